From an optimization exercise on the open Yosys and OpenROAD flow, aimed at small area; shortcuts taken in it are not production practice. RTL that was checked went through simulation tests only; none was proved equivalent to the original. Runs are listed by start time; runs that overlapped did not see each other's results, and the first one shown may already differ from the original design. The series may have gaps, and a smaller design here may also do less where the tests do not look. For runs 6, 15 to 17, 19, 20 and 23 to 26, only the layout was checked, not whether the RTL still works.

### design/flow/run.sh
#!/bin/bash
# synth_recipe.tcl (not shown) runs the flow's synth.tcl, then flattens the netlist and writes it again
# the make line also repeats each setting of config.mk as NAME=value (left out here)
make -C /OpenROAD-flow-scripts/flow DESIGN_CONFIG=/design/flow/config.mk WORK_HOME=/design/flow/orfs CLKGATE_MAP_FILE= SYNTH_SCRIPT=/design/flow/synth_recipe.tcl finish
### design/flow/config.mk
export PLATFORM = sky130hd
export DESIGN_NAME = systolic
export DESIGN_NICKNAME = systolic
export VERILOG_FILES = /design/flow/design.v
export SDC_FILE = /design/flow/constraint.sdc
export NUM_CORES = 4
export LEC_CHECK = 0
export CAP_MARGIN = 20
export CORE_MARGIN = 2
export CORE_UTILIZATION = 40
export SLEW_MARGIN = 20
### design/flow/constraint.sdc
create_clock -name core_clock -period 7.0 [get_ports {clk}]
set_input_delay 1.4000 -clock core_clock [delete_from_list [all_inputs] [get_ports {clk}]]
set_output_delay 1.4000 -clock core_clock [all_outputs]
set_load 0.01 [all_outputs]
### design/flow/design.v
`timescale 1 ps / 1 ps
module counter
#(
  parameter   WIDTH   = 32,
  parameter   HEIGHT  = 32
)
(
  input   wire clk,
  input   wire rst,
  input   wire enable_row_count,
  output  reg  [($clog2(WIDTH)?$clog2(WIDTH):1)-1:0]     pixel_cntr,
  output  reg  [($clog2(HEIGHT)?$clog2(HEIGHT):1)-1:0]    slice_cntr
);
always@(posedge clk)
begin
  if (rst)
  begin
    pixel_cntr <= 0;
    slice_cntr <= 0;
  end
  else if(enable_row_count)
  begin
    if((pixel_cntr + 1) % WIDTH == 0)
    begin
      slice_cntr <= (slice_cntr + 1) % HEIGHT;
      pixel_cntr <= (pixel_cntr + 1) % WIDTH;
    end
    else
    pixel_cntr <= (pixel_cntr + 1) % WIDTH;
  end
  else
  pixel_cntr <= (pixel_cntr + 1) % WIDTH;
end
endmodule
`timescale 1 ps / 1 ps
module control
  #(
    parameter   N   = 3,
    parameter   M   = 6
  )
  (
    input   wire                                        clk,
    input   wire                                        rst,
    input   wire                                        enable_row_count,
    output  wire    [$clog2(M)-1:0]                     pixel_cntr_A,
    output  wire    [($clog2(M/N)?$clog2(M/N):1)-1:0]   slice_cntr_A,
    output  wire    [($clog2(M/N)?$clog2(M/N):1)-1:0]   pixel_cntr_B,
    output  wire    [$clog2(M)-1:0]                     slice_cntr_B,
    output  wire    [$clog2((M*M)/N)-1:0]               rd_addr_A,
    output  wire    [$clog2((M*M)/N)-1:0]               rd_addr_B
  );
assign rd_addr_A = slice_cntr_A*M+pixel_cntr_A;
assign rd_addr_B = pixel_cntr_B*M+slice_cntr_B;
counter#
(
  .WIDTH  (M),
  .HEIGHT (M/N)
)
counter_B
(
  .clk                  (clk),
  .rst                  (rst),
  .enable_row_count     (1'b1),
  .pixel_cntr           (slice_cntr_B),
  .slice_cntr           (pixel_cntr_B)
);
counter#
(
  .WIDTH  (M),
  .HEIGHT (M/N)
)
counter_A
(
  .clk                  (clk),
  .rst                  (rst),
  .enable_row_count     (enable_row_count),
  .pixel_cntr           (pixel_cntr_A),
  .slice_cntr           (slice_cntr_A)
);
endmodule
`timescale 1 ps / 1 ps
module pe
#(
    parameter   D_W_ACC  = 64,  
    parameter   D_W      = 32   
)
(
    input   wire                  clk,
    input   wire                  rst,
    input   wire                  init,
    input   wire    [D_W-1:0]     in_a,
    input   wire    [D_W-1:0]     in_b,
    output  reg     [D_W_ACC-1:0] out_sum,
    output  reg     [D_W-1:0]     out_b,
    output  reg     [D_W-1:0]     out_a,
    output  reg                  valid_D
);
reg     [D_W_ACC-1:0] counter;
always @(posedge clk)
begin
    if (rst == 1)
    begin
      valid_D <= 0;
      out_sum <= 0;
      counter <= 0;
      out_a <= 0;
      out_b <= 0;
    end
    else if (init == 1)
    begin
      valid_D <= 1;
      out_sum <= counter;
      counter <= in_a*in_b;
      out_a <= in_a;
      out_b <= in_b;
    end
    else 
    begin
      valid_D <= 0;
      counter <= counter + in_a*in_b;
      out_a <= in_a;
      out_b <= in_b;
    end
end
endmodule
`timescale 1 ps / 1 ps
module systolic
#
(
    parameter   D_W  = 8,  
    parameter   D_W_ACC = 16,  
    parameter   N   = 8,
    parameter   M   = 16
)
(
    input   wire                                        clk,
    input   wire                                        rst,
    input   wire                                        enable_row_count_A,
    output  wire    [$clog2(M)-1:0]                     pixel_cntr_A,
    output  wire    [($clog2(M/N)?$clog2(M/N):1)-1:0]   slice_cntr_A,
    output  wire    [($clog2(M/N)?$clog2(M/N):1)-1:0]   pixel_cntr_B,
    output  wire    [$clog2(M)-1:0]                     slice_cntr_B,
    output  wire    [$clog2((M*M)/N)-1:0]               rd_addr_A,
    output  wire    [$clog2((M*M)/N)-1:0]               rd_addr_B,
    input   wire    [N*D_W-1:0]                         A,  
    input   wire    [N*D_W-1:0]                         B,  
    output  wire    [N*N*D_W_ACC-1:0]                   D,  
    output  wire    [N*N-1:0]                           valid_D  
);
wire    [D_W-1:0]    out_a   [N-1:0][N-1:0];
wire    [D_W-1:0]    out_b   [N-1:0][N-1:0];
wire    [D_W-1:0]    in_a   [N-1:0][N-1:0];
wire    [D_W-1:0]    in_b   [N-1:0][N-1:0];
reg    [N-1:0] init_pe  [N-1:0];
integer p;
integer q;
control #
(
    .N        (N),
    .M        (M)
  )
  control_inst
  (
    .clk                  (clk),
    .rst                  (rst),
    .enable_row_count     (enable_row_count_A),
    .pixel_cntr_B         (pixel_cntr_B),
    .slice_cntr_B         (slice_cntr_B),
    .pixel_cntr_A         (pixel_cntr_A),
    .slice_cntr_A         (slice_cntr_A),
    .rd_addr_A            (rd_addr_A),
    .rd_addr_B            (rd_addr_B)
  );
genvar i;
genvar j;
genvar k;
generate
  for(k = 0; k < N; k =k+1)
  begin 
    assign in_a[k][0] = A[k*D_W +: D_W];
    assign in_b[0][k] = B[k*D_W +: D_W];
  end
  for(i = 0; i < N; i = i + 1)
  begin
    for(j = 0; j < N; j = j + 1)
    begin
    pe#
    (
      .D_W_ACC   (D_W_ACC),
      .D_W (D_W)
    )
    pe_v
    (
      .clk                  (clk),
      .rst                  (rst),
      .init     (init_pe[i][j]),
      .in_a           (in_a[i][j]),
      .in_b           (in_b[i][j]),
      .out_sum           (D[(i*N+j)*D_W_ACC +: D_W_ACC]),
      .out_a           (out_a[i][j]),
      .out_b           (out_b[i][j]),
      .valid_D           (valid_D[i*N+j])
    );
    if (j+1 <N)
    begin
      assign in_a[i][j+1] = out_a[i][j];
    end
    if (i+1 <N)
    begin
      assign in_b[i+1][j] = out_b[i][j];
    end
    end
  end
endgenerate
reg [$clog2(M)-1:0] tempA;
reg [$clog2(M)-1:0] tempB;
always @(posedge clk)
begin  
  if(pixel_cntr_A == 0 && slice_cntr_B == 0 && tempA == M-1 && tempB == M-1)
  begin
    init_pe[0][0] <= 1;
  end
  else 
  init_pe[0][0] <= 0;
  for(p = 0; p < N; p = p + 1)
  begin
    for(q = 0; q < N; q = q + 1)
    begin
      begin
        if (q+1 < N)
        init_pe[p][q+1] <= init_pe[p][q];
        if (p+1 < N)
        init_pe[p+1][q] <= init_pe[p][q];
      end
    end
  end
  tempA <= pixel_cntr_A;
  tempB <= slice_cntr_B;
end
endmodule
==> run summary, run 1 <==
* Unrepaired setup endpoints after global routing: no
* Hold Startpoint: control_inst.counter_B.pixel_cntr[0]$_SDFF_PP0_
* Post-Route WL at 772000 um
* CP Class: reg2reg
* Fillers at 64.0k
* Dpl ws at -0.414 ns
* Number of CTS-inserted buffers at 377
* Final setup vio count at 0
* Max Clk Rate at 0.155 GHz
* CTS root buffer: clkbuf_16
* WP data arrival at approximately 7.4 ns
* Fin worst setup slack at ~0.57 ns
* First-pass GRT wire length at around 1200000 um
* Placed cell count at 39.4k
* Share of layout cells above drive strength 1 at ~4.5%
* Fin crit period at 6.43 ns
* DR pass1 iterations at 6
* Row count at 299
* Synthesized instance count at 29.4k
* Port Buffers at about 1.2k
* Element type at the critical path start: register
* Clk sinks at 2992
* Total core area at about 0.66 mm^2
* Layout Cells excl Fill at about 40k
* Post-synth top cells: and2_1, inv_1, ha_1, dfxtp_1, nor2_1
* Crit path max fanout at 9
* # H-tree levels at 5
* Synth unique cells at between 80 and 90
* Area Overhead vs Synth at 14.7%
* Hold Fails Final Rpt at 0
* Final Max Slew Viols at 0
* Top-count cell post-synth: and2_1
* Die H at between 800 and 900 um
* Die X at 821 um
* # DRC at 0
* CP startpoint: genblk2[2].genblk1[5].pe_v.out_b[2]$_SDFF_PP0_
* Total grt overflow at 0
* Post-cts hold buffer count at 0
* Latest clock arrival within the worst-skew pair at 1.06 ns
* Reg clk slew, reported paths at 0.06 ns
* Post-cts gate resize count at 0
* Post-Syn Area at ~0.27 mm^2
* Worst slew pin tran at 1.11 ns
* # IOs at 1239
* GP Congestion at 0.900
* Initial Utilization at 40.2%
* Critical Path RT at roughly 8.0 ns
* Largest net degree at the start of global routing at approximately 170
* Antenna violation net count after detailed routing at 0
* CTS tree: done
* Asr flop ratio synth at 0%
* Vias in the first global route at 206k
* Post-DR vias/cell at ~5.1
* Multi-input gate area at 0.191 mm^2
* Synth warn at 5
* Clock buffer depth at 4
* Wire per inst at 19.2 um
* DRT iter0 DRCs at 9968
* Initial antenna violation count at between 50 and 60
* Register area share after synthesis at 22.5%
* Final net count at 36.8k
* Worst R2R Start: genblk2[2].genblk1[5].pe_v.out_b[2]$_SDFF_PP0_
* Die area at 0.673 mm^2
* Vias at 203k
* Max_slew headroom at 25.8%
* Synth area leader: dfxtp_1
* Synth top area cells: dfxtp_1, fa_1, ha_1, and2_1, mux2i_1
* FF+latch area at 0.0599 mm^2
* Synth top area share at 22.5%
* Clk_skew at between 0.09 and 0.1 ns
* Tcrit/Tclk final at 91.9%
* Buffer count from post-CTS setup fixing at 0
* Yosys reg bits at 2992
* Total GRT Usage at 22.6%
* Most used DFF post-synth: dfxtp_1
* Max Cap Viol at 0
* HPWL after DPL at 621000 um
* Hold Crit Class: reg2reg
* Crit end category: register
* Avg Inst Size Synth at 9.07 um^2
* Post-synth EDFFs at 0
* Status: finished clean
layer usage:
metal  routed length (um)  GRT usage [%]  part of all wire [%]
met1               339000           29.2                    44
met2               359000           38.0                    47
met3                39600           3.67                   5.1
met4                33800           8.50                   4.4
met5                  189              0                 0.024
placed cells by master (no fill, tap or decap), types with 52 or more instances in the layout:
master	instances
nor4_1	52
xnor2_1	1028
a21oi_1	1490
and2_1	3568
dfxtp_1	2977
mux2i_1	1286
nor2_1	2940
clkbuf_16	379
o21ai_0	463
xor2_1	521
o21a_1	168
nand2_1	1234
inv_1	3398
clkbuf_8	65
clkdlybuf4s50_1	1237
a21o_1	462
nand2b_1	99
nor3_1	440
ha_1	3334
fa_1	2368
clkinv_2	57
o31ai_1	68
a211oi_1	118
o211ai_1	64
a22o_1	77
nor2b_1	1029
and3_1	147
o41ai_1	88
buf_4	576
o21bai_1	206
or2_2	68
nand3_1	219
a31oi_1	107
or3_1	121
layout make-up:
| cell class | instances | share of cell area [%] |
|---|---|---|
| multi-input cells | 22300 | 62.5 |
| flip-flops and latches | 2992 | 19.6 |
| repair buffers | 1837 | 5.62 |
| inverters | 3403 | 4.18 |
| well taps | 8879 | 3.63 |
| clock buffers | 491 | 3.45 |
| clock inverters | 207 | 0.981 |
| diodes | 32 | 0.0262 |
worst paths after layout:
path                            depth (start not counted)                                           endpoint  slack (ns)
worst min register to register                          0                                   tempB[0]$_DFF_P_        0.45
worst min-delay path                                    0                                   tempB[0]$_DFF_P_        0.45
worst max-delay path                                   21  genblk2[3].genblk1[5].pe_v.counter[15]$_SDFF_PP0_        0.57
worst max register to register                         21  genblk2[3].genblk1[5].pe_v.counter[15]$_SDFF_PP0_        0.57
stage by stage:
step	TNS (ns)	area [um^2]	hold WS [ns]	utilization, %
after floorplan	0	267000	0.329	-
after global placement	-3.65	292000	0.451	44.0
after detailed placement	-5.56	292000	0.459	44.0
after CTS	0	306000	0.436	46.1
after global routing	0	306000	0.471	46.1
final	0	306000	0.450	46.1
flip-flops by register name, summed over array words and instances (netlist names):
signal	count
genblk2.genblk1.pe_v.valid_D	15
control_inst.counter_A.pixel_cntr	4
genblk2.genblk1.pe_v.counter	1024
init_pe	15
control_inst.counter_B.pixel_cntr	4
genblk2.genblk1.pe_v.out_a	448
control_inst.counter_B.slice_cntr	1
tempB	4
genblk2.genblk1.pe_v.out_sum	1024
control_inst.counter_A.slice_cntr	1
genblk2.genblk1.pe_v.out_b	448
tempA	4
critical path: stages (launching register included):
cell	delay [ns]
dfxtp_1	0.59
nand2_1	0.14
fa_1	0.52
fa_1	0.54
inv_1	0.05
fa_1	0.47
inv_1	0.05
fa_1	0.47
inv_1	0.04
ha_1	0.32
a2111oi_0	0.91
o31ai_1	0.18
a21oi_1	0.25
xnor2_1	0.16
ha_1	0.38
nand2_1	0.12
nor2_1	0.11
o31ai_1	0.10
a311oi_1	0.33
xnor2_1	0.13
or3_1	0.35
a21oi_1	0.14
cells by family after synthesis:
family / Yosys count / synth area share (%)
compound gates: 3702 / 8.86
xor+xnor: 1549 / 5.09
fa+ha+maj: 5702 / 33.4
buf+inv: 4105 / 5.88
flops: 2992 / 22.5
mux: 1287 / 4.83
simple gates: 10100 / 19.5
Power of run 1 is not shown: the default activity estimate is doubtful for this run.
==> inputs of run 2 (changes only) <==
==> design/flow/design.v (replaced) <==
`timescale 1 ps / 1 ps
module counter
(
  input   wire       clk,
  input   wire       rst,
  output  reg  [3:0] cnt
);
always @(posedge clk)
  if (rst) cnt <= 4'd0;
  else     cnt <= cnt + 4'd1;
endmodule
`timescale 1 ps / 1 ps
module control
(
  input   wire       clk,
  input   wire       rst,
  input   wire       enable_row_count,
  output  wire [3:0] pixel_cntr_A,
  output  reg        slice_cntr_A,
  output  reg        pixel_cntr_B,
  output  wire [3:0] slice_cntr_B,
  output  wire [4:0] rd_addr_A,
  output  wire [4:0] rd_addr_B,
  output  wire       wrap         
);
wire [3:0] cnt;
counter cnt_inst (.clk(clk), .rst(rst), .cnt(cnt));
assign wrap = &cnt;
always @(posedge clk)
  if (rst) begin
    slice_cntr_A <= 1'b0;
    pixel_cntr_B <= 1'b0;
  end else begin
    if (wrap & enable_row_count) slice_cntr_A <= ~slice_cntr_A;
    if (wrap)                    pixel_cntr_B <= ~pixel_cntr_B;
  end
assign pixel_cntr_A = cnt;
assign slice_cntr_B = cnt;
assign rd_addr_A    = {slice_cntr_A, cnt};
assign rd_addr_B    = {pixel_cntr_B, cnt};
endmodule
`timescale 1 ps / 1 ps
module pe
(
    input   wire          clk,
    input   wire          clr,
    input   wire  [7:0]   in_a,
    input   wire  [7:0]   in_b,
    output  reg   [7:0]   out_a,
    output  reg   [7:0]   out_b,
    output  reg   [15:0]  acc
);
always @(posedge clk) begin
    out_a <= in_a;
    out_b <= in_b;
    acc   <= (clr ? 16'd0 : acc) + out_a * out_b;
end
endmodule
`timescale 1 ps / 1 ps
module systolic
#
(
    parameter   D_W  = 8,  
    parameter   D_W_ACC = 16,  
    parameter   N   = 8,
    parameter   M   = 16
)
(
    input   wire                                        clk,
    input   wire                                        rst,
    input   wire                                        enable_row_count_A,
    output  wire    [$clog2(M)-1:0]                     pixel_cntr_A,
    output  wire    [($clog2(M/N)?$clog2(M/N):1)-1:0]   slice_cntr_A,
    output  wire    [($clog2(M/N)?$clog2(M/N):1)-1:0]   pixel_cntr_B,
    output  wire    [$clog2(M)-1:0]                     slice_cntr_B,
    output  wire    [$clog2((M*M)/N)-1:0]               rd_addr_A,
    output  wire    [$clog2((M*M)/N)-1:0]               rd_addr_B,
    input   wire    [N*D_W-1:0]                         A,  
    input   wire    [N*D_W-1:0]                         B,  
    output  wire    [N*N*D_W_ACC-1:0]                   D,  
    output  wire    [N*N-1:0]                           valid_D  
);
wire wrap;
control control_inst
  (
    .clk                  (clk),
    .rst                  (rst),
    .enable_row_count     (enable_row_count_A),
    .pixel_cntr_A         (pixel_cntr_A),
    .slice_cntr_A         (slice_cntr_A),
    .pixel_cntr_B         (pixel_cntr_B),
    .slice_cntr_B         (slice_cntr_B),
    .rd_addr_A            (rd_addr_A),
    .rd_addr_B            (rd_addr_B),
    .wrap                 (wrap)
  );
reg        was15;
reg [15:0] chain;    
always @(posedge clk) begin
  was15    <= wrap;
  chain[0] <= (pixel_cntr_A == 4'd0) && was15;
  chain[15:1] <= rst ? 15'd0 : chain[14:0];
end
reg [8:0] rd;
always @(posedge clk)
  rd <= {rd[7:0], rst};
wire [7:0] rstart;
genvar i, j;
generate
  for (i = 0; i < N; i = i + 1) begin : g_rs
    assign rstart[i] = rd[i+1] & ~rd[i];
  end
endgenerate
wire [D_W-1:0] fa [N-1:0][N:0];
wire [D_W-1:0] fb [N:0][N-1:0];
generate
  for (i = 0; i < N; i = i + 1) begin : g_in
    assign fa[i][0] = A[i*D_W +: D_W];
    assign fb[0][i] = B[i*D_W +: D_W];
  end
  for (i = 0; i < N; i = i + 1) begin : g_row
    for (j = 0; j < N; j = j + 1) begin : g_col
      localparam K = (i > j) ? i : j;
      assign valid_D[i*N+j] = chain[i+j+1];
      pe pe_v
      (
        .clk    (clk),
        .clr    (chain[i+j+1] | rstart[K]),
        .in_a   (fa[i][j]),
        .in_b   (fb[i][j]),
        .out_a  (fa[i][j+1]),
        .out_b  (fb[i+1][j]),
        .acc    (D[(i*N+j)*D_W_ACC +: D_W_ACC])
      );
    end
  end
endgenerate
endmodule
==> run 2 against run 1 <==
Against the previous run: utilization grew 0.057 points; via count shrank 30%; routed wire length shrank 23%; final cell count shrank 26%; critical path depth shrank 4; synthesized cell count shrank 27%; die area shrank 24%; non-clock buffer count shrank 547; sequential share of layout area shrank 1.7 points; hold slack lost 0.099 ns; sequential cell count shrank 912.
==> run summary, run 2 <==
* Status: finished clean
* Post-Syn Area at 0.203 mm^2 (-24%)
* Unrepaired setup endpoints after global routing: no
* Wire per inst at 20.1 um (+4.5%)
* CTS tree: done
* Vias in the first global route at 153k (-26%)
* Largest net degree at the start of global routing at 33 (-81%)
* Hold Fails Final Rpt at 0 (unchanged)
* Worst slew pin tran at 1.13 ns (+0.0151 ns)
* Port Buffers at 1238 (unchanged)
* Post-cts gate resize count at 0 (unchanged)
* Synthesized instance count at 21.4k (-27%)
* Commonest non-fill, non-tap cell in the layout: inv_1
* Post-DR vias/cell at 4.77 (-5.6%)
* Simple logic cell fraction of the synthesized area at 15.0% (-4.4 points)
* Clk_skew at 0.0820 ns (-0.0113 ns)
* Die X at 716 um (-13%)
* DR pass1 iterations at 6 (unchanged)
* Crit end category: register
* Critical path cell sequence: nor2b_2 > nor2_2 > nand2_1 > fa_1 > inv_1 > fa_1 > fa_1 > inv_1 > fa_1 > inv_1 > ha_1 > o21ai_0 > nor2_1 > a211oi_1 > o21bai_1 > a21oi_1 > xnor2_1
* Max reg flops at 1024
* Total grt overflow at 0 (unchanged)
* Synth area leader: fa_1
* Yosys reg bits at 2080 (-30%)
* Initial Utilization at 40.1% (-0.077 points)
* WP buf/inv at 3 (unchanged)
* Max Clk Rate at 0.173 GHz (+11%)
* WHS Endpoint: rd[1]$_DFF_P_
* Element type at the critical path start: register
* Share of layout cells above drive strength 1 at 2.84% (-1.7 points)
* First-pass GRT wire length at 925000 um (-23%)
* Fin crit period at 5.79 ns (-0.645 ns)
* Tcrit/Tclk final at 82.7% (-9.2 points)
* Synth top area share at 31.6% (+9.2 points)
* Post-synth top cells: inv_1, fa_1, and2_1, nand2_1, ha_1
* Fillers at 48.4k (-24%)
* Hold Crit Class: reg2reg
* Total core area at 0.505 mm^2 (-24%)
* Final net count at 28.4k (-23%)
* Reg-to-reg slack, setup at 1.21 ns (+0.64 ns)
* Final setup vio count at 0 (unchanged)
* Row count at 261 (-13%)
* Die H at 716 um (-13%)
* Synth warn at 4 (-1)
* Top delay family on crit path: adder cells
* DRT iter0 DRCs at 6324 (-37%)
* Vias at 142k (-30%)
* Slowest CP cell: nor2_2
* CP Class: reg2reg
* Clock buffer depth at 4 (unchanged)
* Max Cap Viol at 0 (unchanged)
* Most frequent cells in the layout: inv_1, fa_1, and2_1, nand2_1, ha_1
* Post-synth EDFFs at 0 (unchanged)
* Mux cell area share after synthesis at 0.0204% (-4.8 points)
* Critical Path RT at 7.87 ns (-0.11 ns)
* # IOs at 1239 (unchanged)
* Register area share after synthesis at 20.6% (-1.9 points)
* Area Overhead vs Synth at 15.0%
* Total GRT Usage at 23.7% (+1.1 points)
* Number of CTS-inserted buffers at 284 (-25%)
* XOR/XNOR Fraction of Synth Area at 3.70% (-1.4 points)
* HPWL after DPL at 498000 um (-20%)
* FF+latch area at 0.0416 mm^2 (-31%)
* RR Endpoint: g_row[4].g_col[3].pe_v.acc[13]$_DFF_P_
* Latest clock arrival within the worst-skew pair at 0.99 ns (-0.07 ns)
* Post-cts hold buffer count at 0 (unchanged)
* Synth unique cells at 72 (-11%)
* Worst R2R Path Depth at 17 (-19%)
* Reg clk slew, reported paths at 0.06 ns (about the same)
* Initial antenna violation count at 48 (-14%)
* GP Congestion at 0.909 (+0.94%)
* Main combinational cell family by area after synthesis: adder cells
* Asr flop ratio synth at 0% (unchanged)
* Setup TNS Final at 0 ns (unchanged)
* Antenna violation net count after detailed routing at 0 (unchanged)
* Multi-input gate area at 0.140 mm^2 (-27%)
* Compound-Gate Fraction of Synth Area at 4.90% (-4.0 points)
* Most used cell, CP: fa_1
* Die area at 0.512 mm^2 (-24%)
* # H-tree levels at 5 (unchanged)
* Hold Startpoint: rd[0]$_DFF_P_
* Synth top area cells: fa_1, dfxtp_1, ha_1, inv_1, and2_1
* WHS Path Cells at 0 (unchanged)
* Final Max Slew Viols at 0 (unchanged)
* Synth Area in Adders at 45.5% (+12 points)
* Worst R2R Start: rd[4]$_DFF_P_
* Reg with most FFs: g_row.g_col.pe_v.acc
* Biggest regs: g_row.g_col.pe_v.acc (1024), g_row.g_col.pe_v.out_a (512), g_row.g_col.pe_v.out_b (512)
* Crit-path max cell delay at 0.85 ns (-0.06 ns)
* Avg Inst Size Synth at 9.46 um^2 (+4.3%)
* # DRC at 0 (unchanged)
* WP data arrival at 6.66 ns (-0.75 ns)
* Post-Route WL at 598000 um (-23%)
* CTS root buffer: clkbuf_16
* Crit path max fanout at 9 (unchanged)
* Top-count cell post-synth: inv_1
* Max_slew headroom at 24.6% (-1.2 points)
* Clk sinks at 2080 (-30%)
* Most used DFF post-synth: dfxtp_1
* Buffer count from post-CTS setup fixing at 0 (unchanged)
## run 2: how the worst max path moves through the flow
stage / from / endpoint / slack, ns / cells after the start
after detailed placement: rd[4]$_DFF_P_ / g_row[3].g_col[4].pe_v.acc[15]$_DFF_P_ / 1.27 / 18
after floorplan: rd[7]$_DFF_P_ / g_row[3].g_col[6].pe_v.acc[15]$_DFF_P_ / 2.21 / 19
after CTS: rd[4]$_DFF_P_ / g_row[4].g_col[3].pe_v.acc[13]$_DFF_P_ / 1.25 / 17
after global placement: rd[4]$_DFF_P_ / g_row[3].g_col[4].pe_v.acc[15]$_DFF_P_ / 1.31 / 18
final: rd[4]$_DFF_P_ / g_row[4].g_col[3].pe_v.acc[13]$_DFF_P_ / 1.21 / 17
after global routing: rd[4]$_DFF_P_ / g_row[4].g_col[3].pe_v.acc[15]$_DFF_P_ / 0.95 / 17
## run 2: kinds of logic (layout without fill, tap and decap cells)
kind of cell / after synthesis / in the layout
AOI/OAI and AO/OA: 1554 / 1554
adders and majority gates: 5442 / 5442
xor gates and xnor gates: 856 / 856
buffers and inverters: 5479 / 7091
DFF: 2080 / 2080
and+or+nand+nor: 5992 / 5992
muxes: 4 / 4
other: 0 / 40
## run 2: stage by stage
stage | utilization [%] | area (um^2) | std cells | setup slack (ns) | hold WS, ns
5_1_grt | 46.1 | 233000 | 29800 | 0.952 | 0.372
6_report | 46.1 | 233000 | 29800 | 1.21 | 0.351
2_1_floorplan | - | 203000 | 21400 | 2.21 | 0.329
3_5_place_dp | 44.1 | 223000 | 29200 | 1.27 | 0.342
4_1_cts | 46.1 | 233000 | 29700 | 1.25 | 0.354
3_3_place_gp | 44.1 | 223000 | 29200 | 1.31 | 0.341
## run 2: area by class of cell
class	instances	area share (%)
clock inverters	154	0.946
flip-flops and latches	2080	17.9
clock buffers	363	3.35
repair buffers	1290	5.49
well taps	6706	3.60
diodes	40	0.0430
inverters	5284	8.51
multi-input cells	13800	60.2
## run 2: metal layers
metal	GRT usage, %	vias to the layer above	wire (um)
li1	-	66700	-
met1	27.9	71600	236000
met2	41.0	2743	291000
met3	4.96	942	35500
met4	11.6	36	35100
met5	0	-	220
Power of run 2 is not shown: the default activity estimate is doubtful for this run.
==> inputs of run 3 (changes only) <==
--- a/design/flow/design.v
+++ b/design/flow/design.v
@@ -46,13 +46,246 @@
     input   wire          clr,
-    input   wire  [7:0]   in_a,
-    input   wire  [7:0]   in_b,
-    output  reg   [7:0]   out_a,
-    output  reg   [7:0]   out_b,
+    input   wire  [7:0]   in_a_n,
+    input   wire  [7:0]   in_b_n,
+    output  reg   [7:0]   a_n,
+    output  reg   [7:0]   b_n,
     output  reg   [15:0]  acc
 );
+wire [15:0] accg = acc & {16{~clr}};
+wire pp0_0 = ~(a_n[0] | b_n[0]);
+wire pp0_1 = ~(a_n[0] | b_n[1]);
+wire pp0_2 = ~(a_n[0] | b_n[2]);
+wire pp0_3 = ~(a_n[0] | b_n[3]);
+wire pp0_4 = ~(a_n[0] | b_n[4]);
+wire pp0_5 = ~(a_n[0] | b_n[5]);
+wire pp0_6 = ~(a_n[0] | b_n[6]);
+wire pp0_7 = ~(a_n[0] | b_n[7]);
+wire pp1_0 = ~(a_n[1] | b_n[0]);
+wire pp1_1 = ~(a_n[1] | b_n[1]);
+wire pp1_2 = ~(a_n[1] | b_n[2]);
+wire pp1_3 = ~(a_n[1] | b_n[3]);
+wire pp1_4 = ~(a_n[1] | b_n[4]);
+wire pp1_5 = ~(a_n[1] | b_n[5]);
+wire pp1_6 = ~(a_n[1] | b_n[6]);
+wire pp1_7 = ~(a_n[1] | b_n[7]);
+wire pp2_0 = ~(a_n[2] | b_n[0]);
+wire pp2_1 = ~(a_n[2] | b_n[1]);
+wire pp2_2 = ~(a_n[2] | b_n[2]);
+wire pp2_3 = ~(a_n[2] | b_n[3]);
+wire pp2_4 = ~(a_n[2] | b_n[4]);
+wire pp2_5 = ~(a_n[2] | b_n[5]);
+wire pp2_6 = ~(a_n[2] | b_n[6]);
+wire pp2_7 = ~(a_n[2] | b_n[7]);
+wire pp3_0 = ~(a_n[3] | b_n[0]);
+wire pp3_1 = ~(a_n[3] | b_n[1]);
+wire pp3_2 = ~(a_n[3] | b_n[2]);
+wire pp3_3 = ~(a_n[3] | b_n[3]);
+wire pp3_4 = ~(a_n[3] | b_n[4]);
+wire pp3_5 = ~(a_n[3] | b_n[5]);
+wire pp3_6 = ~(a_n[3] | b_n[6]);
+wire pp3_7 = ~(a_n[3] | b_n[7]);
+wire pp4_0 = ~(a_n[4] | b_n[0]);
+wire pp4_1 = ~(a_n[4] | b_n[1]);
+wire pp4_2 = ~(a_n[4] | b_n[2]);
+wire pp4_3 = ~(a_n[4] | b_n[3]);
+wire pp4_4 = ~(a_n[4] | b_n[4]);
+wire pp4_5 = ~(a_n[4] | b_n[5]);
+wire pp4_6 = ~(a_n[4] | b_n[6]);
+wire pp4_7 = ~(a_n[4] | b_n[7]);
+wire pp5_0 = ~(a_n[5] | b_n[0]);
+wire pp5_1 = ~(a_n[5] | b_n[1]);
+wire pp5_2 = ~(a_n[5] | b_n[2]);
+wire pp5_3 = ~(a_n[5] | b_n[3]);
+wire pp5_4 = ~(a_n[5] | b_n[4]);
+wire pp5_5 = ~(a_n[5] | b_n[5]);
+wire pp5_6 = ~(a_n[5] | b_n[6]);
+wire pp5_7 = ~(a_n[5] | b_n[7]);
+wire pp6_0 = ~(a_n[6] | b_n[0]);
+wire pp6_1 = ~(a_n[6] | b_n[1]);
+wire pp6_2 = ~(a_n[6] | b_n[2]);
+wire pp6_3 = ~(a_n[6] | b_n[3]);
+wire pp6_4 = ~(a_n[6] | b_n[4]);
+wire pp6_5 = ~(a_n[6] | b_n[5]);
+wire pp6_6 = ~(a_n[6] | b_n[6]);
+wire pp6_7 = ~(a_n[6] | b_n[7]);
+wire pp7_0 = ~(a_n[7] | b_n[0]);
+wire pp7_1 = ~(a_n[7] | b_n[1]);
+wire pp7_2 = ~(a_n[7] | b_n[2]);
+wire pp7_3 = ~(a_n[7] | b_n[3]);
+wire pp7_4 = ~(a_n[7] | b_n[4]);
+wire pp7_5 = ~(a_n[7] | b_n[5]);
+wire pp7_6 = ~(a_n[7] | b_n[6]);
+wire pp7_7 = ~(a_n[7] | b_n[7]);
+wire s0, c0;
+ha us0 (.a(pp0_0), .b(accg[0]), .s(s0), .co(c0));
+wire s1, c1;
+fa us1 (.a(pp0_1), .b(pp1_0), .c(accg[1]), .s(s1), .co(c1));
+wire s2, c2;
+ha us2 (.a(c0), .b(s1), .s(s2), .co(c2));
+wire s3, c3;
+fa us3 (.a(pp0_2), .b(pp1_1), .c(pp2_0), .s(s3), .co(c3));
+wire s4, c4;
+fa us4 (.a(s3), .b(accg[2]), .c(c1), .s(s4), .co(c4));
+wire s5, c5;
+ha us5 (.a(c2), .b(s4), .s(s5), .co(c5));
+wire s6, c6;
+fa us6 (.a(pp0_3), .b(pp1_2), .c(pp2_1), .s(s6), .co(c6));
+wire s7, c7;
+fa us7 (.a(pp3_0), .b(c3), .c(s6), .s(s7), .co(c7));
+wire s8, c8;
+fa us8 (.a(accg[3]), .b(s7), .c(c4), .s(s8), .co(c8));
+wire s9, c9;
+ha us9 (.a(c5), .b(s8), .s(s9), .co(c9));
+wire s10, c10;
+fa us10 (.a(pp0_4), .b(pp1_3), .c(pp2_2), .s(s10), .co(c10));
+wire s11, c11;
+fa us11 (.a(pp3_1), .b(pp4_0), .c(c6), .s(s11), .co(c11));
+wire s12, c12;
+fa us12 (.a(s10), .b(accg[4]), .c(s11), .s(s12), .co(c12));
+wire s13, c13;
+fa us13 (.a(c7), .b(s12), .c(c8), .s(s13), .co(c13));
+wire s14, c14;
+ha us14 (.a(c9), .b(s13), .s(s14), .co(c14));
+wire s15, c15;
+fa us15 (.a(pp0_5), .b(pp1_4), .c(pp2_3), .s(s15), .co(c15));
+wire s16, c16;
+fa us16 (.a(pp3_2), .b(pp4_1), .c(pp5_0), .s(s16), .co(c16));
+wire s17, c17;
+fa us17 (.a(c10), .b(s15), .c(s16), .s(s17), .co(c17));
+wire s18, c18;
+fa us18 (.a(accg[5]), .b(c11), .c(s17), .s(s18), .co(c18));
+wire s19, c19;
+fa us19 (.a(c12), .b(s18), .c(c13), .s(s19), .co(c19));
+wire s20, c20;
+ha us20 (.a(c14), .b(s19), .s(s20), .co(c20));
+wire s21, c21;
+fa us21 (.a(pp0_6), .b(pp1_5), .c(pp2_4), .s(s21), .co(c21));
+wire s22, c22;
+fa us22 (.a(pp3_3), .b(pp4_2), .c(pp5_1), .s(s22), .co(c22));
+wire s23, c23;
+fa us23 (.a(pp6_0), .b(c15), .c(c16), .s(s23), .co(c23));
+wire s24, c24;
+fa us24 (.a(s21), .b(s22), .c(accg[6]), .s(s24), .co(c24));
+wire s25, c25;
+fa us25 (.a(s23), .b(c17), .c(s24), .s(s25), .co(c25));
+wire s26, c26;
+fa us26 (.a(c18), .b(s25), .c(c19), .s(s26), .co(c26));
+wire s27, c27;
+ha us27 (.a(c20), .b(s26), .s(s27), .co(c27));
+wire s28, c28;
+fa us28 (.a(pp0_7), .b(pp1_6), .c(pp2_5), .s(s28), .co(c28));
+wire s29, c29;
+fa us29 (.a(pp3_4), .b(pp4_3), .c(pp5_2), .s(s29), .co(c29));
+wire s30, c30;
+fa us30 (.a(pp6_1), .b(pp7_0), .c(c21), .s(s30), .co(c30));
+wire s31, c31;
+fa us31 (.a(c22), .b(s28), .c(s29), .s(s31), .co(c31));
+wire s32, c32;
+fa us32 (.a(accg[7]), .b(c23), .c(s30), .s(s32), .co(c32));
+wire s33, c33;
+fa us33 (.a(s31), .b(c24), .c(s32), .s(s33), .co(c33));
+wire s34, c34;
+fa us34 (.a(c25), .b(s33), .c(c26), .s(s34), .co(c34));
+wire s35, c35;
+ha us35 (.a(c27), .b(s34), .s(s35), .co(c35));
+wire s36, c36;
+fa us36 (.a(pp1_7), .b(pp2_6), .c(pp3_5), .s(s36), .co(c36));
+wire s37, c37;
+fa us37 (.a(pp4_4), .b(pp5_3), .c(pp6_2), .s(s37), .co(c37));
+wire s38, c38;
+fa us38 (.a(pp7_1), .b(c28), .c(c29), .s(s38), .co(c38));
+wire s39, c39;
+fa us39 (.a(s36), .b(s37), .c(accg[8]), .s(s39), .co(c39));
+wire s40, c40;
+fa us40 (.a(c30), .b(s38), .c(c31), .s(s40), .co(c40));
+wire s41, c41;
+fa us41 (.a(s39), .b(c32), .c(s40), .s(s41), .co(c41));
+wire s42, c42;
+fa us42 (.a(c33), .b(s41), .c(c34), .s(s42), .co(c42));
+wire s43, c43;
+ha us43 (.a(c35), .b(s42), .s(s43), .co(c43));
+wire s44, c44;
+fa us44 (.a(pp2_7), .b(pp3_6), .c(pp4_5), .s(s44), .co(c44));
+wire s45, c45;
+fa us45 (.a(pp5_4), .b(pp6_3), .c(pp7_2), .s(s45), .co(c45));
+wire s46, c46;
+fa us46 (.a(c36), .b(c37), .c(s44), .s(s46), .co(c46));
+wire s47, c47;
+fa us47 (.a(s45), .b(accg[9]), .c(c38), .s(s47), .co(c47));
+wire s48, c48;
+fa us48 (.a(s46), .b(c39), .c(s47), .s(s48), .co(c48));
+wire s49, c49;
+fa us49 (.a(c40), .b(s48), .c(c41), .s(s49), .co(c49));
+wire s50, c50;
+fa us50 (.a(s49), .b(c42), .c(c43), .s(s50), .co(c50));
+wire s51, c51;
+fa us51 (.a(pp3_7), .b(pp4_6), .c(pp5_5), .s(s51), .co(c51));
+wire s52, c52;
+fa us52 (.a(pp6_4), .b(pp7_3), .c(c44), .s(s52), .co(c52));
+wire s53, c53;
+fa us53 (.a(c45), .b(s51), .c(accg[10]), .s(s53), .co(c53));
+wire s54, c54;
+fa us54 (.a(s52), .b(c46), .c(s53), .s(s54), .co(c54));
+wire s55, c55;
+fa us55 (.a(c47), .b(s54), .c(c48), .s(s55), .co(c55));
+wire s56, c56;
+ha us56 (.a(c49), .b(s55), .s(s56), .co(c56));
+wire s57, c57;
+fa us57 (.a(pp4_7), .b(pp5_6), .c(pp6_5), .s(s57), .co(c57));
+wire s58, c58;
+fa us58 (.a(pp7_4), .b(c51), .c(s57), .s(s58), .co(c58));
+wire s59, c59;
+fa us59 (.a(accg[11]), .b(c52), .c(s58), .s(s59), .co(c59));
+wire s60, c60;
+fa us60 (.a(c53), .b(s59), .c(c54), .s(s60), .co(c60));
+wire s61, c61;
+fa us61 (.a(s60), .b(c55), .c(c56), .s(s61), .co(c61));
+wire s62, c62;
+fa us62 (.a(pp5_7), .b(pp6_6), .c(pp7_5), .s(s62), .co(c62));
+wire s63, c63;
+fa us63 (.a(c57), .b(s62), .c(accg[12]), .s(s63), .co(c63));
+wire s64, c64;
+fa us64 (.a(c58), .b(s63), .c(c59), .s(s64), .co(c64));
+wire s65, c65;
+fa us65 (.a(s64), .b(c60), .c(c61), .s(s65), .co(c65));
+wire s66, c66;
+fa us66 (.a(pp6_7), .b(pp7_6), .c(c62), .s(s66), .co(c66));
+wire s67, c67;
+fa us67 (.a(accg[13]), .b(s66), .c(c63), .s(s67), .co(c67));
+wire s68, c68;
+fa us68 (.a(s67), .b(c64), .c(c65), .s(s68), .co(c68));
+wire s69, c69;
+fa us69 (.a(pp7_7), .b(accg[14]), .c(c66), .s(s69), .co(c69));
+wire s70, c70;
+fa us70 (.a(s69), .b(c67), .c(c68), .s(s70), .co(c70));
+wire x71 = accg[15] ^ c69 ^ c70;
+wire q10 = s56 ^ c50;
+wire g11 = s56 & c50;
+wire q11 = s61 ^ g11;
+wire pr11 = s56 & s61;
+wire g12 = pr11 & c50;
+wire q12 = s65 ^ g12;
+wire pr12 = pr11 & s65;
+wire g13 = pr12 & c50;
+wire q13 = s68 ^ g13;
+wire pr13 = pr12 & s68;
+wire g14 = pr13 & c50;
+wire q14 = s70 ^ g14;
+wire pr14 = pr13 & s70;
+wire g15 = pr14 & c50;
+wire q15 = x71 ^ g15;
+wire pr15 = pr14 & x71;
+wire [15:0] nxt = {q15, q14, q13, q12, q11, q10, s50, s43, s35, s27, s20, s14, s9, s5, s2, s0};
 always @(posedge clk) begin
-    out_a <= in_a;
-    out_b <= in_b;
-    acc   <= (clr ? 16'd0 : acc) + out_a * out_b;
+    a_n <= in_a_n;
+    b_n <= in_b_n;
+    acc <= nxt;
 end
+endmodule
+module fa (input wire a, input wire b, input wire c, output wire s, output wire co);
+assign s  = a ^ b ^ c;
+assign co = (a & b) | (a & c) | (b & c);
+endmodule
+module ha (input wire a, input wire b, output wire s, output wire co);
+assign s  = a ^ b;
+assign co = a & b;
 endmodule
@@ -98,23 +331,16 @@
 reg [15:0] chain;    
+reg [14:0] clr;
 always @(posedge clk) begin
-  was15    <= wrap;
-  chain[0] <= (pixel_cntr_A == 4'd0) && was15;
+  was15       <= wrap;
+  chain[0]    <= (pixel_cntr_A == 4'd0) && was15;
   chain[15:1] <= rst ? 15'd0 : chain[14:0];
+  clr         <= rst ? 15'h7fff : chain[14:0];
 end
-reg [8:0] rd;
-always @(posedge clk)
-  rd <= {rd[7:0], rst};
-wire [7:0] rstart;
+wire [D_W-1:0] fa [N-1:0][N:0];
+wire [D_W-1:0] fb [N:0][N-1:0];
 genvar i, j;
 generate
-  for (i = 0; i < N; i = i + 1) begin : g_rs
-    assign rstart[i] = rd[i+1] & ~rd[i];
-  end
-endgenerate
-wire [D_W-1:0] fa [N-1:0][N:0];
-wire [D_W-1:0] fb [N:0][N-1:0];
-generate
   for (i = 0; i < N; i = i + 1) begin : g_in
-    assign fa[i][0] = A[i*D_W +: D_W];
-    assign fb[0][i] = B[i*D_W +: D_W];
+    assign fa[i][0] = rst ? {D_W{1'b1}} : ~A[i*D_W +: D_W];
+    assign fb[0][i] = rst ? {D_W{1'b1}} : ~B[i*D_W +: D_W];
   end
@@ -122,3 +348,2 @@
     for (j = 0; j < N; j = j + 1) begin : g_col
-      localparam K = (i > j) ? i : j;
       assign valid_D[i*N+j] = chain[i+j+1];
@@ -127,7 +352,7 @@
         .clk    (clk),
-        .clr    (chain[i+j+1] | rstart[K]),
-        .in_a   (fa[i][j]),
-        .in_b   (fb[i][j]),
-        .out_a  (fa[i][j+1]),
-        .out_b  (fb[i+1][j]),
+        .clr    (clr[i+j]),
+        .in_a_n (fa[i][j]),
+        .in_b_n (fb[i][j]),
+        .a_n    (fa[i][j+1]),
+        .b_n    (fb[i+1][j]),
         .acc    (D[(i*N+j)*D_W_ACC +: D_W_ACC])
--- a/design/flow/config.mk
+++ b/design/flow/config.mk
@@ -11 +11,3 @@
 export SLEW_MARGIN = 20
+export SYNTH_HIERARCHICAL = 1
+export SYNTH_MINIMUM_KEEP_SIZE = 0
==> run 3 against run 2 <==
Against the previous run: final area fell by 20%; utilization fell by 0.17 points; synthesized cell count decreased by 35%; sequential share of layout area increased by 4.5 points; worst setup slack better by 0.24 ns; non-clock buffer count increased by 8; register-to-register slack improved by 0.24 ns; routed wire length fell by 21%; hold slack better by 0.093 ns; clock skew fell by 0.025 ns; critical path type unchanged; largest cell class unchanged.
==> run summary, run 3 <==
* Number of CTS-inserted buffers at 265 (-6.7%)
* Register area share after synthesis at 25.7% (+5.1 points)
* Post-cts gate resize count at 0 (unchanged)
* Element type at the critical path start: register
* Clk_skew at 0.0573 ns (-0.0246 ns)
* CTS root buffer: clkbuf_16
* Latest clock arrival within the worst-skew pair at 0.93 ns (-0.06 ns)
* Total grt overflow at 0 (unchanged)
* Status: finished clean
* Final Max Slew Viols at 0 (unchanged)
* Setup TNS Final at 0 ns (unchanged)
* Synth top area share at 48.1% (+16 points)
* Synthesized instance count at 13.9k (-35%)
* Fillers at 36.9k (-24%)
* Crit end category: register
* Worst slew pin tran at 0.907 ns (-0.221 ns)
* Port Buffers at 1238 (unchanged)
* Hold Crit Class: reg2reg
* CTS tree: done
* Vias in the first global route at 114k (-26%)
* Tcrit/Tclk final at 79.3% (-3.4 points)
* Die H at 641 um (-10%)
* Initial antenna violation count at 10 (-79%)
* Final setup vio count at 0 (unchanged)
* Largest net degree at the start of global routing at 88 (+170%)
* Post-Syn Area at 0.163 mm^2 (-20%)
* # IOs at 1239 (unchanged)
* Yosys reg bits at 2086 (+0.29%)
* Die area at 0.412 mm^2 (-20%)
* Post-DR vias/cell at 5.03 (+5.4%)
* Final net count at 19.0k (-33%)
* Synth warn at 10 (+6)
* Initial Utilization at 40.1% (about the same)
* Avg Inst Size Synth at 11.7 um^2 (+24%)
* Clock buffer depth at 4 (unchanged)
* Reg with most FFs: g_row.g_col.pe_v.acc
* Post-synth top cells: nor2_1, fa_1, dfxtp_1, clkbuf_1, nor2b_1
* Crit path max fanout at 9 (unchanged)
* Buffer count from post-CTS setup fixing at 0 (unchanged)
* Synth area leader: fa_1
* Post-cts hold buffer count at 0 (unchanged)
* Multi-input gate area at 0.116 mm^2 (-17%)
* WP data arrival at 6.37 ns (-0.29 ns)
* Total GRT Usage at 23.4% (-0.28 points)
* Total core area at 0.406 mm^2 (-20%)
* Fin crit period at 5.55 ns (-0.241 ns)
* Area Overhead vs Synth at 14.7%
* Synth top area cells: fa_1, dfxtp_1, nor2_1, ha_1, nor2b_1
* Hold Fails Final Rpt at 0 (unchanged)
* Max_slew headroom at 39.5% (+15 points)
* Row count at 234 (-10%)
* CP Class: reg2reg
* Unrepaired setup endpoints after global routing: no
* Commonest non-fill, non-tap cell in the layout: nor2_1
* Asr flop ratio synth at 0% (unchanged)
* Antenna violation net count after detailed routing at 0 (unchanged)
* First-pass GRT wire length at 723000 um (-22%)
* GP Congestion at 0.890 (-2.1%)
* Post-Route WL at 471000 um (-21%)
* Max Cap Viol at 0 (unchanged)
* Max reg flops at 1024 (unchanged)
* Critical Path RT at 7.83 ns (-0.04 ns)
* HPWL after DPL at 388000 um (-22%)
* Clk sinks at 2086 (+0.29%)
* Most used DFF post-synth: dfxtp_1
* DR pass1 iterations at 7 (+1)
* Wire per inst at 23.6 um (+18%)
* Reg clk slew, reported paths at 0.05 ns (about the same)
* # H-tree levels at 5 (unchanged)
* Max Clk Rate at 0.180 GHz (+4.3%)
* Die X at 641 um (-10%)
* Most frequent cells in the layout: nor2_1, fa_1, dfxtp_1, clkdlybuf4s50_1, nor2b_1
* Synth unique cells at 25 (-65%)
* DRT iter0 DRCs at 5699 (-9.9%)
* Share of layout cells above drive strength 1 at 4.41% (+1.6 points)
* Post-synth EDFFs at 0 (unchanged)
* FF+latch area at 0.0418 mm^2 (+0.36%)
* Vias at 100k (-30%)
* Top-count cell post-synth: nor2_1
* # DRC at 0 (unchanged)
* Biggest regs: g_row.g_col.pe_v.acc (1024), g_row.g_col.pe_v.a_n (512), g_row.g_col.pe_v.b_n (512)
run 3: changes by cell type after synthesis, sizes merged, moves of 797 or more:
cell	previous run	this run
nor2	290	4101
nor2b	52	849
ha	2242	705
and2	2853	1
nand2	2475	64
clkbuf	117	1026
inv	5284	0
run 3: stage by stage:
stage	setup slack (ns)	utilization [%]	instances	instance area, um^2	hold slack, ns
2_1_floorplan	1.57	-	13900	163000	0.329
4_1_cts	1.37	46.0	19900	186000	0.445
6_report	1.45	46.0	19900	186000	0.444
3_3_place_gp	1.40	43.7	19400	177000	0.440
3_5_place_dp	1.37	43.7	19400	177000	0.427
5_1_grt	1.19	46.0	19900	186000	0.452
run 3: kinds of logic after synthesis:
kind of cell / count (synthesis) / share of synthesized area (%)
AND/OR/NAND/NOR: 5546 / 15.4
XOR/XNOR: 450 / 2.42
multiplexers: 1 / 0.00923
AO/OA/AOI/OAI: 2 / 0.0108
flip-flops: 2086 / 25.7
adder cells (fa/ha/maj): 4609 / 53.5
buffers and inverters: 1184 / 2.98
run 3: per-layer routing:
metal  track usage, %  up-vias  routed length [um]
met5                0        -                 161
met4             12.5       18               30200
met2             38.7     3208              228000
met1             28.5    53400              180000
li1                 -    42600                   -
met3             5.38      818               32300
run 3: final cells by class:
| cell class | instances | area share, % |
|---|---|---|
| Clock buffer | 355 | 4.03 |
| Multi-Input combinational cell | 10600 | 62.2 |
| Timing Repair Buffer | 1298 | 6.90 |
| Sequential cell | 2086 | 22.4 |
| Antenna cell | 7 | 0.00940 |
| Clock inverter | 122 | 0.799 |
| Tap cell | 5428 | 3.64 |
run 3: critical path: stages (launching register included):
cell	delay (ns)
dfxtp_1	0.73
nor2_1	0.14
fa_1	0.46
fa_1	0.53
fa_1	0.46
fa_1	0.43
fa_1	0.39
fa_1	0.42
fa_1	0.41
fa_1	0.44
ha_1	0.20
fa_1	0.43
and4_4	0.24
nand2_1	0.08
xnor2_1	0.12
run 3: per-module statistics from Yosys, one instance, submodules excluded:
module / cells / flip-flops and latches
ha: 1 / 0
fa: 1 / 0
systolic: 273 / 32
pe: 141 / 32
control: 24 / 2
counter: 13 / 4
run 3: worst paths after layout:
| check | start | end | slack [ns] | cells after the start |
|---|---|---|---|---|
| max | g_row[3].g_col[5].pe_v.a_n[0]$_DFF_P_ | g_row[3].g_col[5].pe_v.acc[14]$_DFF_P_ | 1.45 | 14 |
| min reg2reg | was15$_DFF_P_ | chain[0]$_DFF_P_ | 0.44 | 1 |
| max reg2reg | g_row[3].g_col[5].pe_v.a_n[0]$_DFF_P_ | g_row[3].g_col[5].pe_v.acc[14]$_DFF_P_ | 1.45 | 14 |
| min | was15$_DFF_P_ | chain[0]$_DFF_P_ | 0.44 | 1 |
Power of run 3 is not shown: the default activity estimate is doubtful for this run.
==> inputs of run 4 (changes only) <==
--- a/design/flow/design.v
+++ b/design/flow/design.v
@@ -230,3 +230,3 @@
 wire s56, c56;
-ha us56 (.a(c49), .b(s55), .s(s56), .co(c56));
+fa us56 (.a(c49), .b(s55), .c(c50), .s(s56), .co(c56));
 wire s57, c57;
@@ -248,3 +248,3 @@
 wire s65, c65;
-fa us65 (.a(s64), .b(c60), .c(c61), .s(s65), .co(c65));
+ha us65 (.a(s64), .b(c60), .s(s65), .co(c65));
 wire s66, c66;
@@ -260,19 +260,13 @@
 wire x71 = accg[15] ^ c69 ^ c70;
-wire q10 = s56 ^ c50;
-wire g11 = s56 & c50;
-wire q11 = s61 ^ g11;
-wire pr11 = s56 & s61;
-wire g12 = pr11 & c50;
-wire q12 = s65 ^ g12;
-wire pr12 = pr11 & s65;
-wire g13 = pr12 & c50;
+wire q12 = s65 ^ c61;
+wire g13 = s65 & c61;
 wire q13 = s68 ^ g13;
-wire pr13 = pr12 & s68;
-wire g14 = pr13 & c50;
+wire pr13 = s65 & s68;
+wire g14 = pr13 & c61;
 wire q14 = s70 ^ g14;
 wire pr14 = pr13 & s70;
-wire g15 = pr14 & c50;
+wire g15 = pr14 & c61;
 wire q15 = x71 ^ g15;
 wire pr15 = pr14 & x71;
-wire [15:0] nxt = {q15, q14, q13, q12, q11, q10, s50, s43, s35, s27, s20, s14, s9, s5, s2, s0};
+wire [15:0] nxt = {q15, q14, q13, q12, s61, s56, s50, s43, s35, s27, s20, s14, s9, s5, s2, s0};
 always @(posedge clk) begin
==> run 4 against run 3 <==
Against the previous run: still clean; sequential share of layout area is 0.051 points higher; global-route usage rose by 1.3 points; worst setup slack got worse by 0.80 ns; area after synthesis down 1.4%; hold slack got worse by 0.043 ns; maximum frequency shrank 13%; final cell count is 0.85% lower; non-clock buffer count grew 239; critical path depth grew 1; first-iteration DRC count rose by 0.91%; via count fell by 0.56%; highest routed layer unchanged.
==> run summary, run 4 <==
* Status: finished clean
* Yosys reg bits at 2086 (unchanged)
* Max reg flops at 1024 (unchanged)
* Total core area at 0.399 mm^2 (-1.6%)
* HPWL after DPL at 412000 um (+6.2%)
* Fin crit period at 6.35 ns (+0.799 ns)
* Most used DFF post-synth: dfxtp_1
* Die H at 637 um (-0.71%)
* Biggest regs: g_row.g_col.pe_v.acc (1024), g_row.g_col.pe_v.a_n (512), g_row.g_col.pe_v.b_n (512)
* Hold Crit Class: reg2reg
* # DRC at 0 (unchanged)
* Layout Cells excl Fill at 19.7k (-0.85%)
* Asr flop ratio synth at 0% (unchanged)
* WP buf/inv at 0 (unchanged)
* Die area at 0.406 mm^2 (-1.4%)
* Register area share after synthesis at 26.1% (+0.37 points)
* Top delay family on crit path: adder cells
* Post-DR vias/cell at 5.05 (+0.30%)
* Placed cell count at 19.2k (-0.93%)
* Synth top area cells: fa_1, dfxtp_1, nor2_1, ha_1, nor2b_1
* Total grt overflow at 0 (unchanged)
* Vias at 99.6k (-0.56%)
* Share of layout cells above drive strength 1 at 5.22% (+0.81 points)
* Crit path max fanout at 9 (unchanged)
* # IOs at 1239 (unchanged)
* Port Buffers at 1238 (unchanged)
* Post-synth top cells: nor2_1, fa_1, dfxtp_1, clkbuf_1, nor2b_1
* Hold Fails Final Rpt at 0 (unchanged)
* First-pass GRT wire length at 743000 um (+2.7%)
* Final net count at 19.0k (-0.089%)
* Synth unique cells at 23 (-8.0%)
* Post-Route WL at 491000 um (+4.4%)
* Synthesized instance count at 13.6k (-1.8%)
* Post-cts hold buffer count at 0 (unchanged)
* Synth warn at 10 (unchanged)
* Reg clk slew, reported paths at 0.06 ns (about the same)
* Post-cts gate resize count at 0 (unchanged)
* Reg with most FFs: g_row.g_col.pe_v.acc
* Max_slew headroom at 35.3% (-4.3 points)
* Fin worst setup slack at 0.651 ns (-0.799 ns)
* Post-Syn Area at 0.160 mm^2 (-1.4%)
* CP Class: reg2reg
* Synth top area share at 48.8% (+0.70 points)
* Total GRT Usage at 24.8% (+1.3 points)
* Max Clk Rate at 0.158 GHz (-13%)
* Dpl ws at 0.497 ns (-0.875 ns)
* Worst slew pin tran at 0.968 ns (+0.0608 ns)
* DRT iter0 DRCs at 5751 (+0.91%)
* Setup TNS Final at 0 ns (unchanged)
* Buffer count from post-CTS setup fixing at 0 (unchanged)
* Largest net degree at the start of global routing at 67 (-24%)
* Row count at 232 (-0.85%)
* CTS tree: done
* Unrepaired setup endpoints after global routing: no
* Most frequent cells in the layout: nor2_1, fa_1, dfxtp_1, clkdlybuf4s50_1, nor2b_1
* Placed inst area at 0.177 mm^2 (-0.41%)
* Final Max Slew Viols at 0 (unchanged)
* Crit-path max cell delay at 0.84 ns (+0.11 ns)
* Area Overhead vs Synth at 16.1%
* Wire per inst at 24.9 um (+5.3%)
* Avg Inst Size Synth at 11.8 um^2 (+0.42%)
* Antenna violation net count after detailed routing at 0 (unchanged)
* Commonest non-fill, non-tap cell in the layout: nor2_1
* Max Cap Viol at 0 (unchanged)
* Slowest CP cell: dfxtp_1
* Crit end category: register
* CTS root buffer: clkbuf_16
* Element type at the critical path start: register
* Latest clock arrival within the worst-skew pair at 0.93 ns (about the same)
* Clock buffer depth at 4 (unchanged)
* # H-tree levels at 5 (unchanged)
* Die X at 637 um (-0.71%)
* Initial Utilization at 40.1% (+0.058 points)
* Clk sinks at 2086 (unchanged)
* Tcrit/Tclk final at 90.7% (+11 points)
* Critical Path RT at 7.79 ns (-0.04 ns)
* WP data arrival at 7.14 ns (+0.77 ns)
* Clk_skew at 0.0449 ns (-0.0124 ns)
* Design area at 0.186 mm^2 (-0.23%)
* Initial antenna violation count at 25 (+15)
* GP Congestion at 0.920 (+3.5%)
* Final setup vio count at 0 (unchanged)
* Post-synth EDFFs at 0 (unchanged)
* Synth area leader: fa_1
* Top-count cell post-synth: nor2_1
* Vias in the first global route at 113k (-0.58%)
* DR pass1 iterations at 6 (-1)
* Most used cell, CP: fa_1
* Number of CTS-inserted buffers at 265 (unchanged)
* Critical path cell sequence: nor2_1 > fa_1 > fa_1 > fa_1 > fa_1 > fa_1 > fa_1 > fa_1 > fa_1 > ha_1 > fa_1 > fa_1 > fa_1 > ha_1 > xor2_1
-- run 4: logic make-up (layout without fill, tap and decap cells) --
group	after synthesis	in the layout	share of synthesized area [%]
AOI/OAI and AO/OA	2	2	0.0109
xor gates and xnor gates	322	322	1.76
adders and majority gates	4609	4609	54.3
buffers and inverters	1184	2011	3.03
DFF	2086	2086	26.1
muxes	1	1	0.00937
other	0	20	0
and+or+nand+nor	5418	5418	14.8
-- run 4: modules after synthesis (local to each module, per instance) --
module	flip-flops and latches	area, um^2
fa	0	20.0
pe	32	1120
ha	0	12.5
counter	4	145
control	2	205
systolic	32	2210
-- run 4: per-stage QoR --
step	utilization (%)	hold WS [ns]
after floorplan	-	0.329
after global placement	44.3	0.391
after detailed placement	44.3	0.391
after CTS	46.6	0.401
after global routing	46.6	0.418
final	46.6	0.401
-- run 4: area by class of cell --
class                      instances  area, um^2
clock buffer                     346        7440
multi-input combinational      10400      114000
clock inverter                   128        1830
fill                           35900      213000
tap                             5265        6590
timing repair buffer            1537       14700
sequential                      2086       41800
antenna                           20        50.0
-- run 4: path summary, 6_finish.rpt --
kind / endpoint / depth (start not counted) / slack, ns / start
worst max-delay path: g_row[2].g_col[5].pe_v.acc[13]$_DFF_P_ / 15 / 0.65 / g_row[2].g_col[5].pe_v.a_n[1]$_DFF_P_
worst max register to register: g_row[2].g_col[5].pe_v.acc[13]$_DFF_P_ / 15 / 0.65 / g_row[2].g_col[5].pe_v.a_n[1]$_DFF_P_
worst min-delay path: g_row[2].g_col[7].pe_v.a_n[2]$_DFF_P_ / 0 / 0.40 / g_row[2].g_col[6].pe_v.a_n[2]$_DFF_P_
worst min register to register: g_row[2].g_col[7].pe_v.a_n[2]$_DFF_P_ / 0 / 0.40 / g_row[2].g_col[6].pe_v.a_n[2]$_DFF_P_
-- run 4: routing by layer --
metal  wire length (um)  GRT usage [%]  up-vias
met5                118              0        -
met4              38800           15.8       20
met3              34000           5.53      854
met2             245000           42.1     3589
met1             174000           28.2    52800
li1                   -              -    42300
Power of run 4 is not shown: the default activity estimate is doubtful for this run.
==> inputs of run 5 (changes only) <==
==> design/flow/flow/run.sh (new file) <==
#!/bin/bash
# Standard layout, with the port buffers made from the smallest buffer cell
# instead of the flow's default choice.
set -e
cp standard.sh standard_sh_copy.log
cp synth_recipe.tcl synth_recipe_copy.log
cp config.mk config_mk_copy.log
export BUFFER_PORTS_ARGS="-buffer_cell sky130_fd_sc_hd__buf_1"
bash standard.sh > standard.log 2>&1
==> design/flow/standard.sh (new file) <==
#!/bin/bash
# synth_recipe.tcl (not shown) runs the flow's synth.tcl, then flattens the netlist and writes it again
# the make line also repeats each setting of config.mk as NAME=value (left out here)
make -C /OpenROAD-flow-scripts/flow DESIGN_CONFIG=/design/flow/config.mk WORK_HOME=/design/flow/orfs CLKGATE_MAP_FILE= SYNTH_SCRIPT=/design/flow/synth_recipe.tcl "${@:-finish}"
removed: design/flow/run.sh
==> run 5 against run 4 <==
Against the previous run: utilization shrank 1.9 points; routed wire length shrank 0.36%; area after synthesis is the same; critical path depth is the same; final area shrank 4.0%; sequential share of layout area grew 0.94 points; still clean on timing, DRC and antenna; global-route usage shrank 0.14 points.
==> run summary, run 5 <==
* Vias in the first global route at 112k (-0.53%)
* Reg clk slew, reported paths at 0.06 ns (about the same)
* CP Class: reg2reg
* Share of layout cells above drive strength 1 at 5.35% (+0.14 points)
* Hold Crit Class: reg2reg
* Final net count at 19.0k (+0.095%)
* Buffer count from post-CTS setup fixing at 0 (unchanged)
* Final Max Slew Viols at 0 (unchanged)
* DR pass1 iterations at 5 (-1)
* Post-synth top cells: nor2_1, fa_1, dfxtp_1, clkbuf_1, nor2b_1
* Post-Syn Area at 0.160 mm^2 (unchanged)
* Crit path max fanout at 9 (unchanged)
* Synth unique cells at 23 (unchanged)
* Wire per inst at 24.8 um (-0.42%)
* Die area at 0.406 mm^2 (unchanged)
* DRT iter0 DRCs at 5689 (-1.1%)
* Total core area at 0.399 mm^2 (unchanged)
* CTS tree: done
* Port Buffers at 1238 (unchanged)
* Max_slew headroom at 36.0% (+0.71 points)
* Biggest regs: g_row.g_col.pe_v.acc (1024), g_row.g_col.pe_v.a_n (512), g_row.g_col.pe_v.b_n (512)
* Crit end category: register
* Status: finished clean
* GP Congestion at 0.918 (-0.24%)
* Element type at the critical path start: register
* First-pass GRT wire length at 738000 um (-0.58%)
* Most frequent cells in the layout: nor2_1, fa_1, dfxtp_1, buf_1, nor2b_1
* Placed cell count at 19.3k (+0.068%)
* Setup TNS Final at 0 ns (unchanged)
* Post-Route WL at 490000 um (-0.36%)
* CTS root buffer: clkbuf_16
* Vias at 100k (+0.57%)
* Tcrit/Tclk final at 91.8% (+1.1 points)
* Synth top area share at 48.8% (unchanged)
* Die X at 637 um (unchanged)
* Max reg flops at 1024 (unchanged)
* Most used DFF post-synth: dfxtp_1
* Number of CTS-inserted buffers at 270 (+1.9%)
* Post-cts hold buffer count at 0 (unchanged)
* Layout Cells excl Fill at 19.7k (+0.066%)
* Asr flop ratio synth at 0% (unchanged)
* Most used cell, CP: fa_1
* Avg Inst Size Synth at 11.8 um^2 (unchanged)
* Clock buffer depth at 4 (unchanged)
* Clk_skew at 0.0533 ns (+0.00837 ns)
* Final setup vio count at 0 (unchanged)
* WP data arrival at 7.23 ns (+0.09 ns)
* Synth area leader: fa_1
* Max Clk Rate at 0.156 GHz (-1.2%)
* Unrepaired setup endpoints after global routing: no
* Largest net degree at the start of global routing at 91 (+36%)
* Initial antenna violation count at 20 (-20%)
* Synthesized instance count at 13.6k (unchanged)
* Max Cap Viol at 0 (unchanged)
* Area Overhead vs Synth at 11.4%
* Slowest CP cell: dfxtp_1
* Design area at 0.179 mm^2 (-4.0%)
* Latest clock arrival within the worst-skew pair at 0.92 ns (about the same)
* Synth top area cells: fa_1, dfxtp_1, nor2_1, ha_1, nor2b_1
* Top-count cell post-synth: nor2_1
* Reg with most FFs: g_row.g_col.pe_v.acc
* Antenna violation net count after detailed routing at 0 (unchanged)
* Fin crit period at 6.43 ns (+0.0775 ns)
* Die H at 637 um (unchanged)
* Placed inst area at 0.169 mm^2 (-4.3%)
* Critical path cell sequence: nor2_1 > fa_1 > fa_1 > fa_1 > fa_1 > fa_1 > fa_1 > fa_1 > fa_1 > ha_1 > fa_1 > fa_1 > fa_1 > ha_1 > xor2_1
* Post-DR vias/cell at 5.07 (+0.50%)
* # DRC at 0 (unchanged)
* Row count at 232 (unchanged)
* Post-synth EDFFs at 0 (unchanged)
* Critical Path RT at 7.81 ns (+0.02 ns)
* # H-tree levels at 5 (unchanged)
* Synth warn at 10 (unchanged)
* Total GRT Usage at 24.6% (-0.14 points)
* Initial Utilization at 40.1% (unchanged)
* HPWL after DPL at 410000 um (-0.48%)
* Clk sinks at 2086 (unchanged)
* Register area share after synthesis at 26.1% (unchanged)
* Hold Fails Final Rpt at 0 (unchanged)
* Commonest non-fill, non-tap cell in the layout: nor2_1
* Worst slew pin tran at 0.964 ns (-0.00375 ns)
* Yosys reg bits at 2086 (unchanged)
* Total grt overflow at 0 (unchanged)
* # IOs at 1239 (unchanged)
* Crit-path max cell delay at 0.77 ns (-0.07 ns)
* Post-cts gate resize count at 0 (unchanged)
[run 5: cell counts after synthesis]
Identical to the previous run, type by type.
[run 5: worst max-delay path, delay by kind of cell, from the launching register on]
kind	cells	cell delay [ns]
fa+ha+maj	13	5.19
flops	1	0.77
simple gates	1	0.18
xor+xnor	1	0.15
[run 5: layout make-up]
| class | count | area (um^2) |
|---|---|---|
| sequential | 2086 | 41800 |
| clock inverter | 141 | 2080 |
| timing repair buffer | 1550 | 7010 |
| antenna | 8 | 20.0 |
| multi-input combinational | 10400 | 114000 |
| clock buffer | 345 | 7430 |
| tap | 5265 | 6590 |
| fill | 36900 | 221000 |
[run 5: final timing paths]
| path | from | endpoint | slack, ns | cells after the start |
|---|---|---|---|---|
| max | g_row[1].g_col[2].pe_v.b_n[2]$_DFF_P_ | g_row[1].g_col[2].pe_v.acc[13]$_DFF_P_ | 0.57 | 15 |
| min | g_row[5].g_col[1].pe_v.a_n[2]$_DFF_P_ | g_row[5].g_col[2].pe_v.a_n[2]$_DFF_P_ | 0.41 | 0 |
| max reg2reg | g_row[1].g_col[2].pe_v.b_n[2]$_DFF_P_ | g_row[1].g_col[2].pe_v.acc[13]$_DFF_P_ | 0.57 | 15 |
| min reg2reg | g_row[5].g_col[1].pe_v.a_n[2]$_DFF_P_ | g_row[5].g_col[2].pe_v.a_n[2]$_DFF_P_ | 0.41 | 0 |
[run 5: cell families (layout without fill, tap and decap cells)]
logic type	Yosys count	count (layout)	synth area share, %
muxes	1	1	0.00937
DFF	2086	2086	26.1
and+or+nand+nor	5418	5418	14.8
xor gates and xnor gates	322	322	1.76
other	0	8	0
AOI/OAI and AO/OA	2	2	0.0109
buffers and inverters	1184	2036	3.03
adders and majority gates	4609	4609	54.3
[run 5: per-layer routing]
| layer | up-vias | routed length [um] | track usage (%) | part of all wire (%) |
|---|---|---|---|---|
| li1 | 42300 | - | - | - |
| met1 | 53300 | 173000 | 28.0 | 35 |
| met2 | 3514 | 245000 | 42.1 | 50 |
| met3 | 943 | 32800 | 5.32 | 6.7 |
| met4 | 20 | 38600 | 15.5 | 7.9 |
| met5 | - | 129 | 0 | 0.026 |
[run 5: per-stage QoR]
| step | util (%) | hold slack, ns | worst slack, ns |
|---|---|---|---|
| 5_1_grt | 44.7 | 0.423 | 0.336 |
| 3_3_place_gp | 42.3 | 0.386 | 0.542 |
| 3_5_place_dp | 42.3 | 0.396 | 0.526 |
| 6_report | 44.7 | 0.408 | 0.574 |
| 4_1_cts | 44.7 | 0.404 | 0.518 |
| 2_1_floorplan | - | 0.329 | 0.813 |
[run 5: modules after synthesis (local to each module, per instance)]
module,times used,cell area (um^2),cells inside,flip-flops and latches
control,1,205,24,2
counter,1,145,13,4
fa,3904,20.0,1,0
ha,640,12.5,1,0
pe,64,1120,137,32
systolic,1,2210,273,32
Power of run 5 is not shown: the default activity estimate is doubtful for this run.
==> inputs of run 6 (changes only) <==
--- a/design/flow/design.v
+++ b/design/flow/design.v
@@ -248,3 +248,3 @@
 wire s65, c65;
-ha us65 (.a(s64), .b(c60), .s(s65), .co(c65));
+fa us65 (.a(s64), .b(c60), .c(c61), .s(s65), .co(c65));
 wire s66, c66;
@@ -254,3 +254,3 @@
 wire s68, c68;
-fa us68 (.a(s67), .b(c64), .c(c65), .s(s68), .co(c68));
+ha us68 (.a(s67), .b(c64), .s(s68), .co(c68));
 wire s69, c69;
@@ -260,13 +260,10 @@
 wire x71 = accg[15] ^ c69 ^ c70;
-wire q12 = s65 ^ c61;
-wire g13 = s65 & c61;
-wire q13 = s68 ^ g13;
-wire pr13 = s65 & s68;
-wire g14 = pr13 & c61;
+wire q13 = s68 ^ c65;
+wire g14 = s68 & c65;
 wire q14 = s70 ^ g14;
-wire pr14 = pr13 & s70;
-wire g15 = pr14 & c61;
+wire pr14 = s68 & s70;
+wire g15 = pr14 & c65;
 wire q15 = x71 ^ g15;
 wire pr15 = pr14 & x71;
-wire [15:0] nxt = {q15, q14, q13, q12, s61, s56, s50, s43, s35, s27, s20, s14, s9, s5, s2, s0};
+wire [15:0] nxt = {q15, q14, q13, s65, s61, s56, s50, s43, s35, s27, s20, s14, s9, s5, s2, s0};
 always @(posedge clk) begin
==> run 6 against run 5 <==
Against the previous run: area after synthesis is 0.30% higher; critical path depth is 1 higher; worst setup slack worse by 0.26 ns; synthesized cell count is 1.4% lower; non-clock buffer count is 214 higher; critical endpoint is now g_row[3].g_col[6].pe_v.acc[14]$_DFF_P_.
==> run summary, run 6 <==
* Crit path max fanout at 5 (-4)
* CTS root buffer: clkbuf_16
* Clk_skew at 0.0515 ns (-0.00184 ns)
* Final setup vio count at 0 (unchanged)
* CTS tree: done
* XOR/XNOR Fraction of Synth Area at 1.61% (-0.15 points)
* Synth warn at 10 (unchanged)
* Initial Utilization at 40.2% (+0.062 points)
* Multi-input gate area at 0.114 mm^2 (+0.49%)
* Setup TNS Final at 0 ns (unchanged)
* Avg Inst Size Synth at 12.0 um^2 (+1.7%)
* Post-DR vias/cell at 5.03 (-0.82%)
* Worst slew pin tran at 0.921 ns (-0.0438 ns)
* Synth top area cells: fa_1, dfxtp_1, nor2_1, ha_1, clkbuf_1
* Wire per inst at 24.5 um (-1.4%)
* Number of CTS-inserted buffers at 267 (-1.1%)
* Buffer count from post-CTS setup fixing at 0 (unchanged)
* Synthesized instance count at 13.4k (-1.4%)
* Clock buffer depth at 4 (unchanged)
* Fillers at 36.6k (-0.80%)
* Die X at 638 um (+0.15%)
* Asr flop ratio synth at 0% (unchanged)
* Antenna violation net count after detailed routing at 0 (unchanged)
* Register area share after synthesis at 26.0% (-0.078 points)
* Die area at 0.407 mm^2 (+0.30%)
* Most frequent cells in the layout: nor2_1, fa_1, dfxtp_1, buf_1, ha_1
* Synth area leader: fa_1
* Post-Route WL at 484000 um (-1.2%)
* Initial antenna violation count at 21 (+5.0%)
* Top-count cell post-synth: nor2_1
* Simple logic cell fraction of the synthesized area at 15.3% (+0.45 points)
* WP data arrival at 7.46 ns (+0.23 ns)
* Clk sinks at 2086 (unchanged)
* Synth Area in Adders at 54.1% (-0.16 points)
* Critical Path RT at 7.77 ns (-0.04 ns)
* Most used DFF post-synth: dfxtp_1
* Tcrit/Tclk final at 95.6% (+3.8 points)
* Max Clk Rate at 0.149 GHz (-3.9%)
* CP Class: reg2reg
* Main combinational cell family by area after synthesis: adder cells
* Synth unique cells at 25 (+8.7%)
* HPWL after DPL at 410000 um (about the same)
* Post-cts hold buffer count at 0 (unchanged)
* Total grt overflow at 0 (unchanged)
* Largest net degree at the start of global routing at 79 (-13%)
* # IOs at 1239 (unchanged)
* Row count at 232 (unchanged)
* Post-cts gate resize count at 0 (unchanged)
* Reg with most FFs: g_row.g_col.pe_v.acc
* Element type at the critical path start: register
* Synth top area share at 48.6% (-0.15 points)
* # H-tree levels at 5 (unchanged)
* Hold Fails Final Rpt at 0 (unchanged)
* Post-synth top cells: nor2_1, fa_1, dfxtp_1, clkbuf_1, ha_1
* Post-synth EDFFs at 0 (unchanged)
* Latest clock arrival within the worst-skew pair at 0.93 ns (about the same)
* Vias at 99.5k (-0.63%)
* Max_slew headroom at 38.9% (+2.9 points)
* Post-Syn Area at 0.161 mm^2 (+0.30%)
* Max reg flops at 1024 (unchanged)
* Vias in the first global route at 112k (-0.65%)
* Reg clk slew, reported paths at 0.06 ns (about the same)
* Status: finished clean
* Total GRT Usage at 24.3% (-0.31 points)
* Area Overhead vs Synth at 12.5%
* Total core area at 0.400 mm^2 (+0.15%)
* Max Cap Viol at 0 (unchanged)
* Die H at 638 um (+0.15%)
* Crit end category: register
* FF+latch area at 0.0418 mm^2 (about the same)
* Final Max Slew Viols at 0 (unchanged)
* Share of layout cells above drive strength 1 at 9.49% (+4.1 points)
* Unrepaired setup endpoints after global routing: no
* DRT iter0 DRCs at 6900 (+21%)
* Port Buffers at 1238 (unchanged)
* Yosys reg bits at 2086 (unchanged)
* Biggest regs: g_row.g_col.pe_v.acc (1024), g_row.g_col.pe_v.a_n (512), g_row.g_col.pe_v.b_n (512)
* First-pass GRT wire length at 732000 um (-0.89%)
* DR pass1 iterations at 5 (unchanged)
* Fin crit period at 6.69 ns (+0.263 ns)
* # DRC at 0 (unchanged)
* Final net count at 19.0k (+0.10%)
* Hold Crit Class: reg2reg
* GP Congestion at 0.932 (+1.5%)
* Commonest non-fill, non-tap cell in the layout: nor2_1
* Mux cell area share after synthesis at 0.00934% (-0.000028 points)
* Compound-Gate Fraction of Synth Area at 0.0109% (-0.000033 points)
run 6: cell count changes in the layout (fill, tap and decap cells not counted), sizes merged, moves of 19 or more:
cell / change
xnor3: +64
nand2b: +64
nor2b: -576
and2b: +512
buf: +214
diode: +19
xnor2: -192
nand4: -64
run 6: cells by family after synthesis:
logic type	after synthesis
flops	2086
compound gates	2
mux	1
xor+xnor	194
fa+ha+maj	4609
buf+inv	1184
simple gates	5354
run 6: Yosys stat by module (local to each module, per instance):
module / cells / cell area [um^2]
control: 24 / 205
counter: 13 / 145
fa: 1 / 20.0
ha: 1 / 12.5
pe: 134 / 1120
systolic: 273 / 2210
run 6: critical path, stage by stage, from the launching register on:
cell and delay [ns]:
dfxtp_1 0.74, nor2_1 0.14, fa_1 0.59, fa_1 0.45, fa_1 0.42, fa_1 0.39
fa_1 0.39, fa_1 0.40, fa_1 0.39, fa_1 0.46, ha_1 0.21, fa_1 0.38
fa_1 0.39, fa_1 0.39, fa_1 0.41, ha_1 0.22, xor2_1 0.16
run 6: layer usage:
metal / track usage (%) / vias up / part of all wire, %
met4: 14.2 / 16 / 7.2
li1: - / 42200 / -
met5: 0 / - / 0.023
met2: 41.3 / 3761 / 50
met1: 28.2 / 52700 / 36
met3: 5.47 / 886 / 7.2
run 6: per-stage QoR:
stage	cell area, um^2	util (%)	instances	setup slack [ns]	hold slack [ns]
after global routing	181000	45.2	19800	0.0961	0.394
final	181000	45.2	19800	0.311	0.390
after detailed placement	171000	42.8	19300	0.185	0.394
after global placement	171000	42.8	19300	0.243	0.384
after floorplan	161000	-	13400	0.555	0.329
after CTS	181000	45.2	19800	0.189	0.381
run 6: path summary, 6_finish.rpt:
path                                          from                                      to  slack, ns  depth (start not counted)
max          g_row[3].g_col[6].pe_v.a_n[0]$_DFF_P_  g_row[3].g_col[6].pe_v.acc[14]$_DFF_P_       0.31                         16
min          g_row[4].g_col[3].pe_v.b_n[2]$_DFF_P_   g_row[5].g_col[3].pe_v.b_n[2]$_DFF_P_       0.39                          0
max reg2reg  g_row[3].g_col[6].pe_v.a_n[0]$_DFF_P_  g_row[3].g_col[6].pe_v.acc[14]$_DFF_P_       0.31                         16
min reg2reg  g_row[4].g_col[3].pe_v.b_n[2]$_DFF_P_   g_row[5].g_col[3].pe_v.b_n[2]$_DFF_P_       0.39                          0
run 6: layout make-up:
type / instances / area share [%]
Clock inverter: 144 / 1.21
Timing Repair Buffer: 1764 / 4.78
Clock buffer: 339 / 4.07
Antenna cell: 27 / 0.0374
Multi-Input combinational cell: 10200 / 63.1
Tap cell: 5265 / 3.64
Sequential cell: 2086 / 23.1
Power of run 6 is not shown: the default activity estimate is doubtful for this run.
==> inputs of run 7 (changes only) <==
--- a/design/flow/design.v
+++ b/design/flow/design.v
@@ -248,3 +248,3 @@
 wire s65, c65;
-fa us65 (.a(s64), .b(c60), .c(c61), .s(s65), .co(c65));
+ha us65 (.a(s64), .b(c60), .s(s65), .co(c65));
 wire s66, c66;
@@ -254,3 +254,3 @@
 wire s68, c68;
-ha us68 (.a(s67), .b(c64), .s(s68), .co(c68));
+fa us68 (.a(s67), .b(c64), .c(c65), .s(s68), .co(c68));
 wire s69, c69;
@@ -260,10 +260,13 @@
 wire x71 = accg[15] ^ c69 ^ c70;
-wire q13 = s68 ^ c65;
-wire g14 = s68 & c65;
+wire q12 = s65 ^ c61;
+wire g13 = s65 & c61;
+wire q13 = s68 ^ g13;
+wire pr13 = s65 & s68;
+wire g14 = pr13 & c61;
 wire q14 = s70 ^ g14;
-wire pr14 = s68 & s70;
-wire g15 = pr14 & c65;
+wire pr14 = pr13 & s70;
+wire g15 = pr14 & c61;
 wire q15 = x71 ^ g15;
 wire pr15 = pr14 & x71;
-wire [15:0] nxt = {q15, q14, q13, s65, s61, s56, s50, s43, s35, s27, s20, s14, s9, s5, s2, s0};
+wire [15:0] nxt = {q15, q14, q13, q12, s61, s56, s50, s43, s35, s27, s20, s14, s9, s5, s2, s0};
 always @(posedge clk) begin
--- a/design/flow/config.mk
+++ b/design/flow/config.mk
@@ -10,2 +10,5 @@
 export CORE_UTILIZATION = 40
+export CTS_BUF_LIST = sky130_fd_sc_hd__clkbuf_8
+export CTS_CLUSTER_SIZE = 20
+export GPL_TIMING_DRIVEN = 0
 export SLEW_MARGIN = 20
==> run 7 against run 6 <==
Against the previous run: critical path depth did not move; die area fell by 0.30%; hold slack got worse by 0.089 ns; sequential cell count did not move; clock-buffer cell count rose by 125; area after synthesis fell by 0.30%; maximum frequency rose by 0.17%; sequential share of layout area barely moved; utilization barely moved; final cell count rose by 5.4%; critical endpoint is now g_row[2].g_col[1].pe_v.acc[13]$_DFF_P_.
==> run summary, run 7 <==
* # DRC at 0 (unchanged)
* Layout Cells excl Fill at 20.9k (+5.4%)
* Total core area at 0.399 mm^2 (-0.15%)
* Compound-Gate Fraction of Synth Area at 0.0109% (+0.000033 points)
* Post-DR vias/cell at 4.94 (-1.7%)
* Most used cell, CP: fa_1
* Slowest CP cell: fa_1
* Top-count cell post-synth: nor2_1
* Asr flop ratio synth at 0% (unchanged)
* Synth top area share at 48.8% (+0.15 points)
* Max_slew headroom at 37.0% (-1.9 points)
* Post-cts hold buffer count at 0 (unchanged)
* Main combinational cell family by area after synthesis: adder cells
* Tcrit/Tclk final at 95.4% (-0.17 points)
* Buffer count from post-CTS setup fixing at 0 (unchanged)
* Clk_skew at 0.0910 ns (+0.0395 ns)
* Die X at 637 um (-0.15%)
* Post-Syn Area at 0.160 mm^2 (-0.30%)
* CP Class: reg2reg
* Commonest non-fill, non-tap cell in the layout: nor2_1
* Area Overhead vs Synth at 12.8%
* Vias at 103k (+3.6%)
* GP Congestion at 0.946 (+1.5%)
* WHS Path Cells at 0 (unchanged)
* Fin crit period at 6.68 ns (-0.0116 ns)
* Number of CTS-inserted buffers at 383 (+43%)
* Port Buffers at 1238 (unchanged)
* Clock buffer depth at 4 (unchanged)
* Hold Fails Final Rpt at 0 (unchanged)
* Largest net degree at the start of global routing at 40 (-49%)
* Crit. path cell count at 16 (unchanged)
* Wire per inst at 24.0 um (-2.0%)
* Max Clk Rate at 0.150 GHz (+0.17%)
* DR pass1 iterations at 7 (+2)
* Vias in the first global route at 114k (+1.8%)
* Crit end category: register
* Yosys reg bits at 2086 (unchanged)
* Multi-input gate area at 0.114 mm^2 (-0.49%)
* Synth area leader: fa_1
* Fin worst setup slack at 0.323 ns (+0.0116 ns)
* Placed cell count at 20.1k (+4.5%)
* XOR/XNOR Fraction of Synth Area at 1.76% (+0.15 points)
* Row count at 232 (unchanged)
* WP buf/inv at 1 (+1)
* Post-cts gate resize count at 0 (unchanged)
* Antenna violation net count after detailed routing at 0 (unchanged)
* Synth Area in Adders at 54.3% (+0.16 points)
* First-pass GRT wire length at 743000 um (+1.6%)
* Most used DFF post-synth: dfxtp_1
* Crit path max fanout at 8 (+3)
* Max reg flops at 1024 (unchanged)
* Crit-path max cell delay at 0.58 ns (-0.16 ns)
* Synth unique cells at 23 (-8.0%)
* Initial antenna violation count at 48 (+130%)
* Latest clock arrival within the worst-skew pair at 1.15 ns (+0.22 ns)
* DRT iter0 DRCs at 6299 (-8.7%)
* Avg Inst Size Synth at 11.8 um^2 (-1.7%)
* Final Max Slew Viols at 0 (unchanged)
* Initial Utilization at 40.1% (-0.062 points)
* Hold Crit Class: reg2reg
* Met1 global-route usage at 29.4% (+1.3 points)
* Worst slew pin tran at 0.944 ns (+0.0236 ns)
* Met3 Use GR at 5.99% (+0.51 points)
* Synth warn at 10 (unchanged)
* Worst R2R Path Depth at 16 (unchanged)
* Max Cap Viol at 0 (unchanged)
* Reg with most FFs: g_row.g_col.pe_v.acc
* Total GRT Usage at 25.1% (+0.76 points)
* Synth top area cells: fa_1, dfxtp_1, nor2_1, ha_1, nor2b_1
* Biggest regs: g_row.g_col.pe_v.acc (1024), g_row.g_col.pe_v.a_n (512), g_row.g_col.pe_v.b_n (512)
* Unrepaired setup endpoints after global routing: no
* Layer with the highest usage: met2
* CTS tree: done
* Post-Route WL at 500000 um (+3.3%)
* WP data arrival at 7.66 ns (+0.20 ns)
* Status: finished clean
* HPWL after DPL at 429000 um (+4.6%)
* Reg clk slew, reported paths at 0.07 ns (about the same)
* Clk sinks at 2086 (unchanged)
* Register area share after synthesis at 26.1% (+0.078 points)
* Dpl ws at 0.303 ns (+0.118 ns)
* # H-tree levels at 5 (unchanged)
* # IOs at 1239 (unchanged)
* Share of layout cells above drive strength 1 at 5.34% (-4.1 points)
* CTS root buffer: clkbuf_8
* Post-synth EDFFs at 0 (unchanged)
* Total grt overflow at 0 (unchanged)
* Synthesized instance count at 13.6k (+1.4%)
* Most frequent cells in the layout: nor2_1, fa_1, dfxtp_1, buf_1, clkbuf_1
* Met2 GRT Util at 40.9% (-0.42 points)
* Post-synth top cells: nor2_1, fa_1, dfxtp_1, clkbuf_1, nor2b_1
* Final net count at 20.0k (+5.1%)
* Die H at 637 um (-0.15%)
* Mux cell area share after synthesis at 0.00937% (+0.000028 points)
* Critical Path RT at 7.98 ns (+0.21 ns)
* Fillers at 37.3k (+1.8%)
* Element type at the critical path start: register
* Top delay family on crit path: adder cells
* FF+latch area at 0.0418 mm^2 (about the same)
* Die area at 0.406 mm^2 (-0.30%)
* Critical path cell sequence: clkbuf_1 > nor2_1 > fa_1 > fa_1 > fa_1 > fa_1 > fa_1 > fa_1 > fa_1 > fa_1 > ha_1 > fa_1 > fa_1 > fa_1 > ha_1 > xor2_1
* Simple logic cell fraction of the synthesized area at 14.8% (-0.45 points)
* Final setup vio count at 0 (unchanged)
==> run 7: changes by cell type in the layout (fill, tap and decap cells not counted), sizes merged, moves of 33 or more <==
cell | previous run | this run
nand2b | 193 | 129
nor2b | 273 | 849
xnor3 | 64 | 0
nand4 | 0 | 64
clkinv | 58 | 91
buf | 1763 | 1404
clkbuf | 340 | 1490
inv | 17 | 75
xnor2 | 66 | 258
and2b | 704 | 192
==> run 7: final cells by class <==
class,instances,share of cell area [%]
multi-input cells,10400,62.9
plain buffers,1184,2.69
well taps,5265,3.65
flip-flops and latches,2086,23.1
clock buffers,464,3.53
repair buffers,1246,2.69
clock inverters,238,1.39
diodes,24,0.0332
==> run 7: worst paths after layout <==
check             slack, ns                                  start                                endpoint
setup / recovery       0.32  g_row[2].g_col[1].pe_v.b_n[3]$_DFF_P_  g_row[2].g_col[1].pe_v.acc[13]$_DFF_P_
hold / removal         0.30  g_row[7].g_col[3].pe_v.a_n[1]$_DFF_P_   g_row[7].g_col[4].pe_v.a_n[1]$_DFF_P_
setup reg to reg       0.32  g_row[2].g_col[1].pe_v.b_n[3]$_DFF_P_  g_row[2].g_col[1].pe_v.acc[13]$_DFF_P_
hold reg to reg        0.30  g_row[7].g_col[3].pe_v.a_n[1]$_DFF_P_   g_row[7].g_col[4].pe_v.a_n[1]$_DFF_P_
==> run 7: metal layers <==
layer	vias to the layer above	wire length, um
li1	44400	-
met1	53900	181000
met2	3751	240000
met3	988	36300
met4	34	41900
met5	-	223
==> run 7: logic make-up (layout without fill, tap and decap cells) <==
group                      Yosys count  after routing
buffers and inverters             1184           3132
other                                0             24
AOI/OAI and AO/OA                    2              2
and+or+nand+nor                   5418           5418
muxes                                1              1
adders and majority gates         4609           4609
DFF                               2086           2086
xor gates and xnor gates           322            322
==> run 7: worst reg2reg max path, cell delays in order, from the launching register on <==
cell	delay, ns
dfxtp_1	0.52
clkbuf_1	0.39
nor2_1	0.14
fa_1	0.58
fa_1	0.46
fa_1	0.43
fa_1	0.40
fa_1	0.40
fa_1	0.45
fa_1	0.41
fa_1	0.49
ha_1	0.22
fa_1	0.39
fa_1	0.39
fa_1	0.46
ha_1	0.25
xor2_1	0.17
==> run 7: stage by stage <==
step           TNS (ns)  cell area, um^2  utilization [%]  hold WS [ns]
2_1_floorplan         0           160000                -         0.329
3_3_place_gp    -152.29           171000             43.0         0.333
3_5_place_dp          0           172000             43.0         0.335
4_1_cts               0           181000             45.3         0.259
5_1_grt               0           181000             45.3         0.302
6_report              0           181000             45.3         0.301
==> run 7: modules after synthesis, one instance, submodules excluded <==
| module | area (um^2) | cells | copies in the design | flip-flops and latches |
|---|---|---|---|---|
| counter | 145 | 13 | 1 | 4 |
| ha | 12.5 | 1 | 640 | 0 |
| systolic | 2210 | 273 | 1 | 32 |
| pe | 1120 | 137 | 64 | 32 |
| control | 205 | 24 | 1 | 2 |
| fa | 20.0 | 1 | 3904 | 0 |
Power of run 7 is not shown: the default activity estimate is doubtful for this run.
==> inputs of run 8 (changes only) <==
--- a/design/flow/config.mk
+++ b/design/flow/config.mk
@@ -10,5 +10,4 @@
 export CORE_UTILIZATION = 40
-export CTS_BUF_LIST = sky130_fd_sc_hd__clkbuf_8
-export CTS_CLUSTER_SIZE = 20
-export GPL_TIMING_DRIVEN = 0
+export CTS_CLUSTER_DIAMETER = 120
+export CTS_CLUSTER_SIZE = 25
 export SLEW_MARGIN = 20
==> run 8 against run 7 <==
Against the previous run: still clean; utilization fell by 2.0 points; critical path depth down 1; non-clock buffer count is 880 lower; routed wire length fell by 3.3%; worst setup slack improved by 0.21 ns; area after synthesis unchanged; sequential share of layout area increased by 1.1 points; critical endpoint is now g_row[1].g_col[2].pe_v.acc[13]$_DFF_P_; largest cell class unchanged.
==> run summary, run 8 <==
* # IOs at 1239 (unchanged)
* Die area at 0.406 mm^2 (unchanged)
* Vias at 98.4k (-4.6%)
* Biggest regs: g_row.g_col.pe_v.acc (1024), g_row.g_col.pe_v.a_n (512), g_row.g_col.pe_v.b_n (512)
* Crit path max fanout at 9 (+1)
* Post-synth top cells: nor2_1, fa_1, dfxtp_1, clkbuf_1, nor2b_1
* Post-synth EDFFs at 0 (unchanged)
* Status: finished clean
* # DRC at 0 (unchanged)
* Top-count cell post-synth: nor2_1
* Synth area leader: fa_1
* Final setup vio count at 0 (unchanged)
* Max_slew headroom at 27.9% (-9.1 points)
* Largest net degree at the start of global routing at 91 (+130%)
* Unrepaired setup endpoints after global routing: no
* Final net count at 18.8k (-5.7%)
* Synth top area share at 48.8% (unchanged)
* Reg clk slew, reported paths at 0.10 ns (+0.03 ns)
* Synth unique cells at 23 (unchanged)
* Die H at 637 um (unchanged)
* Slowest CP cell: dfxtp_1
* Critical path cell sequence: nor2_1 > fa_1 > fa_1 > fa_1 > fa_1 > fa_1 > fa_1 > fa_1 > fa_1 > ha_1 > fa_1 > fa_1 > fa_1 > ha_1 > xor2_1
* Setup TNS Final at 0 ns (unchanged)
* # H-tree levels at 3 (-2)
* Commonest non-fill, non-tap cell in the layout: nor2_1
* Reg with most FFs: g_row.g_col.pe_v.acc
* Row count at 232 (unchanged)
* Post-Route WL at 483000 um (-3.3%)
* Synth Area in Adders at 54.3% (unchanged)
* Max reg flops at 1024 (unchanged)
* Clk_skew at 0.0741 ns (-0.0169 ns)
* Buffer count from post-CTS setup fixing at 0 (unchanged)
* Wire per inst at 24.9 um (+3.7%)
* Asr flop ratio synth at 0% (unchanged)
* Post-cts hold buffer count at 0 (unchanged)
* Synth warn at 10 (unchanged)
* DRT iter0 DRCs at 5956 (-5.4%)
* Post-DR vias/cell at 5.06 (+2.4%)
* Yosys reg bits at 2086 (unchanged)
* Max Cap Viol at 0 (unchanged)
* Main combinational cell family by area after synthesis: adder cells
* CTS root buffer: clkbuf_16
* Critical Path RT at 7.79 ns (-0.19 ns)
* Vias in the first global route at 111k (-2.7%)
* Clk sinks at 2086 (unchanged)
* Number of CTS-inserted buffers at 115 (-70%)
* Most used cell, CP: fa_1
* Hold Fails Final Rpt at 0 (unchanged)
* CP Class: reg2reg
* Hold Crit Class: reg2reg
* Total core area at 0.399 mm^2 (unchanged)
* Port Buffers at 1238 (unchanged)
* Total grt overflow at 0 (unchanged)
* Share of layout cells above drive strength 1 at 3.50% (-1.8 points)
* HPWL after DPL at 410000 um (-4.4%)
* Initial Utilization at 40.1% (unchanged)
* WP data arrival at 7.26 ns (-0.40 ns)
* Clock buffer depth at 4 (unchanged)
* WP buf/inv at 0 (-1)
* Antenna violation net count after detailed routing at 0 (unchanged)
* Max Clk Rate at 0.155 GHz (+3.3%)
* Synth top area cells: fa_1, dfxtp_1, nor2_1, ha_1, nor2b_1
* GP Congestion at 0.918 (-2.9%)
* First-pass GRT wire length at 729000 um (-1.9%)
* Post-cts gate resize count at 0 (unchanged)
* Final Max Slew Viols at 0 (unchanged)
* Worst slew pin tran at 1.09 ns (+0.142 ns)
* Latest clock arrival within the worst-skew pair at 0.95 ns (-0.20 ns)
* DR pass1 iterations at 6 (-1)
* Crit-path max cell delay at 0.80 ns (+0.22 ns)
* Element type at the critical path start: register
* Register area share after synthesis at 26.1% (unchanged)
* Simple logic cell fraction of the synthesized area at 14.8% (unchanged)
* Compound-Gate Fraction of Synth Area at 0.0109% (unchanged)
* Tcrit/Tclk final at 92.4% (-3.0 points)
* Total GRT Usage at 24.3% (-0.75 points)
* Mux cell area share after synthesis at 0.00937% (unchanged)
* Initial antenna violation count at 19 (-60%)
* Crit end category: register
* CTS tree: done
* Most frequent cells in the layout: nor2_1, fa_1, dfxtp_1, buf_1, nor2b_1
* Top delay family on crit path: adder cells
* Post-Syn Area at 0.160 mm^2 (unchanged)
* Most used DFF post-synth: dfxtp_1
* Die X at 637 um (unchanged)
* Fin crit period at 6.47 ns (-0.211 ns)
* Synthesized instance count at 13.6k (unchanged)
* XOR/XNOR Fraction of Synth Area at 1.76% (unchanged)
* Avg Inst Size Synth at 11.8 um^2 (unchanged)
* Area Overhead vs Synth at 7.82%
-- run 8: cell counts after synthesis --
No cell type changed its count.
-- run 8: worst register-to-register path: stages (launching register included) --
cell	delay (ns)
dfxtp_1	0.80
nor2_1	0.20
fa_1	0.50
fa_1	0.52
fa_1	0.43
fa_1	0.39
fa_1	0.39
fa_1	0.40
fa_1	0.42
fa_1	0.46
ha_1	0.21
fa_1	0.39
fa_1	0.40
fa_1	0.44
ha_1	0.23
xor2_1	0.15
-- run 8: path summary, 6_finish.rpt --
| kind | start | endpoint | slack, ns | depth (start not counted) |
|---|---|---|---|---|
| worst max-delay path | g_row[1].g_col[2].pe_v.b_n[2]$_DFF_P_ | g_row[1].g_col[2].pe_v.acc[13]$_DFF_P_ | 0.53 | 15 |
| worst min-delay path | g_row[0].g_col[2].pe_v.b_n[2]$_DFF_P_ | g_row[1].g_col[2].pe_v.b_n[2]$_DFF_P_ | 0.42 | 0 |
| worst max register to register | g_row[1].g_col[2].pe_v.b_n[2]$_DFF_P_ | g_row[1].g_col[2].pe_v.acc[13]$_DFF_P_ | 0.53 | 15 |
| worst min register to register | g_row[0].g_col[2].pe_v.b_n[2]$_DFF_P_ | g_row[1].g_col[2].pe_v.b_n[2]$_DFF_P_ | 0.42 | 0 |
-- run 8: per-module statistics from Yosys (local to each module, per instance) --
module    cells  cell area, um^2  copies in the design  flops+latches
pe          137             1120                    64             32
systolic    273             2210                     1             32
ha            1             12.5                   640              0
fa            1             20.0                  3904              0
counter      13              145                     1              4
control      24              205                     1              2
-- run 8: kinds of logic after synthesis --
| group | after synthesis |
|---|---|
| simple gates | 5418 |
| xor+xnor | 322 |
| mux | 1 |
| fa+ha+maj | 4609 |
| compound gates | 2 |
| buf+inv | 1184 |
| flops | 2086 |
-- run 8: final cells by class --
| type | instances | area (um^2) |
|---|---|---|
| clock buffers | 123 | 2930 |
| clock inverters | 49 | 801 |
| multi-input cells | 10400 | 114000 |
| flip-flops and latches | 2086 | 41800 |
| repair buffers | 1550 | 7010 |
| well taps | 5265 | 6590 |
| diodes | 11 | 27.5 |
| fillers | 37400 | 226000 |
-- run 8: routing by layer --
metal	wire length, um	part of all wire [%]	GRT usage [%]
met3	29100	6.0	4.65
met5	174	0.036	0
met4	40100	8.3	15.9
met1	174000	36	27.8
met2	240000	50	41.6
-- run 8: stage by stage --
stage	hold WS [ns]	instances	worst slack, ns	utilization, %	cell area, um^2
2_1_floorplan	0.329	13600	0.813	-	160000
3_3_place_gp	0.386	19300	0.542	42.3	169000
3_5_place_dp	0.396	19300	0.526	42.3	169000
4_1_cts	0.416	19400	0.510	43.3	173000
5_1_grt	0.434	19400	0.356	43.3	173000
6_report	0.421	19400	0.533	43.3	173000
Power of run 8 is not shown: the default activity estimate is doubtful for this run.
==> inputs of run 9 (changes only) <==
==> design/flow/flow/run.sh (replaced) <==
#!/bin/bash
# Standard layout, with two changes: the port buffers are made from the
# smallest buffer cell, and the buffers synthesis leaves on the nets between
# processing elements are removed at floorplan (placement here is not
# timing-driven, which is where the standard flow would remove them).
set -e
export BUFFER_PORTS_ARGS="-buffer_cell sky130_fd_sc_hd__buf_1"
export REMOVE_ABC_BUFFERS=1
bash standard.sh > standard.log 2>&1
--- a/design/flow/config.mk
+++ b/design/flow/config.mk
@@ -10,4 +10,3 @@
 export CORE_UTILIZATION = 40
-export CTS_CLUSTER_DIAMETER = 120
-export CTS_CLUSTER_SIZE = 25
+export GPL_TIMING_DRIVEN = 0
 export SLEW_MARGIN = 20
==> run 9 against run 8 <==
Against the previous run: register-to-register slack got worse by 0.17 ns; maximum frequency shrank 2.6%; critical path depth rose by 2; final area increased by 2.3%; sequential share of layout area fell by 0.53 points; final cell count about the same; critical endpoint is now g_row[4].g_col[3].pe_v.acc[13]$_DFF_P_; first-iteration DRC count fell by 9.6%; via count fell by 0.12%; synthesized cell count unchanged.
==> run summary, run 9 <==
* Reg clk slew, reported paths at 0.06 ns (-0.04 ns)
* Post-cts hold buffer count at 0 (unchanged)
* Post-synth top cells: nor2_1, fa_1, dfxtp_1, clkbuf_1, nor2b_1
* Vias at 98.2k (-0.12%)
* Max reg flops at 1024 (unchanged)
* # IOs at 1239 (unchanged)
* Post-DR vias/cell at 5.05 (-0.20%)
* Top-count cell post-synth: nor2_1
* Total core area at 0.399 mm^2 (unchanged)
* Worst R2R Start: clr[7]$_SDFF_PP1_
* Hold Startpoint: chain[0]$_DFF_P_
* DR pass1 iterations at 5 (-1)
* Number of CTS-inserted buffers at 270 (+130%)
* Synth area leader: fa_1
* Reg with most FFs: g_row.g_col.pe_v.acc
* DRT iter0 DRCs at 5385 (-9.6%)
* Synth top area share at 48.8% (unchanged)
* Synth top area cells: fa_1, dfxtp_1, nor2_1, ha_1, nor2b_1
* CP startpoint: clr[7]$_SDFF_PP1_
* Placed cell count at 19.0k (-1.5%)
* Crit end category: register
* # H-tree levels at 5 (+2)
* Fin crit period at 6.64 ns (+0.170 ns)
* Most used DFF post-synth: dfxtp_1
* Final setup vio count at 0 (unchanged)
* Post-cts gate resize count at 0 (unchanged)
* Die X at 637 um (unchanged)
* Commonest non-fill, non-tap cell in the layout: nor2_1
* Synth warn at 10 (unchanged)
* Unrepaired setup endpoints after global routing: no
* Crit path max fanout at 48 (+39)
* WP data arrival at 7.39 ns (+0.13 ns)
* Area Overhead vs Synth at 10.3%
* Max_slew headroom at 34.6% (+6.7 points)
* Die H at 637 um (unchanged)
* Clk_skew at 0.0536 ns (-0.0206 ns)
* Tcrit/Tclk final at 94.8% (+2.4 points)
* Total GRT Usage at 23.3% (-0.96 points)
* Die area at 0.406 mm^2 (unchanged)
* Yosys reg bits at 2086 (unchanged)
* CTS tree: done
* Element type at the critical path start: register
* Vias in the first global route at 111k (+0.41%)
* Total grt overflow at 0 (unchanged)
* Post-Route WL at 465000 um (-3.8%)
* Final Max Slew Viols at 0 (unchanged)
* Register area share after synthesis at 26.1% (unchanged)
* Synth unique cells at 23 (unchanged)
* Wire per inst at 23.9 um (-3.8%)
* Port Buffers at 1238 (unchanged)
* Latest clock arrival within the worst-skew pair at 0.92 ns (-0.03 ns)
* Clock buffer depth at 4 (unchanged)
* Avg Inst Size Synth at 11.8 um^2 (unchanged)
* Post-Syn Area at 0.160 mm^2 (unchanged)
* Post-synth EDFFs at 0 (unchanged)
* Hold Fails Final Rpt at 0 (unchanged)
* First-pass GRT wire length at 709000 um (-2.8%)
* GP Congestion at 0.896 (-2.5%)
* Asr flop ratio synth at 0% (unchanged)
* Hold Crit Class: reg2reg
* Initial Utilization at 40.1% (unchanged)
* Clk sinks at 2086 (unchanged)
* Status: finished clean
* CP Class: reg2reg
* Layout Cells excl Fill at 19.5k (+0.077%)
* Antenna violation net count after detailed routing at 0 (unchanged)
* Initial antenna violation count at 23 (+4)
* Final net count at 18.7k (-0.73%)
* Synthesized instance count at 13.6k (unchanged)
* Fillers at 36.8k (-1.7%)
* Biggest regs: g_row.g_col.pe_v.acc (1024), g_row.g_col.pe_v.a_n (512), g_row.g_col.pe_v.b_n (512)
* Largest net degree at the start of global routing at 59 (-35%)
* Max Clk Rate at 0.151 GHz (-2.6%)
* Max Cap Viol at 0 (unchanged)
* Most frequent cells in the layout: nor2_1, fa_1, dfxtp_1, buf_1, nor2b_1
* HPWL after DPL at 381000 um (-7.0%)
* CTS root buffer: clkbuf_16
* Critical Path RT at 7.76 ns (-0.03 ns)
* Share of layout cells above drive strength 1 at 3.47% (-0.033 points)
* # DRC at 0 (unchanged)
* Row count at 232 (unchanged)
* Worst slew pin tran at 0.980 ns (-0.106 ns)
==> run 9: final timing paths <==
kind / slack (ns) / to / cells past startpoint
max: 0.36 / g_row[4].g_col[3].pe_v.acc[13]$_DFF_P_ / 17
min: 0.42 / clr[0]$_SDFF_PP1_ / 1
max reg2reg: 0.36 / g_row[4].g_col[3].pe_v.acc[13]$_DFF_P_ / 17
min reg2reg: 0.42 / clr[0]$_SDFF_PP1_ / 1
==> run 9: cell type report <==
cell class                 instances  area (um^2)  share of cell area [%]
sequential                      2086        41800                    23.7
multi-input combinational      10400       114000                    64.3
tap                             5265         6590                    3.73
antenna                            6         15.0                 0.00850
clock inverter                   139         2000                    1.13
clock buffer                     346         7540                    4.27
timing repair buffer            1257         5110                    2.89
==> run 9: metrics by stage <==
step                setup TNS (ns)  area [um^2]  setup WS (ns)  hold WS (ns)  util (%)
CTS                              0       177000          0.112         0.421      44.3
detailed placement               0       167000          0.153         0.410      41.9
global placement           -727.40       167000          -3.13         0.412      41.7
global route                     0       177000          0.128         0.429      44.3
finish                           0       177000          0.364         0.421      44.3
floorplan                   -14.71       155000         -0.430         0.406         -
==> run 9: cells by family after synthesis <==
group | count (synthesis) | synth area share, %
XOR/XNOR | 322 | 1.76
AND/OR/NAND/NOR | 5418 | 14.8
flip-flops | 2086 | 26.1
multiplexers | 1 | 0.00937
buffers and inverters | 1184 | 3.03
AO/OA/AOI/OAI | 2 | 0.0109
adder cells (fa/ha/maj) | 4609 | 54.3
==> run 9: repair_timing <==
| action | CTS | global route |
|---|---|---|
| setup endpoints to repair | 0 | 4 |
| setup buffers | 0 | 1 |
| hold endpoints to repair | 0 | 0 |
==> run 9: metal layers <==
| layer | wire length, um | track usage (%) |
|---|---|---|
| met1 | 166000 | 26.3 |
| met2 | 231000 | 40.0 |
| met3 | 32700 | 5.50 |
| met4 | 35200 | 14.4 |
| met5 | 195 | 0 |
==> run 9: worst max-delay path, stage by stage (launching register included) <==
cell     delay, ns
dfxtp_4       0.60
buf_12        0.26
buf_16        0.24
and2b_1       0.24
fa_1          0.39
fa_1          0.39
fa_1          0.39
fa_1          0.41
fa_1          0.41
fa_1          0.40
fa_1          0.39
fa_1          0.44
ha_1          0.21
fa_1          0.38
fa_1          0.39
fa_1          0.44
ha_1          0.23
xor2_1        0.15
==> run 9: Yosys stat by module (local to each module, per instance) <==
| module | cells | flops+latches |
|---|---|---|
| ha | 1 | 0 |
| pe | 137 | 32 |
| fa | 1 | 0 |
| counter | 13 | 4 |
| systolic | 273 | 32 |
| control | 24 | 2 |
Power of run 9 is not shown: the default activity estimate is doubtful for this run.
==> inputs of run 10 (changes only) <==
--- a/design/flow/config.mk
+++ b/design/flow/config.mk
@@ -10,2 +10,4 @@
 export CORE_UTILIZATION = 40
+export CTS_CLUSTER_DIAMETER = 130
+export CTS_CLUSTER_SIZE = 28
 export GPL_TIMING_DRIVEN = 0
==> run 10 against run 9 <==
Against the previous run: highest routed layer unchanged; critical path depth unchanged; die area unchanged; sequential share of layout area increased by 0.88 points; hold slack got worse by 0.013 ns; clock skew increased by 0.017 ns; still clean; sequential cell count unchanged; largest cell class unchanged; first-iteration DRC count decreased by 4.2%; register-to-register slack improved by 0.05 ns; non-clock buffer count unchanged.
==> run summary, run 10 <==
* Status: finished clean
* Avg Inst Size Synth at 11.8 um^2 (unchanged)
* Met2 GRT Util at 39.7% (-0.28 points)
* CTS tree: done
* Max reg flops at 1024 (unchanged)
* Vias in the first global route at 109k (-2.0%)
* Crit end category: register
* Synth top area share at 48.8% (unchanged)
* Post-synth EDFFs at 0 (unchanged)
* Latest clock arrival within the worst-skew pair at 0.91 ns (about the same)
* Post-Route WL at 458000 um (-1.5%)
* Hold Fails Final Rpt at 0 (unchanged)
* Post-cts hold buffer count at 0 (unchanged)
* Max Clk Rate at 0.152 GHz (+0.76%)
* # DRC at 0 (unchanged)
* Critical Path RT at 7.79 ns (+0.03 ns)
* Clk sinks at 2086 (unchanged)
* Fin crit period at 6.59 ns (-0.0502 ns)
* Reg-to-reg slack, setup at 0.41 ns (+0.05 ns)
* Post-DR vias/cell at 5.05 (about the same)
* CTS root buffer: clkbuf_16
* Synth area leader: fa_1
* Most used DFF post-synth: dfxtp_1
* Largest net degree at the start of global routing at 59 (unchanged)
* Antenna violation net count after detailed routing at 0 (unchanged)
* Total grt overflow at 0 (unchanged)
* Final Max Slew Viols at 0 (unchanged)
* Yosys reg bits at 2086 (unchanged)
* Commonest non-fill, non-tap cell in the layout: nor2_1
* Die area at 0.406 mm^2 (unchanged)
* Hold Crit Class: reg2reg
* WP data arrival at 7.38 ns (about the same)
* Row count at 232 (unchanged)
* Asr flop ratio synth at 0% (unchanged)
* Met3 Use GR at 4.63% (-0.88 points)
* Layer with the highest usage: met2
* Total core area at 0.399 mm^2 (unchanged)
* Slowest CP cell: dfxtp_4
* Worst slew pin tran at 0.938 ns (-0.0414 ns)
* Die H at 637 um (unchanged)
* Area Overhead vs Synth at 6.32%
* Register area share after synthesis at 26.1% (unchanged)
* DR pass1 iterations at 6 (+1)
* Vias at 96.5k (-1.7%)
* Crit path max fanout at 56 (+17%)
* Crit-path max cell delay at 0.56 ns (-0.04 ns)
* Placed cell count at 19.0k (unchanged)
* Most used cell, CP: fa_1
* HPWL after DPL at 381000 um (unchanged)
* Synthesized instance count at 13.6k (unchanged)
* GP Congestion at 0.896 (unchanged)
* Reg clk slew, reported paths at 0.11 ns (+0.05 ns)
* Synth top area cells: fa_1, dfxtp_1, nor2_1, ha_1, nor2b_1
* Met1 global-route usage at 26.3% (-0.055 points)
* Post-cts gate resize count at 0 (unchanged)
* DRT iter0 DRCs at 5160 (-4.2%)
* Most frequent cells in the layout: nor2_1, fa_1, dfxtp_1, buf_1, nor2b_1
* First-pass GRT wire length at 699000 um (-1.5%)
* Max Cap Viol at 0 (unchanged)
* WP buf/inv at 2 (unchanged)
* Top delay family on crit path: adder cells
* Die X at 637 um (unchanged)
* Clock buffer depth at 4 (unchanged)
* CP Class: reg2reg
* Port Buffers at 1238 (unchanged)
* Element type at the critical path start: register
* Layout Cells excl Fill at 19.1k (-1.7%)
* Post-synth top cells: nor2_1, fa_1, dfxtp_1, clkbuf_1, nor2b_1
* Synth unique cells at 23 (unchanged)
* Synth warn at 10 (unchanged)
* Max_slew headroom at 37.4% (+2.8 points)
* Number of CTS-inserted buffers at 101 (-63%)
* Biggest regs: g_row.g_col.pe_v.acc (1024), g_row.g_col.pe_v.a_n (512), g_row.g_col.pe_v.b_n (512)
* Reg with most FFs: g_row.g_col.pe_v.acc
* Unrepaired setup endpoints after global routing: no
* Post-Syn Area at 0.160 mm^2 (unchanged)
* Total GRT Usage at 23.0% (-0.35 points)
* Wire per inst at 24.0 um (+0.22%)
* Initial antenna violation count at 23 (unchanged)
* Tcrit/Tclk final at 94.1% (-0.72 points)
* Final setup vio count at 0 (unchanged)
* # H-tree levels at 3 (-2)
* Final net count at 18.5k (-0.90%)
* Buffer count from post-CTS setup fixing at 0 (unchanged)
* Clk_skew at 0.0704 ns (+0.0169 ns)
* # IOs at 1239 (unchanged)
* Share of layout cells above drive strength 1 at 1.33% (-2.1 points)
* Critical path cell sequence: buf_16 > buf_16 > and2b_1 > fa_1 > fa_1 > fa_1 > fa_1 > fa_1 > fa_1 > fa_1 > fa_1 > ha_1 > fa_1 > fa_1 > fa_1 > ha_1 > xor2_1
* Top-count cell post-synth: nor2_1
* Initial Utilization at 40.1% (unchanged)
-- run 10: Yosys stat by module (local to each module, per instance) --
module,cells inside,times used,flip-flops and latches,cell area (um^2)
systolic,273,1,32,2210
pe,137,64,32,1120
control,24,1,2,205
counter,13,1,4,145
fa,1,3904,0,20.0
ha,1,640,0,12.5
-- run 10: per-stage QoR --
| step | utilization, % | TNS (ns) | hold slack, ns | area, um^2 | worst slack (ns) |
|---|---|---|---|---|---|
| floorplan | - | -14.71 | 0.406 | 155000 | -0.430 |
| global placement | 41.7 | -727.40 | 0.412 | 167000 | -3.13 |
| detailed placement | 41.9 | 0 | 0.410 | 167000 | 0.153 |
| CTS | 42.7 | 0 | 0.414 | 170000 | 0.171 |
| global route | 42.7 | 0 | 0.433 | 170000 | 0.157 |
| finish | 42.7 | 0 | 0.408 | 170000 | 0.414 |
-- run 10: cell type report --
class | instances | area (um^2)
clock inverters | 38 | 593
clock buffers | 111 | 2630
multi-input cells | 10400 | 114000
fillers | 37400 | 229000
diodes | 7 | 17.5
well taps | 5265 | 6590
repair buffers | 1257 | 5110
flip-flops and latches | 2086 | 41800
-- run 10: path summary, 6_finish.rpt --
kind | from | endpoint | depth (start not counted)
worst max-delay path | clr[6]$_SDFF_PP1_ | g_row[1].g_col[5].pe_v.acc[13]$_DFF_P_ | 17
worst min-delay path | was15$_DFF_P_ | chain[0]$_DFF_P_ | 1
worst max register to register | clr[6]$_SDFF_PP1_ | g_row[1].g_col[5].pe_v.acc[13]$_DFF_P_ | 17
worst min register to register | was15$_DFF_P_ | chain[0]$_DFF_P_ | 1
-- run 10: per-layer routing --
layer / vias up / wire (um)
li1: 41200 / -
met1: 51700 / 166000
met2: 2899 / 228000
met3: 747 / 28800
met4: 34 / 34800
met5: - / 224
-- run 10: cells by family (layout without fill, tap and decap cells) --
| family | after synthesis | in the layout | share of synthesized area [%] |
|---|---|---|---|
| and+or+nand+nor | 5418 | 5418 | 14.8 |
| adders and majority gates | 4609 | 4609 | 54.3 |
| DFF | 2086 | 2086 | 26.1 |
| buffers and inverters | 1184 | 1406 | 3.03 |
| xor gates and xnor gates | 322 | 322 | 1.76 |
| AOI/OAI and AO/OA | 2 | 2 | 0.0109 |
| muxes | 1 | 1 | 0.00937 |
| other | 0 | 7 | 0 |
Power of run 10 is not shown: the default activity estimate is doubtful for this run.
==> inputs of run 11 (changes only) <==
--- a/design/flow/config.mk
+++ b/design/flow/config.mk
@@ -10,4 +10,4 @@
 export CORE_UTILIZATION = 40
-export CTS_CLUSTER_DIAMETER = 130
-export CTS_CLUSTER_SIZE = 28
+export CTS_CLUSTER_DIAMETER = 120
+export CTS_CLUSTER_SIZE = 25
 export GPL_TIMING_DRIVEN = 0
==> run 11 against run 10 <==
Against the previous run: worst setup slack lost 0.062 ns; utilization grew 0.095 points; clock skew grew 0.0027 ns; final area grew 0.22%; global-route usage grew 0.056 points; sequential share of layout area shrank 0.054 points; first-iteration DRC count grew 2.2%; largest cell class unchanged; via count grew 0.23%; still clean; non-clock buffer count is the same.
==> run summary, run 11 <==
* Status: finished clean
* Row count at 232 (unchanged)
* Placed cell count at 19.0k (unchanged)
* Slowest CP cell: dfxtp_4
* Register area share after synthesis at 26.1% (unchanged)
* Main combinational cell family by area after synthesis: adder cells
* Reg with most FFs: g_row.g_col.pe_v.acc
* # IOs at 1239 (unchanged)
* First-pass GRT wire length at 700000 um (+0.23%)
* XOR/XNOR Fraction of Synth Area at 1.76% (unchanged)
* WP data arrival at 7.43 ns (+0.05 ns)
* DR pass1 iterations at 5 (-1)
* Yosys reg bits at 2086 (unchanged)
* Post-Syn Area at 0.160 mm^2 (unchanged)
* Reg clk slew, reported paths at 0.11 ns (about the same)
* Max Cap Viol at 0 (unchanged)
* Vias in the first global route at 109k (+0.23%)
* Port Buffers at 1238 (unchanged)
* Latest clock arrival within the worst-skew pair at 0.92 ns (about the same)
* Multi-input gate area at 0.114 mm^2 (unchanged)
* Post-synth top cells: nor2_1, fa_1, dfxtp_1, clkbuf_1, nor2b_1
* Initial antenna violation count at 24 (+4.3%)
* Synthesized instance count at 13.6k (unchanged)
* Largest net degree at the start of global routing at 59 (unchanged)
* Share of layout cells above drive strength 1 at 1.48% (+0.15 points)
* Critical path cell sequence: buf_16 > buf_16 > and2b_1 > fa_1 > fa_1 > fa_1 > fa_1 > fa_1 > fa_1 > fa_1 > fa_1 > ha_1 > fa_1 > fa_1 > fa_1 > ha_1 > xor2_1
* Crit path max fanout at 56 (unchanged)
* HPWL after DPL at 381000 um (unchanged)
* Wire per inst at 24.0 um (+0.12%)
* Fin crit period at 6.65 ns (+0.0622 ns)
* Mux cell area share after synthesis at 0.00937% (unchanged)
* Total GRT Usage at 23.1% (+0.056 points)
* Hold Fails Final Rpt at 0 (unchanged)
* Synth warn at 10 (unchanged)
* Synth top area cells: fa_1, dfxtp_1, nor2_1, ha_1, nor2b_1
* Die area at 0.406 mm^2 (unchanged)
* Final setup vio count at 0 (unchanged)
* FF+latch area at 0.0418 mm^2 (unchanged)
* WP buf/inv at 2 (unchanged)
* Worst slew pin tran at 0.966 ns (+0.0276 ns)
* Most used cell, CP: fa_1
* Vias at 96.7k (+0.23%)
* CP Class: reg2reg
* Total grt overflow at 0 (unchanged)
* Compound-Gate Fraction of Synth Area at 0.0109% (unchanged)
* Synth Area in Adders at 54.3% (unchanged)
* Dpl ws at 0.153 ns (unchanged)
* Max_slew headroom at 35.5% (-1.8 points)
* Post-cts gate resize count at 0 (unchanged)
* Most used DFF post-synth: dfxtp_1
* Synth area leader: fa_1
* Asr flop ratio synth at 0% (unchanged)
* Synth top area share at 48.8% (unchanged)
* Fin worst setup slack at 0.352 ns (-0.0622 ns)
* DRT iter0 DRCs at 5271 (+2.2%)
* Antenna violation net count after detailed routing at 0 (unchanged)
* Critical Path RT at 7.78 ns (about the same)
* Tcrit/Tclk final at 95.0% (+0.89 points)
* Top delay family on crit path: adder cells
* Final Max Slew Viols at 0 (unchanged)
* GP Congestion at 0.896 (unchanged)
* Max Clk Rate at 0.150 GHz (-0.94%)
* Reg-to-reg slack, setup at 0.35 ns (-0.06 ns)
* Final core utilization at 42.8% (+0.095 points)
* Clock buffer depth at 4 (unchanged)
* Max reg flops at 1024 (unchanged)
* Crit end category: register
* Simple logic cell fraction of the synthesized area at 14.8% (unchanged)
* # DRC at 0 (unchanged)
* Avg Inst Size Synth at 11.8 um^2 (unchanged)
* Biggest regs: g_row.g_col.pe_v.acc (1024), g_row.g_col.pe_v.a_n (512), g_row.g_col.pe_v.b_n (512)
* CTS root buffer: clkbuf_16
* Total core area at 0.399 mm^2 (unchanged)
* # H-tree levels at 3 (unchanged)
* Post-DR vias/cell at 5.05 (+0.11%)
* Post-Route WL at 459000 um (+0.24%)
* Synth unique cells at 23 (unchanged)
* CTS tree: done
* Initial Utilization at 40.1% (unchanged)
* Clk_skew at 0.0731 ns (+0.00267 ns)
* Die X at 637 um (unchanged)
* Crit-path max cell delay at 0.55 ns (about the same)
* Number of CTS-inserted buffers at 115 (+14%)
* Clk sinks at 2086 (unchanged)
* Fillers at 37.3k (-0.14%)
* Post-synth EDFFs at 0 (unchanged)
* Unrepaired setup endpoints after global routing: no
* Layout Cells excl Fill at 19.1k (+0.12%)
* Area Overhead vs Synth at 6.55%
* Die H at 637 um (unchanged)
* Final net count at 18.6k (+0.076%)
* Top-count cell post-synth: nor2_1
* Most frequent cells in the layout: nor2_1, fa_1, dfxtp_1, buf_1, nor2b_1
* Commonest non-fill, non-tap cell in the layout: nor2_1
* Element type at the critical path start: register
* Hold Crit Class: reg2reg
==> run 11: cell counts after synthesis <==
No cell type changed its count.
==> run 11: metal layers <==
layer	routed length, um	track usage [%]	share of wire (%)	vias up
met2	229000	39.6	50	2943
li1	-	-	-	41200
met5	180	0	0.039	-
met3	29200	4.76	6.4	743
met4	35300	14.3	7.7	28
met1	166000	26.3	36	51800
==> run 11: cell families after synthesis <==
group | after synthesis
AOI/OAI and AO/OA | 2
xor gates and xnor gates | 322
adders and majority gates | 4609
buffers and inverters | 1184
DFF | 2086
muxes | 1
and+or+nand+nor | 5418
==> run 11: layout make-up <==
class / count / area share (%)
sequential: 2086 / 24.5
multi-input combinational: 10400 / 66.5
antenna: 6 / 0.00879
tap: 5265 / 3.86
timing repair buffer: 1257 / 2.99
clock inverter: 47 / 0.383
clock buffer: 125 / 1.73
==> run 11: final timing paths <==
path,depth (start not counted),from,end
worst max-delay path,17,clr[6]$_SDFF_PP1_,g_row[1].g_col[5].pe_v.acc[13]$_DFF_P_
worst min-delay path,1,was15$_DFF_P_,chain[0]$_DFF_P_
worst max register to register,17,clr[6]$_SDFF_PP1_,g_row[1].g_col[5].pe_v.acc[13]$_DFF_P_
worst min register to register,1,was15$_DFF_P_,chain[0]$_DFF_P_
==> run 11: stage by stage <==
| step | cell area (um^2) | hold WS, ns | setup TNS [ns] |
|---|---|---|---|
| 2_1_floorplan | 155000 | 0.406 | -14.71 |
| 3_3_place_gp | 167000 | 0.412 | -727.40 |
| 3_5_place_dp | 167000 | 0.410 | 0 |
| 4_1_cts | 171000 | 0.411 | 0 |
| 5_1_grt | 171000 | 0.432 | 0 |
| 6_report | 171000 | 0.412 | 0 |
==> run 11: per-module statistics from Yosys (local to each module, per instance) <==
module	cells inside	cell area [um^2]	copies in the design	flops+latches
counter	13	145	1	4
systolic	273	2210	1	32
pe	137	1120	64	32
ha	1	12.5	640	0
control	24	205	1	2
fa	1	20.0	3904	0
==> run 11: what timing repair did <==
action | in CTS | in global routing
hold buffers | 0 | 0
setup endpoints to repair | 0 | 4
setup buffers | 0 | 1
Power of run 11 is not shown: the default activity estimate is doubtful for this run.
==> inputs of run 12 (changes only) <==
==> design/flow/flow/run.sh (replaced) <==
#!/bin/bash
# Standard layout (standard.sh) with these changes:
#  - the port buffers are made from the smallest buffer cell;
#  - the buffers synthesis leaves on the nets between processing elements
#    are removed at floorplan (placement here is not timing-driven, which is
#    where the standard flow would remove them);
#  - clock tree: larger sink clusters and no dummy loads.
set -e
export BUFFER_PORTS_ARGS="-buffer_cell sky130_fd_sc_hd__buf_1"
export REMOVE_ABC_BUFFERS=1
export CTS_ARGS="-sink_clustering_enable -repair_clock_nets -sink_clustering_size 25 -sink_clustering_max_diameter 120 -dont_use_dummy_load"
bash standard.sh > standard.log 2>&1
--- a/design/flow/config.mk
+++ b/design/flow/config.mk
@@ -9,3 +9,3 @@
 export CORE_MARGIN = 2
-export CORE_UTILIZATION = 40
+export CORE_UTILIZATION = 55
 export CTS_CLUSTER_DIAMETER = 120
==> run 12 against run 11 <==
Against the previous run: via count increased by 1.0%; register-to-register slack got worse by 0.08 ns; worst setup slack got worse by 0.083 ns; final area decreased by 1.6%; utilization increased by 15 points; maximum frequency decreased by 1.2%; clock skew decreased by 0.0021 ns; non-clock buffer count decreased by 3; first-iteration DRC count increased by 19%.
==> run summary, run 12 <==
* RR Endpoint: g_row[1].g_col[6].pe_v.acc[13]$_DFF_P_
* Total grt overflow at 0 (unchanged)
* # H-tree levels at 3 (unchanged)
* Number of CTS-inserted buffers at 105 (-8.7%)
* Max Clk Rate at 0.149 GHz (-1.2%)
* Simple logic cell fraction of the synthesized area at 14.8% (unchanged)
* Die X at 544 um (-15%)
* DR pass1 iterations at 5 (unchanged)
* Main combinational cell family by area after synthesis: adder cells
* Post-Route WL at 444000 um (-3.4%)
* Buffer count from post-CTS setup fixing at 0 (unchanged)
* Fin crit period at 6.73 ns (+0.0829 ns)
* Max_slew headroom at 23.2% (-12 points)
* Largest net degree at the start of global routing at 65 (+10%)
* Die H at 544 um (-15%)
* Mux cell area share after synthesis at 0.00937% (unchanged)
* Wire per inst at 25.1 um (+4.4%)
* Synth top area share at 48.8% (unchanged)
* Unrepaired setup endpoints after global routing: no
* Asr flop ratio synth at 0% (unchanged)
* Critical Path RT at 7.79 ns (about the same)
* WHS Endpoint: chain[0]$_DFF_P_
* Latest clock arrival within the worst-skew pair at 0.92 ns (about the same)
* Commonest non-fill, non-tap cell in the layout: nor2_1
* Tcrit/Tclk final at 96.2% (+1.2 points)
* GP Congestion at 0.927 (+3.5%)
* Reg clk slew, reported paths at 0.10 ns (about the same)
* Synth unique cells at 23 (unchanged)
* Post-synth EDFFs at 0 (unchanged)
* Avg Inst Size Synth at 11.8 um^2 (unchanged)
* Total core area at 0.290 mm^2 (-27%)
* Clock buffer depth at 4 (unchanged)
* Worst slew pin tran at 1.15 ns (+0.184 ns)
* Crit end category: register
* Final net count at 18.5k (-0.070%)
* CP Class: reg2reg
* Compound-Gate Fraction of Synth Area at 0.0109% (unchanged)
* Synthesized instance count at 13.6k (unchanged)
* Top-count cell post-synth: nor2_1
* Area Overhead vs Synth at 4.85%
* Post-cts hold buffer count at 0 (unchanged)
* Clk_skew at 0.0710 ns (-0.00214 ns)
* Initial antenna violation count at 26 (+8.3%)
* Synth Area in Adders at 54.3% (unchanged)
* Clk sinks at 2086 (unchanged)
* Hold Crit Class: reg2reg
* Max reg flops at 1024 (unchanged)
* Hold Startpoint: was15$_DFF_P_
* CTS root buffer: clkbuf_16
* Die area at 0.296 mm^2 (-27%)
* Reg-to-reg slack, setup at 0.27 ns (-0.08 ns)
* Max Cap Viol at 0 (unchanged)
* # DRC at 0 (unchanged)
* Hold Fails Final Rpt at 0 (unchanged)
* Post-synth top cells: nor2_1, fa_1, dfxtp_1, clkbuf_1, nor2b_1
* Synth warn at 10 (unchanged)
* Most frequent cells in the layout: nor2_1, fa_1, dfxtp_1, buf_1, nor2b_1
* Crit path max fanout at 60 (+7.1%)
* Total GRT Usage at 31.0% (+7.9 points)
* XOR/XNOR Fraction of Synth Area at 1.76% (unchanged)
* Post-DR vias/cell at 5.52 (+9.2%)
* Vias at 97.7k (+1.0%)
* Vias in the first global route at 111k (+1.9%)
* Final core utilization at 57.9% (+15 points)
* Row count at 198 (-15%)
* Worst R2R Start: clr[7]$_SDFF_PP1_
* CTS tree: done
* WHS Path Cells at 1 (unchanged)
* Status: finished clean
* DRT iter0 DRCs at 6259 (+19%)
* Reg with most FFs: g_row.g_col.pe_v.acc
* # IOs at 1239 (unchanged)
* Final Max Slew Viols at 0 (unchanged)
* Biggest regs: g_row.g_col.pe_v.acc (1024), g_row.g_col.pe_v.a_n (512), g_row.g_col.pe_v.b_n (512)
* Share of layout cells above drive strength 1 at 1.03% (-0.45 points)
* Post-Syn Area at 0.160 mm^2 (unchanged)
* First-pass GRT wire length at 685000 um (-2.3%)
* Synth top area cells: fa_1, dfxtp_1, nor2_1, ha_1, nor2b_1
* Port Buffers at 1238 (unchanged)
* Antenna violation net count after detailed routing at 0 (unchanged)
* Post-cts gate resize count at 0 (unchanged)
* Most used DFF post-synth: dfxtp_1
* Worst R2R Path Depth at 17 (unchanged)
* WP data arrival at 7.52 ns (+0.09 ns)
* Element type at the critical path start: register
* HPWL after DPL at 366000 um (-4.0%)
* Synth area leader: fa_1
* Register area share after synthesis at 26.1% (unchanged)
* Initial Utilization at 55.2% (+15 points)
* Final setup vio count at 0 (unchanged)
* Yosys reg bits at 2086 (unchanged)
## run 12: cell types whose count changed in the layout (fill, tap and decap cells not counted), moves of 4 or more
cell | before | now
inv_16 | 5 | 0
diode_2 | 6 | 18
clkbuf_16 | 115 | 105
inv_6 | 8 | 0
clkinv_8 | 9 | 0
clkinv_2 | 4 | 0
inv_12 | 4 | 0
clkbuf_1 | 7 | 0
clkinv_16 | 4 | 0
clkinv_4 | 5 | 0
clkinvlp_4 | 4 | 0
## run 12: cell type report
| cell class | instances | area (um^2) |
|---|---|---|
| fill | 24200 | 122000 |
| multi-input combinational | 10400 | 114000 |
| sequential | 2086 | 41800 |
| timing repair buffer | 1254 | 5040 |
| tap | 3900 | 4880 |
| clock buffer | 105 | 2630 |
| antenna | 18 | 45.0 |
## run 12: how the worst max path moves through the flow
stage | start | cells after the start | endpoint | slack [ns]
floorplan | clr[7]$_SDFF_PP1_ | 15 | g_row[0].g_col[7].pe_v.acc[13]$_DFF_P_ | -0.43
detailed placement | clr[7]$_SDFF_PP1_ | 17 | g_row[1].g_col[6].pe_v.acc[13]$_DFF_P_ | 0.30
global route | clr[7]$_SDFF_PP1_ | 17 | g_row[1].g_col[6].pe_v.acc[13]$_DFF_P_ | 0.04
CTS | clr[7]$_SDFF_PP1_ | 17 | g_row[1].g_col[6].pe_v.acc[13]$_DFF_P_ | 0.27
finish | clr[7]$_SDFF_PP1_ | 17 | g_row[1].g_col[6].pe_v.acc[13]$_DFF_P_ | 0.27
global placement | clr[7]$_SDFF_PP1_ | 15 | g_row[1].g_col[6].pe_v.acc[13]$_DFF_P_ | -2.69
## run 12: critical path, cell delays in order (launching register included)
cell	delay, ns
dfxtp_4	0.63
buf_12	0.28
buf_16	0.26
and2b_1	0.24
fa_1	0.37
fa_1	0.40
fa_1	0.40
fa_1	0.40
fa_1	0.40
fa_1	0.41
fa_1	0.43
fa_1	0.45
ha_1	0.21
fa_1	0.40
fa_1	0.40
fa_1	0.45
ha_1	0.24
xor2_1	0.16
## run 12: cell families after synthesis
| logic type | Yosys count |
|---|---|
| simple gates | 5418 |
| fa+ha+maj | 4609 |
| flops | 2086 |
| buf+inv | 1184 |
| xor+xnor | 322 |
| compound gates | 2 |
| mux | 1 |
## run 12: stage by stage
stage | instances | hold WS [ns] | setup slack (ns) | setup TNS, ns | cell area (um^2)
2_1_floorplan | 12400 | 0.406 | -0.430 | -14.71 | 155000
3_3_place_gp | 17600 | 0.412 | -2.69 | -600.57 | 165000
3_5_place_dp | 17600 | 0.418 | 0.302 | 0 | 165000
4_1_cts | 17700 | 0.443 | 0.269 | 0 | 168000
5_1_grt | 17700 | 0.476 | 0.0410 | 0 | 168000
6_report | 17700 | 0.443 | 0.269 | 0 | 168000
## run 12: Yosys stat by module, one instance, submodules excluded
module | cell area (um^2) | copies in the design | flops+latches
systolic | 2210 | 1 | 32
pe | 1120 | 64 | 32
control | 205 | 1 | 2
ha | 12.5 | 640 | 0
fa | 20.0 | 3904 | 0
counter | 145 | 1 | 4
## run 12: layer usage
| metal | global-route usage, % | wire length, um |
|---|---|---|
| met1 | 37.3 | 163000 |
| met2 | 49.6 | 209000 |
| met3 | 8.80 | 38100 |
| met4 | 18.9 | 33400 |
| met5 | 0 | 63 |
Power of run 12 is not shown: the default activity estimate is doubtful for this run.
==> inputs of run 13 (changes only) <==
--- a/design/flow/config.mk
+++ b/design/flow/config.mk
@@ -9,3 +9,3 @@
 export CORE_MARGIN = 2
-export CORE_UTILIZATION = 55
+export CORE_UTILIZATION = 40
 export CTS_CLUSTER_DIAMETER = 120
==> run 13 against run 12 <==
Against the previous run: sequential share of layout area down 0.29 points; first-iteration DRC count down 19%; die area up 37%; worst setup slack better by 0.065 ns; hold slack worse by 0.055 ns; synthesized cell count unchanged; critical path type unchanged; utilization down 15 points.
==> run summary, run 13 <==
* WHS Endpoint: chain[0]$_DFF_P_
* Register area share after synthesis at 26.1% (unchanged)
* Clk_skew at 0.117 ns (+0.0463 ns)
* Element type at the critical path start: register
* Synth warn at 10 (unchanged)
* Die H at 637 um (+17%)
* Final net count at 18.6k (+0.070%)
* Fillers at 37.4k (+54%)
* Port Buffers at 1238 (unchanged)
* Biggest regs: g_row.g_col.pe_v.acc (1024), g_row.g_col.pe_v.a_n (512), g_row.g_col.pe_v.b_n (512)
* Crit end category: register
* CTS tree: done
* Avg Inst Size Synth at 11.8 um^2 (unchanged)
* Dpl ws at 0.153 ns (-0.149 ns)
* Post-cts gate resize count at 0 (unchanged)
* # IOs at 1239 (unchanged)
* Reg with most FFs: g_row.g_col.pe_v.acc
* Largest net degree at the start of global routing at 59 (-9.2%)
* Latest clock arrival within the worst-skew pair at 0.91 ns (about the same)
* Final Max Slew Viols at 0 (unchanged)
* Total core area at 0.399 mm^2 (+37%)
* DRT iter0 DRCs at 5085 (-19%)
* Worst R2R Path Depth at 17 (unchanged)
* DR pass1 iterations at 5 (unchanged)
* Synth unique cells at 23 (unchanged)
* Buffer count from post-CTS setup fixing at 0 (unchanged)
* Worst R2R Start: clr[6]$_SDFF_PP1_
* Synth top area cells: fa_1, dfxtp_1, nor2_1, ha_1, nor2b_1
* Reg-to-reg slack, setup at 0.33 ns (+0.07 ns)
* Slowest CP cell: dfxtp_4
* Post-synth top cells: nor2_1, fa_1, dfxtp_1, clkbuf_1, nor2b_1
* Final hold slack at 0.388 ns (-0.0546 ns)
* Die X at 637 um (+17%)
* Worst slew pin tran at 0.990 ns (-0.160 ns)
* Asr flop ratio synth at 0% (unchanged)
* HPWL after DPL at 381000 um (+4.2%)
* Final setup vio count at 0 (unchanged)
* Max Cap Viol at 0 (unchanged)
* Post-synth EDFFs at 0 (unchanged)
* Critical Path RT at 7.74 ns (-0.05 ns)
* WHS Path Cells at 1 (unchanged)
* Crit-path max cell delay at 0.54 ns (-0.09 ns)
* Wire per inst at 24.0 um (-4.1%)
* Top-count cell post-synth: nor2_1
* Max Clk Rate at 0.150 GHz (+0.98%)
* # DRC at 0 (unchanged)
* Clock buffer depth at 4 (unchanged)
* Critical path cell sequence: buf_16 > buf_16 > and2b_1 > fa_1 > fa_1 > fa_1 > fa_1 > fa_1 > fa_1 > fa_1 > fa_1 > ha_1 > fa_1 > fa_1 > fa_1 > ha_1 > xor2_1
* Fin worst setup slack at 0.334 ns (+0.0652 ns)
* Hold Crit Class: reg2reg
* Total grt overflow at 0 (unchanged)
* Vias in the first global route at 109k (-2.0%)
* Post-Syn Area at 0.160 mm^2 (unchanged)
* GP Congestion at 0.896 (-3.4%)
* Share of layout cells above drive strength 1 at 1.12% (+0.093 points)
* Commonest non-fill, non-tap cell in the layout: nor2_1
* Most used cell, CP: fa_1
* Reg clk slew, reported paths at 0.11 ns (about the same)
* CP startpoint: clr[6]$_SDFF_PP1_
* WP data arrival at 7.41 ns (-0.11 ns)
* Initial antenna violation count at 23 (-12%)
* Row count at 232 (+17%)
* Vias at 96.6k (-1.2%)
* Antenna violation net count after detailed routing at 0 (unchanged)
* Post-Route WL at 459000 um (+3.3%)
* Post-cts hold buffer count at 0 (unchanged)
* Number of CTS-inserted buffers at 115 (+9.5%)
* CTS root buffer: clkbuf_16
* Hold Fails Final Rpt at 0 (unchanged)
* Total GRT Usage at 23.0% (-7.9 points)
* Synthesized instance count at 13.6k (unchanged)
* Initial Utilization at 40.1% (-15 points)
* Synth area leader: fa_1
* CP Class: reg2reg
* Clk sinks at 2086 (unchanged)
* Area Overhead vs Synth at 6.11%
* RR Endpoint: g_row[1].g_col[5].pe_v.acc[13]$_DFF_P_
* Max_slew headroom at 33.9% (+11 points)
* Most frequent cells in the layout: nor2_1, fa_1, dfxtp_1, buf_1, nor2b_1
* Most used DFF post-synth: dfxtp_1
* Fin crit period at 6.67 ns (-0.0652 ns)
* Synth top area share at 48.8% (unchanged)
* Yosys reg bits at 2086 (unchanged)
* Die area at 0.406 mm^2 (+37%)
* Tcrit/Tclk final at 95.2% (-0.93 points)
* Status: finished clean
* Unrepaired setup endpoints after global routing: no
* Post-DR vias/cell at 5.06 (-8.2%)
* Max reg flops at 1024 (unchanged)
* Hold Startpoint: was15$_DFF_P_
* First-pass GRT wire length at 700000 um (+2.2%)
* # H-tree levels at 3 (unchanged)
* Crit path max fanout at 56 (-6.7%)
[run 13: cell counts after synthesis]
Identical to the previous run, type by type.
[run 13: cell families after synthesis]
logic type	Yosys count	share of synthesized area [%]
buf+inv	1184	3.03
xor+xnor	322	1.76
mux	1	0.00937
fa+ha+maj	4609	54.3
compound gates	2	0.0109
simple gates	5418	14.8
flops	2086	26.1
[run 13: metal layers]
metal | routed length, um | GRT usage, % | vias up | share of wire, %
met4 | 35700 | 14.4 | 26 | 7.8
met1 | 164000 | 26.2 | 51700 | 36
met3 | 29800 | 4.79 | 771 | 6.5
li1 | - | - | 41200 | -
met2 | 229000 | 39.6 | 2995 | 50
met5 | 166 | 0 | - | 0.036
[run 13: area by class of cell]
cell class                 count  area [um^2]  area share, %
sequential                  2086        41800           24.6
multi-input combinational  10400       114000           66.8
timing repair buffer        1257         5110           3.01
antenna                        8         20.0         0.0118
clock buffer                 115         2880           1.69
tap                         5265         6590           3.87
[run 13: Yosys stat by module (local to each module, per instance)]
module | times used | area (um^2)
control | 1 | 205
fa | 3904 | 20.0
pe | 64 | 1120
systolic | 1 | 2210
ha | 640 | 12.5
counter | 1 | 145
[run 13: worst max-delay path: cells and delay by family (launching register included)]
| kind | cells | cell delay (ns) |
|---|---|---|
| buffers and inverters | 2 | 0.54 |
| flip-flops | 1 | 0.54 |
| XOR/XNOR | 1 | 0.15 |
| adder cells (fa/ha/maj) | 13 | 4.92 |
| AND/OR/NAND/NOR | 1 | 0.23 |
[run 13: worst max path at each step]
| stage | end | slack (ns) |
|---|---|---|
| 3_3_place_gp | g_row[3].g_col[4].pe_v.acc[13]$_DFF_P_ | -3.13 |
| 2_1_floorplan | g_row[0].g_col[7].pe_v.acc[13]$_DFF_P_ | -0.43 |
| 6_report | g_row[1].g_col[5].pe_v.acc[13]$_DFF_P_ | 0.33 |
| 4_1_cts | g_row[3].g_col[4].pe_v.acc[13]$_DFF_P_ | 0.14 |
| 3_5_place_dp | g_row[3].g_col[4].pe_v.acc[13]$_DFF_P_ | 0.15 |
| 5_1_grt | g_row[1].g_col[3].pe_v.acc[13]$_DFF_P_ | 0.10 |
[run 13: through the flow]
| stage | util [%] | cell area, um^2 | TNS, ns | cells |
|---|---|---|---|---|
| 2_1_floorplan | - | 155000 | -14.71 | 12400 |
| 3_3_place_gp | 41.7 | 167000 | -727.40 | 18900 |
| 3_5_place_dp | 41.9 | 167000 | 0 | 19000 |
| 4_1_cts | 42.6 | 170000 | 0 | 19100 |
| 5_1_grt | 42.6 | 170000 | 0 | 19100 |
| 6_report | 42.6 | 170000 | 0 | 19100 |
Power of run 13 is not shown: the default activity estimate is doubtful for this run.
==> inputs of run 14 (changes only) <==
--- a/design/flow/flow/run.sh
+++ b/design/flow/flow/run.sh
@@ -10,3 +10,3 @@
 export REMOVE_ABC_BUFFERS=1
-export CTS_ARGS="-sink_clustering_enable -repair_clock_nets -sink_clustering_size 25 -sink_clustering_max_diameter 120 -dont_use_dummy_load"
+export CTS_ARGS="-sink_clustering_enable -repair_clock_nets -sink_clustering_size 28 -sink_clustering_max_diameter 130 -dont_use_dummy_load"
 bash standard.sh > standard.log 2>&1
--- a/design/flow/config.mk
+++ b/design/flow/config.mk
@@ -9,5 +9,3 @@
 export CORE_MARGIN = 2
-export CORE_UTILIZATION = 40
-export CTS_CLUSTER_DIAMETER = 120
-export CTS_CLUSTER_SIZE = 25
+export CORE_UTILIZATION = 55
 export GPL_TIMING_DRIVEN = 0
==> run 14 against run 13 <==
Against the previous run: still clean; final cell count decreased by 7.3%; routed wire length down 3.1%; hold slack improved by 0.054 ns; synthesized cell count did not move; register-to-register slack worse by 0.07 ns; non-clock buffer count decreased by 3; first-iteration DRC count up 32%; via count rose by 1.3%; worst setup slack worse by 0.067 ns; final area shrank 1.4%; critical path type unchanged; largest cell class unchanged.
==> run summary, run 14 <==
* Reg with most FFs: g_row.g_col.pe_v.acc
* Worst R2R Path Depth at 17 (unchanged)
* Clock buffer depth at 4 (unchanged)
* Max_slew headroom at 25.3% (-8.6 points)
* Slowest CP cell: dfxtp_4
* Fillers at 24.3k (-35%)
* Total core area at 0.290 mm^2 (-27%)
* Initial Utilization at 55.2% (+15 points)
* Post-Route WL at 444000 um (-3.1%)
* Area Overhead vs Synth at 4.62%
* Worst R2R Start: clr[7]$_SDFF_PP1_
* Total GRT Usage at 31.0% (+7.9 points)
* WHS Endpoint: chain[0]$_DFF_P_
* Crit path max fanout at 60 (+7.1%)
* Fin crit period at 6.73 ns (+0.0667 ns)
* Synth warn at 10 (unchanged)
* Unrepaired setup endpoints after global routing: no
* Final Max Slew Viols at 0 (unchanged)
* Wire per inst at 25.1 um (+4.4%)
* Synth top area cells: fa_1, dfxtp_1, nor2_1, ha_1, nor2b_1
* Latest clock arrival within the worst-skew pair at 0.88 ns (-0.03 ns)
* HPWL after DPL at 366000 um (-4.0%)
* # IOs at 1239 (unchanged)
* Synth unique cells at 23 (unchanged)
* Design area at 0.168 mm^2 (-1.4%)
* Post-cts hold buffer count at 0 (unchanged)
* Share of layout cells above drive strength 1 at 0.921% (-0.20 points)
* CTS root buffer: clkbuf_16
* Avg Inst Size Synth at 11.8 um^2 (unchanged)
* # H-tree levels at 3 (unchanged)
* Vias at 97.9k (+1.3%)
* Asr flop ratio synth at 0% (unchanged)
* Biggest regs: g_row.g_col.pe_v.acc (1024), g_row.g_col.pe_v.a_n (512), g_row.g_col.pe_v.b_n (512)
* Largest net degree at the start of global routing at 65 (+10%)
* FF+latch area at 0.0418 mm^2 (unchanged)
* Critical Path RT at 7.76 ns (+0.02 ns)
* Top-count cell post-synth: nor2_1
* GP Congestion at 0.927 (+3.5%)
* Hold Crit Class: reg2reg
* Clk sinks at 2086 (unchanged)
* Top delay family on crit path: adder cells
* Number of CTS-inserted buffers at 90 (-22%)
* # DRC at 0 (unchanged)
* Synth top area share at 48.8% (unchanged)
* Synth area leader: fa_1
* Crit-path max cell delay at 0.64 ns (+0.10 ns)
* Post-synth EDFFs at 0 (unchanged)
* Setup TNS Final at 0 ns (unchanged)
* Max Clk Rate at 0.149 GHz (-0.99%)
* Post-Syn Area at 0.160 mm^2 (unchanged)
* Element type at the critical path start: register
* Tcrit/Tclk final at 96.2% (+0.95 points)
* Max reg flops at 1024 (unchanged)
* Max Cap Viol at 0 (unchanged)
* Crit end category: register
* WHS Path Cells at 1 (unchanged)
* Most used cell, CP: fa_1
* Total grt overflow at 0 (unchanged)
* Placed inst area at 0.165 mm^2 (-1.1%)
* CP Class: reg2reg
* Initial antenna violation count at 29 (+26%)
* DRT iter0 DRCs at 6728 (+32%)
* Final setup vio count at 0 (unchanged)
* Critical path cell sequence: buf_12 > buf_16 > and2b_1 > fa_1 > fa_1 > fa_1 > fa_1 > fa_1 > fa_1 > fa_1 > fa_1 > ha_1 > fa_1 > fa_1 > fa_1 > ha_1 > xor2_1
* Vias in the first global route at 111k (+1.7%)
* RR Endpoint: g_row[1].g_col[6].pe_v.acc[13]$_DFF_P_
* Clk_skew at 0.0560 ns (-0.0612 ns)
* Row count at 198 (-15%)
* Most frequent cells in the layout: nor2_1, fa_1, dfxtp_1, buf_1, nor2b_1
* Commonest non-fill, non-tap cell in the layout: nor2_1
* Synthesized instance count at 13.6k (unchanged)
* First-pass GRT wire length at 684000 um (-2.2%)
* Die X at 544 um (-15%)
* Final net count at 18.5k (-0.15%)
* Post-DR vias/cell at 5.53 (+9.2%)
* WP buf/inv at 2 (unchanged)
* Antenna violation net count after detailed routing at 0 (unchanged)
* Most used DFF post-synth: dfxtp_1
* Hold Fails Final Rpt at 0 (unchanged)
* Die H at 544 um (-15%)
* Worst slew pin tran at 1.12 ns (+0.128 ns)
* Register area share after synthesis at 26.1% (unchanged)
* CTS tree: done
* Reg-to-reg slack, setup at 0.27 ns (-0.07 ns)
* Port Buffers at 1238 (unchanged)
* WP data arrival at 7.50 ns (+0.09 ns)
* Buffer count from post-CTS setup fixing at 0 (unchanged)
* Post-cts gate resize count at 0 (unchanged)
* Status: finished clean
* Multi-input gate area at 0.114 mm^2 (unchanged)
* Die area at 0.296 mm^2 (-27%)
* DR pass1 iterations at 5 (unchanged)
* Post-synth top cells: nor2_1, fa_1, dfxtp_1, clkbuf_1, nor2b_1
* Hold Startpoint: was15$_DFF_P_
* Yosys reg bits at 2086 (unchanged)
* Reg clk slew, reported paths at 0.11 ns (about the same)
-- run 14: per-stage QoR --
step | setup slack (ns) | instances | utilization, % | hold WS (ns)
floorplan | -0.430 | 12400 | - | 0.406
global placement | -2.69 | 17600 | 56.8 | 0.412
detailed placement | 0.302 | 17600 | 56.9 | 0.418
CTS | 0.277 | 17700 | 57.7 | 0.445
global route | 0.0398 | 17700 | 57.7 | 0.493
finish | 0.267 | 17700 | 57.7 | 0.442
-- run 14: metal layers --
layer | global-route usage, % | vias to the layer above | wire, um | share of wire [%]
met5 | 0 | - | 92 | 0.021
met4 | 19.1 | 14 | 32800 | 7.4
met3 | 8.07 | 830 | 37300 | 8.4
met2 | 49.7 | 3888 | 211000 | 47
met1 | 37.5 | 52100 | 163000 | 37
li1 | - | 41100 | - | -
-- run 14: cells by family (layout without fill, tap and decap cells) --
family                     Yosys count  count (layout)  share of synthesized area [%]
other                                0              17                              0
buffers and inverters             1184            1344                           3.03
and+or+nand+nor                   5418            5418                           14.8
AOI/OAI and AO/OA                    2               2                         0.0109
xor gates and xnor gates           322             322                           1.76
muxes                                1               1                        0.00937
DFF                               2086            2086                           26.1
adders and majority gates         4609            4609                           54.3
-- run 14: modules after synthesis (local to each module, per instance) --
module | flops+latches | cells inside | cell area (um^2) | copies in the design
fa | 0 | 1 | 20.0 | 3904
control | 2 | 24 | 205 | 1
pe | 32 | 137 | 1120 | 64
ha | 0 | 1 | 12.5 | 640
systolic | 32 | 273 | 2210 | 1
counter | 4 | 13 | 145 | 1
-- run 14: final cells by class --
cell class,instances,area share [%]
Clock buffer,90,1.34
Timing Repair Buffer,1254,3.00
Multi-Input combinational cell,10400,67.8
Sequential cell,2086,24.9
Antenna cell,17,0.0254
Tap cell,3900,2.91
-- run 14: worst max-delay path by stage --
stage	startpoint	endpoint	depth (start not counted)
after floorplan	clr[7]$_SDFF_PP1_	g_row[0].g_col[7].pe_v.acc[13]$_DFF_P_	15
after global placement	clr[7]$_SDFF_PP1_	g_row[1].g_col[6].pe_v.acc[13]$_DFF_P_	15
after detailed placement	clr[7]$_SDFF_PP1_	g_row[1].g_col[6].pe_v.acc[13]$_DFF_P_	17
after CTS	clr[7]$_SDFF_PP1_	g_row[1].g_col[6].pe_v.acc[13]$_DFF_P_	17
after global routing	clr[7]$_SDFF_PP1_	g_row[1].g_col[6].pe_v.acc[13]$_DFF_P_	17
final	clr[7]$_SDFF_PP1_	g_row[1].g_col[6].pe_v.acc[13]$_DFF_P_	17
Power of run 14 is not shown: the default activity estimate is doubtful for this run.
==> inputs of run 15 (changes only) <==
--- a/design/flow/design.v
+++ b/design/flow/design.v
@@ -248,3 +248,3 @@
 wire s65, c65;
-ha us65 (.a(s64), .b(c60), .s(s65), .co(c65));
+fa us65 (.a(s64), .b(c60), .c(c61), .s(s65), .co(c65));
 wire s66, c66;
@@ -254,3 +254,3 @@
 wire s68, c68;
-fa us68 (.a(s67), .b(c64), .c(c65), .s(s68), .co(c68));
+ha us68 (.a(s67), .b(c64), .s(s68), .co(c68));
 wire s69, c69;
@@ -260,13 +260,10 @@
 wire x71 = accg[15] ^ c69 ^ c70;
-wire q12 = s65 ^ c61;
-wire g13 = s65 & c61;
-wire q13 = s68 ^ g13;
-wire pr13 = s65 & s68;
-wire g14 = pr13 & c61;
+wire q13 = s68 ^ c65;
+wire g14 = s68 & c65;
 wire q14 = s70 ^ g14;
-wire pr14 = pr13 & s70;
-wire g15 = pr14 & c61;
+wire pr14 = s68 & s70;
+wire g15 = pr14 & c65;
 wire q15 = x71 ^ g15;
 wire pr15 = pr14 & x71;
-wire [15:0] nxt = {q15, q14, q13, q12, s61, s56, s50, s43, s35, s27, s20, s14, s9, s5, s2, s0};
+wire [15:0] nxt = {q15, q14, q13, s65, s61, s56, s50, s43, s35, s27, s20, s14, s9, s5, s2, s0};
 always @(posedge clk) begin
--- a/design/flow/flow/run.sh
+++ b/design/flow/flow/run.sh
@@ -10,3 +10,3 @@
 export REMOVE_ABC_BUFFERS=1
-export CTS_ARGS="-sink_clustering_enable -repair_clock_nets -sink_clustering_size 28 -sink_clustering_max_diameter 130 -dont_use_dummy_load"
+export CTS_ARGS="-sink_clustering_enable -repair_clock_nets -sink_clustering_size 25 -sink_clustering_max_diameter 120 -dont_use_dummy_load"
 bash standard.sh > standard.log 2>&1
--- a/design/flow/config.mk
+++ b/design/flow/config.mk
@@ -9,3 +9,5 @@
 export CORE_MARGIN = 2
-export CORE_UTILIZATION = 55
+export CORE_UTILIZATION = 40
+export CTS_CLUSTER_DIAMETER = 120
+export CTS_CLUSTER_SIZE = 25
 export GPL_TIMING_DRIVEN = 0
==> run 15 against run 14 <==
Against the previous run: worst setup slack worse by 0.095 ns; still clean on timing, DRC and antenna; critical endpoint is now g_row[6].g_col[3].pe_v.acc[14]$_DFF_P_; clock-buffer cell count is 25 higher; sequential cell count stayed put; critical path depth is 1 lower; final cell count is 6.7% higher; final area is 1.8% higher; die area is 38% higher.
==> run summary, run 15 <==
* Fillers at 37.3k (+54%)
* GP Congestion at 0.923 (-0.46%)
* DR pass1 iterations at 7 (+2)
* Crit end category: register
* Simple logic cell fraction of the synthesized area at 15.3% (+0.45 points)
* Latest clock arrival within the worst-skew pair at 0.94 ns (+0.06 ns)
* Row count at 232 (+17%)
* WP data arrival at 7.63 ns (+0.13 ns)
* # IOs at 1239 (unchanged)
* WHS Endpoint: clr[0]$_SDFF_PP1_
* Total core area at 0.400 mm^2 (+38%)
* DRT iter0 DRCs at 5270 (-22%)
* Post-DR vias/cell at 5.03 (-9.0%)
* Compound-Gate Fraction of Synth Area at 0.0109% (-0.000033 points)
* Hold Startpoint: chain[0]$_DFF_P_
* Clk sinks at 2086 (unchanged)
* CTS tree: done
* Slowest CP cell: dfxtp_1
* Wire per inst at 23.8 um (-5.3%)
* Reg-to-reg slack, setup at 0.17 ns (-0.09 ns)
* Asr flop ratio synth at 0% (unchanged)
* Register area share after synthesis at 26.0% (-0.078 points)
* Worst R2R Start: g_row[6].g_col[3].pe_v.a_n[1]$_DFF_P_
* Post-cts hold buffer count at 0 (unchanged)
* Yosys reg bits at 2086 (unchanged)
* Tcrit/Tclk final at 97.5% (+1.4 points)
* Synth Area in Adders at 54.1% (-0.16 points)
* Clock buffer depth at 4 (unchanged)
* Initial Utilization at 40.2% (-15 points)
* Vias at 95.1k (-2.8%)
* # H-tree levels at 3 (unchanged)
* Fin crit period at 6.83 ns (+0.0950 ns)
* Mux cell area share after synthesis at 0.00934% (-0.000028 points)
* Status: finished clean
* Hold Fails Final Rpt at 0 (unchanged)
* Port Buffers at 1238 (unchanged)
* Reg with most FFs: g_row.g_col.pe_v.acc
* Synthesized instance count at 13.4k (-1.4%)
* XOR/XNOR Fraction of Synth Area at 1.61% (-0.15 points)
* Crit path max fanout at 10 (-83%)
* Critical path cell sequence: nor2_1 > fa_1 > fa_1 > fa_1 > fa_1 > fa_1 > fa_1 > fa_1 > fa_1 > ha_1 > fa_1 > fa_1 > fa_1 > fa_1 > ha_1 > xor2_1
* Max reg flops at 1024 (unchanged)
* Synth warn at 10 (unchanged)
* Synth area leader: fa_1
* Total grt overflow at 0 (unchanged)
* Die area at 0.407 mm^2 (+38%)
* Biggest regs: g_row.g_col.pe_v.acc (1024), g_row.g_col.pe_v.a_n (512), g_row.g_col.pe_v.b_n (512)
* Dpl ws at -0.0623 ns (-0.364 ns)
* Area Overhead vs Synth at 6.18%
* Hold Crit Class: reg2reg
* Clk_skew at 0.0919 ns (+0.0359 ns)
* CP Class: reg2reg
* Design area at 0.171 mm^2 (+1.8%)
* Crit-path max cell delay at 0.85 ns (+0.21 ns)
* Element type at the critical path start: register
* Max Clk Rate at 0.146 GHz (-1.4%)
* Synth top area share at 48.6% (-0.15 points)
* Placed inst area at 0.168 mm^2 (+1.4%)
* Largest net degree at the start of global routing at 65 (unchanged)
* Vias in the first global route at 107k (-3.7%)
* RR Endpoint: g_row[6].g_col[3].pe_v.acc[14]$_DFF_P_
* Share of layout cells above drive strength 1 at 4.02% (+3.1 points)
* WHS Path Cells at 1 (unchanged)
* Post-synth top cells: nor2_1, fa_1, dfxtp_1, clkbuf_1, ha_1
* Total GRT Usage at 22.4% (-8.5 points)
* Die H at 638 um (+17%)
* Fin worst setup slack at 0.172 ns (-0.0950 ns)
* Final Max Slew Viols at 0 (unchanged)
* Worst R2R Path Depth at 16 (-1)
* Max Cap Viol at 0 (unchanged)
* Setup TNS Final at 0 ns (unchanged)
* Reg clk slew, reported paths at 0.10 ns (about the same)
* # DRC at 0 (unchanged)
* Commonest non-fill, non-tap cell in the layout: nor2_1
* Top-count cell post-synth: nor2_1
* Post-synth EDFFs at 0 (unchanged)
* Post-Route WL at 449000 um (+1.0%)
* Avg Inst Size Synth at 12.0 um^2 (+1.7%)
* Synth top area cells: fa_1, dfxtp_1, nor2_1, ha_1, clkbuf_1
* Critical Path RT at 7.80 ns (+0.04 ns)
* Synth unique cells at 25 (+8.7%)
* Final net count at 18.4k (-0.86%)
* Die X at 638 um (+17%)
* Initial antenna violation count at 9 (-69%)
* Most used DFF post-synth: dfxtp_1
* Final setup vio count at 0 (unchanged)
* CTS root buffer: clkbuf_16
* Antenna violation net count after detailed routing at 0 (unchanged)
* HPWL after DPL at 371000 um (+1.5%)
* Max_slew headroom at 36.6% (+11 points)
* Worst slew pin tran at 0.949 ns (-0.169 ns)
* Most frequent cells in the layout: nor2_1, fa_1, dfxtp_1, buf_1, ha_1
* Post-Syn Area at 0.161 mm^2 (+0.30%)
* Most used cell, CP: fa_1
* Final core utilization at 42.7% (-15 points)
* First-pass GRT wire length at 684000 um (about the same)
* Number of CTS-inserted buffers at 115 (+28%)
* Main combinational cell family by area after synthesis: adder cells
run 15: cell count changes after synthesis:
cell / before / now
nand2b_2: 0 / 64
buf_2: 77 / 13
xnor3_1: 0 / 64
and2b_2: 0 / 320
nand4_1: 64 / 0
xnor2_1: 258 / 66
and2b_1: 192 / 384
clkbuf_1: 1026 / 1090
nor2b_1: 849 / 273
run 15: final cells by class:
cell class | count | area [um^2] | area share [%]
timing repair buffer | 1262 | 5180 | 3.03
tap | 5265 | 6590 | 3.86
sequential | 2086 | 41800 | 24.5
clock buffer | 115 | 2880 | 1.69
antenna | 4 | 10.0 | 0.00587
multi-input combinational | 10200 | 114000 | 66.9
run 15: modules after synthesis, one instance, submodules excluded:
| module | cell area, um^2 | times used | cells |
|---|---|---|---|
| pe | 1120 | 64 | 134 |
| ha | 12.5 | 640 | 1 |
| control | 205 | 1 | 24 |
| counter | 145 | 1 | 13 |
| systolic | 2210 | 1 | 273 |
| fa | 20.0 | 3904 | 1 |
run 15: routing by layer:
layer	vias up	GRT usage (%)	part of all wire, %
li1	40500	-	-
met3	736	4.39	6.1
met1	50800	26.2	36
met4	6	16.4	9.3
met5	-	0	0.0069
met2	2985	37.0	48
run 15: cell families (layout without fill, tap and decap cells):
family                   Yosys count  count (layout)
other                              0               4
adder cells (fa/ha/maj)         4609            4609
flip-flops                      2086            2086
AO/OA/AOI/OAI                      2               2
multiplexers                       1               1
AND/OR/NAND/NOR                 5354            5354
buffers and inverters           1184            1377
XOR/XNOR                         194             194
run 15: worst max-delay path: cells and delay by family (launching register included):
kind                       cells  cell delay, ns
DFF                            1            0.85
and+or+nand+nor                1            0.15
xor gates and xnor gates       1            0.16
adders and majority gates     14            5.58
run 15: worst max path at each step:
stage / startpoint / end / slack [ns]
after floorplan: clr[7]$_SDFF_PP1_ / g_row[0].g_col[7].pe_v.acc[14]$_DFF_P_ / -0.39
after global placement: clr[7]$_SDFF_PP1_ / g_row[1].g_col[6].pe_v.acc[14]$_DFF_P_ / -2.97
after detailed placement: clr[7]$_SDFF_PP1_ / g_row[1].g_col[6].pe_v.acc[14]$_DFF_P_ / -0.06
after CTS: clr[8]$_SDFF_PP1_ / g_row[1].g_col[7].pe_v.acc[14]$_DFF_P_ / 0.02
after global routing: clr[6]$_SDFF_PP1_ / g_row[0].g_col[6].pe_v.acc[14]$_DFF_P_ / -0.003
final: g_row[6].g_col[3].pe_v.a_n[1]$_DFF_P_ / g_row[6].g_col[3].pe_v.acc[14]$_DFF_P_ / 0.17
run 15: metrics by stage:
stage	hold slack [ns]	std cells
after floorplan	0.406	12200
final	0.436	18900
after global placement	0.415	18700
after global routing	0.463	18900
after CTS	0.440	18900
after detailed placement	0.417	18800
run 15: timing repair:
action,4_1_cts,5_1_grt
resized for setup,0,3
setup endpoints to repair,6,33
buffers inserted,2,7
Power of run 15 is not shown: the default activity estimate is doubtful for this run.
==> inputs of run 16 (changes only) <==
--- a/design/flow/design.v
+++ b/design/flow/design.v
@@ -254,3 +254,3 @@
 wire s68, c68;
-ha us68 (.a(s67), .b(c64), .s(s68), .co(c68));
+fa us68 (.a(s67), .b(c64), .c(c65), .s(s68), .co(c68));
 wire s69, c69;
@@ -258,12 +258,9 @@
 wire s70, c70;
-fa us70 (.a(s69), .b(c67), .c(c68), .s(s70), .co(c70));
+ha us70 (.a(s69), .b(c67), .s(s70), .co(c70));
 wire x71 = accg[15] ^ c69 ^ c70;
-wire q13 = s68 ^ c65;
-wire g14 = s68 & c65;
-wire q14 = s70 ^ g14;
-wire pr14 = s68 & s70;
-wire g15 = pr14 & c65;
+wire q14 = s70 ^ c68;
+wire g15 = s70 & c68;
 wire q15 = x71 ^ g15;
-wire pr15 = pr14 & x71;
-wire [15:0] nxt = {q15, q14, q13, s65, s61, s56, s50, s43, s35, s27, s20, s14, s9, s5, s2, s0};
+wire pr15 = s70 & x71;
+wire [15:0] nxt = {q15, q14, s68, s65, s61, s56, s50, s43, s35, s27, s20, s14, s9, s5, s2, s0};
 always @(posedge clk) begin
==> run 16 against run 15 <==
Against the previous run: still clean on timing, DRC and antenna; final cell count is 0.52% higher; maximum frequency is 0.43% lower; hold slack worse by 0.082 ns; highest routed layer unchanged.
==> run summary, run 16 <==
* Hold Crit Class: reg2reg
* Top-count cell post-synth: nor2_1
* CTS root buffer: clkbuf_16
* Reg clk slew, reported paths at 0.10 ns (about the same)
* Status: finished clean
* Vias at 95.5k (+0.41%)
* Clock buffer depth at 4 (unchanged)
* HPWL after DPL at 355000 um (-4.4%)
* Latest clock arrival within the worst-skew pair at 0.93 ns (about the same)
* Area Overhead vs Synth at 9.06%
* Max_slew headroom at 31.0% (-5.6 points)
* Synth top area share at 49.1% (+0.51 points)
* Most frequent cells in the layout: nor2_1, fa_1, dfxtp_1, buf_1, ha_1
* Post-Syn Area at 0.159 mm^2 (-1.0%)
* Commonest non-fill, non-tap cell in the layout: nor2_1
* Post-cts hold buffer count at 0 (unchanged)
* Tcrit/Tclk final at 98.0% (+0.42 points)
* Worst R2R Path Depth at 18 (+2)
* Clk sinks at 2086 (unchanged)
* Worst slew pin tran at 1.04 ns (+0.0895 ns)
* GP Congestion at 0.904 (-2.0%)
* First-pass GRT wire length at 683000 um (-0.21%)
* Placed cell count at 18.6k (-0.78%)
* Post-Route WL at 450000 um (+0.20%)
* Avg Inst Size Synth at 12.0 um^2 (about the same)
* # IOs at 1239 (unchanged)
* Initial Utilization at 40.2% (-0.044 points)
* Final Max Slew Viols at 0 (unchanged)
* Max Clk Rate at 0.146 GHz (-0.43%)
* Vias in the first global route at 106k (-0.34%)
* Crit path max fanout at 8 (-2)
* Synthesized instance count at 13.3k (-0.95%)
* Final setup vio count at 0 (unchanged)
* Synth warn at 10 (unchanged)
* Initial antenna violation count at 9 (unchanged)
* Total grt overflow at 0 (unchanged)
* Synth area leader: fa_1
* CP Class: reg2reg
* DR pass1 iterations at 6 (-1)
* Post-synth top cells: nor2_1, fa_1, dfxtp_1, clkbuf_1, ha_1
* Element type at the critical path start: register
* # DRC at 0 (unchanged)
* Post-DR vias/cell at 5.03 (-0.10%)
* Largest net degree at the start of global routing at 44 (-32%)
* Critical Path RT at 7.76 ns (-0.04 ns)
* Last element of the critical path: g_row[5].g_col[7].pe_v.acc[15]$_DFF_P_
* Die area at 0.403 mm^2 (-1.0%)
* Crit end category: register
* Die H at 635 um (-0.52%)
* Reg-to-reg slack, setup at 0.14 ns (-0.03 ns)
* Number of CTS-inserted buffers at 111 (-3.5%)
* Share of layout cells above drive strength 1 at 8.51% (+4.5 points)
* Clk_skew at 0.127 ns (+0.0349 ns)
* Max reg flops at 1024 (unchanged)
* Wire per inst at 23.7 um (-0.32%)
* Synth top area cells: fa_1, dfxtp_1, nor2_1, ha_1, nor2b_1
* Worst R2R Start: g_row[5].g_col[7].pe_v.a_n[0]$_DFF_P_
* Total core area at 0.396 mm^2 (-0.94%)
* RR Endpoint: g_row[5].g_col[7].pe_v.acc[15]$_DFF_P_
* Final net count at 18.5k (+0.65%)
* Post-synth EDFFs at 0 (unchanged)
* DRT iter0 DRCs at 5245 (-0.47%)
* Row count at 231 (-0.43%)
* Asr flop ratio synth at 0% (unchanged)
* Synth unique cells at 23 (-8.0%)
* Layout Cells excl Fill at 19.0k (+0.52%)
* Reg with most FFs: g_row.g_col.pe_v.acc
* Max Cap Viol at 0 (unchanged)
* WP data arrival at 7.62 ns (about the same)
* Yosys reg bits at 2086 (unchanged)
* Biggest regs: g_row.g_col.pe_v.acc (1024), g_row.g_col.pe_v.a_n (512), g_row.g_col.pe_v.b_n (512)
* CTS tree: done
* Hold Fails Final Rpt at 0 (unchanged)
* Most used DFF post-synth: dfxtp_1
* # H-tree levels at 3 (unchanged)
* Die X at 635 um (-0.52%)
* Total GRT Usage at 22.6% (+0.14 points)
* Register area share after synthesis at 26.3% (+0.27 points)
* Fin crit period at 6.86 ns (+0.0295 ns)
* Port Buffers at 1238 (unchanged)
* CP startpoint: g_row[5].g_col[7].pe_v.a_n[0]$_DFF_P_
* Antenna violation net count after detailed routing at 0 (unchanged)
==> run 16: area by class of cell <==
type / count / area, um^2
Multi-Input combinational cell: 10000 / 113000
Antenna cell: 6 / 15.0
Tap cell: 5242 / 6560
Timing Repair Buffer: 1513 / 7920
Clock buffer: 111 / 2780
Fill cell: 36700 / 223000
Sequential cell: 2086 / 43000
==> run 16: cells by family (layout without fill, tap and decap cells) <==
logic type / after synthesis / after routing / share of synthesized area [%]
AOI/OAI and AO/OA: 2 / 2 / 0.0110
adders and majority gates: 4609 / 4609 / 54.7
other: 0 / 6 / 0
DFF: 2086 / 2086 / 26.3
muxes: 1 / 1 / 0.00944
xor gates and xnor gates: 130 / 130 / 1.27
and+or+nand+nor: 5290 / 5290 / 14.7
buffers and inverters: 1184 / 1624 / 3.05
==> run 16: per-layer routing <==
layer  vias to the layer above  global-route usage [%]  part of all wire (%)
met1                     51200                    27.0                    37
met2                      2935                    38.3                    50
li1                      40600                       -                     -
met5                         -                       0                 0.010
met3                       704                    4.60                   6.5
met4                         6                    12.1                   7.0
==> run 16: through the flow <==
stage          cell area (um^2)  hold slack (ns)  setup TNS [ns]  utilization [%]  setup slack (ns)
5_1_grt                  173000            0.370          -0.132             43.8           -0.0317
3_3_place_gp             165000            0.412        -1062.74             41.8             -3.85
4_1_cts                  171000            0.383               0             43.1         0.0000639
6_report                 173000            0.354               0             43.8             0.143
2_1_floorplan            154000            0.406         -106.81                -             -1.37
3_5_place_dp             166000            0.416          -18.30             41.9            -0.680
==> run 16: Yosys stat by module (local to each module, per instance) <==
module    copies in the design  area, um^2
systolic                     1        2210
counter                      1         145
pe                          64        1100
control                      1         205
ha                         640        12.5
fa                        3904        20.0
==> run 16: worst max-delay path, stage by stage, from the launching register on <==
cell and delay, ns:
dfxtp_2 0.43, nor2_1 0.09, fa_1 0.44, fa_1 0.52
fa_1 0.44, fa_1 0.43, fa_1 0.40, fa_1 0.40
fa_1 0.40, fa_1 0.44, ha_1 0.20, fa_1 0.38
fa_1 0.39, fa_1 0.39, fa_1 0.40, fa_1 0.39
ha_1 0.22, xnor2_1 0.15, xnor3_1 0.23
==> run 16: how the worst min path moves through the flow <==
stage / cells after the start / endpoint / slack (ns) / startpoint
after floorplan: 1 / clr[0]$_SDFF_PP1_ / 0.41 / chain[0]$_DFF_P_
after global placement: 1 / chain[0]$_DFF_P_ / 0.41 / was15$_DFF_P_
after detailed placement: 1 / chain[0]$_DFF_P_ / 0.42 / was15$_DFF_P_
after CTS: 0 / g_row[3].g_col[2].pe_v.b_n[3]$_DFF_P_ / 0.38 / g_row[2].g_col[2].pe_v.b_n[3]$_DFF_P_
after global routing: 0 / g_row[6].g_col[4].pe_v.b_n[0]$_DFF_P_ / 0.37 / g_row[5].g_col[4].pe_v.b_n[0]$_DFF_P_
final: 0 / g_row[6].g_col[4].pe_v.b_n[2]$_DFF_P_ / 0.35 / g_row[5].g_col[4].pe_v.b_n[2]$_DFF_P_
==> run 16: repair_timing <==
action	CTS	global route
resized for setup	363	578
setup endpoints to repair	81	64
setup buffers	73	153
cloned	21	8
pin swaps	4	25
Power of run 16 is not shown: the default activity estimate is doubtful for this run.
==> inputs of run 17 (changes only) <==
--- a/design/flow/design.v
+++ b/design/flow/design.v
@@ -254,3 +254,3 @@
 wire s68, c68;
-fa us68 (.a(s67), .b(c64), .c(c65), .s(s68), .co(c68));
+ha us68 (.a(s67), .b(c64), .s(s68), .co(c68));
 wire s69, c69;
@@ -258,9 +258,12 @@
 wire s70, c70;
-ha us70 (.a(s69), .b(c67), .s(s70), .co(c70));
+fa us70 (.a(s69), .b(c67), .c(c68), .s(s70), .co(c70));
 wire x71 = accg[15] ^ c69 ^ c70;
-wire q14 = s70 ^ c68;
-wire g15 = s70 & c68;
+wire q13 = s68 ^ c65;
+wire g14 = s68 & c65;
+wire q14 = s70 ^ g14;
+wire pr14 = s68 & s70;
+wire g15 = pr14 & c65;
 wire q15 = x71 ^ g15;
-wire pr15 = s70 & x71;
-wire [15:0] nxt = {q15, q14, s68, s65, s61, s56, s50, s43, s35, s27, s20, s14, s9, s5, s2, s0};
+wire pr15 = pr14 & x71;
+wire [15:0] nxt = {q15, q14, q13, s65, s61, s56, s50, s43, s35, s27, s20, s14, s9, s5, s2, s0};
 always @(posedge clk) begin
--- a/design/flow/config.mk
+++ b/design/flow/config.mk
@@ -10,5 +10,4 @@
 export CORE_UTILIZATION = 40
-export CTS_CLUSTER_DIAMETER = 120
-export CTS_CLUSTER_SIZE = 25
 export GPL_TIMING_DRIVEN = 0
+export PLACE_DENSITY = 0.8
 export SLEW_MARGIN = 20
==> run 17 against run 16 <==
Against the previous run: still clean on timing, DRC and antenna; clock-buffer cell count is 1 lower; sequential share of layout area shrank 0.26 points; via count grew 4.3%; hold slack improved by 0.064 ns; synthesized cell count is 0.96% higher; global-route usage increased by 0.85 points; non-clock buffer count fell by 254; clock skew up 0.018 ns; sequential cell count stayed put; maximum frequency down 0.42%; routed wire length up 5.0%; highest routed layer unchanged.
==> run summary, run 17 <==
* WP data arrival at 7.67 ns (+0.05 ns)
* Most used DFF post-synth: dfxtp_1
* WHS Path Cells at 0 (unchanged)
* Clk sinks at 2086 (unchanged)
* Total core area at 0.400 mm^2 (+0.95%)
* RR Endpoint: g_row[0].g_col[2].pe_v.acc[14]$_DFF_P_
* Hold Fails Final Rpt at 0 (unchanged)
* Final net count at 18.4k (-0.69%)
* Max reg flops at 1024 (unchanged)
* Vias at 99.6k (+4.3%)
* Post-Syn Area at 0.161 mm^2 (+1.1%)
* Latest clock arrival within the worst-skew pair at 0.94 ns (about the same)
* Post-synth top cells: nor2_1, fa_1, dfxtp_1, clkbuf_1, ha_1
* Die area at 0.407 mm^2 (+1.1%)
* Total grt overflow at 0 (unchanged)
* Die X at 638 um (+0.52%)
* Synth unique cells at 25 (+8.7%)
* Crit end category: register
* Synth area leader: fa_1
* HPWL after DPL at 391000 um (+10%)
* Antenna violation net count after detailed routing at 0 (unchanged)
* Reg-to-reg slack, setup at 0.11 ns (-0.03 ns)
* # IOs at 1239 (unchanged)
* Number of CTS-inserted buffers at 110 (-0.90%)
* Worst R2R Start: g_row[0].g_col[2].pe_v.b_n[3]$_DFF_P_
* Die H at 638 um (+0.52%)
* Yosys reg bits at 2086 (unchanged)
* Reg with most FFs: g_row.g_col.pe_v.acc
* Area Overhead vs Synth at 6.12%
* Synth warn at 10 (unchanged)
* Critical path cell sequence: nor2_1 > fa_1 > fa_1 > fa_1 > fa_1 > fa_1 > fa_1 > fa_1 > fa_1 > ha_1 > fa_1 > fa_1 > fa_1 > fa_1 > ha_1 > xor2_1
* Register area share after synthesis at 26.0% (-0.27 points)
* Max_slew headroom at 28.8% (-2.2 points)
* Final Max Slew Viols at 0 (unchanged)
* Worst slew pin tran at 1.07 ns (+0.0334 ns)
* Initial antenna violation count at 41 (+32)
* Most frequent cells in the layout: nor2_1, fa_1, dfxtp_1, buf_1, ha_1
* # DRC at 0 (unchanged)
* WHS Endpoint: g_row[1].g_col[7].pe_v.b_n[1]$_DFF_P_
* Max Clk Rate at 0.145 GHz (-0.42%)
* Final hold slack at 0.418 ns (+0.0635 ns)
* Unrepaired setup endpoints after global routing: no
* Top delay family on crit path: adder cells
* Row count at 232 (+0.43%)
* Clk_skew at 0.145 ns (+0.0177 ns)
* Synthesized instance count at 13.4k (+0.96%)
* Post-synth EDFFs at 0 (unchanged)
* Hold Crit Class: reg2reg
* Post-DR vias/cell at 5.27 (+4.8%)
* Crit-path max cell delay at 0.84 ns (+0.32 ns)
* First-pass GRT wire length at 711000 um (+4.1%)
* Tcrit/Tclk final at 98.4% (+0.41 points)
* Clock buffer depth at 4 (unchanged)
* Worst R2R Path Depth at 16 (-2)
* Critical Path RT at 7.78 ns (+0.02 ns)
* Crit path max fanout at 9 (+1)
* Final setup vio count at 0 (unchanged)
* Largest net degree at the start of global routing at 65 (+48%)
* WP buf/inv at 0 (unchanged)
* Element type at the critical path start: register
* GP Congestion at 0.941 (+4.0%)
* Port Buffers at 1238 (unchanged)
* Most used cell, CP: fa_1
* Asr flop ratio synth at 0% (unchanged)
* # H-tree levels at 3 (unchanged)
* CP Class: reg2reg
* Biggest regs: g_row.g_col.pe_v.acc (1024), g_row.g_col.pe_v.a_n (512), g_row.g_col.pe_v.b_n (512)
* Vias in the first global route at 112k (+5.6%)
* Slowest CP cell: dfxtp_1
* Share of layout cells above drive strength 1 at 4.02% (-4.5 points)
* Reg clk slew, reported paths at 0.10 ns (about the same)
* Status: finished clean
* Top-count cell post-synth: nor2_1
* Final core utilization at 42.7% (-1.1 points)
* Synth top area share at 48.6% (-0.51 points)
* Synth top area cells: fa_1, dfxtp_1, nor2_1, ha_1, clkbuf_1
* Avg Inst Size Synth at 12.0 um^2 (about the same)
* Crit. path cell count at 16 (-2)
* Post-Route WL at 472000 um (+5.0%)
* CTS root buffer: clkbuf_16
* Initial Utilization at 40.2% (+0.044 points)
* Fin crit period at 6.89 ns (+0.0290 ns)
* DRT iter0 DRCs at 7310 (+39%)
* Max Cap Viol at 0 (unchanged)
* Commonest non-fill, non-tap cell in the layout: nor2_1
* Total GRT Usage at 23.4% (+0.85 points)
* Post-cts hold buffer count at 0 (unchanged)
* Wire per inst at 25.0 um (+5.5%)
* CTS tree: done
* DR pass1 iterations at 8 (+2)
* Hold Startpoint: g_row[0].g_col[7].pe_v.b_n[1]$_DFF_P_
-- run 17: changes by cell type in the layout (fill, tap and decap cells not counted), sizes merged, moves of 21 or more --
| cell | change |
|---|---|
| and2b | +384 |
| buf | -223 |
| bufbuf | -21 |
| nand2b | +64 |
| nand3 | +64 |
| nor2b | -448 |
| xor2 | +64 |
-- run 17: timing repair --
item,4_1_cts,5_1_grt
buffers inserted,2,5
resized for setup,2,11
setup endpoints to repair,10,20
-- run 17: area by class of cell --
| class | instances | area (um^2) |
|---|---|---|
| timing repair buffer | 1259 | 5150 |
| tap | 5265 | 6590 |
| sequential | 2086 | 41800 |
| antenna | 24 | 60.1 |
| fill | 35900 | 229000 |
| clock buffer | 110 | 2750 |
| multi-input combinational | 10200 | 114000 |
-- run 17: logic make-up after synthesis --
family                   count (synthesis)  synth area share (%)
multiplexers                             1               0.00934
buffers and inverters                 1184                  2.97
flip-flops                            2086                  26.0
AO/OA/AOI/OAI                            2                0.0109
XOR/XNOR                               194                  1.61
AND/OR/NAND/NOR                       5354                  15.3
adder cells (fa/ha/maj)               4609                  54.1
-- run 17: worst max-delay path by stage --
stage,startpoint,endpoint
6_report,g_row[0].g_col[2].pe_v.b_n[3]$_DFF_P_,g_row[0].g_col[2].pe_v.acc[14]$_DFF_P_
5_1_grt,g_row[0].g_col[6].pe_v.b_n[3]$_DFF_P_,g_row[0].g_col[6].pe_v.acc[14]$_DFF_P_
4_1_cts,g_row[5].g_col[3].pe_v.a_n[0]$_DFF_P_,g_row[5].g_col[3].pe_v.acc[14]$_DFF_P_
3_5_place_dp,clr[7]$_SDFF_PP1_,g_row[2].g_col[5].pe_v.acc[14]$_DFF_P_
3_3_place_gp,clr[7]$_SDFF_PP1_,g_row[1].g_col[6].pe_v.acc[14]$_DFF_P_
2_1_floorplan,clr[7]$_SDFF_PP1_,g_row[0].g_col[7].pe_v.acc[14]$_DFF_P_
-- run 17: routing by layer --
layer  wire [um]  up-vias  part of all wire [%]  GRT usage [%]
li1            -    40600                     -              -
met4       52900       50                    11           20.7
met5         304        -                 0.064              0
met3       41200     1510                   8.7           6.20
met2      229000     5170                    49           39.1
met1      148000    52300                    31           24.4
-- run 17: modules after synthesis, one instance, submodules excluded --
module    area (um^2)  copies in the design  cells  flip-flops and latches
counter           145                     1     13                       4
pe               1120                    64    134                      32
ha               12.5                   640      1                       0
systolic         2210                     1    273                      32
control           205                     1     24                       2
fa               20.0                  3904      1                       0
-- run 17: per-stage QoR --
step	setup TNS (ns)	setup slack (ns)	instances	instance area (um^2)
finish	0	0.114	18900	171000
global route	0	0.0111	18900	171000
CTS	0	0.00515	18900	170000
detailed placement	-0.624	-0.131	18800	168000
global placement	-641.18	-2.78	18700	167000
floorplan	-15.03	-0.390	12200	156000
-- run 17: worst register-to-register path, cell delays in order, from the launching register on --
cell	delay, ns
dfxtp_1	0.84
nor2_1	0.17
fa_1	0.48
fa_1	0.52
fa_1	0.46
fa_1	0.45
fa_1	0.44
fa_1	0.43
fa_1	0.40
fa_1	0.44
ha_1	0.21
fa_1	0.39
fa_1	0.39
fa_1	0.39
fa_1	0.40
ha_1	0.22
xor2_1	0.16
Power of run 17 is not shown: the default activity estimate is doubtful for this run.
==> inputs of run 18 (changes only) <==
--- a/design/flow/design.v
+++ b/design/flow/design.v
@@ -248,3 +248,3 @@
 wire s65, c65;
-fa us65 (.a(s64), .b(c60), .c(c61), .s(s65), .co(c65));
+ha us65 (.a(s64), .b(c60), .s(s65), .co(c65));
 wire s66, c66;
@@ -254,3 +254,3 @@
 wire s68, c68;
-ha us68 (.a(s67), .b(c64), .s(s68), .co(c68));
+fa us68 (.a(s67), .b(c64), .c(c65), .s(s68), .co(c68));
 wire s69, c69;
@@ -260,10 +260,13 @@
 wire x71 = accg[15] ^ c69 ^ c70;
-wire q13 = s68 ^ c65;
-wire g14 = s68 & c65;
+wire q12 = s65 ^ c61;
+wire g13 = s65 & c61;
+wire q13 = s68 ^ g13;
+wire pr13 = s65 & s68;
+wire g14 = pr13 & c61;
 wire q14 = s70 ^ g14;
-wire pr14 = s68 & s70;
-wire g15 = pr14 & c65;
+wire pr14 = pr13 & s70;
+wire g15 = pr14 & c61;
 wire q15 = x71 ^ g15;
 wire pr15 = pr14 & x71;
-wire [15:0] nxt = {q15, q14, q13, s65, s61, s56, s50, s43, s35, s27, s20, s14, s9, s5, s2, s0};
+wire [15:0] nxt = {q15, q14, q13, q12, s61, s56, s50, s43, s35, s27, s20, s14, s9, s5, s2, s0};
 always @(posedge clk) begin
==> run 18 against run 17 <==
Against the previous run: still clean on timing, DRC and antenna; worst setup slack better by 0.098 ns; final area decreased by 0.35%; first-iteration DRC count increased by 7.6%; critical path depth rose by 1; utilization fell by 0.088 points; global-route usage grew 0.33 points; largest cell class unchanged.
==> run summary, run 18 <==
* Status: finished clean
* Initial Utilization at 40.1% (-0.062 points)
* Max_slew headroom at 30.5% (+1.7 points)
* Synthesized instance count at 13.6k (+1.4%)
* Number of CTS-inserted buffers at 113 (+2.7%)
* # H-tree levels at 3 (unchanged)
* Clk sinks at 2086 (unchanged)
* Post-Syn Area at 0.160 mm^2 (-0.30%)
* CTS root buffer: clkbuf_16
* Yosys reg bits at 2086 (unchanged)
* Post-synth EDFFs at 0 (unchanged)
* Unrepaired setup endpoints after global routing: no
* Fillers at 36.1k (+0.67%)
* Post-Route WL at 477000 um (+0.96%)
* Asr flop ratio synth at 0% (unchanged)
* Met3 wire length at 41200 um (about the same)
* Crit end category: register
* Vias in the first global route at 114k (+1.0%)
* Wire length on met2 at 225000 um (-1.7%)
* Post-DR vias/cell at 5.29 (+0.41%)
* Share of layout cells above drive strength 1 at 1.10% (-2.9 points)
* Initial antenna violation count at 47 (+15%)
* Critical path cell sequence: buf_16 > buf_16 > and2b_1 > fa_1 > fa_1 > fa_1 > fa_1 > fa_1 > fa_1 > fa_1 > fa_1 > ha_1 > fa_1 > fa_1 > fa_1 > ha_1 > xor2_1
* Element type at the critical path start: register
* Synth warn at 10 (unchanged)
* Synth top area cells: fa_1, dfxtp_1, nor2_1, ha_1, nor2b_1
* Worst slew pin tran at 1.05 ns (-0.0251 ns)
* Crit-path max cell delay at 0.58 ns (-0.26 ns)
* Clock buffer depth at 4 (unchanged)
* DRT iter0 DRCs at 7862 (+7.6%)
* Crit path max fanout at 57 (+48)
* # IOs at 1239 (unchanged)
* Post-synth top cells: nor2_1, fa_1, dfxtp_1, clkbuf_1, nor2b_1
* # DRC at 0 (unchanged)
* Port Buffers at 1238 (unchanged)
* Wire per inst at 25.0 um (about the same)
* CTS tree: done
* Commonest non-fill, non-tap cell in the layout: nor2_1
* Hold Fails Final Rpt at 0 (unchanged)
* Biggest regs: g_row.g_col.pe_v.acc (1024), g_row.g_col.pe_v.a_n (512), g_row.g_col.pe_v.b_n (512)
* CP Class: reg2reg
* Hold Crit Class: reg2reg
* Total grt overflow at 0 (unchanged)
* Setup TNS Final at 0 ns (unchanged)
* Critical Path RT at 7.78 ns (about the same)
* Max Clk Rate at 0.147 GHz (+1.4%)
* Max Used Layer: met5
* Final net count at 18.5k (+1.0%)
* Avg Inst Size Synth at 11.8 um^2 (-1.7%)
* Die area at 0.406 mm^2 (-0.30%)
* Post-cts gate resize count at 0 (-2)
* Max Cap Viol at 0 (unchanged)
* Largest net degree at the start of global routing at 62 (-4.6%)
* Synth top area share at 48.8% (+0.15 points)
* Most frequent cells in the layout: nor2_1, fa_1, dfxtp_1, buf_1, nor2b_1
* Final Max Slew Viols at 0 (unchanged)
* First-pass GRT wire length at 718000 um (+1.1%)
* Tcrit/Tclk final at 97.0% (-1.4 points)
* HPWL after DPL at 394000 um (+0.79%)
* Die H at 637 um (-0.15%)
* DR pass1 iterations at 6 (-2)
* Synth area leader: fa_1
* WP data arrival at 7.56 ns (-0.11 ns)
* GP Congestion at 0.943 (+0.22%)
* Reg with most FFs: g_row.g_col.pe_v.acc
* Latest clock arrival within the worst-skew pair at 0.93 ns (about the same)
* Most used cell, CP: fa_1
* Area Overhead vs Synth at 6.06% (about the same)
* Top-count cell post-synth: nor2_1
* Die X at 637 um (-0.15%)
* Register area share after synthesis at 26.1% (+0.078 points)
* Max reg flops at 1024 (unchanged)
* Reg clk slew, reported paths at 0.10 ns (about the same)
* Most used DFF post-synth: dfxtp_1
* Met1 Wirelength at 152000 um (+2.2%)
* Synth unique cells at 23 (-8.0%)
* Total core area at 0.399 mm^2 (-0.15%)
* Row count at 232 (unchanged)
* Vias at 101k (+1.3%)
* Fin crit period at 6.79 ns (-0.0980 ns)
* Buffer count from post-CTS setup fixing at 0 (-2)
* Clk_skew at 0.110 ns (-0.0343 ns)
* Antenna violation net count after detailed routing at 0 (unchanged)
* Total GRT Usage at 23.7% (+0.33 points)
* Slowest CP cell: fa_1
* Post-cts hold buffer count at 0 (unchanged)
* Final setup vio count at 0 (unchanged)
==> run 18: cell count changes after synthesis, moves of 192 or more <==
| cell | change |
|---|---|
| nor2b_1 | +576 |
| and2b_2 | -320 |
| and2b_1 | -192 |
| xnor2_1 | +192 |
==> run 18: area by class of cell <==
class                      count  area [um^2]  share of cell area [%]
multi-input combinational  10400       114000                    66.9
sequential                  2086        41800                    24.6
tap                         5265         6590                    3.88
timing repair buffer        1256         5100                    3.00
clock buffer                 113         2830                    1.66
antenna                        6         15.0                 0.00883
==> run 18: per-layer routing <==
layer,vias up,track usage [%]
met5,-,0
met4,52,22.7
met3,1493,6.11
met2,5380,38.6
met1,52900,25.1
li1,41200,-
==> run 18: worst max-delay path, delay by kind of cell, from the launching register on <==
family	cells	cell delay, ns
buf+inv	2	0.55
xor+xnor	1	0.16
simple gates	1	0.24
flops	1	0.50
fa+ha+maj	13	5.08
==> run 18: modules after synthesis, one instance, submodules excluded <==
module	cell area, um^2	copies in the design	cells inside	flip-flops and latches
pe	1120	64	137	32
control	205	1	24	2
ha	12.5	640	1	0
fa	20.0	3904	1	0
systolic	2210	1	273	32
counter	145	1	13	4
==> run 18: worst paths after layout <==
check / from / to / slack, ns / cells after the start
max: clr[7]$_SDFF_PP1_ / g_row[5].g_col[2].pe_v.acc[13]$_DFF_P_ / 0.21 / 17
max reg2reg: clr[7]$_SDFF_PP1_ / g_row[5].g_col[2].pe_v.acc[13]$_DFF_P_ / 0.21 / 17
min: was15$_DFF_P_ / chain[0]$_DFF_P_ / 0.44 / 1
min reg2reg: was15$_DFF_P_ / chain[0]$_DFF_P_ / 0.44 / 1
==> run 18: cells by family (layout without fill, tap and decap cells) <==
group                    Yosys count  count (layout)  share of synthesized area, %
AND/OR/NAND/NOR                 5418            5418                          14.8
adder cells (fa/ha/maj)         4609            4609                          54.3
multiplexers                       1               1                       0.00937
AO/OA/AOI/OAI                      2               2                        0.0109
buffers and inverters           1184            1369                          3.03
other                              0               6                             0
XOR/XNOR                         322             322                          1.76
flip-flops                      2086            2086                          26.1
==> run 18: per-stage QoR <==
stage               util [%]  setup WS [ns]  std cells  hold WS (ns)  area (um^2)
finish                  42.6          0.212      19100         0.436       170000
detailed placement      41.9          0.210      19000         0.420       167000
CTS                     42.6          0.212      19100         0.434       170000
global placement        41.7          -2.98      18900         0.413       167000
floorplan                  -         -0.430      12400         0.406       155000
global route            42.6         0.0353      19100         0.436       170000
Power of run 18 is not shown: the default activity estimate is doubtful for this run.
==> inputs of run 19 (changes only) <==
--- a/design/flow/design.v
+++ b/design/flow/design.v
@@ -52,3 +52,19 @@
 );
-wire [15:0] accg = acc & {16{~clr}};
+wire [15:0] accg;
+gt ug0 (.a(acc[0]), .c(clr), .y(accg[0]));
+gt ug1 (.a(acc[1]), .c(clr), .y(accg[1]));
+gt ug2 (.a(acc[2]), .c(clr), .y(accg[2]));
+gt ug3 (.a(acc[3]), .c(clr), .y(accg[3]));
+gt ug4 (.a(acc[4]), .c(clr), .y(accg[4]));
+gt ug5 (.a(acc[5]), .c(clr), .y(accg[5]));
+gt ug6 (.a(acc[6]), .c(clr), .y(accg[6]));
+gt ug7 (.a(acc[7]), .c(clr), .y(accg[7]));
+gt ug8 (.a(acc[8]), .c(clr), .y(accg[8]));
+gt ug9 (.a(acc[9]), .c(clr), .y(accg[9]));
+gt ug10 (.a(acc[10]), .c(clr), .y(accg[10]));
+gt ug11 (.a(acc[11]), .c(clr), .y(accg[11]));
+gt ug12 (.a(acc[12]), .c(clr), .y(accg[12]));
+gt ug13 (.a(acc[13]), .c(clr), .y(accg[13]));
+gt ug14 (.a(acc[14]), .c(clr), .y(accg[14]));
+gt ug15 (.a(acc[15]), .c(clr), .y(accg[15]));
 wire pp0_0 = ~(a_n[0] | b_n[0]);
@@ -248,3 +264,3 @@
 wire s65, c65;
-ha us65 (.a(s64), .b(c60), .s(s65), .co(c65));
+fa us65 (.a(s64), .b(c60), .c(c61), .s(s65), .co(c65));
 wire s66, c66;
@@ -254,3 +270,3 @@
 wire s68, c68;
-fa us68 (.a(s67), .b(c64), .c(c65), .s(s68), .co(c68));
+ha us68 (.a(s67), .b(c64), .s(s68), .co(c68));
 wire s69, c69;
@@ -260,13 +276,10 @@
 wire x71 = accg[15] ^ c69 ^ c70;
-wire q12 = s65 ^ c61;
-wire g13 = s65 & c61;
-wire q13 = s68 ^ g13;
-wire pr13 = s65 & s68;
-wire g14 = pr13 & c61;
+wire q13 = s68 ^ c65;
+wire g14 = s68 & c65;
 wire q14 = s70 ^ g14;
-wire pr14 = pr13 & s70;
-wire g15 = pr14 & c61;
+wire pr14 = s68 & s70;
+wire g15 = pr14 & c65;
 wire q15 = x71 ^ g15;
 wire pr15 = pr14 & x71;
-wire [15:0] nxt = {q15, q14, q13, q12, s61, s56, s50, s43, s35, s27, s20, s14, s9, s5, s2, s0};
+wire [15:0] nxt = {q15, q14, q13, s65, s61, s56, s50, s43, s35, s27, s20, s14, s9, s5, s2, s0};
 always @(posedge clk) begin
@@ -285,2 +298,5 @@
 endmodule
+module gt (input wire a, input wire c, output wire y);
+assign y = a & ~c;
+endmodule
 `timescale 1 ps / 1 ps
--- a/design/flow/config.mk
+++ b/design/flow/config.mk
@@ -10,4 +10,5 @@
 export CORE_UTILIZATION = 40
+export CTS_CLUSTER_DIAMETER = 120
+export CTS_CLUSTER_SIZE = 25
 export GPL_TIMING_DRIVEN = 0
-export PLACE_DENSITY = 0.8
 export SLEW_MARGIN = 20
==> run 19 against run 18 <==
Against the previous run: still clean on timing, DRC and antenna; sequential share of layout area decreased by 1.2 points; first-iteration DRC count decreased by 34%; maximum frequency decreased by 1.1%; non-clock buffer count increased by 106; largest cell class unchanged.
==> run summary, run 19 <==
* Max Cap Viol at 0 (unchanged)
* Status: finished clean
* Max Clk Rate at 0.146 GHz (-1.1%)
* Most frequent cells in the layout: nor2_1, fa_1, dfxtp_1, buf_1, nor2b_4
* Element type at the critical path start: register
* Initial Utilization at 40.1% (-0.044 points)
* Top delay family on crit path: adder cells
* Hold Crit Class: reg2reg
* DR pass1 iterations at 5 (-1)
* Worst slew pin tran at 0.974 ns (-0.0728 ns)
* Total grt overflow at 0 (unchanged)
* Fin crit period at 6.86 ns (+0.0754 ns)
* Avg Inst Size Synth at 12.5 um^2 (+6.0%)
* WP data arrival at 7.71 ns (+0.15 ns)
* Synth top area share at 46.9% (-1.9 points)
* Crit end category: register
* Register area share after synthesis at 25.0% (-1.0 points)
* Synth unique cells at 23 (unchanged)
* Reg with most FFs: g_row.g_col.pe_v.acc
* Tcrit/Tclk final at 98.1% (+1.1 points)
* Post-DR vias/cell at 5.01 (-5.4%)
* Post-synth top cells: nor2_1, fa_1, dfxtp_1, clkbuf_1, nor2b_4
* Post-synth EDFFs at 0 (unchanged)
* Total GRT Usage at 22.3% (-1.4 points)
* Clk sinks at 2086 (unchanged)
* Dpl ws at -0.894 ns (-1.10 ns)
* Unrepaired setup endpoints after global routing: no
* Antenna violation net count after detailed routing at 0 (unchanged)
* RR Endpoint: g_row[4].g_col[2].pe_v.acc[14]$_DFF_P_
* DRT iter0 DRCs at 5200 (-34%)
* Total core area at 0.416 mm^2 (+4.2%)
* Reg-to-reg slack, setup at 0.14 ns (-0.08 ns)
* Share of layout cells above drive strength 1 at 9.47% (+8.4 points)
* Fin worst setup slack at 0.136 ns (-0.0754 ns)
* Crit path max fanout at 18 (-68%)
* Biggest regs: g_row.g_col.pe_v.acc (1024), g_row.g_col.pe_v.a_n (512), g_row.g_col.pe_v.b_n (512)
* Crit-path max cell delay at 0.44 ns (-0.14 ns)
* Row count at 237 (+2.2%)
* Number of CTS-inserted buffers at 116 (+2.7%)
* Die area at 0.422 mm^2 (+4.0%)
* GP Congestion at 0.911 (-3.3%)
* Commonest non-fill, non-tap cell in the layout: nor2_1
* Vias at 96.3k (-4.6%)
* Top-count cell post-synth: nor2_1
* WP buf/inv at 5 (+3)
* HPWL after DPL at 387000 um (-1.9%)
* Critical Path RT at 7.84 ns (+0.06 ns)
* Final setup vio count at 0 (unchanged)
* Reg clk slew, reported paths at 0.11 ns (about the same)
* Clock buffer depth at 4 (unchanged)
* Most used cell, CP: fa_1
* Hold Startpoint: chain[0]$_DFF_P_
* Synthesized instance count at 13.4k (-1.9%)
* Worst R2R Start: clr[6]$_SDFF_PP1_
* Final Max Slew Viols at 0 (unchanged)
* Critical path cell sequence: buf_16 > buf_16 > buf_16 > buf_16 > buf_16 > nor2b_4 > fa_1 > fa_1 > fa_1 > fa_1 > fa_1 > fa_1 > fa_1 > fa_1 > ha_1 > fa_1 > fa_1 > fa_1 > fa_1 > ha_1 > xor2_1
* Post-Route WL at 464000 um (-2.7%)
* # DRC at 0 (unchanged)
* Most used DFF post-synth: dfxtp_1
* Hold Fails Final Rpt at 0 (unchanged)
* Latest clock arrival within the worst-skew pair at 0.90 ns (-0.03 ns)
* Die X at 650 um (+2.0%)
* First-pass GRT wire length at 705000 um (-1.9%)
* CP Class: reg2reg
* Slowest CP cell: fa_1
* Worst R2R Path Depth at 21 (+4)
* Synth top area cells: fa_1, dfxtp_1, nor2_1, nor2b_4, ha_1
* Largest net degree at the start of global routing at 45 (-27%)
* Max reg flops at 1024 (unchanged)
* Clk_skew at 0.0879 ns (-0.0223 ns)
* Initial antenna violation count at 36 (-23%)
* Max_slew headroom at 35.0% (+4.6 points)
* Die H at 650 um (+2.0%)
* WHS Endpoint: clr[0]$_SDFF_PP1_
* CTS tree: done
* Area Overhead vs Synth at 7.30%
* Wire per inst at 24.1 um (-3.5%)
* Synth area leader: fa_1
* Synth warn at 10 (unchanged)
* Vias in the first global route at 109k (-3.7%)
* Yosys reg bits at 2086 (unchanged)
* Port Buffers at 1238 (unchanged)
* WHS Path Cells at 1 (unchanged)
* Final net count at 18.5k (-0.45%)
* # IOs at 1239 (unchanged)
* Post-Syn Area at 0.167 mm^2 (+4.0%)
* CTS root buffer: clkbuf_16
* # H-tree levels at 3 (unchanged)
* Asr flop ratio synth at 0% (unchanged)
-- run 19: changes by cell type in the layout (fill, tap and decap cells not counted), moves of 21 or more --
cell     before   now
and2b_1     192     0
buf_16       12    33
nor2b_4       0  1024
xnor3_1       0    64
nor2b_1     849    17
buf_4         0    58
nand4_1      64     0
xnor2_1     258     2
xor2_1       64   128
-- run 19: final cells by class --
class                      instances  area (um^2)
fill                           38500       237000
multi-input combinational      10200       120000
sequential                      2086        41800
tap                             5497         6880
timing repair buffer            1362         6810
clock buffer                     116         2900
antenna                           16         40.0
-- run 19: logic make-up (layout without fill, tap and decap cells) --
kind of cell    count (synthesis)  after routing  share of synthesized area [%]
fa+ha+maj                    4609           4609                           52.2
buf+inv                      1120           1478                           2.72
xor+xnor                      194            194                           1.55
other cells                     0             16                              0
flops                        2086           2086                           25.0
simple gates                 5354           5354                           18.5
mux                             1              1                        0.00900
compound gates                  2              2                         0.0105
-- run 19: how the worst max path moves through the flow --
stage | start | endpoint | cells after the start
6_report | clr[6]$_SDFF_PP1_ | g_row[4].g_col[2].pe_v.acc[14]$_DFF_P_ | 21
5_1_grt | g_row[3].g_col[6].pe_v.a_n[0]$_DFF_P_ | g_row[3].g_col[6].pe_v.acc[14]$_DFF_P_ | 16
4_1_cts | g_row[2].g_col[5].pe_v.b_n[0]$_DFF_P_ | g_row[2].g_col[5].pe_v.acc[14]$_DFF_P_ | 16
3_5_place_dp | clr[6]$_SDFF_PP1_ | g_row[4].g_col[2].pe_v.acc[14]$_DFF_P_ | 21
3_3_place_gp | clr[7]$_SDFF_PP1_ | g_row[2].g_col[5].pe_v.acc[14]$_DFF_P_ | 16
2_1_floorplan | clr[7]$_SDFF_PP1_ | g_row[0].g_col[7].pe_v.acc[14]$_DFF_P_ | 16
-- run 19: layer usage --
layer	GRT usage, %	vias up	part of all wire [%]
met3	4.75	788	6.6
met2	39.4	2989	51
met1	24.5	51800	35
met4	13.6	36	7.6
met5	0	-	0.053
li1	-	40700	-
-- run 19: modules after synthesis (local to each module, per instance) --
module | flops+latches | times used
pe | 32 | 64
ha | 0 | 640
systolic | 32 | 1
gt | 0 | 1024
fa | 0 | 3904
control | 2 | 1
counter | 4 | 1
-- run 19: timing repair --
item / in CTS / in global routing
hold endpoints to repair: 0 / 0
pin swaps: 0 / 1
cloned: 12 / 4
setup endpoints to repair: 83 / 22
setup buffers: 19 / 41
hold buffers: 0 / 0
gates resized for setup: 9 / 12
-- run 19: worst reg2reg max path: cells and delay by family, from the launching register on --
| family | cells | cell delay [ns] |
|---|---|---|
| simple gates | 1 | 0.04 |
| buf+inv | 5 | 0.99 |
| xor+xnor | 1 | 0.15 |
| fa+ha+maj | 14 | 5.25 |
| flops | 1 | 0.38 |
-- run 19: metrics by stage --
| step | std cells | setup TNS, ns | cell area, um^2 | utilization, % | hold WS, ns |
|---|---|---|---|---|---|
| detailed placement | 19000 | -24.62 | 175000 | 42.1 | 0.425 |
| global route | 19200 | 0 | 179000 | 43.0 | 0.469 |
| finish | 19200 | 0 | 179000 | 43.0 | 0.449 |
| global placement | 19000 | -3660.17 | 174000 | 41.8 | 0.430 |
| floorplan | 12200 | -1988.78 | 162000 | - | 0.406 |
| CTS | 19200 | 0 | 178000 | 42.9 | 0.455 |
Power of run 19 is not shown: the default activity estimate is doubtful for this run.
==> inputs of run 20 (changes only) <==
--- a/design/flow/design.v
+++ b/design/flow/design.v
@@ -264,3 +264,3 @@
 wire s65, c65;
-fa us65 (.a(s64), .b(c60), .c(c61), .s(s65), .co(c65));
+ha us65 (.a(s64), .b(c60), .s(s65), .co(c65));
 wire s66, c66;
@@ -270,3 +270,3 @@
 wire s68, c68;
-ha us68 (.a(s67), .b(c64), .s(s68), .co(c68));
+fa us68 (.a(s67), .b(c64), .c(c65), .s(s68), .co(c68));
 wire s69, c69;
@@ -276,10 +276,13 @@
 wire x71 = accg[15] ^ c69 ^ c70;
-wire q13 = s68 ^ c65;
-wire g14 = s68 & c65;
+wire q12 = s65 ^ c61;
+wire g13 = s65 & c61;
+wire q13 = s68 ^ g13;
+wire pr13 = s65 & s68;
+wire g14 = pr13 & c61;
 wire q14 = s70 ^ g14;
-wire pr14 = s68 & s70;
-wire g15 = pr14 & c65;
+wire pr14 = pr13 & s70;
+wire g15 = pr14 & c61;
 wire q15 = x71 ^ g15;
 wire pr15 = pr14 & x71;
-wire [15:0] nxt = {q15, q14, q13, s65, s61, s56, s50, s43, s35, s27, s20, s14, s9, s5, s2, s0};
+wire [15:0] nxt = {q15, q14, q13, q12, s61, s56, s50, s43, s35, s27, s20, s14, s9, s5, s2, s0};
 always @(posedge clk) begin
==> run 20 against run 19 <==
Against the previous run: non-clock buffer count is 56 lower; final area is essentially flat; global-route usage decreased by 0.90 points; highest routed layer unchanged; clock-buffer cell count is 3 lower; still clean on timing, DRC and antenna; final cell count increased by 0.30%; routed wire length decreased by 3.6%.
==> run summary, run 20 <==
* Status: finished clean
* Synth top area share at 46.6% (-0.27 points)
* Synth area leader: fa_1
* Port Buffers at 1238 (unchanged)
* Placed inst area at 0.176 mm^2 (+0.60%)
* Post-synth top cells: nor2_1, fa_1, dfxtp_1, clkbuf_1, nor2b_4
* Register area share after synthesis at 24.9% (-0.14 points)
* Tcrit/Tclk final at 98.2% (+0.11 points)
* Hold Startpoint: was15$_DFF_P_
* Most frequent cells in the layout: nor2_1, fa_1, dfxtp_1, buf_1, nor2b_4
* Unrepaired setup endpoints after global routing: yes
* Share of layout cells above drive strength 1 at 8.96% (-0.51 points)
* Latest clock arrival within the worst-skew pair at 0.94 ns (+0.04 ns)
* Initial Utilization at 40.2% (+0.12 points)
* Crit end category: register
* Die X at 651 um (+0.29%)
* WHS Path Cells at 1 (unchanged)
* WP data arrival at 7.71 ns (about the same)
* Clock buffer depth at 4 (unchanged)
* Most used DFF post-synth: dfxtp_1
* Post-Route WL at 447000 um (-3.6%)
* DR pass1 iterations at 5 (unchanged)
* # DRC at 0 (unchanged)
* Top-count cell post-synth: nor2_1
* Wire per inst at 23.2 um (-3.9%)
* Most used cell, CP: fa_1
* Hold Fails Final Rpt at 0 (unchanged)
* HPWL after DPL at 373000 um (-3.6%)
* Post-cts hold buffer count at 0 (unchanged)
* Worst slew pin tran at 0.851 ns (-0.124 ns)
* Crit-path max cell delay at 0.45 ns (about the same)
* Post-Syn Area at 0.168 mm^2 (+0.58%)
* Crit path max fanout at 20 (+2)
* Synth top area cells: fa_1, dfxtp_1, nor2_1, nor2b_4, ha_1
* Final Max Slew Viols at 0 (unchanged)
* WHS Endpoint: chain[0]$_DFF_P_
* Yosys reg bits at 2086 (unchanged)
* First-pass GRT wire length at 689000 um (-2.2%)
* Initial antenna violation count at 18 (-50%)
* Die H at 651 um (+0.29%)
* Largest net degree at the start of global routing at 50 (+11%)
* Die area at 0.424 mm^2 (+0.57%)
* Synth unique cells at 24 (+4.3%)
* CTS tree: done
* Number of CTS-inserted buffers at 113 (-2.6%)
* Synth warn at 10 (unchanged)
* Vias in the first global route at 109k (-0.40%)
* GP Congestion at 0.886 (-2.8%)
* Final setup vio count at 0 (unchanged)
* Post-DR vias/cell at 5.00 (about the same)
* Commonest non-fill, non-tap cell in the layout: nor2_1
* Fin crit period at 6.87 ns (+0.00802 ns)
* Avg Inst Size Synth at 12.4 um^2 (-0.38%)
* Clk_skew at 0.0958 ns (+0.00788 ns)
* Element type at the critical path start: register
* Max reg flops at 1024 (unchanged)
* Antenna violation net count after detailed routing at 0 (unchanged)
* Row count at 237 (unchanged)
* RR Endpoint: g_row[6].g_col[0].pe_v.acc[13]$_DFF_P_
* Total grt overflow at 0 (unchanged)
* Total GRT Usage at 21.4% (-0.90 points)
* Critical path cell sequence: buf_16 > buf_16 > buf_16 > buf_16 > buf_16 > nor2b_4 > fa_1 > fa_1 > fa_1 > fa_1 > fa_1 > fa_1 > fa_1 > fa_1 > ha_1 > fa_1 > fa_1 > fa_2 > ha_1 > xor2_1
* Reg with most FFs: g_row.g_col.pe_v.acc
* Setup TNS Final at 0 ns (unchanged)
* Area Overhead vs Synth at 6.77%
* Asr flop ratio synth at 0% (unchanged)
* Post-synth EDFFs at 0 (unchanged)
* Reg-to-reg slack, setup at 0.13 ns (about the same)
* Design area at 0.179 mm^2 (about the same)
* Max_slew headroom at 43.5% (+8.5 points)
* DRT iter0 DRCs at 5111 (-1.7%)
* # H-tree levels at 3 (unchanged)
* Max Cap Viol at 0 (unchanged)
* Vias at 96.5k (+0.26%)
* Critical Path RT at 7.84 ns (about the same)
* CTS root buffer: clkbuf_16
* CP Class: reg2reg
* Synthesized instance count at 13.5k (+0.96%)
* Final net count at 18.5k (+0.37%)
* Slowest CP cell: fa_1
* Clk sinks at 2086 (unchanged)
* Total core area at 0.417 mm^2 (+0.29%)
* Hold Crit Class: reg2reg
* Max Clk Rate at 0.146 GHz (-0.12%)
* # IOs at 1239 (unchanged)
* Final hold slack at 0.435 ns (-0.0146 ns)
* Reg clk slew, reported paths at 0.11 ns (about the same)
* Worst R2R Start: clr[6]$_SDFF_PP1_
* Biggest regs: g_row.g_col.pe_v.acc (1024), g_row.g_col.pe_v.a_n (512), g_row.g_col.pe_v.b_n (512)
* Worst R2R Path Depth at 20 (-4.8%)
run 20: per-layer routing:
metal / wire [um] / global-route usage [%] / vias up
met5: 104 / 0 / -
met3: 28400 / 4.55 / 648
met2: 223000 / 36.8 / 2789
met4: 27300 / 10.5 / 18
li1: - / - / 41100
met1: 168000 / 25.5 / 52000
run 20: how the worst max path moves through the flow:
stage	startpoint	to	slack, ns	depth (start not counted)
after floorplan	clr[7]$_SDFF_PP1_	g_row[0].g_col[7].pe_v.acc[13]$_DFF_P_	-5.74	15
after global placement	clr[7]$_SDFF_PP1_	g_row[6].g_col[1].pe_v.acc[13]$_DFF_P_	-8.39	15
after detailed placement	clr[6]$_SDFF_PP1_	g_row[6].g_col[0].pe_v.acc[13]$_DFF_P_	-0.60	20
after CTS	clr[6]$_SDFF_PP1_	g_row[6].g_col[0].pe_v.acc[13]$_DFF_P_	0.03	20
after global routing	clr[6]$_SDFF_PP1_	g_row[6].g_col[0].pe_v.acc[13]$_DFF_P_	-0.04	20
final	clr[6]$_SDFF_PP1_	g_row[6].g_col[0].pe_v.acc[13]$_DFF_P_	0.13	20
run 20: what timing repair did:
item | 4_1_cts | 5_1_grt
setup buffers | 8 | 6
resized for setup | 4 | 0
cloned | 1 | 1
setup endpoints to repair | 19 | 5
endpoints found under the hold margin | 0 | 0
run 20: final cells by class:
type	instances	area [um^2]
clock buffers	113	2830
repair buffers	1306	6110
well taps	5497	6880
diodes	5	12.5
fillers	38700	238000
flip-flops and latches	2086	41800
multi-input cells	10300	121000
run 20: worst max-delay path: cells and delay by family (launching register included):
| kind | cells | cell delay, ns |
|---|---|---|
| xor+xnor | 1 | 0.15 |
| flops | 1 | 0.44 |
| simple gates | 1 | 0.06 |
| buf+inv | 5 | 1.21 |
| fa+ha+maj | 13 | 4.76 |
run 20: logic make-up after synthesis:
kind of cell,Yosys count,synth area share [%]
AOI/OAI and AO/OA,2,0.0104
and+or+nand+nor,5418,18.6
DFF,2086,24.9
xor gates and xnor gates,258,1.87
buffers and inverters,1120,2.70
muxes,1,0.00895
adders and majority gates,4609,51.9
run 20: stage by stage:
stage | utilization (%) | setup WS (ns) | std cells
2_1_floorplan | - | -5.74 | 12400
3_3_place_gp | 41.9 | -8.39 | 19100
3_5_place_dp | 42.2 | -0.600 | 19200
4_1_cts | 42.9 | 0.0316 | 19300
5_1_grt | 42.9 | -0.0397 | 19300
6_report | 42.9 | 0.128 | 19300
run 20: modules after synthesis, one instance, submodules excluded:
module	cells inside	area, um^2	copies in the design
ha	1	12.5	640
systolic	273	2210	1
pe	119	1010	64
control	24	205	1
fa	1	20.0	3904
gt	1	13.8	1024
counter	13	145	1
Power of run 20 is not shown: the default activity estimate is doubtful for this run.
==> inputs of run 21 (changes only) <==
--- a/design/flow/design.v
+++ b/design/flow/design.v
@@ -52,19 +52,3 @@
 );
-wire [15:0] accg;
-gt ug0 (.a(acc[0]), .c(clr), .y(accg[0]));
-gt ug1 (.a(acc[1]), .c(clr), .y(accg[1]));
-gt ug2 (.a(acc[2]), .c(clr), .y(accg[2]));
-gt ug3 (.a(acc[3]), .c(clr), .y(accg[3]));
-gt ug4 (.a(acc[4]), .c(clr), .y(accg[4]));
-gt ug5 (.a(acc[5]), .c(clr), .y(accg[5]));
-gt ug6 (.a(acc[6]), .c(clr), .y(accg[6]));
-gt ug7 (.a(acc[7]), .c(clr), .y(accg[7]));
-gt ug8 (.a(acc[8]), .c(clr), .y(accg[8]));
-gt ug9 (.a(acc[9]), .c(clr), .y(accg[9]));
-gt ug10 (.a(acc[10]), .c(clr), .y(accg[10]));
-gt ug11 (.a(acc[11]), .c(clr), .y(accg[11]));
-gt ug12 (.a(acc[12]), .c(clr), .y(accg[12]));
-gt ug13 (.a(acc[13]), .c(clr), .y(accg[13]));
-gt ug14 (.a(acc[14]), .c(clr), .y(accg[14]));
-gt ug15 (.a(acc[15]), .c(clr), .y(accg[15]));
+wire [15:0] accg = acc & {16{~clr}};
 wire pp0_0 = ~(a_n[0] | b_n[0]);
@@ -301,5 +285,2 @@
 endmodule
-module gt (input wire a, input wire c, output wire y);
-assign y = a & ~c;
-endmodule
 `timescale 1 ps / 1 ps
--- a/design/flow/config.mk
+++ b/design/flow/config.mk
@@ -9,5 +9,3 @@
 export CORE_MARGIN = 2
-export CORE_UTILIZATION = 40
-export CTS_CLUSTER_DIAMETER = 120
-export CTS_CLUSTER_SIZE = 25
+export CORE_UTILIZATION = 55
 export GPL_TIMING_DRIVEN = 0
==> run 21 against run 20 <==
Against the previous run: largest cell class unchanged; final cell count shrank 8.2%; clock skew decreased by 0.025 ns; first-iteration DRC count increased by 22%; die area down 30%; global-route usage grew 9.6 points; final area fell by 6.2%; still clean on timing, DRC and antenna; critical path depth down 3; hold slack better by 0.0084 ns; sequential share of layout area grew 1.5 points; area after synthesis shrank 4.4%; critical path type unchanged; maximum frequency grew 2.1%.
==> run summary, run 21 <==
* Register area share after synthesis at 26.1% (+1.2 points)
* Clk sinks at 2086 (unchanged)
* Tcrit/Tclk final at 96.2% (-2.0 points)
* Post-Syn Area at 0.160 mm^2 (-4.4%)
* Total core area at 0.290 mm^2 (-30%)
* Max_slew headroom at 23.2% (-20 points)
* Final setup vio count at 0 (unchanged)
* Buffer count from post-CTS setup fixing at 0 (-8)
* CP Class: reg2reg
* Vias in the first global route at 111k (+2.2%)
* Commonest non-fill, non-tap cell in the layout: nor2_1
* Largest net degree at the start of global routing at 65 (+30%)
* Top-count cell post-synth: nor2_1
* CTS root buffer: clkbuf_16
* GP Congestion at 0.927 (+4.6%)
* Fin crit period at 6.73 ns (-0.140 ns)
* DR pass1 iterations at 5 (unchanged)
* HPWL after DPL at 366000 um (-1.9%)
* Post-cts hold buffer count at 0 (unchanged)
* Final net count at 18.5k (+0.022%)
* Element type at the critical path start: register
* Layout Cells excl Fill at 17.7k (-8.2%)
* Placed cell count at 17.6k (-8.2%)
* Max Cap Viol at 0 (unchanged)
* Crit end category: register
* Synth unique cells at 23 (-4.2%)
* Most frequent cells in the layout: nor2_1, fa_1, dfxtp_1, buf_1, nor2b_1
* Port Buffers at 1238 (unchanged)
* Avg Inst Size Synth at 11.8 um^2 (-5.3%)
* Max Clk Rate at 0.149 GHz (+2.1%)
* Row count at 198 (-16%)
* Multi-input gate area at 0.114 mm^2 (-6.4%)
* WP data arrival at 7.52 ns (-0.19 ns)
* Die H at 544 um (-17%)
* FF+latch area at 0.0418 mm^2 (about the same)
* Max reg flops at 1024 (unchanged)
* Antenna violation net count after detailed routing at 0 (unchanged)
* Crit path max fanout at 60 (+200%)
* DRT iter0 DRCs at 6259 (+22%)
* Fillers at 24.2k (-37%)
* Vias at 97.7k (+1.2%)
* CTS tree: done
* # H-tree levels at 3 (unchanged)
* Synth top area cells: fa_1, dfxtp_1, nor2_1, ha_1, nor2b_1
* Worst slew pin tran at 1.15 ns (+0.299 ns)
* Reg with most FFs: g_row.g_col.pe_v.acc
* Critical Path RT at 7.79 ns (-0.05 ns)
* Asr flop ratio synth at 0% (unchanged)
* Post-synth top cells: nor2_1, fa_1, dfxtp_1, clkbuf_1, nor2b_1
* First-pass GRT wire length at 685000 um (-0.68%)
* Number of CTS-inserted buffers at 105 (-7.1%)
* Total grt overflow at 0 (unchanged)
* Post-DR vias/cell at 5.52 (+10%)
* Synth area leader: fa_1
* Die area at 0.296 mm^2 (-30%)
* Status: finished clean
* Reg-to-reg slack, setup at 0.27 ns (+0.14 ns)
* Clock buffer depth at 4 (unchanged)
* Reg clk slew, reported paths at 0.10 ns (about the same)
* Hold Fails Final Rpt at 0 (unchanged)
* Wire per inst at 25.1 um (+8.1%)
* Initial antenna violation count at 26 (+8)
* Synth top area share at 48.8% (+2.2 points)
* Hold Crit Class: reg2reg
* Share of layout cells above drive strength 1 at 1.03% (-7.9 points)
* Post-synth EDFFs at 0 (unchanged)
* Die X at 544 um (-17%)
* Clk_skew at 0.0710 ns (-0.0248 ns)
* # DRC at 0 (unchanged)
* Unrepaired setup endpoints after global routing: no
* Latest clock arrival within the worst-skew pair at 0.92 ns (-0.02 ns)
* Yosys reg bits at 2086 (unchanged)
* Biggest regs: g_row.g_col.pe_v.acc (1024), g_row.g_col.pe_v.a_n (512), g_row.g_col.pe_v.b_n (512)
* Post-Route WL at 444000 um (-0.74%)
* Synthesized instance count at 13.6k (+0.95%)
* Post-cts gate resize count at 0 (-4)
* Initial Utilization at 55.2% (+15 points)
* Most used DFF post-synth: dfxtp_1
* Synth warn at 10 (unchanged)
* # IOs at 1239 (unchanged)
* Area Overhead vs Synth at 4.85%
* Final Max Slew Viols at 0 (unchanged)
* Total GRT Usage at 31.0% (+9.6 points)
[run 21: cell families after synthesis]
| kind of cell | count (synthesis) | synth area share, % |
|---|---|---|
| AND/OR/NAND/NOR | 5418 | 14.8 |
| AO/OA/AOI/OAI | 2 | 0.0109 |
| buffers and inverters | 1184 | 3.03 |
| adder cells (fa/ha/maj) | 4609 | 54.3 |
| multiplexers | 1 | 0.00937 |
| XOR/XNOR | 322 | 1.76 |
| flip-flops | 2086 | 26.1 |
[run 21: path summary, 6_finish.rpt]
check / start / endpoint / cells after the start
setup / recovery: clr[7]$_SDFF_PP1_ / g_row[1].g_col[6].pe_v.acc[13]$_DFF_P_ / 17
hold reg to reg: was15$_DFF_P_ / chain[0]$_DFF_P_ / 1
setup reg to reg: clr[7]$_SDFF_PP1_ / g_row[1].g_col[6].pe_v.acc[13]$_DFF_P_ / 17
hold / removal: was15$_DFF_P_ / chain[0]$_DFF_P_ / 1
[run 21: routing by layer]
metal	part of all wire, %	global-route usage (%)	up-vias	wire, um
met1	37	37.3	52000	163000
li1	-	-	41100	-
met2	47	49.6	3730	209000
met3	8.6	8.80	852	38100
met4	7.5	18.9	10	33400
met5	0.014	0	-	63
[run 21: cell type report]
cell class | instances | share of cell area (%)
clock buffer | 105 | 1.56
timing repair buffer | 1254 | 3.00
antenna | 18 | 0.0268
tap | 3900 | 2.90
multi-input combinational | 10400 | 67.6
sequential | 2086 | 24.9
[run 21: critical path, stage by stage (launching register included)]
cell and delay (ns):
dfxtp_4 0.63, buf_12 0.28, buf_16 0.26, and2b_1 0.24, fa_1 0.37, fa_1 0.40, fa_1 0.40, fa_1 0.40
fa_1 0.40, fa_1 0.41, fa_1 0.43, fa_1 0.45, ha_1 0.21, fa_1 0.40, fa_1 0.40, fa_1 0.45
ha_1 0.24, xor2_1 0.16
[run 21: per-stage QoR]
step	setup WS [ns]	area, um^2	hold WS [ns]	util [%]	setup TNS, ns
final	0.269	168000	0.443	57.9	0
after global routing	0.0410	168000	0.476	57.9	0
after CTS	0.269	168000	0.443	57.8	0
after detailed placement	0.302	165000	0.418	56.9	0
after global placement	-2.69	165000	0.412	56.8	-600.57
after floorplan	-0.430	155000	0.406	-	-14.71
[run 21: Yosys stat by module, one instance, submodules excluded]
| module | flip-flops and latches | cells inside | copies in the design |
|---|---|---|---|
| control | 2 | 24 | 1 |
| ha | 0 | 1 | 640 |
| systolic | 32 | 273 | 1 |
| counter | 4 | 13 | 1 |
| fa | 0 | 1 | 3904 |
| pe | 32 | 137 | 64 |
Power of run 21 is not shown: the default activity estimate is doubtful for this run.
==> inputs of run 22 (changes only) <==
--- a/design/flow/config.mk
+++ b/design/flow/config.mk
@@ -10,2 +10,3 @@
 export CORE_UTILIZATION = 55
+export GPL_ROUTABILITY_DRIVEN = 0
 export GPL_TIMING_DRIVEN = 0
==> run 22 against run 21 <==
Against the previous run: still clean; sequential share of layout area hardly changed; global-route usage shrank 0.075 points; sequential cell count did not move; area after synthesis did not move; hold slack got worse by 0.0092 ns; clock-buffer cell count fell by 1; utilization barely moved; clock skew down 0.013 ns; via count increased by 0.48%; critical path depth decreased by 1; final cell count barely moved; largest cell class unchanged; highest routed layer unchanged.
==> run summary, run 22 <==
* Row count at 198 (unchanged)
* Buffer count from post-CTS setup fixing at 0 (unchanged)
* Wire per inst at 25.0 um (-0.32%)
* Placed cell count at 17.6k (unchanged)
* Max Cap Viol at 0 (unchanged)
* FF+latch area at 0.0418 mm^2 (unchanged)
* Top delay family on crit path: adder cells
* Reg clk slew, reported paths at 0.10 ns (about the same)
* Share of layout cells above drive strength 1 at 1.02% (-0.0072 points)
* Synth warn at 10 (unchanged)
* Port Buffers at 1238 (unchanged)
* Final Max Slew Viols at 0 (unchanged)
* Initial Utilization at 55.2% (unchanged)
* Die area at 0.296 mm^2 (unchanged)
* Final net count at 18.5k (-0.0054%)
* Synth top area cells: fa_1, dfxtp_1, nor2_1, ha_1, nor2b_1
* # DRC at 0 (unchanged)
* HPWL after DPL at 363000 um (-0.63%)
* Slowest CP cell: dfxtp_4
* Latest clock arrival within the worst-skew pair at 0.89 ns (-0.03 ns)
* Clk_skew at 0.0582 ns (-0.0127 ns)
* Area Overhead vs Synth at 4.83% (about the same)
* DR pass1 iterations at 5 (unchanged)
* Post-Syn Area at 0.160 mm^2 (unchanged)
* Die X at 544 um (unchanged)
* Max reg flops at 1024 (unchanged)
* Number of CTS-inserted buffers at 104 (-0.95%)
* Fillers at 24.2k (unchanged)
* Tcrit/Tclk final at 95.5% (-0.62 points)
* WP buf/inv at 1 (-1)
* Post-cts gate resize count at 0 (unchanged)
* WHS Path Cells at 1 (unchanged)
* WP data arrival at 7.45 ns (-0.07 ns)
* Hold Fails Final Rpt at 0 (unchanged)
* Initial antenna violation count at 37 (+42%)
* Worst R2R Path Depth at 16 (-1)
* Antenna violation net count after detailed routing at 0 (unchanged)
* Post-DR vias/cell at 5.54 (+0.49%)
* Avg Inst Size Synth at 11.8 um^2 (unchanged)
* Crit end category: register
* Synth area leader: fa_1
* First-pass GRT wire length at 685000 um (about the same)
* Vias at 98.2k (+0.48%)
* # H-tree levels at 3 (unchanged)
* Final core utilization at 57.9% (about the same)
* Crit path max fanout at 60 (unchanged)
* CTS root buffer: clkbuf_16
* Most frequent cells in the layout: nor2_1, fa_1, dfxtp_1, buf_1, nor2b_1
* Top-count cell post-synth: nor2_1
* Layout Cells excl Fill at 17.7k (-0.0056%)
* Reg-to-reg slack, setup at 0.31 ns (+0.04 ns)
* Multi-input gate area at 0.114 mm^2 (unchanged)
* Status: finished clean
* Post-cts hold buffer count at 0 (unchanged)
* DRT iter0 DRCs at 6368 (+1.7%)
* Fin crit period at 6.69 ns (-0.0431 ns)
* Reg with most FFs: g_row.g_col.pe_v.acc
* Critical Path RT at 7.76 ns (-0.03 ns)
* RR Endpoint: g_row[3].g_col[5].pe_v.acc[13]$_DFF_P_
* Post-synth EDFFs at 0 (unchanged)
* Max_slew headroom at 25.8% (+2.6 points)
* Register area share after synthesis at 26.1% (unchanged)
* Total grt overflow at 0 (unchanged)
* Element type at the critical path start: register
* Total GRT Usage at 30.9% (-0.075 points)
* Largest net degree at the start of global routing at 65 (unchanged)
* Clock buffer depth at 4 (unchanged)
* Biggest regs: g_row.g_col.pe_v.acc (1024), g_row.g_col.pe_v.a_n (512), g_row.g_col.pe_v.b_n (512)
* Max Clk Rate at 0.150 GHz (+0.64%)
* WHS Endpoint: chain[0]$_DFF_P_
* Vias in the first global route at 112k (+0.93%)
* Post-synth top cells: nor2_1, fa_1, dfxtp_1, clkbuf_1, nor2b_1
* CP Class: reg2reg
* Final setup vio count at 0 (unchanged)
* Hold Startpoint: was15$_DFF_P_
* Asr flop ratio synth at 0% (unchanged)
* Synth top area share at 48.8% (unchanged)
* # IOs at 1239 (unchanged)
* Synthesized instance count at 13.6k (unchanged)
* Total core area at 0.290 mm^2 (unchanged)
* Worst slew pin tran at 1.11 ns (-0.0392 ns)
* Worst R2R Start: clr[8]$_SDFF_PP1_
* Unrepaired setup endpoints after global routing: no
* CTS tree: done
* Critical path cell sequence: buf_16 > and2b_1 > fa_1 > fa_1 > fa_1 > fa_1 > fa_1 > fa_1 > fa_1 > fa_1 > ha_1 > fa_1 > fa_1 > fa_1 > ha_1 > xor2_1
* Post-Route WL at 442000 um (-0.33%)
* Clk sinks at 2086 (unchanged)
* Most used cell, CP: fa_1
* Commonest non-fill, non-tap cell in the layout: nor2_1
* Die H at 544 um (unchanged)
* Most used DFF post-synth: dfxtp_1
* Synth unique cells at 23 (unchanged)
* Yosys reg bits at 2086 (unchanged)
* Crit-path max cell delay at 0.83 ns (+0.20 ns)
* Hold Crit Class: reg2reg
run 22: cell counts after synthesis:
No cell type changed its count.
run 22: Yosys stat by module (local to each module, per instance):
module | area [um^2] | copies in the design | cells
systolic | 2210 | 1 | 273
pe | 1120 | 64 | 137
control | 205 | 1 | 24
counter | 145 | 1 | 13
fa | 20.0 | 3904 | 1
ha | 12.5 | 640 | 1
run 22: per-stage QoR:
stage               hold slack (ns)  setup TNS [ns]  worst slack (ns)  instance area [um^2]
floorplan                     0.406          -14.71            -0.430                155000
CTS                           0.435               0             0.264                168000
global placement              0.413         -593.78             -2.70                165000
detailed placement            0.413               0             0.316                165000
global route                  0.466               0            0.0605                168000
finish                        0.434               0             0.312                168000
run 22: final cells by class:
type / instances / area share, %
multi-input cells: 10400 / 67.6
diodes: 18 / 0.0268
repair buffers: 1254 / 2.99
well taps: 3900 / 2.90
clock buffers: 104 / 1.55
flip-flops and latches: 2086 / 24.9
run 22: logic make-up (layout without fill, tap and decap cells):
kind of cell	after synthesis	in the layout	synth area share (%)
flip-flops	2086	2086	26.1
AND/OR/NAND/NOR	5418	5418	14.8
AO/OA/AOI/OAI	2	2	0.0109
XOR/XNOR	322	322	1.76
multiplexers	1	1	0.00937
buffers and inverters	1184	1358	3.03
other	0	18	0
adder cells (fa/ha/maj)	4609	4609	54.3
run 22: worst reg2reg max path: stages (launching register included):
cell and delay, ns:
dfxtp_4 0.83, buf_16 0.34, and2b_1 0.34, fa_1 0.38, fa_1 0.41, fa_1 0.43, fa_1 0.40, fa_1 0.39
fa_1 0.39, fa_1 0.39, fa_1 0.45, ha_1 0.20, fa_1 0.38, fa_1 0.39, fa_1 0.45, ha_1 0.24
xor2_1 0.16
run 22: how the worst max path moves through the flow:
stage	end	start	slack, ns	cells after the start
after global routing	g_row[1].g_col[6].pe_v.acc[13]$_DFF_P_	clr[7]$_SDFF_PP1_	0.06	17
after floorplan	g_row[0].g_col[7].pe_v.acc[13]$_DFF_P_	clr[7]$_SDFF_PP1_	-0.43	15
after CTS	g_row[2].g_col[6].pe_v.acc[13]$_DFF_P_	clr[8]$_SDFF_PP1_	0.26	16
after global placement	g_row[1].g_col[6].pe_v.acc[13]$_DFF_P_	clr[7]$_SDFF_PP1_	-2.70	15
final	g_row[3].g_col[5].pe_v.acc[13]$_DFF_P_	clr[8]$_SDFF_PP1_	0.31	16
after detailed placement	g_row[1].g_col[6].pe_v.acc[13]$_DFF_P_	clr[7]$_SDFF_PP1_	0.32	17
run 22: layer usage:
layer	routed length (um)	vias up	part of all wire [%]	GRT usage, %
met2	209000	4121	47	49.6
met1	161000	52000	36	37.3
met3	39300	907	8.9	8.39
met5	118	-	0.027	0
li1	-	41100	-	-
met4	32500	18	7.3	18.7
Power of run 22 is not shown: the default activity estimate is doubtful for this run.
==> inputs of run 23 (changes only) <==
--- a/design/flow/design.v
+++ b/design/flow/design.v
@@ -45,3 +45,3 @@
     input   wire          clk,
-    input   wire          clr,
+    input   wire          clr_d,
     input   wire  [7:0]   in_a_n,
@@ -52,2 +52,3 @@
 );
+reg clr;
 wire [15:0] accg = acc & {16{~clr}};
@@ -126,3 +127,3 @@
 wire s4, c4;
-fa us4 (.a(s3), .b(accg[2]), .c(c1), .s(s4), .co(c4));
+fa us4 (.a(accg[2]), .b(s3), .c(c1), .s(s4), .co(c4));
 wire s5, c5;
@@ -132,5 +133,5 @@
 wire s7, c7;
-fa us7 (.a(pp3_0), .b(c3), .c(s6), .s(s7), .co(c7));
+fa us7 (.a(pp3_0), .b(accg[3]), .c(c3), .s(s7), .co(c7));
 wire s8, c8;
-fa us8 (.a(accg[3]), .b(s7), .c(c4), .s(s8), .co(c8));
+fa us8 (.a(s6), .b(s7), .c(c4), .s(s8), .co(c8));
 wire s9, c9;
@@ -140,5 +141,5 @@
 wire s11, c11;
-fa us11 (.a(pp3_1), .b(pp4_0), .c(c6), .s(s11), .co(c11));
+fa us11 (.a(pp3_1), .b(pp4_0), .c(accg[4]), .s(s11), .co(c11));
 wire s12, c12;
-fa us12 (.a(s10), .b(accg[4]), .c(s11), .s(s12), .co(c12));
+fa us12 (.a(c6), .b(s10), .c(s11), .s(s12), .co(c12));
 wire s13, c13;
@@ -152,5 +153,5 @@
 wire s17, c17;
-fa us17 (.a(c10), .b(s15), .c(s16), .s(s17), .co(c17));
+fa us17 (.a(accg[5]), .b(c10), .c(s15), .s(s17), .co(c17));
 wire s18, c18;
-fa us18 (.a(accg[5]), .b(c11), .c(s17), .s(s18), .co(c18));
+fa us18 (.a(s16), .b(c11), .c(s17), .s(s18), .co(c18));
 wire s19, c19;
@@ -164,5 +165,5 @@
 wire s23, c23;
-fa us23 (.a(pp6_0), .b(c15), .c(c16), .s(s23), .co(c23));
+fa us23 (.a(pp6_0), .b(accg[6]), .c(c15), .s(s23), .co(c23));
 wire s24, c24;
-fa us24 (.a(s21), .b(s22), .c(accg[6]), .s(s24), .co(c24));
+fa us24 (.a(c16), .b(s21), .c(s22), .s(s24), .co(c24));
 wire s25, c25;
@@ -178,9 +179,9 @@
 wire s30, c30;
-fa us30 (.a(pp6_1), .b(pp7_0), .c(c21), .s(s30), .co(c30));
+fa us30 (.a(pp6_1), .b(pp7_0), .c(accg[7]), .s(s30), .co(c30));
 wire s31, c31;
-fa us31 (.a(c22), .b(s28), .c(s29), .s(s31), .co(c31));
+fa us31 (.a(c21), .b(c22), .c(s28), .s(s31), .co(c31));
 wire s32, c32;
-fa us32 (.a(accg[7]), .b(c23), .c(s30), .s(s32), .co(c32));
+fa us32 (.a(s29), .b(s30), .c(c23), .s(s32), .co(c32));
 wire s33, c33;
-fa us33 (.a(s31), .b(c24), .c(s32), .s(s33), .co(c33));
+fa us33 (.a(c24), .b(s31), .c(s32), .s(s33), .co(c33));
 wire s34, c34;
@@ -194,5 +195,5 @@
 wire s38, c38;
-fa us38 (.a(pp7_1), .b(c28), .c(c29), .s(s38), .co(c38));
+fa us38 (.a(pp7_1), .b(accg[8]), .c(c28), .s(s38), .co(c38));
 wire s39, c39;
-fa us39 (.a(s36), .b(s37), .c(accg[8]), .s(s39), .co(c39));
+fa us39 (.a(c29), .b(s36), .c(s37), .s(s39), .co(c39));
 wire s40, c40;
@@ -210,5 +211,5 @@
 wire s46, c46;
-fa us46 (.a(c36), .b(c37), .c(s44), .s(s46), .co(c46));
+fa us46 (.a(accg[9]), .b(c36), .c(c37), .s(s46), .co(c46));
 wire s47, c47;
-fa us47 (.a(s45), .b(accg[9]), .c(c38), .s(s47), .co(c47));
+fa us47 (.a(s44), .b(s45), .c(c38), .s(s47), .co(c47));
 wire s48, c48;
@@ -222,5 +223,5 @@
 wire s52, c52;
-fa us52 (.a(pp6_4), .b(pp7_3), .c(c44), .s(s52), .co(c52));
+fa us52 (.a(pp6_4), .b(pp7_3), .c(accg[10]), .s(s52), .co(c52));
 wire s53, c53;
-fa us53 (.a(c45), .b(s51), .c(accg[10]), .s(s53), .co(c53));
+fa us53 (.a(c44), .b(c45), .c(s51), .s(s53), .co(c53));
 wire s54, c54;
@@ -234,7 +235,7 @@
 wire s58, c58;
-fa us58 (.a(pp7_4), .b(c51), .c(s57), .s(s58), .co(c58));
+fa us58 (.a(pp7_4), .b(accg[11]), .c(c51), .s(s58), .co(c58));
 wire s59, c59;
-fa us59 (.a(accg[11]), .b(c52), .c(s58), .s(s59), .co(c59));
+fa us59 (.a(s57), .b(c52), .c(s58), .s(s59), .co(c59));
 wire s60, c60;
-fa us60 (.a(c53), .b(s59), .c(c54), .s(s60), .co(c60));
+fa us60 (.a(c53), .b(c54), .c(s59), .s(s60), .co(c60));
 wire s61, c61;
@@ -244,3 +245,3 @@
 wire s63, c63;
-fa us63 (.a(c57), .b(s62), .c(accg[12]), .s(s63), .co(c63));
+fa us63 (.a(accg[12]), .b(c57), .c(s62), .s(s63), .co(c63));
 wire s64, c64;
@@ -248,7 +249,7 @@
 wire s65, c65;
-ha us65 (.a(s64), .b(c60), .s(s65), .co(c65));
+ha us65 (.a(c60), .b(s64), .s(s65), .co(c65));
 wire s66, c66;
-fa us66 (.a(pp6_7), .b(pp7_6), .c(c62), .s(s66), .co(c66));
+fa us66 (.a(pp6_7), .b(pp7_6), .c(accg[13]), .s(s66), .co(c66));
 wire s67, c67;
-fa us67 (.a(accg[13]), .b(s66), .c(c63), .s(s67), .co(c67));
+fa us67 (.a(c62), .b(s66), .c(c63), .s(s67), .co(c67));
 wire s68, c68;
@@ -272,2 +273,3 @@
 always @(posedge clk) begin
+    clr <= clr_d;
     a_n <= in_a_n;
@@ -325,3 +327,2 @@
 reg [15:0] chain;    
-reg [14:0] clr;
 always @(posedge clk) begin
@@ -330,4 +331,4 @@
   chain[15:1] <= rst ? 15'd0 : chain[14:0];
-  clr         <= rst ? 15'h7fff : chain[14:0];
 end
+wire [14:0] clr_d = chain[14:0] | {15{rst}};
 wire [D_W-1:0] fa [N-1:0][N:0];
@@ -346,3 +347,3 @@
         .clk    (clk),
-        .clr    (clr[i+j]),
+        .clr_d  (clr_d[i+j]),
         .in_a_n (fa[i][j]),
--- a/design/flow/config.mk
+++ b/design/flow/config.mk
@@ -10,3 +10,2 @@
 export CORE_UTILIZATION = 55
-export GPL_ROUTABILITY_DRIVEN = 0
 export GPL_TIMING_DRIVEN = 0
==> run 23 against run 22 <==
Against the previous run: clock-buffer cell count grew 1; hold slack better by 0.023 ns; register-to-register slack better by 0.38 ns; critical path type unchanged.
==> run summary, run 23 <==
* Max reg flops at 1024 (unchanged)
* Asr flop ratio synth at 0% (unchanged)
* Port Buffers at 1238 (unchanged)
* Status: finished clean
* Post-cts hold buffer count at 0 (unchanged)
* Critical path cell sequence: nor2_1 > fa_1 > fa_1 > fa_1 > fa_1 > fa_1 > fa_1 > fa_1 > fa_1 > ha_1 > fa_1 > fa_1 > fa_1 > ha_1 > xor2_1
* # IOs at 1239 (unchanged)
* Post-synth EDFFs at 0 (unchanged)
* Top-count cell post-synth: nor2_1
* Initial Utilization at 55.3% (+0.15 points)
* Final core utilization at 57.9% (about the same)
* Synth top area share at 48.5% (-0.30 points)
* Clk sinks at 2135 (+2.3%)
* HPWL after DPL at 365000 um (+0.40%)
* Clk_skew at 0.0618 ns (+0.00356 ns)
* Multi-input gate area at 0.114 mm^2 (unchanged)
* DRT iter0 DRCs at 6223 (-2.3%)
* First-pass GRT wire length at 691000 um (+0.84%)
* Fillers at 24.4k (+0.75%)
* Post-Route WL at 439000 um (-0.80%)
* Largest net degree at the start of global routing at 43 (-34%)
* Slowest CP cell: dfxtp_1
* Element type at the critical path start: register
* Biggest regs: g_row.g_col.pe_v.acc (1024), g_row.g_col.pe_v.a_n (512), g_row.g_col.pe_v.b_n (512)
* Critical Path RT at 7.79 ns (+0.03 ns)
* Die H at 545 um (+0.30%)
* Reg with most FFs: g_row.g_col.pe_v.acc
* Top delay family on crit path: adder cells
* Max Clk Rate at 0.159 GHz (+6.1%)
* Register area share after synthesis at 26.5% (+0.45 points)
* Max Cap Viol at 0 (unchanged)
* Dpl ws at 0.715 ns (+0.399 ns)
* Row count at 198 (unchanged)
* FF+latch area at 0.0427 mm^2 (+2.3%)
* Initial antenna violation count at 15 (-59%)
* Hold Startpoint: g_row[4].g_col[2].pe_v.a_n[7]$_DFF_P_
* WHS Path Cells at 0 (-1)
* Final Max Slew Viols at 0 (unchanged)
* # H-tree levels at 3 (unchanged)
* Synth top area cells: fa_1, dfxtp_1, nor2_1, ha_1, nor2b_1
* Post-Syn Area at 0.161 mm^2 (+0.61%)
* Vias at 98.0k (-0.24%)
* Fin worst setup slack at 0.696 ns (+0.385 ns)
* Avg Inst Size Synth at 11.8 um^2 (+0.25%)
* Antenna violation net count after detailed routing at 0 (unchanged)
* Most frequent cells in the layout: nor2_1, fa_1, dfxtp_1, buf_1, nor2b_1
* Max_slew headroom at 36.6% (+11 points)
* Wire per inst at 24.7 um (-0.95%)
* Worst R2R Path Depth at 15 (-1)
* Synth unique cells at 23 (unchanged)
* Area Overhead vs Synth at 4.60%
* Reg-to-reg slack, setup at 0.70 ns (+0.38 ns)
* Total GRT Usage at 30.6% (-0.33 points)
* Vias in the first global route at 113k (+0.85%)
* Clock buffer depth at 4 (unchanged)
* Worst slew pin tran at 0.951 ns (-0.160 ns)
* Share of layout cells above drive strength 1 at 0.853% (-0.17 points)
* Tcrit/Tclk final at 90.1% (-5.5 points)
* Hold Fails Final Rpt at 0 (unchanged)
* Most used cell, CP: fa_1
* Latest clock arrival within the worst-skew pair at 0.90 ns (about the same)
* Post-cts gate resize count at 0 (unchanged)
* Die X at 545 um (+0.30%)
* Post-synth top cells: nor2_1, fa_1, dfxtp_1, clkbuf_1, nor2b_1
* CTS tree: done
* Crit path max fanout at 9 (-85%)
* Hold Crit Class: reg2reg
* WP buf/inv at 0 (-1)
* Final hold slack at 0.457 ns (+0.0231 ns)
* Unrepaired setup endpoints after global routing: no
* Crit-path max cell delay at 0.71 ns (-0.12 ns)
* CTS root buffer: clkbuf_16
* Post-DR vias/cell at 5.52 (-0.39%)
* Crit end category: register
* Final net count at 18.6k (+0.21%)
* Yosys reg bits at 2135 (+2.3%)
* Fin crit period at 6.30 ns (-0.385 ns)
* WP data arrival at 7.09 ns (-0.36 ns)
* Synthesized instance count at 13.7k (+0.36%)
* Die area at 0.297 mm^2 (+0.61%)
* Reg clk slew, reported paths at 0.10 ns (about the same)
* GP Congestion at approximately 0.93
* RR Endpoint: g_row[1].g_col[3].pe_v.acc[13]$_DFF_P_
* WHS Endpoint: g_row[4].g_col[3].pe_v.a_n[7]$_DFF_P_
* Buffer count from post-CTS setup fixing at 0 (unchanged)
* Number of CTS-inserted buffers at 105 (+0.96%)
* Commonest non-fill, non-tap cell in the layout: nor2_1
* Worst R2R Start: g_row[1].g_col[3].pe_v.a_n[0]$_DFF_P_
* Synth warn at 10 (unchanged)
* Synth area leader: fa_1
* Total grt overflow at 0 (unchanged)
* CP Class: reg2reg
* DR pass1 iterations at 6 (+1)
* Most used DFF post-synth: dfxtp_1
* Final setup vio count at 0 (unchanged)
* Total core area at 0.291 mm^2 (+0.34%)
* # DRC at 0 (unchanged)
-- run 23: cells by family (layout without fill, tap and decap cells) --
group                    count (synthesis)  count (layout)  share of synthesized area (%)
AND/OR/NAND/NOR                       5418            5418                           14.8
adder cells (fa/ha/maj)               4609            4609                           53.9
flip-flops                            2135            2135                           26.5
buffers and inverters                 1184            1348                           3.01
XOR/XNOR                               322             322                           1.75
AO/OA/AOI/OAI                            2               2                         0.0109
multiplexers                             1               1                        0.00931
other                                    0               5                              0
-- run 23: through the flow --
stage,TNS [ns],instance area [um^2],std cells
2_1_floorplan,0,156000,12500
3_3_place_gp,-219.70,166000,17600
3_5_place_dp,0,166000,17600
4_1_cts,0,169000,17700
5_1_grt,0,169000,17700
6_report,0,169000,17700
-- run 23: area by class of cell --
type	count	area share (%)
Timing Repair Buffer	1243	2.82
Antenna cell	5	0.00742
Clock buffer	105	1.56
Tap cell	3900	2.89
Multi-Input combinational cell	10400	67.4
Sequential cell	2135	25.3
-- run 23: worst max path at each step --
stage	endpoint	start	depth (start not counted)	slack (ns)
2_1_floorplan	g_row[0].g_col[0].pe_v.acc[13]$_DFF_P_	g_row[0].g_col[0].pe_v.clr$_DFF_P_	15	1.34
3_3_place_gp	g_row[1].g_col[7].pe_v.clr$_DFF_P_	rst	2	-1.78
6_report	g_row[1].g_col[3].pe_v.acc[13]$_DFF_P_	g_row[1].g_col[3].pe_v.a_n[0]$_DFF_P_	15	0.70
4_1_cts	g_row[3].g_col[4].pe_v.acc[13]$_DFF_P_	g_row[3].g_col[4].pe_v.a_n[1]$_DFF_P_	15	0.71
3_5_place_dp	g_row[4].g_col[0].pe_v.acc[13]$_DFF_P_	g_row[4].g_col[0].pe_v.b_n[1]$_DFF_P_	15	0.72
5_1_grt	g_row[1].g_col[4].pe_v.acc[13]$_DFF_P_	g_row[1].g_col[4].pe_v.clr$_DFF_P_	15	0.51
-- run 23: worst register-to-register path, cell delays in order (launching register included) --
cell     delay (ns)
dfxtp_1        0.71
nor2_1         0.14
fa_1           0.47
fa_1           0.49
fa_1           0.44
fa_1           0.43
fa_1           0.44
fa_1           0.42
fa_1           0.41
fa_1           0.45
ha_1           0.20
fa_1           0.38
fa_1           0.39
fa_1           0.44
ha_1           0.23
xor2_1         0.16
-- run 23: modules after synthesis (local to each module, per instance) --
| module | cells | flip-flops and latches |
|---|---|---|
| control | 24 | 2 |
| counter | 13 | 4 |
| fa | 1 | 0 |
| ha | 1 | 0 |
| pe | 138 | 33 |
| systolic | 258 | 17 |
-- run 23: per-layer routing --
metal | global-route usage, % | up-vias | share of wire, %
met2 | 49.5 | 3462 | 48
met5 | 0 | - | 0.0082
met3 | 7.93 | 665 | 8.1
met4 | 15.4 | 6 | 6.2
met1 | 38.1 | 52600 | 38
li1 | - | 41300 | -
Power of run 23 is not shown: the default activity estimate is doubtful for this run.
==> inputs of run 24 (changes only) <==
--- a/design/flow/design.v
+++ b/design/flow/design.v
@@ -249,3 +249,3 @@
 wire s65, c65;
-ha us65 (.a(c60), .b(s64), .s(s65), .co(c65));
+fa us65 (.a(c60), .b(s64), .c(c61), .s(s65), .co(c65));
 wire s66, c66;
@@ -255,3 +255,3 @@
 wire s68, c68;
-fa us68 (.a(s67), .b(c64), .c(c65), .s(s68), .co(c68));
+ha us68 (.a(s67), .b(c64), .s(s68), .co(c68));
 wire s69, c69;
@@ -261,13 +261,10 @@
 wire x71 = accg[15] ^ c69 ^ c70;
-wire q12 = s65 ^ c61;
-wire g13 = s65 & c61;
-wire q13 = s68 ^ g13;
-wire pr13 = s65 & s68;
-wire g14 = pr13 & c61;
+wire q13 = s68 ^ c65;
+wire g14 = s68 & c65;
 wire q14 = s70 ^ g14;
-wire pr14 = pr13 & s70;
-wire g15 = pr14 & c61;
+wire pr14 = s68 & s70;
+wire g15 = pr14 & c65;
 wire q15 = x71 ^ g15;
 wire pr15 = pr14 & x71;
-wire [15:0] nxt = {q15, q14, q13, q12, s61, s56, s50, s43, s35, s27, s20, s14, s9, s5, s2, s0};
+wire [15:0] nxt = {q15, q14, q13, s65, s61, s56, s50, s43, s35, s27, s20, s14, s9, s5, s2, s0};
 always @(posedge clk) begin
==> run 24 against run 23 <==
Against the previous run: still clean; final area rose by 0.37%; hold slack got worse by 0.015 ns; clock skew decreased by 0.0013 ns; final cell count decreased by 0.91%; die area up 0.30%; utilization fell by 0.17 points; clock-buffer cell count grew 1; sequential cell count did not move; largest cell class unchanged.
==> run summary, run 24 <==
* Status: finished clean
* Post-synth EDFFs at 0 (unchanged)
* Element type at the critical path start: register
* Asr flop ratio synth at 0% (unchanged)
* Layout Cells excl Fill at 17.6k (-0.91%)
* Crit end category: register
* CTS root buffer: clkbuf_16
* Dpl ws at 0.330 ns (-0.385 ns)
* Reg-to-reg slack, setup at 0.32 ns (-0.38 ns)
* Max reg flops at 1024 (unchanged)
* # H-tree levels at 3 (unchanged)
* # DRC at 0 (unchanged)
* Most used DFF post-synth: dfxtp_1
* Post-DR vias/cell at 5.52 (about the same)
* CP startpoint: g_row[5].g_col[1].pe_v.clr$_DFF_P_
* Fin crit period at 6.68 ns (+0.378 ns)
* Largest net degree at the start of global routing at 43 (unchanged)
* Reg with most FFs: g_row.g_col.pe_v.acc
* Placed cell count at 17.5k (-0.98%)
* Synth unique cells at 25 (+8.7%)
* Max Cap Viol at 0 (unchanged)
* Final core utilization at 57.7% (-0.17 points)
* Final setup vio count at 0 (unchanged)
* Initial antenna violation count at 18 (+3)
* Post-cts gate resize count at 0 (unchanged)
* WP data arrival at 7.45 ns (+0.36 ns)
* Latest clock arrival within the worst-skew pair at 0.90 ns (about the same)
* Vias in the first global route at 113k (-0.52%)
* CTS tree: done
* Avg Inst Size Synth at 12.0 um^2 (+1.7%)
* Clk_skew at 0.0605 ns (-0.00130 ns)
* Wire per inst at 25.3 um (+2.2%)
* # IOs at 1239 (unchanged)
* Die H at 546 um (+0.15%)
* Unrepaired setup endpoints after global routing: no
* RR Endpoint: g_row[5].g_col[1].pe_v.acc[14]$_DFF_P_
* Fillers at 24.4k (-0.0041%)
* WP buf/inv at 0 (unchanged)
* Share of layout cells above drive strength 1 at 3.69% (+2.8 points)
* Final net count at 18.4k (-1.0%)
* Hold Fails Final Rpt at 0 (unchanged)
* Port Buffers at 1238 (unchanged)
* Buffer count from post-CTS setup fixing at 0 (unchanged)
* CP Class: reg2reg
* Crit-path max cell delay at 0.80 ns (+0.09 ns)
* Max Clk Rate at 0.150 GHz (-5.7%)
* Antenna violation net count after detailed routing at 0 (unchanged)
* Biggest regs: g_row.g_col.pe_v.acc (1024), g_row.g_col.pe_v.a_n (512), g_row.g_col.pe_v.b_n (512)
* Last element of the critical path: g_row[5].g_col[1].pe_v.acc[14]$_DFF_P_
* Post-Route WL at 444000 um (+1.3%)
* Slowest CP cell: dfxtp_1
* Synth top area cells: fa_1, dfxtp_1, nor2_1, ha_1, clkbuf_1
* Clk sinks at 2135 (unchanged)
* Worst R2R Start: g_row[5].g_col[1].pe_v.clr$_DFF_P_
* Post-Syn Area at 0.162 mm^2 (+0.30%)
* WHS Path Cells at 1 (+1)
* Crit path max fanout at 16 (+7)
* Yosys reg bits at 2135 (unchanged)
* Clock buffer depth at 4 (unchanged)
* Max_slew headroom at 35.6% (-0.98 points)
* Tcrit/Tclk final at 95.5% (+5.4 points)
* Initial Utilization at 55.1% (-0.21 points)
* Synthesized instance count at 13.5k (-1.4%)
* Post-synth top cells: nor2_1, fa_1, dfxtp_1, clkbuf_1, ha_1
* Synth warn at 10 (unchanged)
* Critical Path RT at 7.77 ns (-0.02 ns)
* Top-count cell post-synth: nor2_1
* Worst slew pin tran at 0.966 ns (+0.0146 ns)
* Final Max Slew Viols at 0 (unchanged)
* GP Congestion at 0.934 (+0.46%)
* Total GRT Usage at 30.7% (+0.16 points)
* Post-cts hold buffer count at 0 (unchanged)
* Fin worst setup slack at 0.318 ns (-0.378 ns)
* HPWL after DPL at 369000 um (+1.2%)
* Die X at 546 um (+0.15%)
* Critical path cell sequence: and2b_2 > fa_1 > fa_1 > fa_1 > fa_1 > fa_1 > fa_1 > fa_1 > fa_1 > ha_1 > fa_1 > fa_1 > fa_1 > fa_1 > ha_1 > xor2_1
* Setup TNS Final at 0 ns (unchanged)
* Die area at 0.298 mm^2 (+0.30%)
* Synth top area share at 48.3% (-0.14 points)
* Reg clk slew, reported paths at 0.10 ns (about the same)
* Most frequent cells in the layout: nor2_1, fa_1, dfxtp_1, buf_1, ha_1
* Vias at 97.1k (-0.93%)
* Area Overhead vs Synth at 4.68% (about the same)
* Most used cell, CP: fa_1
* Register area share after synthesis at 26.4% (-0.079 points)
* DR pass1 iterations at 5 (-1)
* Synth area leader: fa_1
* Number of CTS-inserted buffers at 106 (+0.95%)
* Worst R2R Path Depth at 16 (+1)
* Hold Crit Class: reg2reg
* Row count at 199 (+0.51%)
* Crit. path cell count at 16 (+1)
* DRT iter0 DRCs at 6031 (-3.1%)
* Total core area at 0.293 mm^2 (+0.68%)
* Total grt overflow at 0 (unchanged)
* Commonest non-fill, non-tap cell in the layout: nor2_1
* Top delay family on crit path: adder cells
* First-pass GRT wire length at 691000 um (about the same)
[run 24: changes by cell type after synthesis]
cell      before   now
and2b_1      192   384
and2b_2        0   320
buf_2         77    13
clkbuf_1    1026  1090
nand2b_2       0    64
nand4_1       64     0
nor2b_1      849   273
xnor2_1      258    66
xnor3_1        0    64
[run 24: cell families after synthesis]
family	share of synthesized area, %
AO/OA/AOI/OAI	0.0108
XOR/XNOR	1.60
adder cells (fa/ha/maj)	53.8
buffers and inverters	2.95
flip-flops	26.4
multiplexers	0.00928
AND/OR/NAND/NOR	15.2
[run 24: through the flow]
step	hold slack, ns	cell area, um^2
after floorplan	0.406	157000
after global placement	0.418	166000
after detailed placement	0.416	167000
after CTS	0.444	169000
after global routing	0.473	169000
final	0.442	169000
[run 24: metal layers]
layer / part of all wire, % / GRT usage (%) / vias to the layer above
li1: - / - / 40600
met4: 8.0 / 20.3 / 12
met3: 7.5 / 6.92 / 852
met1: 37 / 37.5 / 51900
met5: 0.017 / 0 / -
met2: 48 / 49.3 / 3629
[run 24: layout make-up]
type | instances | area (um^2) | area share, %
clock buffers | 106 | 2650 | 1.57
repair buffers | 1243 | 4750 | 2.81
well taps | 3919 | 4900 | 2.90
diodes | 15 | 37.5 | 0.0222
multi-input cells | 10200 | 114000 | 67.5
flip-flops and latches | 2135 | 42700 | 25.3
[run 24: how the worst min path moves through the flow]
stage / start / to / slack, ns
3_5_place_dp: chain[0]$_DFF_P_ / g_row[0].g_col[0].pe_v.clr$_DFF_P_ / 0.42
2_1_floorplan: chain[0]$_DFF_P_ / g_row[0].g_col[0].pe_v.clr$_DFF_P_ / 0.41
4_1_cts: chain[0]$_DFF_P_ / g_row[0].g_col[0].pe_v.clr$_DFF_P_ / 0.44
6_report: chain[0]$_DFF_P_ / g_row[0].g_col[0].pe_v.clr$_DFF_P_ / 0.44
5_1_grt: chain[0]$_DFF_P_ / g_row[0].g_col[0].pe_v.clr$_DFF_P_ / 0.47
3_3_place_gp: was15$_DFF_P_ / chain[0]$_DFF_P_ / 0.42
[run 24: modules after synthesis (local to each module, per instance)]
module,cells,flip-flops and latches
control,24,2
counter,13,4
pe,135,33
ha,1,0
systolic,258,17
fa,1,0
Power of run 24 is not shown: the default activity estimate is doubtful for this run.
==> inputs of run 25 (changes only) <==
--- a/design/flow/design.v
+++ b/design/flow/design.v
@@ -249,3 +249,3 @@
 wire s65, c65;
-fa us65 (.a(c60), .b(s64), .c(c61), .s(s65), .co(c65));
+ha us65 (.a(c60), .b(s64), .s(s65), .co(c65));
 wire s66, c66;
@@ -255,3 +255,3 @@
 wire s68, c68;
-ha us68 (.a(s67), .b(c64), .s(s68), .co(c68));
+fa us68 (.a(s67), .b(c64), .c(c65), .s(s68), .co(c68));
 wire s69, c69;
@@ -261,10 +261,10 @@
 wire x71 = accg[15] ^ c69 ^ c70;
-wire q13 = s68 ^ c65;
-wire g14 = s68 & c65;
-wire q14 = s70 ^ g14;
-wire pr14 = s68 & s70;
-wire g15 = pr14 & c65;
-wire q15 = x71 ^ g15;
-wire pr15 = pr14 & x71;
-wire [15:0] nxt = {q15, q14, q13, s65, s61, s56, s50, s43, s35, s27, s20, s14, s9, s5, s2, s0};
+wire q12, g12;
+ha uq12 (.a(s65), .b(c61), .s(q12), .co(g12));
+wire q13, g13;
+ha uq13 (.a(s68), .b(g12), .s(q13), .co(g13));
+wire q14, g14;
+ha uq14 (.a(s70), .b(g13), .s(q14), .co(g14));
+wire q15 = x71 ^ g14;
+wire [15:0] nxt = {q15, q14, q13, q12, s61, s56, s50, s43, s35, s27, s20, s14, s9, s5, s2, s0};
 always @(posedge clk) begin
==> run 25 against run 24 <==
Against the previous run: final area down 0.10%; routed wire length up 3.2%; hold slack better by 0.023 ns; clock-buffer cell count down 1; synthesized cell count unchanged; via count up 0.14%; critical path depth up 2; maximum frequency down 1.7%; area after synthesis about the same; utilization about the same; final cell count about the same; critical path type unchanged; largest cell class unchanged.
==> run summary, run 25 <==
* Die area at 0.298 mm^2 (about the same)
* Max Cap Viol at 0 (unchanged)
* Post-synth EDFFs at 0 (unchanged)
* Most used DFF post-synth: dfxtp_1
* Commonest non-fill, non-tap cell in the layout: nor2_1
* Worst R2R Path Depth at 18 (+2)
* Synth unique cells at 23 (-8.0%)
* Latest clock arrival within the worst-skew pair at 0.90 ns (about the same)
* Final setup vio count at 0 (unchanged)
* Synth area leader: fa_1
* Number of CTS-inserted buffers at 105 (-0.94%)
* Most frequent cells in the layout: nor2_1, fa_1, dfxtp_1, buf_1, ha_1
* Hold Crit Class: reg2reg
* Max_slew headroom at 37.6% (+2.0 points)
* Max Clk Rate at 0.147 GHz (-1.7%)
* Vias at 97.2k (+0.14%)
* Max reg flops at 1024 (unchanged)
* Area Overhead vs Synth at 4.63% (about the same)
* Antenna violation net count after detailed routing at 0 (unchanged)
* WHS Path Cells at 1 (unchanged)
* CTS tree: done
* Synth warn at 10 (unchanged)
* CTS root buffer: clkbuf_16
* Clk sinks at 2135 (unchanged)
* # IOs at 1239 (unchanged)
* Critical Path RT at 7.77 ns (about the same)
* # DRC at 0 (unchanged)
* Element type at the critical path start: register
* DRT iter0 DRCs at 5861 (-2.8%)
* Final core utilization at 57.7% (about the same)
* Reg-to-reg slack, setup at 0.20 ns (-0.12 ns)
* Asr flop ratio synth at 0% (unchanged)
* Synth top area cells: fa_1, dfxtp_1, nor2_1, ha_1, nor2b_1
* Total GRT Usage at 31.7% (+0.99 points)
* Worst slew pin tran at 0.935 ns (-0.0311 ns)
* Final Max Slew Viols at 0 (unchanged)
* Tcrit/Tclk final at 97.1% (+1.7 points)
* DR pass1 iterations at 5 (unchanged)
* Wire per inst at 26.1 um (+3.2%)
* Clk_skew at 0.0547 ns (-0.00585 ns)
* Post-synth top cells: nor2_1, fa_1, dfxtp_1, clkbuf_1, ha_1
* Row count at 199 (unchanged)
* Avg Inst Size Synth at 12.0 um^2 (about the same)
* Hold Startpoint: was15$_DFF_P_
* Synth top area share at 48.4% (about the same)
* Post-Syn Area at 0.162 mm^2 (about the same)
* RR Endpoint: g_row[2].g_col[7].pe_v.acc[15]$_DFF_P_
* Post-DR vias/cell at 5.53 (+0.17%)
* WP data arrival at 7.57 ns (+0.12 ns)
* Post-Route WL at 458000 um (+3.2%)
* Initial antenna violation count at 22 (+4)
* HPWL after DPL at 382000 um (+3.6%)
* Register area share after synthesis at 26.4% (about the same)
* Worst R2R Start: g_row[2].g_col[7].pe_v.b_n[0]$_DFF_P_
* Top-count cell post-synth: nor2_1
* Initial Utilization at 55.1% (about the same)
* Port Buffers at 1238 (unchanged)
* # H-tree levels at 3 (unchanged)
* Reg clk slew, reported paths at 0.11 ns (about the same)
* CP Class: reg2reg
* Die H at 546 um (about the same)
* GP Congestion at 0.928 (-0.61%)
* Synthesized instance count at 13.5k (unchanged)
* Crit end category: register
* Biggest regs: g_row.g_col.pe_v.acc (1024), g_row.g_col.pe_v.a_n (512), g_row.g_col.pe_v.b_n (512)
* Total grt overflow at 0 (unchanged)
* Setup TNS Final at 0 ns (unchanged)
* Yosys reg bits at 2135 (unchanged)
* Total core area at 0.293 mm^2 (about the same)
* Fin crit period at 6.80 ns (+0.117 ns)
* Status: finished clean
* Final net count at 18.5k (+0.69%)
* Vias in the first global route at 113k (+0.088%)
* Unrepaired setup endpoints after global routing: no
* Clock buffer depth at 4 (unchanged)
* First-pass GRT wire length at 706000 um (+2.1%)
* Largest net degree at the start of global routing at 43 (unchanged)
* Die X at 546 um (about the same)
* Share of layout cells above drive strength 1 at 1.55% (-2.1 points)
* WHS Endpoint: chain[0]$_DFF_P_
* Hold Fails Final Rpt at 0 (unchanged)
* Reg with most FFs: g_row.g_col.pe_v.acc
* Crit path max fanout at 9 (-7)
## run 25: modules after synthesis (local to each module, per instance)
module    copies in the design  cells inside
systolic                     1           258
counter                      1            13
fa                        3904             1
ha                         832             1
control                      1            24
pe                          64           132
## run 25: kinds of logic after synthesis
kind of cell	count (synthesis)	synth area share [%]
multiplexers	1	0.00929
AO/OA/AOI/OAI	2	0.0108
AND/OR/NAND/NOR	5290	14.5
adder cells (fa/ha/maj)	4737	54.8
flip-flops	2135	26.4
XOR/XNOR	130	1.25
buffers and inverters	1184	3.00
## run 25: per-stage QoR
step / cell area, um^2 / cells / hold WS (ns) / setup slack, ns
floorplan: 157000 / 12300 / 0.406 / 0.853
global placement: 166000 / 17500 / 0.417 / -1.44
detailed placement: 166000 / 17500 / 0.422 / -0.187
CTS: 169000 / 17600 / 0.460 / 0.00755
global route: 169000 / 17600 / 0.469 / 0.000171
finish: 169000 / 17600 / 0.464 / 0.201
## run 25: what timing repair did
action                     in CTS  in global routing
resized for setup               2                 25
setup buffers                   0                  0
pin swaps                       0                  0
setup endpoints to repair       2                 14
hold buffers                    0                  0
## run 25: worst max-delay path by stage
stage / startpoint / slack, ns / end / depth (start not counted)
floorplan: g_row[0].g_col[0].pe_v.clr$_DFF_P_ / 0.85 / g_row[0].g_col[0].pe_v.acc[15]$_DFF_P_ / 18
global placement: rst / -1.44 / g_row[7].g_col[0].pe_v.clr$_DFF_P_ / 2
detailed placement: g_row[5].g_col[0].pe_v.b_n[2]$_DFF_P_ / -0.19 / g_row[5].g_col[0].pe_v.acc[15]$_DFF_P_ / 18
CTS: g_row[2].g_col[6].pe_v.b_n[1]$_DFF_P_ / 0.008 / g_row[2].g_col[6].pe_v.acc[15]$_DFF_P_ / 18
global route: g_row[0].g_col[3].pe_v.clr$_DFF_P_ / 0.0002 / g_row[0].g_col[3].pe_v.acc[15]$_DFF_P_ / 18
finish: g_row[2].g_col[7].pe_v.b_n[0]$_DFF_P_ / 0.20 / g_row[2].g_col[7].pe_v.acc[15]$_DFF_P_ / 18
## run 25: per-layer routing
metal | vias up | share of wire [%] | GRT usage (%) | wire length, um
met2 | 3708 | 48 | 51.9 | 221000
li1 | 40700 | - | - | -
met4 | 24 | 7.1 | 19.0 | 32600
met5 | - | 0.029 | 0 | 132
met3 | 851 | 8.7 | 9.11 | 39700
met1 | 51900 | 36 | 37.2 | 164000
## run 25: cell type report
| cell class | instances | area, um^2 |
|---|---|---|
| Tap cell | 3919 | 4900 |
| Sequential cell | 2135 | 42800 |
| Clock buffer | 105 | 2630 |
| Timing Repair Buffer | 1242 | 4730 |
| Fill cell | 24400 | 124000 |
| Multi-Input combinational cell | 10200 | 114000 |
| Antenna cell | 11 | 27.5 |
## run 25: worst max-delay path: stages (launching register included)
cell and delay (ns):
dfxtp_1 0.88, nor2_1 0.16, fa_1 0.42, fa_1 0.48, fa_1 0.42, fa_1 0.38, fa_1 0.40, fa_1 0.39
fa_1 0.40, fa_1 0.45, ha_1 0.21, fa_1 0.37, fa_1 0.39, fa_1 0.38, ha_1 0.20, ha_1 0.18
ha_1 0.19, xnor2_1 0.17, xnor3_1 0.23
Power of run 25 is not shown: the default activity estimate is doubtful for this run.
==> inputs of run 26 (changes only) <==
--- a/design/flow/design.v
+++ b/design/flow/design.v
@@ -249,3 +249,3 @@
 wire s65, c65;
-ha us65 (.a(c60), .b(s64), .s(s65), .co(c65));
+fa us65 (.a(c60), .b(s64), .c(c61), .s(s65), .co(c65));
 wire s66, c66;
@@ -255,3 +255,3 @@
 wire s68, c68;
-fa us68 (.a(s67), .b(c64), .c(c65), .s(s68), .co(c68));
+ha us68 (.a(s67), .b(c64), .s(s68), .co(c68));
 wire s69, c69;
@@ -261,6 +261,4 @@
 wire x71 = accg[15] ^ c69 ^ c70;
-wire q12, g12;
-ha uq12 (.a(s65), .b(c61), .s(q12), .co(g12));
 wire q13, g13;
-ha uq13 (.a(s68), .b(g12), .s(q13), .co(g13));
+ha uq13 (.a(s68), .b(c65), .s(q13), .co(g13));
 wire q14, g14;
@@ -268,3 +266,3 @@
 wire q15 = x71 ^ g14;
-wire [15:0] nxt = {q15, q14, q13, q12, s61, s56, s50, s43, s35, s27, s20, s14, s9, s5, s2, s0};
+wire [15:0] nxt = {q15, q14, q13, s65, s61, s56, s50, s43, s35, s27, s20, s14, s9, s5, s2, s0};
 always @(posedge clk) begin
==> run 26 against run 25 <==
Against the previous run: still clean; register-to-register slack worse by 0.07 ns; first-iteration DRC count down 8.3%; non-clock buffer count unchanged; area after synthesis down 0.50%; final cell count down 0.49%; critical path depth unchanged; routed wire length down 9.2%; global-route usage down 2.5 points; clock skew down 0.0027 ns; largest cell class unchanged.
==> run summary, run 26 <==
* Status: finished clean
* Element type at the critical path start: register
* Top delay family on crit path: adder cells
* Critical path cell sequence: nor2_1 > fa_1 > fa_1 > fa_1 > fa_1 > fa_1 > fa_1 > fa_1 > fa_1 > ha_1 > fa_1 > fa_1 > fa_1 > fa_1 > ha_1 > ha_1 > xnor2_1 > xnor3_1
* Clk sinks at 2135 (unchanged)
* Post-DR vias/cell at 5.46 (-1.4%)
* Vias at 95.4k (-1.8%)
* Final core utilization at 57.9% (+0.21 points)
* Hold Crit Class: reg2reg
* Area Overhead vs Synth at 4.73% (about the same)
* CTS tree: done
* Latest clock arrival within the worst-skew pair at 0.90 ns (about the same)
* CP Class: reg2reg
* Design area at 0.168 mm^2 (-0.40%)
* DR pass1 iterations at 6 (+1)
* Post-synth top cells: nor2_1, fa_1, dfxtp_1, clkbuf_1, ha_1
* Crit end category: register
* GP Congestion at 0.924 (-0.51%)
* Yosys reg bits at 2135 (unchanged)
* Biggest regs: g_row.g_col.pe_v.acc (1024), g_row.g_col.pe_v.a_n (512), g_row.g_col.pe_v.b_n (512)
* Die area at 0.297 mm^2 (-0.49%)
* Share of layout cells above drive strength 1 at 2.49% (+0.94 points)
* Max reg flops at 1024 (unchanged)
* Final Max Slew Viols at 0 (unchanged)
* WP data arrival at 7.64 ns (+0.07 ns)
* Initial Utilization at 55.3% (+0.14 points)
* DRT iter0 DRCs at 5373 (-8.3%)
* Post-cts hold buffer count at 0 (unchanged)
* Most used DFF post-synth: dfxtp_1
* Tcrit/Tclk final at 98.1% (+1.0 points)
* Post-Syn Area at 0.161 mm^2 (-0.50%)
* Synth unique cells at 23 (unchanged)
* Slowest CP cell: dfxtp_1
* Total grt overflow at 0 (unchanged)
* Row count at 198 (-0.50%)
* Max Cap Viol at 0 (unchanged)
* Most frequent cells in the layout: nor2_1, fa_1, dfxtp_1, buf_1, ha_1
* Register area share after synthesis at 26.6% (+0.13 points)
* Worst slew pin tran at 0.955 ns (+0.0206 ns)
* Max_slew headroom at 36.2% (-1.4 points)
* Reg clk slew, reported paths at 0.10 ns (about the same)
* Antenna violation net count after detailed routing at 0 (unchanged)
* Largest net degree at the start of global routing at 54 (+26%)
* Final net count at 18.4k (-0.69%)
* Synth top area cells: fa_1, dfxtp_1, nor2_1, ha_1, nor2b_1
* # IOs at 1239 (unchanged)
* Synth warn at 10 (unchanged)
* Wire per inst at 23.8 um (-8.8%)
* Die X at 545 um (-0.25%)
* Die H at 545 um (-0.25%)
* Most used cell, CP: fa_1
* Setup TNS Final at 0 ns (unchanged)
* Total core area at 0.291 mm^2 (-0.76%)
* Post-synth EDFFs at 0 (unchanged)
* Port Buffers at 1238 (unchanged)
* Top-count cell post-synth: nor2_1
* Synth top area share at 48.6% (+0.24 points)
* Placed inst area at 0.166 mm^2 (-0.50%)
* Number of CTS-inserted buffers at 105 (unchanged)
* Initial antenna violation count at 9 (-59%)
* Final setup vio count at 0 (unchanged)
* Critical Path RT at 7.77 ns (about the same)
* Clock buffer depth at 4 (unchanged)
* # DRC at 0 (unchanged)
* Synthesized instance count at 13.4k (-0.47%)
* Synth area leader: fa_1
* Crit-path max cell delay at 0.61 ns (-0.27 ns)
* HPWL after DPL at 344000 um (-10%)
* Post-Route WL at 416000 um (-9.2%)
* Fillers at 24.2k (-0.48%)
* First-pass GRT wire length at 659000 um (-6.7%)
* Avg Inst Size Synth at 12.0 um^2 (about the same)
* Buffer count from post-CTS setup fixing at 0 (unchanged)
* CTS root buffer: clkbuf_16
* Clk_skew at 0.0520 ns (-0.00270 ns)
* Vias in the first global route at 110k (-2.3%)
* Asr flop ratio synth at 0% (unchanged)
* Hold Fails Final Rpt at 0 (unchanged)
* WP buf/inv at 0 (unchanged)
* Fin crit period at 6.87 ns (+0.0697 ns)
* Reg with most FFs: g_row.g_col.pe_v.acc
* Max Clk Rate at 0.146 GHz (-1.0%)
* Crit path max fanout at 9 (unchanged)
* Commonest non-fill, non-tap cell in the layout: nor2_1
* Total GRT Usage at 29.2% (-2.5 points)
* # H-tree levels at 3 (unchanged)
* Final hold slack at 0.441 ns (-0.0230 ns)
run 26: timing repair:
action                                  4_1_cts  5_1_grt
resized for setup                            10      147
gates cloned                                  0        0
pin swaps                                     0        0
endpoints found under the setup margin        9       63
run 26: cells by family (layout without fill, tap and decap cells):
group	count (synthesis)	after routing	synth area share, %
DFF	2135	2135	26.6
muxes	1	1	0.00933
and+or+nand+nor	5290	5290	14.5
xor gates and xnor gates	130	130	1.26
adders and majority gates	4673	4673	54.6
buffers and inverters	1184	1347	3.02
other	0	8	0
AOI/OAI and AO/OA	2	2	0.0109
run 26: final timing paths:
kind                                               from                                     end  slack, ns  cells after the start
setup reg to reg  g_row[0].g_col[7].pe_v.b_n[0]$_DFF_P_  g_row[0].g_col[7].pe_v.acc[15]$_DFF_P_       0.13                     18
hold / removal                         chain[0]$_DFF_P_      g_row[0].g_col[0].pe_v.clr$_DFF_P_       0.44                      1
setup / recovery  g_row[0].g_col[7].pe_v.b_n[0]$_DFF_P_  g_row[0].g_col[7].pe_v.acc[15]$_DFF_P_       0.13                     18
hold reg to reg                        chain[0]$_DFF_P_      g_row[0].g_col[0].pe_v.clr$_DFF_P_       0.44                      1
run 26: layout make-up:
cell class	instances	area (um^2)	area share, %
well taps	3900	4880	2.90
flip-flops and latches	2135	42900	25.5
clock buffers	105	2630	1.56
repair buffers	1242	4730	2.81
diodes	8	20.0	0.0119
multi-input cells	10100	113000	67.2
run 26: layer usage:
layer | up-vias | GRT usage [%] | share of wire (%)
met5 | - | 0 | 0.0031
met2 | 3366 | 46.5 | 47
met4 | 2 | 15.1 | 6.4
met1 | 50900 | 36.9 | 38
met3 | 678 | 7.81 | 8.3
li1 | 40400 | - | -
run 26: per-module statistics from Yosys, one instance, submodules excluded:
module | cell area [um^2] | times used | cells
systolic | 1910 | 1 | 258
pe | 1110 | 64 | 132
control | 205 | 1 | 24
counter | 145 | 1 | 13
fa | 20.0 | 3904 | 1
ha | 12.5 | 768 | 1
run 26: through the flow:
step / cells / worst slack, ns
finish: 17500 / 0.132
global route: 17500 / -0.00495
global placement: 17400 / -1.59
floorplan: 12200 / 0.645
detailed placement: 17400 / -0.0270
CTS: 17500 / 0.00563
Power of run 26 is not shown: the default activity estimate is doubtful for this run.

## re-timing with driven ports
The flow's constraints put no driver on any port. The routed layouts listed below were extracted and timed again, unchanged, in two steps. Step 1: set_driving_cell puts a clkbuf_16 on clk and a buf_2 on each other input, an assumption about the parent block. Step 2, shift: input delay + t, output delay - t, t = (earliest + latest rising clock arrival at the registers) / 2. This alone moves slack from input paths to output paths. Slacks: no drivers / after step 1 / after step 2; pairs: no drivers / after step 1.
run | t (ns) | setup WS [ns] | worst setup path after step 2
run 1 | 1.152 | 0.565 / 0.565 / -0.464 | input to register
run 2 | 1.072 | 1.210 / 1.210 / 1.210 | register to register
run 3 | 1.013 | 1.450 / 1.450 / 1.450 | register to register
run 4 | 1.012 | 0.651 / 0.651 / 0.651 | register to register
run 5 | 1.011 | 0.574 / 0.574 / 0.574 | register to register
run 6 | 1.009 | 0.311 / 0.311 / 0.311 | register to register
run 7 | 1.198 | 0.323 / 0.323 / 0.323 | register to register
run 8 | 1.023 | 0.533 / 0.533 / 0.533 | register to register
run 9 | 0.995 | 0.364 / 0.364 / 0.364 | register to register
run 10 | 0.988 | 0.414 / 0.414 / 0.414 | register to register
run 11 | 0.998 | 0.352 / 0.352 / 0.352 | register to register
run 12 | 0.993 | 0.269 / 0.269 / 0.269 | register to register
run 13 | 0.972 | 0.334 / 0.334 / 0.334 | register to register
run 14 | 0.961 | 0.267 / 0.267 / 0.267 | register to register
run 15 | 1.011 | 0.172 / 0.172 / 0.172 | register to register
run 16 | 0.984 | 0.143 / 0.143 / 0.143 | register to register
run 17 | 0.951 | 0.114 / 0.114 / 0.114 | register to register
run 18 | 0.960 | 0.212 / 0.212 / 0.212 | register to register
run 19 | 0.992 | 0.136 / 0.136 / 0.136 | register to register
run 20 | 1.016 | 0.128 / 0.128 / 0.128 | register to register
run 21 | 0.993 | 0.269 / 0.269 / 0.269 | register to register
run 22 | 0.971 | 0.312 / 0.312 / 0.312 | register to register
run 23 | 0.977 | 0.696 / 0.696 / 0.696 | register to register
run 24 | 0.978 | 0.318 / 0.318 / 0.318 | register to register
run 25 | 0.983 | 0.201 / 0.201 / 0.201 | register to register
run 26 | 0.985 | 0.132 / 0.132 / 0.132 | register to register
Met with ideal ports but missed after step 2: setup timing in run 1. The setup slack of run 1, which loses most, moves by 0.000 ns with the drivers and by -1.029 ns with both steps.
